What follows belongs to an exercise in optimizing a design on an open flow for a short achievable clock period and few clock cycles; a production flow would make more cautious choices.
RTL that was checked went through simulation tests only; none was proved equivalent to the original.
The runs stand in the order in which they began. Some may have run side by side, so a run need not build on the results above it, and the first need not be the original design.
Not every run is shown, and edits may drop behaviour that the tests do not exercise.
For runs 1 to 3, only the layout was checked, not whether the RTL still works.
Power is estimated from default activity; no workload was simulated.

==> flow/design.v <==
`timescale 1ns / 1ps
module ShiftReg #(
    parameter STEP  = 4,
    parameter WIDTH = 1,
    parameter RST   = 1'b0
) (
    input clk,
    input rst,
    input [WIDTH-1:0] in,
    output [WIDTH-1:0] out
);
  integer i;
  reg [WIDTH-1:0] Info[STEP-1:0];
  assign out = Info[0];
  always @(posedge clk) begin
    if (rst == 1'b1) begin
      for (i = 0; i < STEP; i = i + 1) begin
        Info[i] <= RST;
      end
    end else begin
      for (i = 0; i < STEP - 1; i = i + 1) begin
        Info[i] <= Info[i+1];
      end
      Info[STEP-1] <= in;
    end
  end
endmodule
`timescale 1ns / 1ps
module controller (
    input [31:0] inst,
    output reg [3:0] isB,
    output reg PCSel,
    output reg [2:0] ImmSel,
    output reg BrUn,
    output reg ASel,
    output reg BSel,
    output reg [3:0] ALUSel,
    output reg MemRW,
    output reg RegWen,
    output reg [1:0] WBSel,
    output reg RDValid
);
  wire [4:0] opcode = inst[6:2];
  wire [2:0] funct3 = inst[14:12];
  wire funct7 = inst[30];
  always @(*) begin
    if (inst[1:0] == 2'b11) begin
      isB[3] = 1'b1;
      case (opcode)
        5'b01100: begin
          isB[2:0] = 3'b010;
          PCSel = 1'b0;
          ImmSel = 3'b000;
          BrUn = 1'b0;
          ASel = 1'b0;
          BSel = 1'b0;
          case (funct3)
            3'b000: ALUSel = (funct7 == 1'b1) ? 4'h1 : 4'h0;
            3'b111: ALUSel = 4'h4;
            3'b110: ALUSel = 4'h3;
            3'b100: ALUSel = 4'h2;
            3'b001: ALUSel = 4'h5;
            3'b010: ALUSel = 4'h9;
            3'b011: ALUSel = 4'ha;
            3'b101: ALUSel = (funct7 == 1'b1) ? 4'h7 : 4'h6;
          endcase
          MemRW  = 1'b0;
          RegWen = 1;
          WBSel  = 2'b01;
          RDValid = 1;
        end
        5'b00100: begin
          isB[2:0] = 3'b010;
          PCSel = 1'b0;
          ImmSel = 3'b000;
          BrUn = 1'b0;
          ASel = 1'b0;
          BSel = 1'b1;
          case (funct3)
            3'b000: ALUSel = 4'h0;
            3'b111: ALUSel = 4'h4;
            3'b110: ALUSel = 4'h3;
            3'b100: ALUSel = 4'h2;
            3'b001: ALUSel = 4'h5;
            3'b010: ALUSel = 4'h9;
            3'b011: ALUSel = 4'ha;
            3'b101: ALUSel = (funct7 == 1'b1) ? 4'h7 : 4'h6;
          endcase
          MemRW  = 1'b0;
          RegWen = 1;
          WBSel  = 2'b01;
          RDValid = 1;
        end
        5'b11000: begin
          isB[2:0] = funct3;
          PCSel = 1'b0;
          ImmSel = 3'b010;
          case (funct3)
            3'b110, 3'b111: BrUn = 1'b1;
            default: BrUn = 1'b0;
          endcase
          ASel   = 1'b1;
          BSel   = 1'b1;
          ALUSel = 4'h0;
          MemRW  = 1'b0;
          RegWen = 0;
          WBSel  = 2'b01;
          RDValid = 0;
        end
        5'b00000: begin
          isB[2:0]    = 3'b010;
          PCSel  = 1'b0;
          ImmSel = 3'b000;
          BrUn   = 1'b0;
          ASel   = 1'b0;
          BSel   = 1'b1;
          ALUSel = 4'h0;
          MemRW  = 1'b0;
          case (funct3)
            3'b000, 3'b001, 3'b010, 3'b100, 3'b101: RegWen = 1;
            default: RegWen = 0;
          endcase
          WBSel = 2'b00;
          RDValid = 1;
        end
        5'b01000: begin
          isB[2:0]    = 3'b010;
          PCSel  = 1'b0;
          ImmSel = 3'b001;
          BrUn   = 1'b0;
          ASel   = 1'b0;
          BSel   = 1'b1;
          ALUSel = 4'h0;
          case (funct3)
            3'b000, 3'b001, 3'b010: MemRW = 1'b1;
            default: MemRW = 1'b0;
          endcase
          RegWen = 0;
          WBSel  = 2'b00;
          RDValid = 0;
        end
        5'b11001: begin
          isB[2:0]    = 3'b011;
          PCSel  = 1'b1;
          ImmSel = 3'b000;
          BrUn   = 1'b0;
          ASel   = 1'b0;
          BSel   = 1'b1;
          ALUSel = 4'h0;
          MemRW  = 1'b0;
          case (funct3)
            3'b000: RegWen = 1;
            default: RegWen = 0;
          endcase
          WBSel = 2'b10;
          RDValid = 1;
        end
        5'b11011: begin
          isB[2:0]    = 3'b011;
          PCSel  = 1'b1;
          ImmSel = 3'b011;
          BrUn   = 1'b0;
          ASel   = 1'b1;
          BSel   = 1'b1;
          ALUSel = 4'h0;
          MemRW  = 1'b0;
          RegWen = 1;
          WBSel  = 2'b10;
          RDValid = 1;
        end
        5'b01101: begin
          isB    = 3'b010;
          PCSel  = 1'b0;
          ImmSel = 3'b100;   
          BrUn   = 1'b0;
          ASel   = 1'b1;
          BSel   = 1'b1;
          ALUSel = 4'h8;
          MemRW  = 1'b0;
          RegWen = 1;
          WBSel  = 2'b01;
          RDValid = 1;
        end
        5'b00101: begin
          isB    = 3'b010;
          PCSel  = 1'b0;
          ImmSel = 3'b100;   
          BrUn   = 1'b0;
          ASel   = 1'b1;
          BSel   = 1'b1;
          ALUSel = 4'h0;
          MemRW  = 1'b0;
          RegWen = 1;
          WBSel  = 2'b01;
          RDValid = 1;
        end
        default: begin
          isB[2:0]    = 3'b010;
          PCSel  = 1'b0;
          ImmSel = 3'b000;
          BrUn   = 1'b0;
          ASel   = 1'b1;
          BSel   = 1'b1;
          ALUSel = 4'h0;
          MemRW  = 1'b0;
          RegWen = 0;
          WBSel  = 2'b01;
          RDValid = 0;
        end
      endcase
    end else begin
      isB[3]    = 1'b0;
      isB[2:0] = 3'b010;
      PCSel  = 1'b0;
      ImmSel = 3'b000;
      BrUn   = 1'b0;
      ASel   = 1'b1;
      BSel   = 1'b1;
      ALUSel = 4'h0;
      MemRW  = 1'b0;
      RegWen = 0;
      WBSel  = 2'b01;
      RDValid = 1'b0;
    end
  end
endmodule
`timescale 1ns / 1ps
module regs (
    input clk,
    input rst,
    input [4:0] AddrA,
    input [4:0] AddrB,
    input [4:0] AddrD,
    input RegWEn,
    input [31:0] DataD,
    output [31:0] DataA,
    output [31:0] DataB
);
  integer i;
  reg [31:0] registers[31:0];
  wire hitA = (RegWEn == 1'b1) && (AddrD == AddrA);
  wire hitB = (RegWEn == 1'b1) && (AddrD == AddrB);
  assign DataA = (AddrA == 5'b00000) ? 32'h00000000 : (hitA ? DataD : registers[AddrA]);
  assign DataB = (AddrB == 5'b00000) ? 32'h00000000 : (hitB ? DataD : registers[AddrB]);
  always @(posedge clk) begin
    if (rst == 1) begin
      for (i = 0; i < 32; i = i + 1) begin
        registers[i] <= 32'h00000000;
      end
      registers[1] <= 32'h00010ffc;
      registers[2] <= 32'h00010054;
      registers[8] <= 32'h00010054;
    end else begin
      if (RegWEn == 1) begin
        registers[AddrD] <= DataD;
      end
    end
  end
endmodule
`timescale 1ns / 1ps
module ImmGen (
    input [24:0] inst_imm,
    input [2:0] ImmSel,
    output reg [31:0] imm
);
  always @(*) begin
    case (ImmSel)
      3'b000: begin
          imm[11:0]  = inst_imm[24:13];
          imm[31:12] = {(32 - 12) {imm[11]}};
      end
      3'b001: begin
        imm[11:5]  = inst_imm[24:18];
        imm[4:0]   = inst_imm[4:0];
        imm[31:12] = {(32 - 12) {imm[11]}};
      end
      3'b010: begin
        imm[12] = inst_imm[24];
        imm[11] = inst_imm[0];
        imm[10:5] = inst_imm[23:18];
        imm[4:1] = inst_imm[4:1];
        imm[0] = 1'b0;
        imm[31:13] = {(32 - 13) {imm[12]}};
      end
      3'b011: begin
        imm[20] = inst_imm[24];
        imm[19:12] = inst_imm[12:5];
        imm[11] = inst_imm[13];
        imm[10:1] = inst_imm[23:14];
        imm[0] = 1'b0;
        imm[31:21] = {(32 - 21) {imm[20]}};
      end
      3'b100: begin
        imm[31:12] = inst_imm[24:5];
        imm[11:0]  = 12'h000;
      end
      3'b101: begin
        imm[31:12] = inst_imm[24:5];
        imm[11:0]  = 12'h000;
      end
      default: imm[31:0] = 32'h00000000;
    endcase
  end
endmodule
`timescale 1ns / 1ps
module BranchComp (
    input [31:0] DataA,
    input [31:0] DataB,
    input BrUn,
    output reg BrEQ,
    output reg BrLT
);
  always @(*) begin
    if (DataA == DataB) begin
      BrEQ = 1'b1;
      BrLT = 1'b0;
    end else begin
      BrEQ = 1'b0;
      case (BrUn)
        1'b1: begin
          if (DataA < DataB) begin
            BrLT = 1'b1;
          end else begin
            BrLT = 1'b0;
          end
        end
        1'b0: begin
          if ($signed(DataA) < $signed(DataB)) begin
            BrLT = 1'b1;
          end else begin
            BrLT = 1'b0;
          end
        end
      endcase
    end
  end
endmodule
`timescale 1ns / 1ps
module BranchController (
    input [3:0] isB,
    input BrEQ,
    input BrLT,
    input PCSel_In,
    output reg PCSel_Out,
    output reg Clear
);
  always @(*) begin
    if (isB[3] == 1'b0) begin
      PCSel_Out = 1'b0;
      Clear = 1'b1;
    end else begin
      case (isB[2:0])
        3'b011: begin
          PCSel_Out = 1'b1;
          Clear = 1'b0;
        end
        3'b010: begin
          PCSel_Out = PCSel_In;
          Clear = 1'b1;
        end
        3'b000: begin
          PCSel_Out = (BrEQ) ? 1'b1 : 1'b0;
          Clear = (BrEQ) ? 1'b0 : 1'b1;
        end
        3'b001: begin
          PCSel_Out = (BrEQ) ? 1'b0 : 1'b1;
          Clear = (BrEQ) ? 1'b1 : 1'b0;
        end
        3'b100: begin
          PCSel_Out = (BrLT) ? 1'b1 : 1'b0;
          Clear = (BrLT) ? 1'b0 : 1'b1;
        end
        3'b101: begin
          PCSel_Out = (BrLT) ? 1'b0 : 1'b1;
          Clear = (BrLT) ? 1'b1 : 1'b0;
        end
        3'b110: begin
          PCSel_Out = (BrLT) ? 1'b1 : 1'b0;
          Clear = (BrLT) ? 1'b0 : 1'b1;
        end
        3'b111: begin
          PCSel_Out = (BrLT) ? 1'b0 : 1'b1;
          Clear = (BrLT) ? 1'b1 : 1'b0;
        end
      endcase
    end
  end
endmodule
`timescale 1ns / 1ps
module alu (
    input [31:0] op1,
    input [31:0] op2,
    input [3:0] ALUSel,
    output reg [31:0] res
);
  wire [31:0] srlres;
  wire [31:0] srlmask;
  assign srlres = op1 >> op2[4:0];
  assign srlmask = 32'hffffffff >> op2[4:0];
  always @(*) begin
    case (ALUSel)
      4'h0: begin
        res = op1 + op2;
      end
      4'h1: begin
        res = op1 - op2;
      end
      4'h2: begin
        res = op1 ^ op2;
      end
      4'h3: begin
        res = op1 | op2;
      end
      4'h4: begin
        res = op1 & op2;
      end
      4'h5: begin
        res = op1 << op2[4:0];
      end
      4'h6: begin
        res = srlres;
      end
      4'h7: begin
        res = srlres | ({32{op1[31]}} & (~srlmask));
      end
      4'h8: begin
        res = op2;
      end
      4'h9: begin
        res = {32{(~($signed(op1) >= $signed(op2)))}} & 32'h1;
      end
      4'ha: begin
        res = {32{(~(op1 >= op2))}} & 32'h1;
      end
      default: res = 32'h11111111;
    endcase
  end
endmodule
`timescale 1ns / 1ps
module DataSel (
    input  [31:0] DataIn,
    input  [ 1:0] Offset,
    input  [ 2:0] DataSel,
    output reg [31:0] DataOut
);
  localparam [31:0] ByteSel = 32'h000000ff;
  localparam [31:0] HalfSel = 32'h0000ffff;
  wire [31:0] Shifted = DataIn >> {Offset, 3'b000};
  always @(*) begin
    case (DataSel)
      3'b000:  DataOut = ((Shifted & ByteSel) | ({32{Shifted[7]}}) & (~ByteSel));
      3'b001:  DataOut = ((Shifted & HalfSel) | ({32{Shifted[15]}}) & (~HalfSel));
      3'b010:  DataOut = DataIn;
      3'b100: DataOut = Shifted & ByteSel;
      3'b101: DataOut = Shifted & HalfSel;
      default: DataOut = 32'h00000000;
    endcase
  end
endmodule
`timescale 1ns / 1ps
module Forward (
    input [4:0] Addr,
    input [4:0] AddrD4,
    input RDValid4,
    input [4:0] AddrD5,
    input RDValid5,
    input WBSel4,
    input WBSel5,
    input [31:0] DataALU4,
    input [31:0] DataALU5,
    input [31:0] DataMem4,
    input [31:0] DataMem5,
    input [31:0] DataIn,
    output [31:0] DataOut
);
  wire [1:0] ForwardSel;
  assign ForwardSel[1] = (Addr == AddrD5) & (RDValid5 == 1'b1);   
  assign ForwardSel[0] = (Addr == AddrD4) & (RDValid4 == 1'b1);   
  wire [31:0] DataForward4 = (WBSel4 == 1'b1) ? DataALU4 : DataMem4;
  wire [31:0] DataForward5 = (WBSel5 == 1'b1) ? DataALU5 : DataMem5;
  wire [31:0] DataForward = (ForwardSel[0]) ? DataForward4 : DataForward5;
  assign DataOut = (Addr == 5'b00000) ? 5'b00000 : ((ForwardSel[0] | ForwardSel[1]) ? DataForward : DataIn);
endmodule
`timescale 1ns / 1ps
module writeback (
    input [31:0] rd,
    input [31:0] mem,
    input [31:0] pc,
    input [1:0] WBSel,
    output reg [31:0] wb
);
  always @(*) begin
    case (WBSel)
      2'b01: wb = rd;
      2'b00: wb = mem;
      2'b10: wb = pc + 32'h00000004;
      default: wb = rd;
    endcase
  end
endmodule
`timescale 1ns / 1ps
module datapath (
    input clk,
    input rst,
    input [31:0] inst,
    input [31:0] l_data,
    output [31:0] addr_inst,
    output reg [31:0] addr_data,
    output reg [31:0] s_data,
    output reg mem_rw,
    output reg [3:0] mem_be
);
  reg [31:0] pc;
  assign addr_inst = pc;
  reg [3:0] isB_buf[1:0];
  reg mem_rw_buf[2:0];
  reg reg_w_en_buf[3:0];
  wire [4:0] addr_a2;
  wire [4:0] addr_b2;
  reg [4:0] addr_a3;
  reg [4:0] addr_b3;
  wire [4:0] addr_d4;
  reg [4:0] addr_d5;
  wire rd_valid_ctrl;
  reg rd_valid[3:0];
  reg [31:0] alu_out_wb;
  reg [31:0] l_data_reg;
  reg [1:0] wb_sel;
  wire [31:0] pc_n;
  wire pc_sel;
  wire [31:0] alu_out;
  assign pc_n = (pc_sel == 1'b0) ? (pc + 32'h00000004) : {alu_out[31:1], 1'b0};
  wire [31:0] s_data_selected;
  wire [3:0] mem_be_selected;
  wire clr;
  wire [3:0] isB;
  wire [3:0] isB_ctrl;
  assign isB = isB_buf[1];
  wire mem_rw_ctrl;
  wire [31:0] l_data_selected;
  wire reg_w_en;
  wire reg_w_en_ctrl;
  assign reg_w_en = reg_w_en_buf[3];
  wire [1:0] wb_sel_forward;
  always @(posedge clk) begin
    if (rst == 0) begin
      pc <= pc_n;
      addr_data <= alu_out;
      s_data <= s_data_selected;
      mem_be <= mem_be_selected;
      alu_out_wb <= addr_data;
      l_data_reg <= l_data_selected;
      isB_buf[1] <= (clr == 1'b1) ? isB_buf[0] : 4'h0;
      isB_buf[0] <= (clr == 1'b1) ? isB_ctrl : 4'h0;
      mem_rw <= mem_rw_buf[1];
      mem_rw_buf[1] <= mem_rw_buf[0] & clr;
      mem_rw_buf[0] <= mem_rw_ctrl & clr;
      reg_w_en_buf[3] <= reg_w_en_buf[2];
      reg_w_en_buf[2] <= reg_w_en_buf[1];
      reg_w_en_buf[1] <= reg_w_en_buf[0] & clr;
      reg_w_en_buf[0] <= reg_w_en_ctrl & clr;
      wb_sel <= wb_sel_forward;
      addr_a3 <= addr_a2;
      addr_b3 <= addr_b2;
      addr_d5 <= addr_d4;
      rd_valid[3] <= rd_valid[2];
      rd_valid[2] <= rd_valid[1];
      rd_valid[1] <= rd_valid[0] & clr;
      rd_valid[0] <= rd_valid_ctrl & clr;
    end else begin
      pc <= 32'h00010054;
      addr_data <= 32'h00000000;
      s_data <= 32'h00000000;
      mem_be <= 4'h0;
      mem_rw <= 1'b0;
      isB_buf[0] <= 4'h0;
      isB_buf[1] <= 4'h0;
      mem_rw_buf[0] <= 1'b0;
      mem_rw_buf[1] <= 1'b0;
      reg_w_en_buf[0] <= 1'b0;
      reg_w_en_buf[1] <= 1'b0;
      reg_w_en_buf[2] <= 1'b0;
      reg_w_en_buf[3] <= 1'b0;
      addr_d5 <= 5'b11111;
      alu_out_wb <= 32'h00000000;
      l_data_reg <= 32'h00000000;
      wb_sel <= 2'b11;
      rd_valid[0] <= 1'b0;
      rd_valid[1] <= 1'b0;
      rd_valid[2] <= 1'b0;
      rd_valid[3] <= 1'b0;
      addr_a3 <= 5'b00000;
      addr_b3 <= 5'b00000;
    end
  end
  wire [31:0] pc_alu;
  ShiftReg #(
      .STEP (2),
      .WIDTH(32),
      .RST  (32'h00000000)
  ) pc_alu_sr (
      .clk(clk),
      .rst(rst),
      .in (pc),
      .out(pc_alu)
  );
  wire [31:0] pc_wb;
  ShiftReg #(
      .STEP (2),
      .WIDTH(32),
      .RST  (32'h00000000)
  ) pc_wb_sr (
      .clk(clk),
      .rst(rst),
      .in (pc_alu),
      .out(pc_wb)
  );
  wire [4:0] addr_a1;
  assign addr_a1 = inst[19:15];
  ShiftReg #(
      .STEP (1),
      .WIDTH(5),
      .RST  (5'b00000)
  ) addr_a_sr (
      .clk(clk),
      .rst(rst),
      .in (addr_a1),
      .out(addr_a2)
  );
  wire [4:0] addr_b1;
  assign addr_b1 = inst[24:20];
  ShiftReg #(
      .STEP (1),
      .WIDTH(5),
      .RST  (5'b00000)
  ) addr_b_sr (
      .clk(clk),
      .rst(rst),
      .in (addr_b1),
      .out(addr_b2)
  );
  wire [4:0] addr_d1;
  assign addr_d1 = inst[11:7];
  ShiftReg #(
      .STEP (3),
      .WIDTH(5),
      .RST  (5'b00000)
  ) addr_d_sr (
      .clk(clk),
      .rst(rst),
      .in (addr_d1),
      .out(addr_d4)
  );
  wire pc_sel_ctrl;
  wire [2:0] imm_sel_ctrl;
  wire br_un_ctrl;
  wire asel_ctrl;
  wire bsel_ctrl;
  wire [3:0] alu_sel_ctrl;
  wire [1:0] wb_sel_ctrl;
  controller my_controller (
      .inst(inst),
      .isB(isB_ctrl),
      .PCSel(pc_sel_ctrl),
      .ImmSel(imm_sel_ctrl),
      .BrUn(br_un_ctrl),
      .ASel(asel_ctrl),
      .BSel(bsel_ctrl),
      .ALUSel(alu_sel_ctrl),
      .MemRW(mem_rw_ctrl),
      .RegWen(reg_w_en_ctrl),
      .WBSel(wb_sel_ctrl),
      .RDValid(rd_valid_ctrl)
  );
  wire pc_sel_branch;
  ShiftReg #(
      .STEP (2),
      .WIDTH(1),
      .RST  (1'b0)
  ) pc_sel_sr (
      .clk(clk),
      .rst(rst),
      .in (pc_sel_ctrl),
      .out(pc_sel_branch)
  );
  wire [2:0] imm_sel;
  ShiftReg #(
      .STEP (2),
      .WIDTH(3),
      .RST  (3'b000)
  ) imm_sel_sr (
      .clk(clk),
      .rst(rst),
      .in (imm_sel_ctrl),
      .out(imm_sel)
  );
  wire br_un_branch;
  ShiftReg #(
      .STEP (2),
      .WIDTH(1),
      .RST  (1'b0)
  ) br_un_sr (
      .clk(clk),
      .rst(rst),
      .in (br_un_ctrl),
      .out(br_un_branch)
  );
  wire asel;
  ShiftReg #(
      .STEP (2),
      .WIDTH(1),
      .RST  (1'b0)
  ) asel_sr (
      .clk(clk),
      .rst(rst),
      .in (asel_ctrl),
      .out(asel)
  );
  wire bsel;
  ShiftReg #(
      .STEP (2),
      .WIDTH(1),
      .RST  (1'b0)
  ) bsel_sr (
      .clk(clk),
      .rst(rst),
      .in (bsel_ctrl),
      .out(bsel)
  );
  wire [3:0] alu_sel;
  ShiftReg #(
      .STEP (2),
      .WIDTH(4),
      .RST  (4'h0)
  ) alu_sel_sr (
      .clk(clk),
      .rst(rst),
      .in (alu_sel_ctrl),
      .out(alu_sel)
  );
  ShiftReg #(
      .STEP (3),
      .WIDTH(2),
      .RST  (2'b01)
  ) wb_sel_sr (
      .clk(clk),
      .rst(rst),
      .in (wb_sel_ctrl),
      .out(wb_sel_forward)
  );
  wire [2:0] data_sel_ctrl;
  assign data_sel_ctrl = inst[14:12];
  wire [2:0] data_sel_store;
  wire [2:0] data_sel_load;
  ShiftReg #(
      .STEP (2),
      .WIDTH(3),
      .RST  (3'b010)
  ) data_sel_store_sr (
      .clk(clk),
      .rst(rst),
      .in (data_sel_ctrl),
      .out(data_sel_store)
  );
  ShiftReg #(
      .STEP (1),
      .WIDTH(3),
      .RST  (3'b010)
  ) data_sel_load_sr (
      .clk(clk),
      .rst(rst),
      .in (data_sel_store),
      .out(data_sel_load)
  );
  wire [24:0] imm_src;
  ShiftReg #(
      .STEP (2),
      .WIDTH(25),
      .RST  (25'b0)
  ) imm_src_sr (
      .clk(clk),
      .rst(rst),
      .in (inst[31:7]),
      .out(imm_src)
  );
  wire [31:0] wb;
  wire [31:0] data_a2;
  wire [31:0] data_b2;
  regs my_regs (
      .clk(clk),
      .rst(rst),
      .AddrA(addr_a2),
      .AddrB(addr_b2),
      .AddrD(addr_d5),
      .RegWEn(reg_w_en),
      .DataD(wb),
      .DataA(data_a2),
      .DataB(data_b2)
  );
  wire [31:0] data_a3_forward;
  wire [31:0] data_a3;
  ShiftReg #(
      .STEP (1),
      .WIDTH(32),
      .RST  (32'h00000000)
  ) data_a_sr (
      .clk(clk),
      .rst(rst),
      .in (data_a2),
      .out(data_a3)
  );
  wire [31:0] data_b3_forward;
  wire [31:0] data_b3;
  ShiftReg #(
      .STEP (1),
      .WIDTH(32),
      .RST  (32'h00000000)
  ) data_b_sr (
      .clk(clk),
      .rst(rst),
      .in (data_b2),
      .out(data_b3)
  );
  wire br_eq;
  wire br_lt;
  BranchComp my_bc (
      .DataA(data_a3_forward),
      .DataB(data_b3_forward),
      .BrUn (br_un_branch),
      .BrEQ (br_eq),
      .BrLT (br_lt)
  );
  wire [31:0] imm;
  ImmGen my_ig (
      .inst_imm(imm_src),
      .ImmSel(imm_sel),
      .imm(imm)
  );
  wire [31:0] alu_in1;
  Forward af (
      .Addr(addr_a3),
      .AddrD4(addr_d4),
      .RDValid4(rd_valid[2]),
      .AddrD5(addr_d5),
      .RDValid5(rd_valid[3]),
      .WBSel4(wb_sel_forward[0]),
      .WBSel5(wb_sel[0]),
      .DataALU4(addr_data),
      .DataALU5(alu_out_wb),
      .DataMem4(l_data_selected),
      .DataMem5(l_data_reg),
      .DataIn(data_a3),
      .DataOut(data_a3_forward)
  );
  assign alu_in1 = (asel == 1'b1) ? pc_alu : data_a3_forward;
  wire [31:0] alu_in2;
  Forward bf (
      .Addr(addr_b3),
      .AddrD4(addr_d4),
      .RDValid4(rd_valid[2]),
      .AddrD5(addr_d5),
      .RDValid5(rd_valid[3]),
      .WBSel4(wb_sel_forward[0]),
      .WBSel5(wb_sel[0]),
      .DataALU4(addr_data),
      .DataALU5(alu_out_wb),
      .DataMem4(l_data_selected),
      .DataMem5(l_data_reg),
      .DataIn(data_b3),
      .DataOut(data_b3_forward)
  );
  assign alu_in2 = (bsel == 1'b0) ? data_b3_forward : imm;
  alu my_alu (
      .op1(alu_in1),
      .op2(alu_in2),
      .ALUSel(alu_sel),
      .res(alu_out)
  );
  assign s_data_selected = (data_sel_store == 3'b000) ? {4{data_b3_forward[7:0]}} :
                           ((data_sel_store == 3'b001) ? {2{data_b3_forward[15:0]}} : data_b3_forward);
  assign mem_be_selected = (data_sel_store == 3'b000) ? (4'b0001 << alu_out[1:0]) :
                           ((data_sel_store == 3'b001) ? (alu_out[1] ? 4'b1100 : 4'b0011) : 4'b1111);
  BranchController my_bctrl (
      .isB(isB),
      .BrEQ(br_eq),
      .BrLT(br_lt),
      .PCSel_In(pc_sel_branch),
      .PCSel_Out(pc_sel),
      .Clear(clr)
  );
  DataSel my_load_ds (
      .DataIn (l_data),
      .Offset (addr_data[1:0]),
      .DataSel(data_sel_load),
      .DataOut(l_data_selected)
  );
  writeback my_wb (
      .rd(alu_out_wb),
      .mem(l_data_reg),
      .pc(pc_wb),
      .WBSel(wb_sel),
      .wb(wb)
  );
endmodule
==> flow/run.sh <==
#!/bin/bash
# synth_recipe.tcl (not shown) runs the flow's synth.tcl, then flattens the netlist and writes it again
# the make line also repeats each setting of config.mk as NAME=value (left out here)
make -C /OpenROAD-flow-scripts/flow DESIGN_CONFIG=/design/flow/config.mk WORK_HOME=/design/flow/orfs CLKGATE_MAP_FILE= SYNTH_SCRIPT=/design/flow/synth_recipe.tcl finish
==> flow/config.mk <==
export PLATFORM = sky130hd
export DESIGN_NAME = datapath
export DESIGN_NICKNAME = datapath
export VERILOG_FILES = /design/flow/design.v
export SDC_FILE = /design/flow/constraint.sdc
export NUM_CORES = 8
export LEC_CHECK = 0
export CAP_MARGIN = 20
export CORE_MARGIN = 2
export CORE_UTILIZATION = 40
export PLACE_DENSITY = 0.6
export SLEW_MARGIN = 20
==> flow/constraint.sdc <==
create_clock -name core_clock -period 10.0 [get_ports {clk}]
set_input_delay 2.0000 -clock core_clock [delete_from_list [all_inputs] [get_ports {clk}]]
set_output_delay 2.0000 -clock core_clock [all_outputs]
set_load 0.01 [all_outputs]
==> results of run 1 <==
[cell type report]
cell class / instances / area (um^2) / area share, %
tap: 2688 / 3360 / 3.65
clock inverter: 68 / 648 / 0.703
antenna: 6 / 15.0 / 0.0163
multi-input combinational: 4913 / 39800 / 43.1
timing repair buffer: 416 / 3650 / 3.96
sequential: 1489 / 39800 / 43.1
inverter: 128 / 489 / 0.530
clock buffer: 229 / 4540 / 4.93
[per-stage QoR]
| step | utilization [%] | total power (uW) |
|---|---|---|
| finish | 45.1 | 15000 |
| global route | 45.1 | 15400 |
| CTS | 45.1 | 15000 |
| detailed placement | 42.5 | 9160 |
| global placement | 42.5 | 9150 |
| floorplan | - | 8250 |
[worst max path at each step]
stage	from	endpoint	slack, ns	cells past startpoint
after floorplan	l_data[26]	mem_be[1]	3.28	22
after global placement	l_data[25]	mem_be[3]	1.04	21
after detailed placement	l_data[25]	mem_be[1]	1.02	21
after CTS	l_data[25]	mem_be[1]	1.86	21
after global routing	l_data[25]	mem_be[1]	1.54	21
final	l_data[25]	mem_be[1]	1.74	21
[routing by layer]
layer	global-route usage, %	up-vias	part of all wire (%)
li1	-	26600	-
met1	41.4	32400	36
met2	52.4	3949	47
met3	6.86	919	9.6
met4	20.6	2	7.4
met5	0	-	0.0031
[where the power goes]
part	internal [uW]	total, uW	switching, uW	leakage (uW)
clock network	3340	5940	2600	0.00254
logic	795	2140	1340	0.0146
registers	6760	6950	194	0.0143
total	10900	15000	4140	0.0314
[worst register-to-register path: cells and delay by family, from the launching register on]
kind	cells	cell delay [ns]
flip-flops	1	0.78
AO/OA/AOI/OAI	11	4.05
adder cells (fa/ha/maj)	1	0.48
buffers and inverters	4	0.71
multiplexers	1	0.38
AND/OR/NAND/NOR	4	1.30
[logic make-up after synthesis]
group | share of synthesized area, %
AOI/OAI and AO/OA | 10.2
xor gates and xnor gates | 0.969
adders and majority gates | 2.04
buffers and inverters | 3.86
DFF | 48.3
muxes | 20.7
other | 0.00456
and+or+nand+nor | 13.9
[cells in the mapped netlist (95+ instances only)]
master / count / area (um^2)
inv_1: 114 / 428
mux4_2: 642 / 14500
dfxtp_1: 497 / 9950
a211oi_1: 135 / 1010
edfxtp_1: 992 / 29800
nor2_1: 1472 / 5530
mux2i_1: 197 / 1970
nor2b_1: 293 / 1830
nand2_1: 342 / 1280
clkbuf_1: 484 / 1820
nor3_1: 95 / 475
o21ai_0: 199 / 996
ha_1: 131 / 1640
a21oi_1: 323 / 1620
[cell usage in the layout, fill, tap and decap left out, types with 131 or more instances in the layout]
cell	n
mux4_2	642
dfxtp_1	487
a21oi_1	322
nand2_1	280
mux2i_1	196
nor2_1	1468
clkbuf_16	166
nor2b_1	292
edfxtp_1	992
clkdlybuf4s50_1	164
buf_4	243
ha_1	131
o21ai_0	197
==> results.tsv, run 1 <==
metric	value	unit
clock_skew	0.0680	ns
crit_buf_inv	4	
dpl_worst_slack	1.02	ns
crit_chain	clkdlybuf4s50_1 > mux2_2 > a221oi_1 > a21oi_1 > and2_1 > o21ai_0 > a2bb2oi_1 > buf_4 > inv_1 > ha_1 > inv_1 > a21oi_1 > a2111oi_0 > o41ai_1 > and3_1 > nor3_1 > or4b_2 > a21oi_1 > a211oi_2 > o221a_2 > a221oi_1	
synthFlopType	edfxtp_1	
cts_hold_buf	0	
placedCellCount	9634	
grt-ovfl-total	0	
synth-edff-count	992	
fmax	121	MHz
worstPathMaxFanout	10	
antenna_found_initial	22	
die_w	457	um
setup_violations	0	
postCtsSetupBuffers	0	
ios	167	
worst_setup_path_end_kind	flip-flop	
drv_slew	0	
report.final.hold_viol_count	0	
crit_arrival	8.96	ns
gp_congestion	1.05	
area_delta_synth_final	12.1	%
port_buffers	165	
finalCritPeriodShare	82.6	%
num_rows	166	
ys.warnings.count	39	
dpl_cell_area	87000	um^2
tightest_slew	1.21	ns
synth_cell_types	128	
min_path_cells	1	
fin_area	92200	um^2
cts_root_buffer	clkbuf_16	
fin_tns_setup	0	ns
grt_pass1_vias	62000	
status	timing/DRC/antenna clean	
drive_above_1_share	19.3	%
layout_min_cycle_time	8.26	ns
core	205000	um^2
min_to	wb_sel_sr.Info[1][0]	
p_per_area	163	nW/um^2
r2r_start	addr_data[1]	
post_cts_resized	0	
finalNonFillerCells	9937	
detail_route.wl_per_cell	35.4	um
dr.first_iter.drc_count	8307	
top_register	my_regs.registers	
max_cap_viol_count	0	
cp-start-kind	input port	
first_pass_iters	8	
h-tree-depth	4	
drc	0	
ff2ff_path_depth	21	
cts_buffers	161	
top_regs	my_regs.registers (1024), pc_alu_sr.Info (62), pc_wb_sr.Info (62)	
cp.required	10.70	ns
clock_latency	0.83	ns
synthCells	7179	
r2r-end	mem_be[1]	
hold_slack	0.395	ns
die_area	209000	um^2
vias	63800	
leakage	0.0314	uW
tritoncts	yes	
synth-seq-cells	1489	
finalNetCount	7308	
fin_ws	1.74	ns
ys_seq_area_share	48.3	%
ant_nets	0	
grt_max_degree	190	
clock_path_buffers	3	
hold_start	wb_sel_sr.Info[2][0]	
ir_drop	0.172	mV
syn_avg_cell_area	11.5	um^2
crit_path_max_incr_delay	0.81	ns
initial_utilization	40.2	%
largest_reg_flops	1024	
grt_usage	33.0	%
die_h	457	um
crit_type	input port to flip-flop	
cpMostUsedCell	a21oi_1	
rsz0062_at_grt	no	
syn_area	82300	um^2
crit_slowest_cell	o41ai_1	
async_reset_ff_share	0	%
hold_path_class	flip-flop to flip-flop	
rrSetupSlack	2.18	ns
routed_via_density	6.42	
clk_pin_slew	0.06	ns
grt_pass1_wl	488	mm
cp_top_family	compound AO/OA/AOI/OAI gates	
fill_cells	18700	
finalWirelength	352	mm
cts.sink_count	1489	
detailed_place_hpwl	243	mm
slew_headroom	19.0	%
==> run 2, diff against run 1 <==
==> flow/design.v (replaced) <==
`timescale 1ns / 1ps
module regs (
    input clk,
    input rst,
    input [4:0] AddrA,
    input [4:0] AddrB,
    input [4:0] AddrD,
    input RegWEn,
    input [31:0] DataD,
    output [31:0] DataA,
    output [31:0] DataB
);
  wire [31:0] rv[0:31];
  assign rv[0] = 32'h00000000;
  assign DataA = rv[AddrA];
  assign DataB = rv[AddrB];
  genvar i;
  generate
    for (i = 1; i < 32; i = i + 1) begin : g_reg
      reg [31:0] r;
      assign rv[i] = r;
      always @(posedge clk) begin
        if (rst) begin
          r <= (i == 1) ? 32'h00010ffc : ((i == 2 || i == 8) ? 32'h00010054 : 32'h00000000);
        end else if (RegWEn && AddrD == i) begin
          r <= DataD;
        end
      end
    end
  endgenerate
endmodule
`timescale 1ns / 1ps
module alu (
    input [31:0] a,
    input [31:0] b,
    input [31:0] c,
    input [31:0] link,
    input s_add,
    input s_sub,
    input s_xor,
    input s_or,
    input s_and,
    input s_sll,
    input s_srl,
    input s_sra,
    input s_slt,
    input s_link,
    input un,
    output [31:0] sum,
    output [31:0] res,
    output eq,
    output lt
);
  assign sum = a + b;
  wire [31:0] diff = a - b;
  wire [4:0] sh = b[4:0];
  wire [31:0] sll = a << sh;
  wire [31:0] srl = a >> sh;
  wire [31:0] sra = $signed(a) >>> sh;
  assign eq = (a == c);
  wire lt31 = a[30:0] < c[30:0];
  wire sdiff = a[31] ^ c[31];
  wire lt_u = sdiff ? c[31] : lt31;
  wire lt_s = sdiff ? a[31] : lt31;
  assign lt = un ? lt_u : lt_s;
  assign res = ({32{s_add}} & sum) | ({32{s_sub}} & diff) | ({32{s_xor}} & (a ^ b)) |
               ({32{s_or}} & (a | b)) | ({32{s_and}} & (a & b)) | ({32{s_sll}} & sll) |
               ({32{s_srl}} & srl) | ({32{s_sra}} & sra) | ({32{s_slt}} & {31'b0, lt}) |
               ({32{s_link}} & link);
endmodule
`timescale 1ns / 1ps
module datapath (
    input clk,
    input rst,
    input [31:0] inst,
    input [31:0] l_data,
    output [31:0] addr_inst,
    output reg [31:0] addr_data,
    output reg [31:0] s_data,
    output reg mem_rw,
    output reg [3:0] mem_be
);
  localparam [31:0] START = 32'h00010054;
  wire mis;               
  wire [31:2] redirect;   
  wire stall;             
  wire upd;               
  wire [3:0] upd_idx;
  wire [31:6] upd_tag;
  wire [31:2] upd_tgt;
  wire [1:0] upd_ctr;
  reg upd_q;
  reg [3:0] uidx_q;
  reg [31:6] utag_q;
  reg [31:2] utgt_q;
  reg [1:0] uctr_q;
  always @(posedge clk) begin
    if (rst) upd_q <= 1'b0;
    else upd_q <= upd;
    uidx_q <= upd_idx;
    utag_q <= upd_tag;
    utgt_q <= upd_tgt;
    uctr_q <= upd_ctr;
  end
  reg [31:2] pc_f;
  assign addr_inst = {pc_f, 2'b00};
  wire btb_v[0:15];
  wire [31:6] btb_tag[0:15];
  wire [31:2] btb_tgt[0:15];
  wire [1:0] btb_ctr[0:15];
  genvar gi;
  generate
    for (gi = 0; gi < 16; gi = gi + 1) begin : g_btb
      reg v;
      reg [31:6] tag;
      reg [31:2] tgt;
      reg [1:0] ctr;
      assign btb_v[gi] = v;
      assign btb_tag[gi] = tag;
      assign btb_tgt[gi] = tgt;
      assign btb_ctr[gi] = ctr;
      always @(posedge clk) begin
        if (rst) v <= 1'b0;
        else if (upd_q && uidx_q == gi) v <= 1'b1;
        if (upd_q && uidx_q == gi) begin
          tag <= utag_q;
          tgt <= utgt_q;
          ctr <= uctr_q;
        end
      end
    end
  endgenerate
  wire [3:0] f_idx = pc_f[5:2];
  wire f_hit = btb_v[f_idx] && (btb_tag[f_idx] == pc_f[31:6]);
  wire [1:0] f_ctr = f_hit ? btb_ctr[f_idx] : 2'b00;
  wire f_pt = f_hit & btb_ctr[f_idx][1];
  wire [31:2] f_tgt = btb_tgt[f_idx];
  wire [31:2] pc_f_inc = pc_f + 30'd1;
  reg [31:2] alt_e, alt1_e;
  reg altf_e;
  wire [3:0] a_idx = alt_e[5:2];
  wire a_hit = btb_v[a_idx] && (btb_tag[a_idx] == alt_e[31:6]);
  wire [1:0] a_ctr = a_hit ? btb_ctr[a_idx] : 2'b00;
  wire a_pt = a_hit & btb_ctr[a_idx][1];
  wire [31:2] a_tgt = btb_tgt[a_idx];
  always @(posedge clk) begin
    if (rst) pc_f <= START[31:2];
    else if (mis) pc_f <= altf_e ? (a_pt ? a_tgt : alt1_e) : redirect;
    else if (stall) pc_f <= pc_f;
    else if (f_pt) pc_f <= f_tgt;
    else pc_f <= pc_f_inc;
  end
  reg v_d;
  reg [31:0] inst_d;
  reg [31:2] pc_d;
  reg pt_d, hit_d;
  reg [1:0] ctr_d;
  reg [31:2] ptgt_d;
  always @(posedge clk) begin
    if (rst) v_d <= 1'b0;
    else if (mis) v_d <= altf_e;
    else if (!stall) v_d <= 1'b1;
    if (mis) begin
      inst_d <= l_data;
      pc_d <= alt_e;
      pt_d <= a_pt;
      hit_d <= a_hit;
      ctr_d <= a_ctr;
      ptgt_d <= a_tgt;
    end else if (!stall) begin
      inst_d <= inst;
      pc_d <= pc_f;
      pt_d <= f_pt;
      hit_d <= f_hit;
      ctr_d <= f_ctr;
      ptgt_d <= f_tgt;
    end
  end
  wire [4:0] d_opc = inst_d[6:2];
  wire d_legal = (inst_d[1:0] == 2'b11);
  wire [4:0] d_rd = inst_d[11:7];
  wire [2:0] d_f3 = inst_d[14:12];
  wire [4:0] d_rs1 = inst_d[19:15];
  wire [4:0] d_rs2 = inst_d[24:20];
  wire d_alt = inst_d[30];
  wire d_op = d_legal & (d_opc == 5'b01100);
  wire d_opi = d_legal & (d_opc == 5'b00100);
  wire d_ld = d_legal & (d_opc == 5'b00000);
  wire d_st = d_legal & (d_opc == 5'b01000);
  wire d_br = d_legal & (d_opc == 5'b11000);
  wire d_jal = d_legal & (d_opc == 5'b11011);
  wire d_jalr = d_legal & (d_opc == 5'b11001);
  wire d_lui = d_legal & (d_opc == 5'b01101);
  wire d_auipc = d_legal & (d_opc == 5'b00101);
  wire d_ld_ok = (d_f3 == 3'b000) | (d_f3 == 3'b001) | (d_f3 == 3'b010) |
                 (d_f3 == 3'b100) | (d_f3 == 3'b101);
  wire d_st_ok = (d_f3 == 3'b000) | (d_f3 == 3'b001) | (d_f3 == 3'b010);
  wire d_writes = d_op | d_opi | (d_ld & d_ld_ok) | d_lui | d_auipc | d_jal |
                  (d_jalr & (d_f3 == 3'b000));
  wire d_wen = d_writes & (d_rd != 5'd0);
  wire d_use1 = d_op | d_opi | d_ld | d_st | d_br | d_jalr;
  wire d_use2 = d_op | d_st | d_br;
  wire [31:0] imm_i = {{20{inst_d[31]}}, inst_d[31:20]};
  wire [31:0] imm_s = {{20{inst_d[31]}}, inst_d[31:25], inst_d[11:7]};
  wire [31:0] imm_b = {{19{inst_d[31]}}, inst_d[31], inst_d[7], inst_d[30:25], inst_d[11:8], 1'b0};
  wire [31:0] imm_u = {inst_d[31:12], 12'b0};
  wire [31:0] imm_j = {{11{inst_d[31]}}, inst_d[31], inst_d[19:12], inst_d[20], inst_d[30:21], 1'b0};
  wire m_wen;
  wire [4:0] m_rd_w;
  wire [31:0] m_wdata;
  wire [31:0] rf_a, rf_b;
  regs my_regs (
      .clk(clk),
      .rst(rst),
      .AddrA(d_rs1),
      .AddrB(d_rs2),
      .AddrD(m_rd_w),
      .RegWEn(m_wen),
      .DataD(m_wdata),
      .DataA(rf_a),
      .DataB(rf_b)
  );
  wire [31:0] d_v1 = (m_wen && m_rd_w == d_rs1) ? m_wdata : rf_a;
  wire [31:0] d_v2 = (m_wen && m_rd_w == d_rs2) ? m_wdata : rf_b;
  reg v_e;
  reg e_wen, e_ld;
  reg [4:0] e_rd;
  wire hz1 = v_e & e_wen & (e_rd == d_rs1) & d_use1;
  wire hz2 = v_e & e_wen & (e_rd == d_rs2) & d_use2;
  assign stall = v_d & e_ld & (hz1 | hz2);
  wire [31:2] d_pc1 = pc_d + 30'd1;
  wire [31:0] d_boff = d_jal ? imm_j : imm_b;
  wire [31:2] d_btgt = pc_d + d_boff[31:2];
  wire [31:0] d_jchk = {ptgt_d, 2'b00} - imm_i;
  reg [31:0] a_e, b_e, c_e, link_e;
  reg fa_e, fb_e, fc_e;
  reg s_add_e, s_sub_e, s_xor_e, s_or_e, s_and_e, s_sll_e, s_srl_e, s_sra_e, s_slt_e, s_link_e;
  reg un_e;
  reg e_st, e_br, e_jal_like, e_jalr, e_ctrl, e_misc_mis, pt_e, hit_e;
  reg [1:0] ctr_e;
  reg [2:0] f3_e;
  reg [31:2] pc_e, btgt_e;
  reg e_ldst;
  wire [31:2] d_altpc = pt_d ? d_pc1 : d_btgt;
  wire d_go = v_d & !stall & !mis;
  wire d_slt = (d_op | d_opi) & (d_f3 == 3'b010 || d_f3 == 3'b011);
  always @(posedge clk) begin
    if (rst) begin
      v_e <= 1'b0;
      e_wen <= 1'b0;
      e_ld <= 1'b0;
      e_ldst <= 1'b0;
      altf_e <= 1'b0;
    end else begin
      e_ldst <= d_go & (d_ld | d_st);
      altf_e <= d_go & (d_br | d_jal) & !e_ldst;
      v_e <= d_go;
      e_wen <= d_go & d_wen;
      e_ld <= d_go & d_ld;
    end
    e_rd <= d_rd;
    a_e <= d_lui ? 32'h00000000 : (d_auipc ? {pc_d, 2'b00} : d_v1);
    b_e <= d_op ? d_v2 : (d_st ? imm_s : ((d_lui | d_auipc) ? imm_u : imm_i));
    c_e <= d_jalr ? d_jchk : (d_opi ? imm_i : d_v2);
    link_e <= {d_pc1, 2'b00};
    fa_e <= hz1;
    fb_e <= hz2 & d_op;
    fc_e <= hz2;
    s_add_e <= ((d_op & !d_alt) | d_opi) & (d_f3 == 3'b000) | d_lui | d_auipc;
    s_sub_e <= d_op & d_alt & (d_f3 == 3'b000);
    s_xor_e <= (d_op | d_opi) & (d_f3 == 3'b100);
    s_or_e <= (d_op | d_opi) & (d_f3 == 3'b110);
    s_and_e <= (d_op | d_opi) & (d_f3 == 3'b111);
    s_sll_e <= (d_op | d_opi) & (d_f3 == 3'b001);
    s_srl_e <= (d_op | d_opi) & (d_f3 == 3'b101) & !d_alt;
    s_sra_e <= (d_op | d_opi) & (d_f3 == 3'b101) & d_alt;
    s_slt_e <= d_slt;
    s_link_e <= d_jal | d_jalr;
    un_e <= d_br ? d_f3[1] : d_f3[0];
    e_st <= d_st & d_st_ok;
    e_br <= d_br;
    e_jal_like <= d_jal;
    e_jalr <= d_jalr;
    e_ctrl <= d_br | d_jal | d_jalr;
    e_misc_mis <= (d_jal & !pt_d) | (!(d_br | d_jal | d_jalr) & pt_d);
    pt_e <= pt_d;
    hit_e <= hit_d;
    ctr_e <= ctr_d;
    f3_e <= d_f3;
    pc_e <= pc_d;
    alt_e <= d_altpc;
    alt1_e <= d_altpc + 30'd1;
    btgt_e <= d_btgt;
  end
  reg [31:0] res_m;
  wire [31:0] ea = fa_e ? res_m : a_e;
  wire [31:0] eb = fb_e ? res_m : b_e;
  wire [31:0] ec = fc_e ? res_m : c_e;
  wire [31:0] e_sum, e_res;
  wire e_eq, e_lt;
  alu my_alu (
      .a(ea),
      .b(eb),
      .c(ec),
      .link(link_e),
      .s_add(s_add_e),
      .s_sub(s_sub_e),
      .s_xor(s_xor_e),
      .s_or(s_or_e),
      .s_and(s_and_e),
      .s_sll(s_sll_e),
      .s_srl(s_srl_e),
      .s_sra(s_sra_e),
      .s_slt(s_slt_e),
      .s_link(s_link_e),
      .un(un_e),
      .sum(e_sum),
      .res(e_res),
      .eq(e_eq),
      .lt(e_lt)
  );
  wire br_taken = f3_e[2] ? (e_lt ^ f3_e[0]) : (e_eq ^ f3_e[0]);
  wire act_taken = e_br ? br_taken : (e_jal_like | e_jalr);
  assign mis = v_e & ((e_br & (br_taken ^ pt_e)) | (e_jalr & !(pt_e & e_eq)) | e_misc_mis);
  assign redirect = e_jalr ? e_sum[31:2] : alt_e;
  assign upd = v_e & e_ctrl & (act_taken | hit_e);
  assign upd_idx = pc_e[5:2];
  assign upd_tag = pc_e[31:6];
  assign upd_tgt = e_jalr ? e_sum[31:2] : btgt_e;
  assign upd_ctr = act_taken ? (hit_e ? ((ctr_e == 2'b11) ? 2'b11 : ctr_e + 2'b01) : 2'b10) :
                               ((ctr_e == 2'b00) ? 2'b00 : ctr_e - 2'b01);
  reg wen_m, ld_m;
  reg [4:0] rd_m;
  reg [2:0] f3_m;
  always @(posedge clk) begin
    if (rst) begin
      wen_m <= 1'b0;
      ld_m <= 1'b0;
      mem_rw <= 1'b0;
    end else begin
      wen_m <= e_wen;
      ld_m <= e_ld;
      mem_rw <= v_e & e_st;
    end
    rd_m <= e_rd;
    f3_m <= f3_e;
    res_m <= e_res;
    addr_data <= e_ldst ? e_sum : {d_altpc, 2'b00};
    s_data <= (f3_e[1:0] == 2'b00) ? {4{ec[7:0]}} : ((f3_e[1:0] == 2'b01) ? {2{ec[15:0]}} : ec);
    mem_be <= (f3_e[1:0] == 2'b00) ? (4'b0001 << e_sum[1:0]) :
              ((f3_e[1:0] == 2'b01) ? (e_sum[1] ? 4'b1100 : 4'b0011) : 4'b1111);
  end
  wire [31:0] l_sh = l_data >> {addr_data[1:0], 3'b000};
  reg [31:0] l_al;
  always @(*) begin
    case (f3_m)
      3'b000: l_al = {{24{l_sh[7]}}, l_sh[7:0]};
      3'b001: l_al = {{16{l_sh[15]}}, l_sh[15:0]};
      3'b100: l_al = {24'b0, l_sh[7:0]};
      3'b101: l_al = {16'b0, l_sh[15:0]};
      default: l_al = l_data;
    endcase
  end
  assign m_wen = wen_m;
  assign m_rd_w = rd_m;
  assign m_wdata = ld_m ? l_al : res_m;
endmodule
==> flow/flow/run.sh (new file) <==
#!/bin/bash
set -euo pipefail
MARGIN=${MARGIN:-7}
if [[ -f flow/margin.txt ]]; then MARGIN=$(cat flow/margin.txt); fi
bash standard.sh SETUP_SLACK_MARGIN=$MARGIN finish > standard.log 2>&1
==> flow/flow/margin.txt (new file) <==
7
==> flow/standard.sh (new file) <==
#!/bin/bash
# synth_recipe.tcl (not shown) runs the flow's synth.tcl, then flattens the netlist and writes it again
# the make line also repeats each setting of config.mk as NAME=value (left out here)
make -C /OpenROAD-flow-scripts/flow DESIGN_CONFIG=/design/flow/config.mk WORK_HOME=/design/flow/orfs CLKGATE_MAP_FILE= SYNTH_SCRIPT=/design/flow/synth_recipe.tcl "${@:-finish}"
--- a/flow/config.mk
+++ b/flow/config.mk
@@ -9,3 +9,3 @@
 export CORE_MARGIN = 2
-export CORE_UTILIZATION = 40
+export CORE_UTILIZATION = 35
 export PLACE_DENSITY = 0.6
removed: flow/run.sh
==> run 2 against run 1 <==
Net effect:
- the run now fails in 5_1_grt
- area after synthesis up 49%
- synthesized cell count up 83%
==> results.tsv, run 2 <==
metric	value	unit
status	aborted with a tool error	
cts.sink_count	2518	
initial_utilization	35.1	%
synth-edff-count	1023	
port_buffers	164	
ys_top_cells_by_count	nand2_1, dfxtp_1, a21oi_1	
post-synth-top-count-cell	nand2_1	
yosys-top-cells-area	edfxtp_1, dfxtp_1, nand2_1	
async_reset_ff_share	0	%
syn_area	123000	um^2
detailed_place_hpwl	426	mm
ys_seq_area_share	49.5	%
synth_cell_types	101	
grt-ovfl-total	1	
synthCells	13100	
stop_error	[ERROR GRT-0232] Routing congestion too high. Check the congestion heatmap in the GUI.	
die_h	596	um
ys.warnings.count	2	
grt_usage	45.4	%
synth_top_cell_by_area	edfxtp_1	
synth_top_cell_area_share	25.1	%
synth-seq-cells	2518	
lastStage	5_1_grt	
clock_path_buffers	4	
die_w	596	um
synthFlopType	dfxtp_1	
dpl_worst_slack	4.19	ns
ios	167	
cts_buffers	284	
num_rows	217	
cts_hold_buf	0	
gp_congestion	1.04	
grt_max_degree	109	
h-tree-depth	5	
syn_avg_cell_area	9.33	um^2
cts_root_buffer	clkbuf_16	
run 2: stage by stage:
step | area (um^2) | instances | power [uW] | hold slack (ns)
after CTS | 161000 | 18600 | 27600 | 0.320
after global placement | 131000 | 17100 | 15800 | 0.312
after floorplan | 125000 | 13100 | 13600 | 0.310
after detailed placement | 131000 | 17100 | 15700 | 0.312
run 2: kinds of logic after synthesis:
kind of cell	after synthesis	share of synthesized area, %
fa+ha+maj	199	2.05
flops	2518	49.5
simple gates	4169	14.7
other cells	1	0.00306
xor+xnor	196	1.40
buf+inv	1375	4.36
mux	411	3.58
compound gates	4268	24.4
run 2: worst min-delay path by stage:
stage	start	end	slack (ns)	depth (start not counted)
floorplan	pc_e[2]	uidx_q[0]	0.31	0
global placement	pc_e[27]	utag_q[27]	0.31	0
detailed placement	pc_e[14]	utag_q[14]	0.31	0
CTS	pc_e[27]	utag_q[27]	0.32	0
run 2: routing by layer:
metal	GRT overflow	GRT usage (%)
met5	0	15.4
met4	0	38.5
met3	1	32.5
met2	0	56.2
met1	0	49.8
run 2: what timing repair did:
action	4_1_cts
gates resized for setup	2700
hold endpoints to repair	0
pin swaps	598
buffers inserted	816
gates cloned	151
setup endpoints to repair	1795
run 2: power groups by stage:
| stage | Combinational, uW | Sequential (uW) | Clock, uW |
|---|---|---|---|
| 2_1_floorplan | 2350 | 11200 | 0 |
| 3_3_place_gp | 4330 | 11400 | 0 |
| 3_5_place_dp | 4320 | 11400 | 0 |
| 4_1_cts | 5530 | 11200 | 10900 |
==> run 3, diff against run 2 <==
==> flow/design.v (replaced) <==
`timescale 1ns / 1ps
module regs (
    input clk,
    input rst,
    input [4:0] AddrA,
    input [4:0] AddrB,
    input [4:0] AddrC,
    input [4:0] AddrE,
    input [4:0] AddrD,
    input RegWEn,
    input [31:0] DataD,
    output [31:0] DataA,
    output [31:0] DataB,
    output [31:0] DataC,
    output [31:0] DataE
);
  wire [31:0] rv[0:31];
  assign rv[0] = 32'h00000000;
  assign DataA = rv[AddrA];
  assign DataB = rv[AddrB];
  assign DataC = rv[AddrC];
  assign DataE = rv[AddrE];
  genvar i;
  generate
    for (i = 1; i < 32; i = i + 1) begin : g_reg
      reg [31:0] r;
      assign rv[i] = r;
      always @(posedge clk) begin
        if (rst) begin
          r <= (i == 1) ? 32'h00010ffc : ((i == 2 || i == 8) ? 32'h00010054 : 32'h00000000);
        end else if (RegWEn && AddrD == i) begin
          r <= DataD;
        end
      end
    end
  endgenerate
endmodule
`timescale 1ns / 1ps
module alu (
    input [31:0] a_r,
    input [31:0] b_r,
    input [31:0] m,
    input fa,
    input fb,
    input [31:0] link,
    input s_add,
    input s_sub,
    input s_xor,
    input s_or,
    input s_and,
    input s_sll,
    input s_srl,
    input s_sra,
    input s_slt,
    input s_link,
    input lt,
    output [31:0] sum,
    output [31:0] res
);
  wire [31:0] a = fa ? m : a_r;
  wire [31:0] b = fb ? m : b_r;
  wire k_ab = !fa & !fb;
  wire k_mb = fa & !fb;
  wire k_am = !fa & fb;
  wire k_mm = fa & fb;
  wire [31:0] sum_ab = a_r + b_r;
  wire [31:0] sum_mb = m + b_r;
  wire [31:0] sum_am = a_r + m;
  wire [31:0] sum_mm = {m[30:0], 1'b0};
  wire [31:0] dif_ab = a_r - b_r;
  wire [31:0] dif_mb = m - b_r;
  wire [31:0] dif_am = a_r - m;
  assign sum = ({32{k_ab}} & sum_ab) | ({32{k_mb}} & sum_mb) | ({32{k_am}} & sum_am) |
               ({32{k_mm}} & sum_mm);
  wire [31:0] diff = ({32{k_ab}} & dif_ab) | ({32{k_mb}} & dif_mb) | ({32{k_am}} & dif_am);
  wire [4:0] sh = b[4:0];
  wire [31:0] sll = a << sh;
  wire [31:0] srl = a >> sh;
  wire [31:0] sra = $signed(a) >>> sh;
  assign res = ({32{s_add}} & sum) | ({32{s_sub}} & diff) | ({32{s_xor}} & (a ^ b)) |
               ({32{s_or}} & (a | b)) | ({32{s_and}} & (a & b)) | ({32{s_sll}} & sll) |
               ({32{s_srl}} & srl) | ({32{s_sra}} & sra) | ({32{s_slt}} & {31'b0, lt}) |
               ({32{s_link}} & link);
endmodule
`timescale 1ns / 1ps
module datapath (
    input clk,
    input rst,
    input [31:0] inst,
    input [31:0] l_data,
    output [31:0] addr_inst,
    output reg [31:0] addr_data,
    output reg [31:0] s_data,
    output reg mem_rw,
    output reg [3:0] mem_be
);
  localparam [31:0] START = 32'h00010054;
  localparam IB = 3;
  localparam NB = 1 << IB;
  localparam TW = 6;
  localparam TL = IB + 2;
  localparam TH = TL + TW - 1;
  localparam ALT_ALL = 1;
  wire mis;               
  wire mis_d;             
  wire [31:2] redirect;   
  wire [31:2] redirect1;  
  wire stall;             
  wire split;             
  wire e_ldst_w;          
  wire use_alt;           
  reg [31:2] alt_e;       
  reg altf_e;             
  wire upd;               
  wire [IB-1:0] upd_idx;
  wire [TW-1:0] upd_tag;
  wire [31:2] upd_tgt;
  wire [1:0] upd_ctr;
  reg upd_q;
  reg [IB-1:0] uidx_q;
  reg [TW-1:0] utag_q;
  reg [31:2] utgt_q;
  reg [1:0] uctr_q;
  always @(posedge clk) begin
    if (rst) upd_q <= 1'b0;
    else upd_q <= upd;
    uidx_q <= upd_idx;
    utag_q <= upd_tag;
    utgt_q <= upd_tgt;
    uctr_q <= upd_ctr;
  end
  wire [31:2] utgt1_q = utgt_q + 30'd1;
  reg [31:2] pc_f;    
  reg [31:2] pcf1;    
  reg s1v;
  assign addr_inst = {pc_f, 2'b00};
  wire btb_v[0:NB-1];
  wire [TW-1:0] btb_tag[0:NB-1];
  wire [31:2] btb_tgt[0:NB-1];
  wire [31:2] btb_tgt1[0:NB-1];
  wire [1:0] btb_ctr[0:NB-1];
  genvar gi;
  generate
    for (gi = 0; gi < NB; gi = gi + 1) begin : g_btb
      reg v;
      reg [TW-1:0] tag;
      reg [31:2] tgt;
      reg [31:2] tgt1;
      reg [1:0] ctr;
      assign btb_v[gi] = v;
      assign btb_tag[gi] = tag;
      assign btb_tgt[gi] = tgt;
      assign btb_tgt1[gi] = tgt1;
      assign btb_ctr[gi] = ctr;
      always @(posedge clk) begin
        if (rst) v <= 1'b0;
        else if (upd_q && uidx_q == gi) v <= 1'b1;
        if (upd_q && uidx_q == gi) begin
          tag <= utag_q;
          tgt <= utgt_q;
          tgt1 <= utgt1_q;
          ctr <= uctr_q;
        end
      end
    end
  endgenerate
  wire [IB-1:0] fa_idx = pc_f[TL-1:2];
  wire fa_hit = btb_v[fa_idx] && (btb_tag[fa_idx] == pc_f[TH:TL]);
  wire [1:0] fa_ctr = fa_hit ? btb_ctr[fa_idx] : 2'b00;
  wire fa_pt = fa_hit & btb_ctr[fa_idx][1];
  wire [31:2] fa_tgt = btb_tgt[fa_idx];
  wire [31:2] fa_tgt1 = btb_tgt1[fa_idx];
  wire [IB-1:0] fb_idx = pcf1[TL-1:2];
  wire fb_hit = btb_v[fb_idx] && (btb_tag[fb_idx] == pcf1[TH:TL]);
  wire [1:0] fb_ctr = fb_hit ? btb_ctr[fb_idx] : 2'b00;
  wire fb_pt = fb_hit & btb_ctr[fb_idx][1];
  wire [31:2] fb_tgt = btb_tgt[fb_idx];
  wire [31:2] fb_tgt1 = btb_tgt1[fb_idx];
  wire [IB-1:0] ac_idx = alt_e[TL-1:2];
  wire ac_hit = btb_v[ac_idx] && (btb_tag[ac_idx] == alt_e[TH:TL]);
  wire [1:0] ac_ctr = ac_hit ? btb_ctr[ac_idx] : 2'b00;
  wire ac_pt = ac_hit & btb_ctr[ac_idx][1];
  wire [31:2] ac_tgt = btb_tgt[ac_idx];
  wire [31:2] ac_tgt1 = btb_tgt1[ac_idx];
  wire [31:2] alt_1 = alt_e + 30'd1;
  wire [31:2] alt_2 = alt_e + 30'd2;
  wire [31:2] alt_n = ac_pt ? ac_tgt : alt_1;
  wire [31:2] alt_n1 = ac_pt ? ac_tgt1 : alt_2;
  wire f_pair = s1v & !fa_pt;
  wire f_two = f_pair & !split;
  wire [31:2] pc_f2 = pcf1 + 30'd1;
  wire [31:2] pc_f3 = pcf1 + 30'd2;
  wire [31:2] seq_n = f_two ? (fb_pt ? fb_tgt : pc_f2) : (fa_pt ? fa_tgt : pcf1);
  wire [31:2] seq_n1 = f_two ? (fb_pt ? fb_tgt1 : pc_f3) : (fa_pt ? fa_tgt1 : pc_f2);
  wire [31:2] pc_n = mis ? (use_alt ? alt_n : redirect) : (stall ? pc_f : seq_n);
  wire [31:2] pc_n1 = mis ? (use_alt ? alt_n1 : redirect1) : (stall ? pcf1 : seq_n1);
  always @(posedge clk) begin
    if (rst) begin
      pc_f <= START[31:2];
      pcf1 <= START[31:2] + 30'd1;
    end else begin
      pc_f <= pc_n;
      pcf1 <= pc_n1;
    end
  end
  reg v_d, f_d;
  reg [31:0] inst_d, inst1_d;
  reg [31:2] pc_d, pc1_d;
  reg pt_d, hit_d, pt1_d, hit1_d;
  reg [1:0] ctr_d, ctr1_d;
  reg [31:2] ptgt_d, ptgt1_d;
  always @(posedge clk) begin
    if (rst) begin
      v_d <= 1'b0;
      f_d <= 1'b0;
    end else if (mis) begin
      v_d <= use_alt;
      f_d <= 1'b0;
    end else if (!stall) begin
      v_d <= 1'b1;
      f_d <= split | f_pair;
    end
    if (mis_d) begin
      inst_d <= l_data;
      pc_d <= alt_e;
      pt_d <= ac_pt;
      hit_d <= ac_hit;
      ctr_d <= ac_ctr;
      ptgt_d <= ac_tgt;
    end else if (!stall) begin
      if (split) begin
        inst_d <= inst1_d;
        pc_d <= pc1_d;
        pt_d <= pt1_d;
        hit_d <= hit1_d;
        ctr_d <= ctr1_d;
        ptgt_d <= ptgt1_d;
      end else begin
        inst_d <= inst;
        pc_d <= pc_f;
        pt_d <= fa_pt;
        hit_d <= fa_hit;
        ctr_d <= fa_ctr;
        ptgt_d <= fa_tgt;
      end
    end
    if (!stall) begin
      if (split) begin
        inst1_d <= inst;
        pc1_d <= pc_f;
        pt1_d <= fa_pt;
        hit1_d <= fa_hit;
        ctr1_d <= fa_ctr;
        ptgt1_d <= fa_tgt;
      end else begin
        inst1_d <= l_data;
        pc1_d <= pcf1;
        pt1_d <= fb_pt;
        hit1_d <= fb_hit;
        ctr1_d <= fb_ctr;
        ptgt1_d <= fb_tgt;
      end
    end
  end
  wire [4:0] d_opc = inst_d[6:2];
  wire d_legal = (inst_d[1:0] == 2'b11);
  wire [4:0] d_rd = inst_d[11:7];
  wire [2:0] d_f3 = inst_d[14:12];
  wire [4:0] d_rs1 = inst_d[19:15];
  wire [4:0] d_rs2 = inst_d[24:20];
  wire d_alt = inst_d[30];
  wire d_op = d_legal & (d_opc == 5'b01100);
  wire d_opi = d_legal & (d_opc == 5'b00100);
  wire d_ld = d_legal & (d_opc == 5'b00000);
  wire d_st = d_legal & (d_opc == 5'b01000);
  wire d_br = d_legal & (d_opc == 5'b11000);
  wire d_jal = d_legal & (d_opc == 5'b11011);
  wire d_jalr = d_legal & (d_opc == 5'b11001);
  wire d_lui = d_legal & (d_opc == 5'b01101);
  wire d_auipc = d_legal & (d_opc == 5'b00101);
  wire d_ctrl = d_br | d_jal | d_jalr;
  wire d_ld_ok = (d_f3 == 3'b000) | (d_f3 == 3'b001) | (d_f3 == 3'b010) |
                 (d_f3 == 3'b100) | (d_f3 == 3'b101);
  wire d_st_ok = (d_f3 == 3'b000) | (d_f3 == 3'b001) | (d_f3 == 3'b010);
  wire d_writes = d_op | d_opi | (d_ld & d_ld_ok) | d_lui | d_auipc | d_jal |
                  (d_jalr & (d_f3 == 3'b000));
  wire d_wen = d_writes & (d_rd != 5'd0);
  wire d_use1 = d_op | d_opi | d_ld | d_st | d_br | d_jalr;
  wire d_use2 = d_op | d_st | d_br;
  wire [31:0] imm_i = {{20{inst_d[31]}}, inst_d[31:20]};
  wire [31:0] imm_s = {{20{inst_d[31]}}, inst_d[31:25], inst_d[11:7]};
  wire [31:0] imm_b = {{19{inst_d[31]}}, inst_d[31], inst_d[7], inst_d[30:25], inst_d[11:8], 1'b0};
  wire [31:0] imm_u = {inst_d[31:12], 12'b0};
  wire [31:0] imm_j = {{11{inst_d[31]}}, inst_d[31], inst_d[19:12], inst_d[20], inst_d[30:21], 1'b0};
  wire d1_br = (inst1_d[6:0] == 7'b1100011);
  wire [2:0] d1_f3 = inst1_d[14:12];
  wire [4:0] d1_rs1 = inst1_d[19:15];
  wire [4:0] d1_rs2 = inst1_d[24:20];
  wire [31:0] imm_b1 = {{19{inst1_d[31]}}, inst1_d[31], inst1_d[7], inst1_d[30:25], inst1_d[11:8], 1'b0};
  wire dep01 = d_wen & ((d_rd == d1_rs1) | (d_rd == d1_rs2));
  wire pair = f_d & !d_ctrl & !pt_d & d1_br & !dep01;
  assign split = v_d & f_d & !pair;
  wire m_wen;
  wire [4:0] m_rd_w;
  wire [31:0] m_wdata;
  wire [31:0] rf_a, rf_b, rf_c, rf_e;
  regs my_regs (
      .clk(clk),
      .rst(rst),
      .AddrA(d_rs1),
      .AddrB(d_rs2),
      .AddrC(d1_rs1),
      .AddrE(d1_rs2),
      .AddrD(m_rd_w),
      .RegWEn(m_wen),
      .DataD(m_wdata),
      .DataA(rf_a),
      .DataB(rf_b),
      .DataC(rf_c),
      .DataE(rf_e)
  );
  reg wen_m, ld_m;
  reg [4:0] rd_m;
  reg [31:0] res_m;
  wire m_alu = wen_m & !ld_m;
  function automatic [31:0] bypass(input [4:0] rs, input [31:0] rf);
    begin
      if (m_alu && rd_m == rs) bypass = res_m;
      else if (m_wen && m_rd_w == rs) bypass = m_wdata;
      else bypass = rf;
    end
  endfunction
  wire [31:0] d_v1 = bypass(d_rs1, rf_a);
  wire [31:0] d_v2 = bypass(d_rs2, rf_b);
  wire [31:0] d1_v1 = bypass(d1_rs1, rf_c);
  wire [31:0] d1_v2 = bypass(d1_rs2, rf_e);
  reg v_e;
  reg e_wen, e_ld;
  reg [4:0] e_rd;
  wire hz1 = v_e & e_wen & (e_rd == d_rs1) & d_use1;
  wire hz2 = v_e & e_wen & (e_rd == d_rs2) & d_use2;
  wire hzp = v_e & e_wen & (e_rd == d1_rs1);
  wire hzq = v_e & e_wen & (e_rd == d1_rs2);
  wire m_ldw = wen_m & ld_m;
  wire hm1 = m_ldw & (rd_m == d_rs1) & d_use1;
  wire hm2 = m_ldw & (rd_m == d_rs2) & d_use2;
  wire hmp = m_ldw & (rd_m == d1_rs1);
  wire hmq = m_ldw & (rd_m == d1_rs2);
  assign stall = v_d & ((e_ld & (hz1 | hz2 | (pair & (hzp | hzq)))) |
                        hm1 | hm2 | (pair & (hmp | hmq)));
  wire [31:2] d_pc1 = pc_d + 30'd1;
  wire [31:2] d_cpc = pair ? pc1_d : pc_d;
  wire [31:2] d_cnxt = d_cpc + 30'd1;
  wire [31:2] d_cnxt1 = d_cpc + 30'd2;
  wire d_cpt = pair ? pt1_d : pt_d;
  wire [1:0] d_cctr = pair ? ctr1_d : ctr_d;
  wire [31:2] d_tb = pc_d + imm_b[31:2];
  wire [31:2] d_tj = pc_d + imm_j[31:2];
  wire [31:2] d_t1 = pc1_d + imm_b1[31:2];
  wire [31:1] d_tb1 = {pc_d, 1'b1} + {imm_b[31:2], 1'b1};
  wire [31:1] d_tj1 = {pc_d, 1'b1} + {imm_j[31:2], 1'b1};
  wire [31:1] d_t11 = {pc1_d, 1'b1} + {imm_b1[31:2], 1'b1};
  wire d_st1 = pair;
  wire d_stj = !pair & d_jal;
  wire d_stb = !pair & !d_jal;
  wire [31:2] d_ctgt = ({30{d_stb}} & d_tb) | ({30{d_stj}} & d_tj) | ({30{d_st1}} & d_t1);
  wire [31:2] d_altpc = d_cpt ? d_cnxt : d_ctgt;
  wire [31:0] d_jchk = {ptgt_d, 2'b00} - imm_i;
  reg [31:0] a_e, b_e, b4_e, c_e, p_e, q_e, link_e;
  reg fa_e, fb_e, fc_e, fp_e, fq_e;
  reg s_add_e, s_sub_e, s_xor_e, s_or_e, s_and_e, s_sll_e, s_srl_e, s_sra_e, s_slt_e, s_link_e;
  reg un_e, unb_e;
  reg e_st, e_ldst;
  reg [2:0] f3_e;
  reg c_br, c_jal, c_jalr, c_ctrl, c_misc, c_pt, c_hit;
  reg [1:0] c_ctr;
  reg [2:0] c_f3;
  reg [31:2] c_pc, c_nxt, c_ptgt;
  reg [31:2] tb_e, tj_e, t1_e, tb1_e, tj1_e, t11_e, c_nxt1;
  reg k_pq, k_mq, k_pm, k_mm;
  reg jk_p, jk_m;
  reg c_jal_v, c_misc_v, c_x, c_ltsel, c_bj;
  reg sel_tb, sel_tj, sel_t1;
  wire d_go = v_d & !stall & !mis;
  wire d_altf = d_go & (pair | d_br | (d_jal & !pt_d)) & !e_ldst &
                (ALT_ALL ? 1'b1 : (d_cctr == 2'b01 || d_cctr == 2'b10));
  wire d_slt = (d_op | d_opi) & (d_f3 == 3'b010 || d_f3 == 3'b011);
  always @(posedge clk) begin
    if (rst) begin
      v_e <= 1'b0;
      e_wen <= 1'b0;
      e_ld <= 1'b0;
      e_ldst <= 1'b0;
      altf_e <= 1'b0;
      k_pq <= 1'b0;
      k_mq <= 1'b0;
      k_pm <= 1'b0;
      k_mm <= 1'b0;
      jk_p <= 1'b0;
      jk_m <= 1'b0;
      c_jal_v <= 1'b0;
      c_misc_v <= 1'b0;
    end else begin
      k_pq <= d_go & (pair | d_br) & !(pair ? hzp : hz1) & !(pair ? hzq : hz2);
      k_mq <= d_go & (pair | d_br) & (pair ? hzp : hz1) & !(pair ? hzq : hz2);
      k_pm <= d_go & (pair | d_br) & !(pair ? hzp : hz1) & (pair ? hzq : hz2);
      k_mm <= d_go & (pair | d_br) & (pair ? hzp : hz1) & (pair ? hzq : hz2);
      jk_p <= d_go & !pair & d_jalr & !hz1;
      jk_m <= d_go & !pair & d_jalr & hz1;
      c_jal_v <= d_go & !pair & d_jal;
      c_misc_v <= d_go & !pair & !d_ctrl & pt_d;
      altf_e <= d_altf;
      v_e <= d_go;
      e_wen <= d_go & d_wen;
      e_ld <= d_go & d_ld;
      e_ldst <= d_go & (d_ld | (d_st & d_st_ok));
    end
    e_rd <= d_rd;
    a_e <= d_lui ? 32'h00000000 : (d_auipc ? {pc_d, 2'b00} : d_v1);
    b_e <= d_op ? d_v2 : (d_st ? imm_s : ((d_lui | d_auipc) ? imm_u : imm_i));
    b4_e <= imm_i + 32'd4;
    c_e <= d_opi ? imm_i : d_v2;
    p_e <= pair ? d1_v1 : d_v1;
    q_e <= pair ? d1_v2 : (d_jalr ? d_jchk : d_v2);
    link_e <= {d_pc1, 2'b00};
    fa_e <= hz1;
    fb_e <= hz2 & d_op;
    fc_e <= hz2;
    fp_e <= pair ? hzp : hz1;
    fq_e <= pair ? hzq : hz2;
    s_add_e <= ((d_op & !d_alt) | d_opi) & (d_f3 == 3'b000) | d_lui | d_auipc;
    s_sub_e <= d_op & d_alt & (d_f3 == 3'b000);
    s_xor_e <= (d_op | d_opi) & (d_f3 == 3'b100);
    s_or_e <= (d_op | d_opi) & (d_f3 == 3'b110);
    s_and_e <= (d_op | d_opi) & (d_f3 == 3'b111);
    s_sll_e <= (d_op | d_opi) & (d_f3 == 3'b001);
    s_srl_e <= (d_op | d_opi) & (d_f3 == 3'b101) & !d_alt;
    s_sra_e <= (d_op | d_opi) & (d_f3 == 3'b101) & d_alt;
    s_slt_e <= d_slt;
    s_link_e <= d_jal | d_jalr;
    un_e <= d_f3[0];
    e_st <= d_st & d_st_ok;
    f3_e <= d_f3;
    c_br <= pair | d_br;
    c_x <= (pair ? d1_f3[0] : d_f3[0]) ^ d_cpt;
    c_ltsel <= pair ? d1_f3[2] : d_f3[2];
    c_bj <= pair | d_br | d_jal;
    c_jal <= !pair & d_jal;
    c_jalr <= !pair & d_jalr;
    c_ctrl <= pair | d_ctrl;
    c_misc <= !pair & !d_ctrl & pt_d;
    c_pt <= pair ? pt1_d : pt_d;
    c_hit <= pair ? hit1_d : hit_d;
    c_ctr <= pair ? ctr1_d : ctr_d;
    c_f3 <= pair ? d1_f3 : d_f3;
    unb_e <= pair ? d1_f3[1] : d_f3[1];
    c_pc <= d_cpc;
    c_nxt <= d_cnxt;
    tb_e <= d_tb;
    tb1_e <= d_tb1[31:2];
    tj1_e <= d_tj1[31:2];
    t11_e <= d_t11[31:2];
    c_nxt1 <= d_cnxt1;
    tj_e <= d_tj;
    t1_e <= d_t1;
    sel_t1 <= d_st1;
    sel_tj <= d_stj;
    sel_tb <= d_stb;
    alt_e <= d_altpc;
    c_ptgt <= pair ? ptgt1_d : ptgt_d;
  end
  wire [31:0] ec = fc_e ? res_m : c_e;
  wire [31:0] e_sum, e_res;
  wire [31:0] e_sum4 = ({32{!fa_e}} & (a_e + b4_e)) | ({32{fa_e}} & (res_m + b4_e));
  wire [31:2] c_tgt = ({30{sel_tb}} & tb_e) | ({30{sel_tj}} & tj_e) | ({30{sel_t1}} & t1_e);
  function automatic less(input [31:0] x, input [31:0] y, input un);
    reg lo;
    begin
      lo = x[30:0] < y[30:0];
      less = (x[31] ^ y[31]) ? (un ? y[31] : x[31]) : lo;
    end
  endfunction
  wire lt_ac = less(a_e, c_e, un_e);
  wire lt_mc = less(res_m, c_e, un_e);
  wire lt_am = less(a_e, res_m, un_e);
  wire e_lt = fa_e ? (!fc_e & lt_mc) : (fc_e ? lt_am : lt_ac);
  wire eq_pq = (p_e == q_e);
  wire eq_mq = (res_m == q_e);
  wire eq_pm = (p_e == res_m);
  wire bl_pq = less(p_e, q_e, unb_e);
  wire bl_mq = less(res_m, q_e, unb_e);
  wire bl_pm = less(p_e, res_m, unb_e);
  wire b_eq = fp_e ? (fq_e | eq_mq) : (fq_e ? eq_pm : eq_pq);
  wire b_lt = fp_e ? (!fq_e & bl_mq) : (fq_e ? bl_pm : bl_pq);
  alu my_alu (
      .a_r(a_e),
      .b_r(b_e),
      .m(res_m),
      .fa(fa_e),
      .fb(fb_e),
      .link(link_e),
      .s_add(s_add_e),
      .s_sub(s_sub_e),
      .s_xor(s_xor_e),
      .s_or(s_or_e),
      .s_and(s_and_e),
      .s_sll(s_sll_e),
      .s_srl(s_srl_e),
      .s_sra(s_sra_e),
      .s_slt(s_slt_e),
      .s_link(s_link_e),
      .lt(e_lt),
      .sum(e_sum),
      .res(e_res)
  );
  wire br_cond = c_f3[2] ? b_lt : b_eq;
  wire br_taken = br_cond ^ c_f3[0];
  wire act_taken = c_br ? br_taken : (c_jal | c_jalr);
  wire bad = c_ptgt != c_tgt;
  wire mtk = !c_pt | bad;
  assign use_alt = altf_e & !(c_pt & bad);
  wire mis_bad = v_e & c_pt & bad & c_bj;
  wire jmis = (jk_p & !(c_pt & eq_pq)) | (jk_m & !(c_pt & eq_mq));
  wire cond_pq = c_ltsel ? bl_pq : eq_pq;
  wire cond_mq = c_ltsel ? bl_mq : eq_mq;
  wire cond_pm = c_ltsel ? bl_pm : eq_pm;
  wire cond_mm = !c_ltsel;
  wire mis_br = (k_pq & (cond_pq ^ c_x)) | (k_mq & (cond_mq ^ c_x)) | (k_pm & (cond_pm ^ c_x)) |
                (k_mm & (cond_mm ^ c_x));
  assign mis_d = mis_br | (c_jal_v & !c_pt) | mis_bad;
  assign mis = mis_d | jmis | c_misc_v | jredir_q;
  wire [31:2] c_tgt1 = ({30{sel_tb}} & tb1_e) | ({30{sel_tj}} & tj1_e) | ({30{sel_t1}} & t11_e);
  reg jredir_q;
  reg [31:2] jr_q, jr1_q;
  always @(posedge clk) begin
    if (rst) jredir_q <= 1'b0;
    else jredir_q <= jmis;
    jr_q <= e_sum[31:2];
    jr1_q <= e_sum4[31:2];
  end
  wire bad_ctl = bad & c_bj;
  assign redirect = jredir_q ? jr_q : (c_pt ? (bad_ctl ? c_pc : c_nxt) : c_tgt);
  assign redirect1 = jredir_q ? jr1_q : (c_pt ? (bad_ctl ? c_nxt : c_nxt1) : c_tgt1);
  assign upd = v_e & c_ctrl & (act_taken | c_hit);
  assign upd_idx = c_pc[TL-1:2];
  assign upd_tag = c_pc[TH:TL];
  assign upd_tgt = c_jalr ? e_sum[31:2] : c_tgt;
  assign upd_ctr = act_taken ? (c_hit ? ((c_ctr == 2'b11) ? 2'b11 : c_ctr + 2'b01) : 2'b10) :
                               ((c_ctr == 2'b00) ? 2'b00 : c_ctr - 2'b01);
  assign e_ldst_w = e_ldst;
  reg [2:0] f3_m;
  always @(posedge clk) begin
    if (rst) begin
      wen_m <= 1'b0;
      ld_m <= 1'b0;
      mem_rw <= 1'b0;
      s1v <= 1'b0;
    end else begin
      wen_m <= e_wen;
      ld_m <= e_ld;
      mem_rw <= v_e & e_st;
      s1v <= !e_ldst & !d_altf;
    end
    rd_m <= e_rd;
    f3_m <= f3_e;
    res_m <= e_res;
    addr_data <= e_ldst ? e_sum : (d_altf ? {d_altpc, 2'b00} : {pc_n1, 2'b00});
    s_data <= (f3_e[1:0] == 2'b00) ? {4{ec[7:0]}} : ((f3_e[1:0] == 2'b01) ? {2{ec[15:0]}} : ec);
    mem_be <= (f3_e[1:0] == 2'b00) ? (4'b0001 << e_sum[1:0]) :
              ((f3_e[1:0] == 2'b01) ? (e_sum[1] ? 4'b1100 : 4'b0011) : 4'b1111);
  end
  reg wen_w, ld_w;
  reg [4:0] rd_w;
  reg [2:0] f3_w;
  reg [1:0] off_w;
  reg [31:0] ld_w_raw, res_w;
  always @(posedge clk) begin
    if (rst) begin
      wen_w <= 1'b0;
      ld_w <= 1'b0;
    end else begin
      wen_w <= wen_m;
      ld_w <= ld_m;
    end
    rd_w <= rd_m;
    f3_w <= f3_m;
    off_w <= addr_data[1:0];
    ld_w_raw <= l_data;
    res_w <= res_m;
  end
  wire [31:0] l_sh = ld_w_raw >> {off_w, 3'b000};
  reg [31:0] l_al;
  always @(*) begin
    case (f3_w)
      3'b000: l_al = {{24{l_sh[7]}}, l_sh[7:0]};
      3'b001: l_al = {{16{l_sh[15]}}, l_sh[15:0]};
      3'b100: l_al = {24'b0, l_sh[7:0]};
      3'b101: l_al = {16'b0, l_sh[15:0]};
      default: l_al = ld_w_raw;
    endcase
  end
  assign m_wen = wen_w;
  assign m_rd_w = rd_w;
  assign m_wdata = ld_w ? l_al : res_w;
endmodule
--- a/flow/config.mk
+++ b/flow/config.mk
@@ -8,5 +8,8 @@
 export CAP_MARGIN = 20
+export CELL_PAD_IN_SITES_DETAIL_PLACEMENT = 1
+export CELL_PAD_IN_SITES_GLOBAL_PLACEMENT = 2
 export CORE_MARGIN = 2
-export CORE_UTILIZATION = 35
-export PLACE_DENSITY = 0.6
+export CORE_UTILIZATION = 20
+export GPL_ROUTABILITY_DRIVEN = 1
+export PLACE_DENSITY = 0.4
 export SLEW_MARGIN = 20
==> run 3 against run 2 <==
Net effect:
- the run now finishes clean
- area after synthesis increased by 34%
- synthesized cell count increased by 52%
==> results.tsv, run 3 <==
metric	value	unit
status	timing/DRC/antenna clean	
ir_drop	0.169	mV
routed_via_density	6.21	
worstPathMaxFanout	10	
post-synth-top-count-cell	nand2_1	
clock_latency	1.12	ns
crit_path_max_incr_delay	0.98	ns
yosys-top-cells-area	dfxtp_1, edfxtp_1, nand2_1	
multi_input_area	116000	um^2
cp-start-kind	flip-flop	
finalNetCount	22500	
fmax	217	MHz
grt_max_degree	147	
slew_headroom	9.19	%
ios	167	
syn_avg_cell_area	8.26	um^2
crit_chain	buf_12 > buf_12 > buf_6 > ha_4 > buf_6 > and3_4 > buf_16 > a22o_1 > a221oi_2 > nand4_1 > o21a_1 > a211oi_2 > a21oi_2 > a221o_1	
async_reset_ff_share	0	%
grt_usage	39.5	%
clk_pin_slew	0.06	ns
port_buffers	164	
gp_congestion	0.945	
vias	206000	
fin_tns_setup	0	ns
detailed_place_hpwl	1120	mm
ys_top_cells_by_count	nand2_1, dfxtp_1, a21oi_1	
largest_reg_flops	992	
max_cap_viol_count	0	
syn_area	165000	um^2
tightest_slew	1.36	ns
ys_seq_area_share	36.9	%
cp_top_family	compound AO/OA/AOI/OAI gates	
die_area	831000	um^2
h-tree-depth	5	
setup_violations	0	
cts_buffers	369	
finalWirelength	1740	mm
grt_pass1_vias	191000	
detail_route.wl_per_cell	52.4	um
die_w	912	um
ant_nets	0	
p_per_area	170	nW/um^2
num_rows	333	
synth_top_cell_area_share	23.5	%
finalCritPeriodShare	46.0	%
crit_buf_inv	5	
drc	0	
hold_path_class	flip-flop to flip-flop	
dpl_cell_area	184000	um^2
ys.warnings.count	2	
top_register	my_regs.g.r	
top_regs	my_regs.g.r (992), g_btb.tgt1 (240), g_btb.tgt (240)	
grt-ovfl-total	0	
layout_min_cycle_time	4.60	ns
cp.required	10.94	ns
die_h	912	um
synthCells	19900	
seq_area	61300	um^2
final_util	29.9	%
cts_root_buffer	clkbuf_16	
fin_area	245000	um^2
report.final.hold_viol_count	0	
drv_slew	0	
tritoncts	yes	
cts.sink_count	2670	
antenna_found_initial	242	
first_pass_iters	14	
final_common_cell	nand2_1	
synth_top_cell_by_area	dfxtp_1	
rsz0062_at_grt	yes	
drive_above_1_share	32.4	%
layout_common_cells	nand2_1, dfxtp_1, buf_4	
synth-edff-count	734	
crit_slowest_cell	nand4_1	
grt_pass1_wl	2170	mm
clock_skew	0.103	ns
worst_setup_path_end_kind	flip-flop	
synth-seq-cells	2670	
dr.first_iter.drc_count	30800	
leakage	0.0903	uW
power	41700	uW
synthFlopType	dfxtp_1	
initial_utilization	20.1	%
clock_path_buffers	4	
area_delta_synth_final	48.9	%
synth_cell_types	106	
crit_arrival	5.54	ns
core	822000	um^2
fill_cells	92200	
crit_type	flip-flop to flip-flop	
-- run 3: layer usage --
layer	up-vias	wire length (um)	GRT usage, %
met5	-	1630	0.342
met4	106	144000	24.9
met3	4562	191000	14.0
met2	15000	692000	55.8
met1	108000	708000	50.8
li1	78400	-	-
-- run 3: stage by stage --
step | std cells | hold WS, ns | setup slack [ns]
2_1_floorplan | 19900 | 0.310 | 6.12
3_3_place_gp | 30200 | 0.310 | 3.44
3_5_place_dp | 30200 | 0.315 | 3.46
4_1_cts | 32600 | 0.324 | 5.54
5_1_grt | 33000 | 0.336 | 5.50
6_report | 33200 | 0.324 | 5.40
-- run 3: kinds of logic (layout without fill, tap and decap cells) --
kind of cell	count (synthesis)	in the layout	synth area share, %
AOI/OAI and AO/OA	6623	6626	27.8
xor gates and xnor gates	724	724	3.85
adders and majority gates	607	607	4.66
buffers and inverters	2199	4349	5.17
DFF	2670	2670	36.9
muxes	655	655	4.75
other	1	148	0.00228
and+or+nand+nor	6466	6487	16.8
-- run 3: cell type report --
type / count / area share (%)
clock inverter: 154 / 0.733
sequential: 2670 / 25.0
antenna: 146 / 0.149
timing repair inverter: 3 / 0.0184
multi-input combinational: 15100 / 47.4
inverter: 461 / 0.838
clock buffer: 519 / 4.33
timing repair buffer: 3212 / 16.0
tap: 10900 / 5.55
-- run 3: worst paths after layout --
check	slack [ns]	cells past startpoint	start	to
setup / recovery	5.40	14	inst_d[22]	b_e[19]
hold / removal	0.32	0	f3_m[1]	f3_w[1]
setup reg to reg	5.40	14	inst_d[22]	b_e[19]
hold reg to reg	0.32	0	f3_m[1]	f3_w[1]
-- run 3: what timing repair did --
action,in CTS,in global routing
endpoints found under the hold margin,0,0
resized for setup,5040,1340
pin swaps,959,776
setup buffers,1522,422
cloned,178,23
endpoints found under the setup margin,2409,1510
hold buffers,0,0
-- run 3: power by group --
group | total (uW) | internal (uW) | switching [uW]
Clock | 14400 | 8200 | 6160
Combinational | 14500 | 4560 | 9930
Sequential | 12900 | 11900 | 951
==> run 4, diff against run 3 <==
--- a/flow/design.v
+++ b/flow/design.v
@@ -4,6 +4,6 @@
     input rst,
-    input [4:0] AddrA,
-    input [4:0] AddrB,
-    input [4:0] AddrC,
-    input [4:0] AddrE,
+    input [31:0] SelA,
+    input [31:0] SelB,
+    input [31:0] SelC,
+    input [31:0] SelE,
     input [4:0] AddrD,
@@ -18,6 +18,10 @@
   assign rv[0] = 32'h00000000;
-  assign DataA = rv[AddrA];
-  assign DataB = rv[AddrB];
-  assign DataC = rv[AddrC];
-  assign DataE = rv[AddrE];
+  wire [31:0] ta[0:31];
+  wire [31:0] tb[0:31];
+  wire [31:0] tc[0:31];
+  wire [31:0] te[0:31];
+  assign ta[0] = 32'h00000000;
+  assign tb[0] = 32'h00000000;
+  assign tc[0] = 32'h00000000;
+  assign te[0] = 32'h00000000;
   genvar i;
@@ -27,2 +31,6 @@
       assign rv[i] = r;
+      assign ta[i] = ta[i-1] | ({32{SelA[i]}} & r);
+      assign tb[i] = tb[i-1] | ({32{SelB[i]}} & r);
+      assign tc[i] = tc[i-1] | ({32{SelC[i]}} & r);
+      assign te[i] = te[i-1] | ({32{SelE[i]}} & r);
       always @(posedge clk) begin
@@ -36,2 +44,6 @@
   endgenerate
+  assign DataA = ta[31];
+  assign DataB = tb[31];
+  assign DataC = tc[31];
+  assign DataE = te[31];
 endmodule
@@ -45,4 +57,9 @@
     input [31:0] link,
-    input s_add,
-    input s_sub,
+    input sa_ab,
+    input sa_mb,
+    input sa_am,
+    input sa_mm,
+    input ss_ab,
+    input ss_mb,
+    input ss_am,
     input s_xor,
@@ -74,3 +91,2 @@
                ({32{k_mm}} & sum_mm);
-  wire [31:0] diff = ({32{k_ab}} & dif_ab) | ({32{k_mb}} & dif_mb) | ({32{k_am}} & dif_am);
   wire [4:0] sh = b[4:0];
@@ -79,3 +95,5 @@
   wire [31:0] sra = $signed(a) >>> sh;
-  assign res = ({32{s_add}} & sum) | ({32{s_sub}} & diff) | ({32{s_xor}} & (a ^ b)) |
+  assign res = ({32{sa_ab}} & sum_ab) | ({32{sa_mb}} & sum_mb) | ({32{sa_am}} & sum_am) |
+               ({32{sa_mm}} & sum_mm) | ({32{ss_ab}} & dif_ab) | ({32{ss_mb}} & dif_mb) |
+               ({32{ss_am}} & dif_am) | ({32{s_xor}} & (a ^ b)) |
                ({32{s_or}} & (a | b)) | ({32{s_and}} & (a & b)) | ({32{s_sll}} & sll) |
@@ -104,2 +122,5 @@
   wire mis;               
+  reg jv_q, jpt_q;
+  reg [31:2] jr_q, jr1_q, jptgt_q;
+  wire jfail = jv_q & !(jpt_q & (jr_q == jptgt_q));
   wire mis_d;             
@@ -205,2 +226,10 @@
   end
+  function automatic [31:0] onehot(input [4:0] r);
+    onehot = 32'd1 << r;
+  endfunction
+  wire [31:0] oh_i1 = onehot(inst[19:15]);
+  wire [31:0] oh_i2 = onehot(inst[24:20]);
+  wire [31:0] oh_l1 = onehot(l_data[19:15]);
+  wire [31:0] oh_l2 = onehot(l_data[24:20]);
+  reg [31:0] s1_d, s2_d, s1b_d, s2b_d;
   reg v_d, f_d;
@@ -224,2 +253,4 @@
       inst_d <= l_data;
+      s1_d <= oh_l1;
+      s2_d <= oh_l2;
       pc_d <= alt_e;
@@ -232,2 +263,4 @@
         inst_d <= inst1_d;
+        s1_d <= s1b_d;
+        s2_d <= s2b_d;
         pc_d <= pc1_d;
@@ -239,2 +272,4 @@
         inst_d <= inst;
+        s1_d <= oh_i1;
+        s2_d <= oh_i2;
         pc_d <= pc_f;
@@ -249,2 +284,4 @@
         inst1_d <= inst;
+        s1b_d <= oh_i1;
+        s2b_d <= oh_i2;
         pc1_d <= pc_f;
@@ -256,2 +293,4 @@
         inst1_d <= l_data;
+        s1b_d <= oh_l1;
+        s2b_d <= oh_l2;
         pc1_d <= pcf1;
@@ -309,6 +348,6 @@
       .rst(rst),
-      .AddrA(d_rs1),
-      .AddrB(d_rs2),
-      .AddrC(d1_rs1),
-      .AddrE(d1_rs2),
+      .SelA(s1_d),
+      .SelB(s2_d),
+      .SelC(s1b_d),
+      .SelE(s2b_d),
       .AddrD(m_rd_w),
@@ -352,4 +391,7 @@
   wire [31:2] d_cpc = pair ? pc1_d : pc_d;
-  wire [31:2] d_cnxt = d_cpc + 30'd1;
-  wire [31:2] d_cnxt1 = d_cpc + 30'd2;
+  wire [31:2] d_pc2 = pc_d + 30'd2;
+  wire [31:2] d1_pc1 = pc1_d + 30'd1;
+  wire [31:2] d1_pc2 = pc1_d + 30'd2;
+  wire [31:2] d_cnxt = ({30{pair}} & d1_pc1) | ({30{!pair}} & d_pc1);
+  wire [31:2] d_cnxt1 = ({30{pair}} & d1_pc2) | ({30{!pair}} & d_pc2);
   wire d_cpt = pair ? pt1_d : pt_d;
@@ -367,6 +409,5 @@
   wire [31:2] d_altpc = d_cpt ? d_cnxt : d_ctgt;
-  wire [31:0] d_jchk = {ptgt_d, 2'b00} - imm_i;
   reg [31:0] a_e, b_e, b4_e, c_e, p_e, q_e, link_e;
   reg fa_e, fb_e, fc_e, fp_e, fq_e;
-  reg s_add_e, s_sub_e, s_xor_e, s_or_e, s_and_e, s_sll_e, s_srl_e, s_sra_e, s_slt_e, s_link_e;
+  reg sa_ab_e, sa_mb_e, sa_am_e, sa_mm_e, ss_ab_e, ss_mb_e, ss_am_e, s_xor_e, s_or_e, s_and_e, s_sll_e, s_srl_e, s_sra_e, s_slt_e, s_link_e;
   reg un_e, unb_e;
@@ -380,3 +421,3 @@
   reg k_pq, k_mq, k_pm, k_mm;
-  reg jk_p, jk_m;
+  reg jk_e;
   reg c_jal_v, c_misc_v, c_x, c_ltsel, c_bj;
@@ -387,2 +428,4 @@
   wire d_slt = (d_op | d_opi) & (d_f3 == 3'b010 || d_f3 == 3'b011);
+  wire d_sadd = ((d_op & !d_alt) | d_opi) & (d_f3 == 3'b000) | d_lui | d_auipc;
+  wire d_ssub = d_op & d_alt & (d_f3 == 3'b000);
   always @(posedge clk) begin
@@ -398,4 +441,3 @@
       k_mm <= 1'b0;
-      jk_p <= 1'b0;
-      jk_m <= 1'b0;
+      jk_e <= 1'b0;
       c_jal_v <= 1'b0;
@@ -407,4 +449,3 @@
       k_mm <= d_go & (pair | d_br) & (pair ? hzp : hz1) & (pair ? hzq : hz2);
-      jk_p <= d_go & !pair & d_jalr & !hz1;
-      jk_m <= d_go & !pair & d_jalr & hz1;
+      jk_e <= d_go & !pair & d_jalr;
       c_jal_v <= d_go & !pair & d_jal;
@@ -423,3 +464,3 @@
     p_e <= pair ? d1_v1 : d_v1;
-    q_e <= pair ? d1_v2 : (d_jalr ? d_jchk : d_v2);
+    q_e <= pair ? d1_v2 : d_v2;
     link_e <= {d_pc1, 2'b00};
@@ -430,4 +471,9 @@
     fq_e <= pair ? hzq : hz2;
-    s_add_e <= ((d_op & !d_alt) | d_opi) & (d_f3 == 3'b000) | d_lui | d_auipc;
-    s_sub_e <= d_op & d_alt & (d_f3 == 3'b000);
+    sa_ab_e <= d_sadd & !hz1 & !(hz2 & d_op);
+    sa_mb_e <= d_sadd & hz1 & !(hz2 & d_op);
+    sa_am_e <= d_sadd & !hz1 & (hz2 & d_op);
+    sa_mm_e <= d_sadd & hz1 & (hz2 & d_op);
+    ss_ab_e <= d_ssub & !hz1 & !hz2;
+    ss_mb_e <= d_ssub & hz1 & !hz2;
+    ss_am_e <= d_ssub & !hz1 & hz2;
     s_xor_e <= (d_op | d_opi) & (d_f3 == 3'b100);
@@ -501,4 +547,9 @@
       .link(link_e),
-      .s_add(s_add_e),
-      .s_sub(s_sub_e),
+      .sa_ab(sa_ab_e),
+      .sa_mb(sa_mb_e),
+      .sa_am(sa_am_e),
+      .sa_mm(sa_mm_e),
+      .ss_ab(ss_ab_e),
+      .ss_mb(ss_mb_e),
+      .ss_am(ss_am_e),
       .s_xor(s_xor_e),
@@ -520,5 +571,4 @@
   wire mtk = !c_pt | bad;
-  assign use_alt = altf_e & !(c_pt & bad);
+  assign use_alt = altf_e & !(c_pt & bad) & !jfail;
   wire mis_bad = v_e & c_pt & bad & c_bj;
-  wire jmis = (jk_p & !(c_pt & eq_pq)) | (jk_m & !(c_pt & eq_mq));
   wire cond_pq = c_ltsel ? bl_pq : eq_pq;
@@ -530,9 +580,13 @@
   assign mis_d = mis_br | (c_jal_v & !c_pt) | mis_bad;
-  assign mis = mis_d | jmis | c_misc_v | jredir_q;
+  assign mis = mis_d | c_misc_v | jfail;
   wire [31:2] c_tgt1 = ({30{sel_tb}} & tb1_e) | ({30{sel_tj}} & tj1_e) | ({30{sel_t1}} & t11_e);
-  reg jredir_q;
-  reg [31:2] jr_q, jr1_q;
+  wire bad_ctl = bad & c_bj;
+  assign redirect = jfail ? jr_q : (c_pt ? (bad_ctl ? c_pc : c_nxt) : c_tgt);
+  assign redirect1 = jfail ? jr1_q : (c_pt ? (bad_ctl ? c_nxt : c_nxt1) : c_tgt1);
+  assign upd = v_e & c_ctrl & (act_taken | c_hit) & !jfail;
   always @(posedge clk) begin
-    if (rst) jredir_q <= 1'b0;
-    else jredir_q <= jmis;
+    if (rst) jv_q <= 1'b0;
+    else jv_q <= jk_e & !jfail;
+    jpt_q <= c_pt;
+    jptgt_q <= c_ptgt;
     jr_q <= e_sum[31:2];
@@ -540,6 +594,2 @@
   end
-  wire bad_ctl = bad & c_bj;
-  assign redirect = jredir_q ? jr_q : (c_pt ? (bad_ctl ? c_pc : c_nxt) : c_tgt);
-  assign redirect1 = jredir_q ? jr1_q : (c_pt ? (bad_ctl ? c_nxt : c_nxt1) : c_tgt1);
-  assign upd = v_e & c_ctrl & (act_taken | c_hit);
   assign upd_idx = c_pc[TL-1:2];
@@ -558,5 +608,5 @@
     end else begin
-      wen_m <= e_wen;
-      ld_m <= e_ld;
-      mem_rw <= v_e & e_st;
+      wen_m <= e_wen & !jfail;
+      ld_m <= e_ld & !jfail;
+      mem_rw <= v_e & e_st & !jfail;
       s1v <= !e_ldst & !d_altf;
==> flow/flow/run.sh (replaced) <==
#!/bin/bash
set -euo pipefail
MARGIN=7
if [[ -f flow/margin.txt ]]; then MARGIN=$(cat flow/margin.txt); fi
EXTRA=()
if [[ -f flow/extra.txt ]]; then read -r -a EXTRA < flow/extra.txt; fi
bash standard.sh SETUP_SLACK_MARGIN=$MARGIN "${EXTRA[@]}" finish > standard.log 2>&1
==> run 4 against run 3 <==
Net effect:
- the layout now fails its checks (antenna rules)
- via count increased by 0.44%
- global-route usage is 1.4 points lower
- final cell count up 1.5%
- cell area up 2.3%
- count of clock-buffer cells in the layout rose by 35
- setup slack improved by 0.21 ns
- largest cell class unchanged
- utilization is 0.35 points lower
- power decreased by 2.8%
- sequential share of layout area grew 1.2 points
- critical endpoint is now s2_d[6]
- combinational power down 19%
==> results.tsv, run 4 <==
metric	value	unit
synth-seq-cells	2829	
worst_setup_path_end_kind	flip-flop	
die_w	927	um
grt_max_degree	144	
ant_nets	2	
ys.warnings.count	2	
layout_min_cycle_time	4.39	ns
cp-start-kind	flip-flop	
cts_buffers	388	
ys_top_cells_by_count	nand2_1, dfxtp_1, a21oi_1	
synth-edff-count	858	
area_delta_synth_final	47.3	%
clock_skew	0.0997	ns
report.final.hold_viol_count	0	
synth_cell_types	103	
p_per_area	162	nW/um^2
finalCritPeriodShare	43.9	%
ir_drop	0.153	mV
grt_usage	38.1	%
crit_type	flip-flop to flip-flop	
status	complete, but fails checks	
core	850000	um^2
cts.sink_count	2829	
routed_via_density	6.14	
slew_headroom	4.81	%
num_rows	339	
ios	167	
top_regs	my_regs.g.r (992), g_btb.tgt1 (240), g_btb.tgt (240)	
antenna_found_initial	182	
finalNetCount	22500	
die_area	859000	um^2
syn_area	170000	um^2
finalWirelength	1740	mm
clock_path_buffers	4	
tritoncts	yes	
drv_slew	0	
fin_tns_setup	0	ns
clk_pin_slew	0.06	ns
yosys-top-cells-area	dfxtp_1, edfxtp_1, nand2_1	
dr.first_iter.drc_count	28600	
grt_pass1_wl	2170	mm
synthFlopType	dfxtp_1	
drc	0	
h-tree-depth	5	
largest_reg_flops	992	
ys_seq_area_share	38.3	%
port_buffers	164	
first_pass_iters	12	
syn_avg_cell_area	8.47	um^2
cts_root_buffer	clkbuf_16	
die_h	927	um
cp.required	10.85	ns
synth_top_cell_by_area	dfxtp_1	
rsz0062_at_grt	yes	
hold_path_class	flip-flop to flip-flop	
top_register	my_regs.g.r	
tightest_slew	1.41	ns
synthCells	20100	
violations	antenna rules	
final_common_cell	nand2_1	
clock_latency	1.12	ns
initial_utilization	20.0	%
layout_common_cells	nand2_1, dfxtp_1, buf_4	
cts_hold_buf	0	
drive_above_1_share	31.7	%
fmax	228	MHz
leakage	0.0908	uW
crit_arrival	5.24	ns
grt-ovfl-total	0	
max_cap_viol_count	0	
vias	207000	
rrSetupSlack	5.61	ns
setup_violations	0	
final_util	29.5	%
grt_pass1_vias	194000	
detail_route.wl_per_cell	51.6	um
async_reset_ff_share	0	%
detailed_place_hpwl	1090	mm
gp_congestion	0.931	
synth_top_cell_area_share	23.2	%
worstPathMaxFanout	7	
post-synth-top-count-cell	nand2_1	
-- run 4: cell families after synthesis --
kind of cell / after synthesis / synth area share, %
AO/OA/AOI/OAI: 6511 / 26.8
multiplexers: 773 / 5.14
adder cells (fa/ha/maj): 569 / 4.23
buffers and inverters: 2259 / 5.10
flip-flops: 2829 / 38.3
AND/OR/NAND/NOR: 6417 / 16.5
XOR/XNOR: 766 / 3.94
other: 1 / 0.00220
-- run 4: power by group --
part	leakage [uW]	internal, uW	total (uW)	switching (uW)
Combinational	0.0596	3930	11700	7820
Sequential	0.0247	12600	13700	1020
Clock	0.00646	8670	15100	6470
Total	0.0908	25200	40600	15300
-- run 4: layout make-up --
class | count | area [um^2]
diodes | 187 | 468
clock buffers | 554 | 11400
clock inverters | 159 | 1800
fillers | 95200 | 600000
inverters | 442 | 1940
multi-input cells | 15100 | 116000
flip-flops and latches | 2829 | 65800
well taps | 11300 | 14100
repair buffers | 3152 | 38800
repair inverters | 7 | 133
-- run 4: what timing repair did --
action,in CTS,in global routing
setup buffers,1306,492
pin swaps,746,770
endpoints found under the setup margin,2542,1892
gates cloned,236,71
gates resized for setup,4461,1736
-- run 4: layer usage --
metal	vias to the layer above	share of wire, %	GRT usage [%]
li1	79300	-	-
met1	107000	38	44.6
met2	14300	44	59.4
met4	64	11	29.9
met5	-	0.049	0.431
met3	5650	8.0	9.57
-- run 4: through the flow --
step	setup slack (ns)	hold slack, ns	power (uW)	std cells	cell area (um^2)
final	5.61	0.325	40600	33600	251000
after global routing	5.71	0.335	41100	33500	250000
after CTS	5.72	0.326	39700	32900	237000
after detailed placement	3.55	0.315	22500	30600	189000
after global placement	3.47	0.314	22500	30600	189000
after floorplan	5.00	0.310	17200	20100	173000
-- run 4: worst max-delay path, stage by stage, from the launching register on --
cell and delay, ns:
dfxtp_4 0.41, a222oi_1 0.77, xnor2_1 0.25, nor4_4 0.31
nand4_1 0.32, o21ai_4 0.28, buf_12 0.15, o21ai_4 0.06
a21oi_4 0.19, buf_4 0.16, buf_6 0.08, and3_4 0.25
buf_12 0.14, nand2_8 0.13, buf_12 0.24, buf_12 0.16
buf_16 0.15
-- run 4: final timing paths --
kind | start | endpoint | depth (start not counted)
hold / removal | f3_m[1] | f3_w[1] | 0
setup reg to reg | sel_tb | s2_d[6] | 16
hold reg to reg | f3_m[1] | f3_w[1] | 0
setup / recovery | sel_tb | s2_d[6] | 16
Testbench counts for the RTL of run 4, summed over its fixed seeds: cycles 375,094.
==> run 5, diff against run 4 <==
==> flow/design.v (replaced) <==
`timescale 1ns / 1ps
module controller (
    input [31:0] inst,
    input [31:2] pc,
    input [31:0] v1,   
    input [31:0] v2,   
    output [4:0] rd,
    output [4:0] rs1,
    output [4:0] rs2,
    output [2:0] f3,
    output op,
    output opi,
    output ld,
    output st,
    output st_ok,
    output br,
    output jal,
    output jalr,
    output ctrl,
    output simple,   
    output wen,
    output use1,
    output use2,
    output [31:0] a,
    output [31:0] b,
    output [31:0] b4,
    output [31:0] c,
    output [31:0] link,
    output s_add,
    output s_sub,
    output s_xor,
    output s_or,
    output s_and,
    output s_sll,
    output s_srl,
    output s_sra,
    output s_slt,
    output s_link
);
  wire [4:0] opc = inst[6:2];
  wire legal = (inst[1:0] == 2'b11);
  wire alt = inst[30];
  assign rd = inst[11:7];
  assign f3 = inst[14:12];
  assign rs1 = inst[19:15];
  assign rs2 = inst[24:20];
  assign op = legal & (opc == 5'b01100);
  assign opi = legal & (opc == 5'b00100);
  assign ld = legal & (opc == 5'b00000);
  assign st = legal & (opc == 5'b01000);
  assign br = legal & (opc == 5'b11000);
  assign jal = legal & (opc == 5'b11011);
  assign jalr = legal & (opc == 5'b11001);
  wire lui = legal & (opc == 5'b01101);
  wire auipc = legal & (opc == 5'b00101);
  assign ctrl = br | jal | jalr;
  assign simple = op | opi | lui | auipc;
  wire ld_ok = (f3 == 3'b000) | (f3 == 3'b001) | (f3 == 3'b010) |
               (f3 == 3'b100) | (f3 == 3'b101);
  assign st_ok = (f3 == 3'b000) | (f3 == 3'b001) | (f3 == 3'b010);
  wire writes = op | opi | (ld & ld_ok) | lui | auipc | jal | (jalr & (f3 == 3'b000));
  assign wen = writes & (rd != 5'd0);
  assign use1 = op | opi | ld | st | br | jalr;
  assign use2 = op | st | br;
  wire [31:0] imm_i = {{20{inst[31]}}, inst[31:20]};
  wire [31:0] imm_s = {{20{inst[31]}}, inst[31:25], inst[11:7]};
  wire [31:0] imm_u = {inst[31:12], 12'b0};
  assign a = lui ? 32'h00000000 : (auipc ? {pc, 2'b00} : v1);
  assign b = op ? v2 : (st ? imm_s : ((lui | auipc) ? imm_u : imm_i));
  assign b4 = imm_i + 32'd4;
  assign c = opi ? imm_i : v2;
  assign link = {pc + 30'd1, 2'b00};
  wire opx = op | opi;
  assign s_add = ((op & !alt) | opi) & (f3 == 3'b000) | lui | auipc;
  assign s_sub = op & alt & (f3 == 3'b000);
  assign s_xor = opx & (f3 == 3'b100);
  assign s_or = opx & (f3 == 3'b110);
  assign s_and = opx & (f3 == 3'b111);
  assign s_sll = opx & (f3 == 3'b001);
  assign s_srl = opx & (f3 == 3'b101) & !alt;
  assign s_sra = opx & (f3 == 3'b101) & alt;
  assign s_slt = opx & (f3 == 3'b010 || f3 == 3'b011);
  assign s_link = jal | jalr;
endmodule
`timescale 1ns / 1ps
module regs (
    input clk,
    input rst,
    input [31:0] SelA,
    input [31:0] SelB,
    input [31:0] SelC,
    input [31:0] SelE,
    input [4:0] AddrD,
    input RegWEn,
    input [31:0] DataD,
    input [4:0] AddrD2,
    input RegWEn2,
    input [31:0] DataD2,
    output [31:0] DataA,
    output [31:0] DataB,
    output [31:0] DataC,
    output [31:0] DataE
);
  wire [31:0] rv[0:31];
  assign rv[0] = 32'h00000000;
  wire [31:0] ta[0:31];
  wire [31:0] tb[0:31];
  wire [31:0] tc[0:31];
  wire [31:0] te[0:31];
  assign ta[0] = 32'h00000000;
  assign tb[0] = 32'h00000000;
  assign tc[0] = 32'h00000000;
  assign te[0] = 32'h00000000;
  genvar i;
  generate
    for (i = 1; i < 32; i = i + 1) begin : g_reg
      reg [31:0] r;
      assign rv[i] = r;
      assign ta[i] = ta[i-1] | ({32{SelA[i]}} & r);
      assign tb[i] = tb[i-1] | ({32{SelB[i]}} & r);
      assign tc[i] = tc[i-1] | ({32{SelC[i]}} & r);
      assign te[i] = te[i-1] | ({32{SelE[i]}} & r);
      always @(posedge clk) begin
        if (rst) begin
          r <= (i == 1) ? 32'h00010ffc : ((i == 2 || i == 8) ? 32'h00010054 : 32'h00000000);
        end else if (RegWEn2 && AddrD2 == i) begin
          r <= DataD2;
        end else if (RegWEn && AddrD == i) begin
          r <= DataD;
        end
      end
    end
  endgenerate
  assign DataA = ta[31];
  assign DataB = tb[31];
  assign DataC = tc[31];
  assign DataE = te[31];
endmodule
`timescale 1ns / 1ps
module alu (
    input [31:0] a_r,
    input [31:0] b_r,
    input [31:0] m1,
    input [31:0] m2,
    input ar,
    input a1,
    input a2,
    input br,
    input b1,
    input b2,
    input [31:0] link,
    input s_add,
    input s_sub,
    input s_xor,
    input s_or,
    input s_and,
    input s_sll,
    input s_srl,
    input s_sra,
    input s_slt,
    input s_link,
    input un,
    output [31:0] sum,
    output [31:0] res
);
  wire [31:0] a = ({32{ar}} & a_r) | ({32{a1}} & m1) | ({32{a2}} & m2);
  wire [31:0] b = ({32{br}} & b_r) | ({32{b1}} & m1) | ({32{b2}} & m2);
  assign sum = a + b;
  wire [31:0] diff = a - b;
  wire lt = (a[31] ^ b[31]) ? (un ? b[31] : a[31]) : diff[31];
  wire [4:0] sh = b[4:0];
  wire [31:0] sll = a << sh;
  wire [31:0] srl = a >> sh;
  wire [31:0] sra = $signed(a) >>> sh;
  assign res = ({32{s_add}} & sum) | ({32{s_sub}} & diff) | ({32{s_xor}} & (a ^ b)) |
               ({32{s_or}} & (a | b)) | ({32{s_and}} & (a & b)) | ({32{s_sll}} & sll) |
               ({32{s_srl}} & srl) | ({32{s_sra}} & sra) | ({32{s_slt}} & {31'b0, lt}) |
               ({32{s_link}} & link);
endmodule
`timescale 1ns / 1ps
module datapath (
    input clk,
    input rst,
    input [31:0] inst,
    input [31:0] l_data,
    output [31:0] addr_inst,
    output reg [31:0] addr_data,
    output reg [31:0] s_data,
    output reg mem_rw,
    output reg [3:0] mem_be
);
  localparam [31:0] START = 32'h00010054;
  localparam IB = 3;
  localparam NB = 1 << IB;
  localparam TW = 6;
  localparam TL = IB + 2;
  localparam TH = TL + TW - 1;
  wire mis;               
  reg jv_q, jpt_q;
  reg [31:2] jr_q, jr1_q, jptgt_q;
  wire jfail = jv_q & !(jpt_q & (jr_q == jptgt_q));
  wire mis_d;             
  wire [31:2] redirect;   
  wire [31:2] redirect1;  
  wire stall;             
  wire split;             
  wire e_ldst_w;          
  wire use_alt;           
  reg [31:2] alt_e;       
  reg altf_e;             
  wire upd;               
  wire [IB-1:0] upd_idx;
  wire [TW-1:0] upd_tag;
  wire [31:2] upd_tgt;
  wire [1:0] upd_ctr;
  reg upd_q;
  reg [IB-1:0] uidx_q;
  reg [TW-1:0] utag_q;
  reg [31:2] utgt_q;
  reg [1:0] uctr_q;
  always @(posedge clk) begin
    if (rst) upd_q <= 1'b0;
    else upd_q <= upd;
    uidx_q <= upd_idx;
    utag_q <= upd_tag;
    utgt_q <= upd_tgt;
    uctr_q <= upd_ctr;
  end
  reg [31:2] pc_f;    
  reg [31:2] pcf1;    
  reg s1v;
  assign addr_inst = {pc_f, 2'b00};
  wire btb_v[0:NB-1];
  wire [TW-1:0] btb_tag[0:NB-1];
  wire [31:2] btb_tgt[0:NB-1];
  wire [1:0] btb_ctr[0:NB-1];
  wire btb_tiv[0:NB-1];
  wire [31:0] btb_tinst[0:NB-1];
  wire [31:2] btb_tiaddr[0:NB-1];
  reg fill_q;
  reg [IB-1:0] fidx_q;
  genvar gi;
  generate
    for (gi = 0; gi < NB; gi = gi + 1) begin : g_btb
      reg v;
      reg [TW-1:0] tag;
      reg [31:2] tgt;
      reg [1:0] ctr;
      reg tiv;
      reg [31:0] tinst;
      reg [31:2] tiaddr;
      assign btb_tiv[gi] = tiv;
      assign btb_tinst[gi] = tinst;
      assign btb_tiaddr[gi] = tiaddr;
      assign btb_v[gi] = v;
      assign btb_tag[gi] = tag;
      assign btb_tgt[gi] = tgt;
      assign btb_ctr[gi] = ctr;
      always @(posedge clk) begin
        if (rst) v <= 1'b0;
        else if (upd_q && uidx_q == gi) v <= 1'b1;
        if (upd_q && uidx_q == gi) begin
          tag <= utag_q;
          tgt <= utgt_q;
          ctr <= uctr_q;
        end
        if (rst) tiv <= 1'b0;
        else if (fill_q && fidx_q == gi) tiv <= (inst[6:4] != 3'b110);
        if (fill_q && fidx_q == gi) begin
          tinst <= inst;
          tiaddr <= pc_f;
        end
      end
    end
  endgenerate
  wire [IB-1:0] fa_idx = pc_f[TL-1:2];
  wire fa_hit = btb_v[fa_idx] && (btb_tag[fa_idx] == pc_f[TH:TL]);
  wire [1:0] fa_ctr = fa_hit ? btb_ctr[fa_idx] : 2'b00;
  wire fa_pt = fa_hit & btb_ctr[fa_idx][1];
  wire [31:2] fa_tgt = btb_tgt[fa_idx];
  wire [31:0] fa_tinst = btb_tinst[fa_idx];
  wire fa_ti = btb_tiv[fa_idx] && (btb_tiaddr[fa_idx] == fa_tgt);
  wire [IB-1:0] fb_idx = pcf1[TL-1:2];
  wire fb_hit = btb_v[fb_idx] && (btb_tag[fb_idx] == pcf1[TH:TL]);
  wire [1:0] fb_ctr = fb_hit ? btb_ctr[fb_idx] : 2'b00;
  wire fb_pt = fb_hit & btb_ctr[fb_idx][1];
  wire [31:2] fb_tgt = btb_tgt[fb_idx];
  wire [IB-1:0] ac_idx = alt_e[TL-1:2];
  wire ac_hit = btb_v[ac_idx] && (btb_tag[ac_idx] == alt_e[TH:TL]);
  wire [1:0] ac_ctr = ac_hit ? btb_ctr[ac_idx] : 2'b00;
  wire ac_pt = ac_hit & btb_ctr[ac_idx][1];
  wire [31:2] ac_tgt = btb_tgt[ac_idx];
  wire [31:2] fa_tgt1 = fa_tgt + 30'd1;
  wire [31:2] fb_tgt1 = fb_tgt + 30'd1;
  wire [31:2] ac_tgt1 = ac_tgt + 30'd1;
  wire [31:2] alt_1 = alt_e + 30'd1;
  wire [31:2] alt_2 = alt_e + 30'd2;
  wire [31:2] alt_n = ({30{ac_pt}} & ac_tgt) | ({30{!ac_pt}} & alt_1);
  wire [31:2] alt_n1 = ({30{ac_pt}} & ac_tgt1) | ({30{!ac_pt}} & alt_2);
  wire f_pair = s1v & !fa_pt;
  wire f_two = f_pair & !split;
  wire f_tj = fa_pt & fa_ti & !split;
  wire [31:2] fa_tgt2 = fa_tgt + 30'd2;
  wire [31:2] pc_f2 = pcf1 + 30'd1;
  wire [31:2] seq_n = f_tj ? fa_tgt1 : (f_two ? (fb_pt ? fb_tgt : pc_f2) : (fa_pt ? fa_tgt : pcf1));
  wire [31:2] pc_f3 = pcf1 + 30'd2;
  wire [31:2] seq_n1 = ({30{f_two & fb_pt}} & fb_tgt1) | ({30{f_two & !fb_pt}} & pc_f3) |
                       ({30{!f_two & fa_pt & !f_tj}} & fa_tgt1) | ({30{!f_two & !fa_pt}} & pc_f2) |
                       ({30{f_tj}} & fa_tgt2);
  wire [31:2] pc_m = use_alt ? alt_n : redirect;
  wire [31:2] pc_m1 = use_alt ? alt_n1 : redirect1;
  wire [31:2] pc_s = stall ? pc_f : seq_n;
  wire [31:2] pc_s1 = stall ? pcf1 : seq_n1;
  wire [31:2] pc_n = mis ? pc_m : pc_s;
  wire [31:2] pc_n1 = mis ? pc_m1 : pc_s1;
  always @(posedge clk) begin
    if (rst) begin
      pc_f <= START[31:2];
      pcf1 <= START[31:2] + 30'd1;
    end else begin
      pc_f <= pc_n;
      pcf1 <= pc_n1;
    end
  end
  function automatic [31:0] onehot(input [4:0] r);
    onehot = 32'd1 << r;
  endfunction
  wire [31:0] oh_i1 = onehot(inst[19:15]);
  wire [31:0] oh_i2 = onehot(inst[24:20]);
  wire [31:0] oh_l1 = onehot(l_data[19:15]);
  wire [31:0] oh_l2 = onehot(l_data[24:20]);
  wire [31:0] oh_t1 = onehot(fa_tinst[19:15]);
  wire [31:0] oh_t2 = onehot(fa_tinst[24:20]);
  always @(posedge clk) begin
    if (rst) fill_q <= 1'b0;
    else fill_q <= fa_pt & !f_tj & !stall & !mis;
    fidx_q <= fa_idx;
  end
  reg [31:0] s1_d, s2_d, s1b_d, s2b_d;
  reg v_d, f_d;
  reg [31:0] inst_d, inst1_d;
  reg [31:2] pc_d, pc1_d;
  reg pt_d, hit_d, pt1_d, hit1_d;
  reg [1:0] ctr_d, ctr1_d;
  reg [31:2] ptgt_d, ptgt1_d;
  always @(posedge clk) begin
    if (rst) begin
      v_d <= 1'b0;
      f_d <= 1'b0;
    end else if (mis) begin
      v_d <= use_alt;
      f_d <= 1'b0;
    end else if (!stall) begin
      v_d <= 1'b1;
      f_d <= split | f_pair | f_tj;
    end
    if (mis_d) begin
      inst_d <= l_data;
      s1_d <= oh_l1;
      s2_d <= oh_l2;
      pc_d <= alt_e;
      pt_d <= ac_pt;
      hit_d <= ac_hit;
      ctr_d <= ac_ctr;
      ptgt_d <= ac_tgt;
    end else if (!stall) begin
      if (split) begin
        inst_d <= inst1_d;
        s1_d <= s1b_d;
        s2_d <= s2b_d;
        pc_d <= pc1_d;
        pt_d <= pt1_d;
        hit_d <= hit1_d;
        ctr_d <= ctr1_d;
        ptgt_d <= ptgt1_d;
      end else begin
        inst_d <= inst;
        s1_d <= oh_i1;
        s2_d <= oh_i2;
        pc_d <= pc_f;
        pt_d <= fa_pt;
        hit_d <= fa_hit;
        ctr_d <= fa_ctr;
        ptgt_d <= fa_tgt;
      end
    end
    if (!stall) begin
      if (split) begin
        inst1_d <= inst;
        s1b_d <= oh_i1;
        s2b_d <= oh_i2;
        pc1_d <= pc_f;
        pt1_d <= fa_pt;
        hit1_d <= fa_hit;
        ctr1_d <= fa_ctr;
        ptgt1_d <= fa_tgt;
      end else if (f_tj) begin
        inst1_d <= fa_tinst;
        s1b_d <= oh_t1;
        s2b_d <= oh_t2;
        pc1_d <= fa_tgt;
        pt1_d <= 1'b0;
        hit1_d <= 1'b0;
        ctr1_d <= 2'b00;
        ptgt1_d <= fa_tgt;
      end else begin
        inst1_d <= l_data;
        s1b_d <= oh_l1;
        s2b_d <= oh_l2;
        pc1_d <= pcf1;
        pt1_d <= fb_pt;
        hit1_d <= fb_hit;
        ctr1_d <= fb_ctr;
        ptgt1_d <= fb_tgt;
      end
    end
  end
  wire [31:0] d_v1, d_v2, d1_v1, d1_v2;
  wire [4:0] d_rd, d_rs1, d_rs2, d1_rd, d1_rs1, d1_rs2;
  wire [2:0] d_f3, d1_f3;
  wire d_op, d_opi, d_ld, d_st, d_st_ok, d_br, d_jal, d_jalr, d_ctrl, d_simple, d_wen,
       d_use1, d_use2;
  wire d1_op, d1_opi, d1_ld, d1_st, d1_st_ok, d1_br, d1_jal, d1_jalr, d1_ctrl, d1_simple,
       d1_wen, d1_use1, d1_use2;
  wire [31:0] d_a, d_b, d_b4, d_c, d_link, d1_a, d1_b, d1_b4, d1_c, d1_link;
  wire d_sadd, d_ssub, d_sxor, d_sor, d_sand, d_ssll, d_ssrl, d_ssra, d_sslt, d_slink;
  wire d1_sadd, d1_ssub, d1_sxor, d1_sor, d1_sand, d1_ssll, d1_ssrl, d1_ssra, d1_sslt, d1_slink;
  controller dec0 (
      .inst(inst_d), .pc(pc_d), .v1(d_v1), .v2(d_v2),
      .rd(d_rd), .rs1(d_rs1), .rs2(d_rs2), .f3(d_f3),
      .op(d_op), .opi(d_opi), .ld(d_ld), .st(d_st), .st_ok(d_st_ok), .br(d_br), .jal(d_jal),
      .jalr(d_jalr), .ctrl(d_ctrl), .simple(d_simple), .wen(d_wen), .use1(d_use1),
      .use2(d_use2), .a(d_a), .b(d_b), .b4(d_b4), .c(d_c), .link(d_link),
      .s_add(d_sadd), .s_sub(d_ssub), .s_xor(d_sxor), .s_or(d_sor), .s_and(d_sand),
      .s_sll(d_ssll), .s_srl(d_ssrl), .s_sra(d_ssra), .s_slt(d_sslt), .s_link(d_slink)
  );
  controller dec1 (
      .inst(inst1_d), .pc(pc1_d), .v1(d1_v1), .v2(d1_v2),
      .rd(d1_rd), .rs1(d1_rs1), .rs2(d1_rs2), .f3(d1_f3),
      .op(d1_op), .opi(d1_opi), .ld(d1_ld), .st(d1_st), .st_ok(d1_st_ok), .br(d1_br),
      .jal(d1_jal), .jalr(d1_jalr), .ctrl(d1_ctrl), .simple(d1_simple), .wen(d1_wen),
      .use1(d1_use1), .use2(d1_use2), .a(d1_a), .b(d1_b), .b4(d1_b4), .c(d1_c),
      .link(d1_link),
      .s_add(d1_sadd), .s_sub(d1_ssub), .s_xor(d1_sxor), .s_or(d1_sor), .s_and(d1_sand),
      .s_sll(d1_ssll), .s_srl(d1_ssrl), .s_sra(d1_ssra), .s_slt(d1_sslt), .s_link(d1_slink)
  );
  wire [31:0] imm_b = {{19{inst_d[31]}}, inst_d[31], inst_d[7], inst_d[30:25], inst_d[11:8], 1'b0};
  wire [31:0] imm_j = {{11{inst_d[31]}}, inst_d[31], inst_d[19:12], inst_d[20], inst_d[30:21], 1'b0};
  wire [31:0] imm_b1 = {{19{inst1_d[31]}}, inst1_d[31], inst1_d[7], inst1_d[30:25], inst1_d[11:8], 1'b0};
  wire dep01 = d_wen & (((d_rd == d1_rs1) & d1_use1) | ((d_rd == d1_rs2) & d1_use2));
  wire x0 = !d_ctrl & !pt_d;
  wire pxb = f_d & x0 & d1_br & !dep01;
  wire pxy = f_d & x0 & d1_simple & !pt1_d & !dep01;
  wire pby = f_d & d_br & d1_simple & !pt1_d;
  wire d_skip1 = (inst_d[31:25] == 7'd0) & (inst_d[11:7] == 5'b01000);
  wire pred = pby & d_skip1 & !pt_d;
  wire two = pxb | pxy | pby;
  assign split = v_d & f_d & !two;
  wire ua = !pby;         
  wire ub = pxy | pby;    
  wire pair = pxb;        
  wire wen_w1;
  wire [4:0] rd_w1;
  wire [31:0] wdata_w1;
  reg wen2_w;
  reg [4:0] rd2_w;
  reg [31:0] res2_w;
  wire [31:0] rf_a, rf_b, rf_c, rf_e;
  regs my_regs (
      .clk(clk),
      .rst(rst),
      .SelA(s1_d),
      .SelB(s2_d),
      .SelC(s1b_d),
      .SelE(s2b_d),
      .AddrD(rd_w1),
      .RegWEn(wen_w1),
      .DataD(wdata_w1),
      .AddrD2(rd2_w),
      .RegWEn2(wen2_w),
      .DataD2(res2_w),
      .DataA(rf_a),
      .DataB(rf_b),
      .DataC(rf_c),
      .DataE(rf_e)
  );
  reg wen_m, ld_m, wen2_m;
  reg [4:0] rd_m, rd2_m;
  reg [31:0] res_m, res2_m;
  wire m_alu = wen_m & !ld_m;
  function automatic [31:0] bypass(input [4:0] rs, input [31:0] rf);
    begin
      if (wen2_m && rd2_m == rs) bypass = res2_m;
      else if (m_alu && rd_m == rs) bypass = res_m;
      else if (wen2_w && rd2_w == rs) bypass = res2_w;
      else if (wen_w1 && rd_w1 == rs) bypass = wdata_w1;
      else bypass = rf;
    end
  endfunction
  assign d_v1 = bypass(d_rs1, rf_a);
  assign d_v2 = bypass(d_rs2, rf_b);
  assign d1_v1 = bypass(d1_rs1, rf_c);
  assign d1_v2 = bypass(d1_rs2, rf_e);
  reg v_e;
  reg e_wen, e_ld, e2_wen;
  reg [4:0] e_rd, e2_rd;
  wire h2_01 = e2_wen & (e2_rd == d_rs1) & d_use1;
  wire h2_02 = e2_wen & (e2_rd == d_rs2) & d_use2;
  wire h2_11 = e2_wen & (e2_rd == d1_rs1) & d1_use1;
  wire h2_12 = e2_wen & (e2_rd == d1_rs2) & d1_use2;
  wire h1_01 = e_wen & (e_rd == d_rs1) & d_use1 & !h2_01;
  wire h1_02 = e_wen & (e_rd == d_rs2) & d_use2 & !h2_02;
  wire h1_11 = e_wen & (e_rd == d1_rs1) & d1_use1 & !h2_11;
  wire h1_12 = e_wen & (e_rd == d1_rs2) & d1_use2 & !h2_12;
  wire m_ldw = wen_m & ld_m;
  wire hm_01 = m_ldw & (rd_m == d_rs1) & d_use1 & !(wen2_m & (rd2_m == d_rs1));
  wire hm_02 = m_ldw & (rd_m == d_rs2) & d_use2 & !(wen2_m & (rd2_m == d_rs2));
  wire hm_11 = m_ldw & (rd_m == d1_rs1) & d1_use1 & !(wen2_m & (rd2_m == d1_rs1));
  wire hm_12 = m_ldw & (rd_m == d1_rs2) & d1_use2 & !(wen2_m & (rd2_m == d1_rs2));
  wire haz0 = (e_ld & (h1_01 | h1_02)) | hm_01 | hm_02;
  wire haz1 = (e_ld & (h1_11 | h1_12)) | hm_11 | hm_12;
  reg kp_rr, kp_1r, kp_2r, kp_r1, kp_r2, kp_11, kp_12, kp_21, kp_22, c_pred;
  wire hp0 = c_pred & (h2_01 | h2_02);
  wire hp1 = c_pred & (h2_11 | h2_12);
  assign stall = v_d & (haz0 | hp0 | (two & (haz1 | hp1)));
  wire [31:2] d_pc1 = pc_d + 30'd1;
  wire [31:2] d_cpc = pair ? pc1_d : pc_d;
  wire [31:2] d_pc2 = pc_d + 30'd2;
  wire [31:2] d1_pc1 = pc1_d + 30'd1;
  wire [31:2] d1_pc2 = pc1_d + 30'd2;
  wire [31:2] d_cnxt = ({30{pair}} & d1_pc1) | ({30{!pair}} & d_pc1);
  wire [31:2] d_cnxt1 = ({30{pair}} & d1_pc2) | ({30{!pair}} & d_pc2);
  wire d_cpt = pair ? pt1_d : pt_d;
  wire [31:2] d_tb = pc_d + imm_b[31:2];
  wire [31:2] d_tj = pc_d + imm_j[31:2];
  wire [31:2] d_t1 = pc1_d + imm_b1[31:2];
  wire d_st1 = pair;
  wire d_stj = !pair & d_jal;
  wire d_stb = !pair & !d_jal;
  wire [31:2] d_ctgt = ({30{d_stb}} & d_tb) | ({30{d_stj}} & d_tj) | ({30{d_st1}} & d_t1);
  wire [31:2] d_altpc = d_cpt ? d_cnxt : d_ctgt;
  reg [31:0] a_e, b_e, b4_e, c_e, link_e;
  reg far_e, fa1_e, fa2_e, fbr_e, fb1_e, fb2_e, fcr_e, fc1_e, fc2_e;
  reg s_add_e, s_sub_e, s_xor_e, s_or_e, s_and_e, s_sll_e, s_srl_e, s_sra_e, s_slt_e, s_link_e;
  reg un_e, e_st, e_ldst;
  reg [2:0] f3_e;
  reg [31:0] a2_e, b2_e;
  reg gar_e, ga1_e, ga2_e, gbr_e, gb1_e, gb2_e;
  reg t_add_e, t_sub_e, t_xor_e, t_or_e, t_and_e, t_sll_e, t_srl_e, t_sra_e, t_slt_e;
  reg un2_e, pby_e;
  reg [31:0] p_e, q_e;
  reg c_br, c_jal, c_jalr, c_ctrl, c_pt, c_hit;
  reg [1:0] c_ctr;
  reg [2:0] c_f3;
  reg unb_e;
  reg [31:2] c_pc, c_nxt, c_ptgt;
  reg [31:2] tb_e, tj_e, t1_e, c_nxt1;
  reg sel_tb, sel_tj, sel_t1;
  reg bad_b, bad_j, bad_1;
  reg k_rr, k_1r, k_2r, k_r1, k_r2, k_11, k_12, k_21, k_22;
  reg jk_e, c_jal_v, c_misc_v, c_x, c_ltsel, c_bj;
  wire d_go = v_d & !stall & !mis;
  wire [1:0] d_cctr = pair ? ctr1_d : ctr_d;
  wire d_weak = (d_cctr == 2'b01) | (d_cctr == 2'b10);
  wire d_altf = d_go & (pair | (d_br & !pred) | (d_jal & !pt_d)) & !e_ldst & d_weak;
  wire d_altp = v_d & !stall & (pair | (d_br & !pred) | (d_jal & !pt_d)) & !e_ldst & d_weak;
  wire p1 = pair ? h1_11 : h1_01;
  wire p2 = pair ? h2_11 : h2_01;
  wire q1 = pair ? h1_12 : h1_02;
  wire q2 = pair ? h2_12 : h2_02;
  wire pr = !p1 & !p2;
  wire qr = !q1 & !q2;
  wire cbr = pair | d_br;
  always @(posedge clk) begin
    if (rst) begin
      v_e <= 1'b0;
      e_wen <= 1'b0;
      e_ld <= 1'b0;
      e_ldst <= 1'b0;
      e2_wen <= 1'b0;
      pby_e <= 1'b0;
      altf_e <= 1'b0;
      kp_rr <= 1'b0;
      kp_1r <= 1'b0;
      kp_2r <= 1'b0;
      kp_r1 <= 1'b0;
      kp_r2 <= 1'b0;
      kp_11 <= 1'b0;
      kp_12 <= 1'b0;
      kp_21 <= 1'b0;
      kp_22 <= 1'b0;
      c_pred <= 1'b0;
      k_rr <= 1'b0;
      k_1r <= 1'b0;
      k_2r <= 1'b0;
      k_r1 <= 1'b0;
      k_r2 <= 1'b0;
      k_11 <= 1'b0;
      k_12 <= 1'b0;
      k_21 <= 1'b0;
      k_22 <= 1'b0;
      jk_e <= 1'b0;
      c_jal_v <= 1'b0;
      c_misc_v <= 1'b0;
    end else begin
      v_e <= d_go;
      e_wen <= d_go & ua & d_wen;
      e_ld <= d_go & ua & d_ld;
      e_ldst <= d_go & ua & (d_ld | (d_st & d_st_ok));
      e2_wen <= d_go & ub & d1_wen;
      pby_e <= d_go & pby;
      altf_e <= d_altf;
      k_rr <= d_go & cbr & !pred & pr & qr;
      k_1r <= d_go & cbr & !pred & p1 & qr;
      k_2r <= d_go & cbr & !pred & p2 & qr;
      k_r1 <= d_go & cbr & !pred & pr & q1;
      k_r2 <= d_go & cbr & !pred & pr & q2;
      k_11 <= d_go & cbr & !pred & p1 & q1;
      k_12 <= d_go & cbr & !pred & p1 & q2;
      k_21 <= d_go & cbr & !pred & p2 & q1;
      k_22 <= d_go & cbr & !pred & p2 & q2;
      kp_rr <= d_go & pred & pr & qr;
      kp_1r <= d_go & pred & p1 & qr;
      kp_2r <= d_go & pred & p2 & qr;
      kp_r1 <= d_go & pred & pr & q1;
      kp_r2 <= d_go & pred & pr & q2;
      kp_11 <= d_go & pred & p1 & q1;
      kp_12 <= d_go & pred & p1 & q2;
      kp_21 <= d_go & pred & p2 & q1;
      kp_22 <= d_go & pred & p2 & q2;
      c_pred <= d_go & pred;
      jk_e <= d_go & !pair & d_jalr;
      c_jal_v <= d_go & !pair & d_jal;
      c_misc_v <= d_go & !two & !d_ctrl & pt_d;
    end
    e_rd <= d_rd;
    a_e <= d_a;
    b_e <= d_b;
    b4_e <= d_b4;
    c_e <= d_v2;
    link_e <= d_link;
    far_e <= !h1_01 & !h2_01;
    fa1_e <= h1_01;
    fa2_e <= h2_01;
    fbr_e <= !(d_op & (h1_02 | h2_02));
    fb1_e <= d_op & h1_02;
    fb2_e <= d_op & h2_02;
    fcr_e <= !h1_02 & !h2_02;
    fc1_e <= h1_02;
    fc2_e <= h2_02;
    s_add_e <= d_sadd;
    s_sub_e <= d_ssub;
    s_xor_e <= d_sxor;
    s_or_e <= d_sor;
    s_and_e <= d_sand;
    s_sll_e <= d_ssll;
    s_srl_e <= d_ssrl;
    s_sra_e <= d_ssra;
    s_slt_e <= d_sslt;
    s_link_e <= d_slink;
    un_e <= d_f3[0];
    e_st <= ua & d_st & d_st_ok;
    f3_e <= d_f3;
    e2_rd <= d1_rd;
    a2_e <= d1_a;
    b2_e <= d1_b;
    gar_e <= !h1_11 & !h2_11;
    ga1_e <= h1_11;
    ga2_e <= h2_11;
    gbr_e <= !(d1_op & (h1_12 | h2_12));
    gb1_e <= d1_op & h1_12;
    gb2_e <= d1_op & h2_12;
    t_add_e <= d1_sadd;
    t_sub_e <= d1_ssub;
    t_xor_e <= d1_sxor;
    t_or_e <= d1_sor;
    t_and_e <= d1_sand;
    t_sll_e <= d1_ssll;
    t_srl_e <= d1_ssrl;
    t_sra_e <= d1_ssra;
    t_slt_e <= d1_sslt;
    un2_e <= d1_f3[0];
    p_e <= pair ? d1_v1 : d_v1;
    q_e <= pair ? d1_v2 : d_v2;
    c_br <= cbr;
    c_x <= (pair ? d1_f3[0] : d_f3[0]) ^ d_cpt;
    c_ltsel <= pair ? d1_f3[2] : d_f3[2];
    c_bj <= pair | d_br | d_jal;
    c_jal <= !pair & d_jal;
    c_jalr <= !pair & d_jalr;
    c_ctrl <= pair | d_ctrl;
    c_pt <= d_cpt;
    c_hit <= pair ? hit1_d : hit_d;
    c_ctr <= pair ? ctr1_d : ctr_d;
    c_f3 <= pair ? d1_f3 : d_f3;
    unb_e <= pair ? d1_f3[1] : d_f3[1];
    c_pc <= d_cpc;
    c_nxt <= d_cnxt;
    c_nxt1 <= d_cnxt1;
    tb_e <= d_tb;
    tj_e <= d_tj;
    t1_e <= d_t1;
    sel_t1 <= d_st1;
    sel_tj <= d_stj;
    sel_tb <= d_stb;
    alt_e <= d_altpc;
    c_ptgt <= pair ? ptgt1_d : ptgt_d;
    bad_b <= ptgt_d != d_tb;
    bad_j <= ptgt_d != d_tj;
    bad_1 <= ptgt1_d != d_t1;
  end
  wire [31:0] ec = ({32{fcr_e}} & c_e) | ({32{fc1_e}} & res_m) | ({32{fc2_e}} & res2_m);
  wire [31:0] ea = ({32{far_e}} & a_e) | ({32{fa1_e}} & res_m) | ({32{fa2_e}} & res2_m);
  wire [31:0] e_sum4 = ea + b4_e;
  wire [31:2] c_tgt = ({30{sel_tb}} & tb_e) | ({30{sel_tj}} & tj_e) | ({30{sel_t1}} & t1_e);
  wire [31:0] e_sum, e_res, e2_sum, e2_res;
  alu alu_a (
      .a_r(a_e), .b_r(b_e), .m1(res_m), .m2(res2_m),
      .ar(far_e), .a1(fa1_e), .a2(fa2_e), .br(fbr_e), .b1(fb1_e), .b2(fb2_e),
      .link(link_e),
      .s_add(s_add_e), .s_sub(s_sub_e), .s_xor(s_xor_e), .s_or(s_or_e), .s_and(s_and_e),
      .s_sll(s_sll_e), .s_srl(s_srl_e), .s_sra(s_sra_e), .s_slt(s_slt_e), .s_link(s_link_e),
      .un(un_e), .sum(e_sum), .res(e_res)
  );
  alu alu_b (
      .a_r(a2_e), .b_r(b2_e), .m1(res_m), .m2(res2_m),
      .ar(gar_e), .a1(ga1_e), .a2(ga2_e), .br(gbr_e), .b1(gb1_e), .b2(gb2_e),
      .link(32'h00000000),
      .s_add(t_add_e), .s_sub(t_sub_e), .s_xor(t_xor_e), .s_or(t_or_e), .s_and(t_and_e),
      .s_sll(t_sll_e), .s_srl(t_srl_e), .s_sra(t_sra_e), .s_slt(t_slt_e), .s_link(1'b0),
      .un(un2_e), .sum(e2_sum), .res(e2_res)
  );
  function automatic less(input [31:0] x, input [31:0] y, input un);
    reg lo;
    begin
      lo = x[30:0] < y[30:0];
      less = (x[31] ^ y[31]) ? (un ? y[31] : x[31]) : lo;
    end
  endfunction
  wire eq_rr = (p_e == q_e);
  wire eq_1r = (res_m == q_e);
  wire eq_2r = (res2_m == q_e);
  wire eq_r1 = (p_e == res_m);
  wire eq_r2 = (p_e == res2_m);
  wire eq_12 = (res_m == res2_m);
  wire lt_rr = less(p_e, q_e, unb_e);
  wire lt_1r = less(res_m, q_e, unb_e);
  wire lt_2r = less(res2_m, q_e, unb_e);
  wire lt_r1 = less(p_e, res_m, unb_e);
  wire lt_r2 = less(p_e, res2_m, unb_e);
  wire lt_12 = less(res_m, res2_m, unb_e);
  wire lt_21 = less(res2_m, res_m, unb_e);
  wire cd_rr = c_ltsel ? lt_rr : eq_rr;
  wire cd_1r = c_ltsel ? lt_1r : eq_1r;
  wire cd_2r = c_ltsel ? lt_2r : eq_2r;
  wire cd_r1 = c_ltsel ? lt_r1 : eq_r1;
  wire cd_r2 = c_ltsel ? lt_r2 : eq_r2;
  wire cd_12 = c_ltsel ? lt_12 : eq_12;
  wire cd_21 = c_ltsel ? lt_21 : eq_12;
  wire cd_same = !c_ltsel;
  wire br_cond = (k_rr & cd_rr) | (k_1r & cd_1r) | (k_2r & cd_2r) | (k_r1 & cd_r1) |
                 (k_r2 & cd_r2) | (k_12 & cd_12) | (k_21 & cd_21) | ((k_11 | k_22) & cd_same);
  wire pred_tk = (kp_rr & (cd_rr ^ c_x)) | (kp_1r & (cd_1r ^ c_x)) | (kp_2r & (cd_2r ^ c_x)) |
                 (kp_r1 & (cd_r1 ^ c_x)) | (kp_r2 & (cd_r2 ^ c_x)) | (kp_12 & (cd_12 ^ c_x)) |
                 (kp_21 & (cd_21 ^ c_x)) | ((kp_11 | kp_22) & (cd_same ^ c_x));
  wire br_taken = br_cond ^ c_f3[0];
  wire act_taken = c_br ? br_taken : (c_jal | c_jalr);
  wire bad = (sel_tb & bad_b) | (sel_tj & bad_j) | (sel_t1 & bad_1);
  assign use_alt = altf_e & !(c_pt & bad) & !jfail;
  wire mis_bad = v_e & c_pt & bad & c_bj;
  wire mis_br = (k_rr & (cd_rr ^ c_x)) | (k_1r & (cd_1r ^ c_x)) | (k_2r & (cd_2r ^ c_x)) |
                (k_r1 & (cd_r1 ^ c_x)) | (k_r2 & (cd_r2 ^ c_x)) | (k_12 & (cd_12 ^ c_x)) |
                (k_21 & (cd_21 ^ c_x)) | ((k_11 | k_22) & (cd_same ^ c_x));
  assign mis_d = mis_br | (c_jal_v & !c_pt) | mis_bad;
  assign mis = mis_d | c_misc_v | jfail;
  wire [31:2] c_tgt1 = c_tgt + 30'd1;
  wire bad_ctl = bad & c_bj;
  assign redirect = jfail ? jr_q : (c_pt ? (bad_ctl ? c_pc : c_nxt) : c_tgt);
  assign redirect1 = jfail ? jr1_q : (c_pt ? (bad_ctl ? c_nxt : c_nxt1) : c_tgt1);
  wire kill_a = jfail;
  wire kill_b = jfail | (pby_e & (mis_br | mis_bad)) | pred_tk;
  assign upd = v_e & c_ctrl & (act_taken | c_hit) & !jfail & !c_pred;
  always @(posedge clk) begin
    if (rst) jv_q <= 1'b0;
    else jv_q <= jk_e & !jfail;
    jpt_q <= c_pt;
    jptgt_q <= c_ptgt;
    jr_q <= e_sum[31:2];
    jr1_q <= e_sum4[31:2];
  end
  assign upd_idx = c_pc[TL-1:2];
  assign upd_tag = c_pc[TH:TL];
  assign upd_tgt = c_jalr ? e_sum[31:2] : c_tgt;
  assign upd_ctr = act_taken ? (c_hit ? ((c_ctr == 2'b11) ? 2'b11 : c_ctr + 2'b01) : 2'b10) :
                               ((c_ctr == 2'b00) ? 2'b00 : c_ctr - 2'b01);
  assign e_ldst_w = e_ldst;
  reg [2:0] f3_m;
  always @(posedge clk) begin
    if (rst) begin
      wen_m <= 1'b0;
      ld_m <= 1'b0;
      wen2_m <= 1'b0;
      mem_rw <= 1'b0;
      s1v <= 1'b0;
    end else begin
      wen_m <= e_wen & !kill_a;
      ld_m <= e_ld & !kill_a;
      wen2_m <= e2_wen & !kill_b;
      mem_rw <= v_e & e_st & !kill_a;
      s1v <= !e_ldst & (mis | !d_altp);
    end
    rd_m <= e_rd;
    rd2_m <= e2_rd;
    f3_m <= f3_e;
    res_m <= e_res;
    res2_m <= e2_res;
    addr_data <= mis ? (e_ldst ? e_sum : {pc_m1, 2'b00}) :
                       (e_ldst ? e_sum : (d_altp ? {d_altpc, 2'b00} : {pc_s1, 2'b00}));
    s_data <= (f3_e[1:0] == 2'b00) ? {4{ec[7:0]}} : ((f3_e[1:0] == 2'b01) ? {2{ec[15:0]}} : ec);
    mem_be <= (f3_e[1:0] == 2'b00) ? (4'b0001 << e_sum[1:0]) :
              ((f3_e[1:0] == 2'b01) ? (e_sum[1] ? 4'b1100 : 4'b0011) : 4'b1111);
  end
  reg wen_w, ld_w;
  reg [4:0] rd_w;
  reg [2:0] f3_w;
  reg [1:0] off_w;
  reg [31:0] ld_w_raw, res_w;
  always @(posedge clk) begin
    if (rst) begin
      wen_w <= 1'b0;
      ld_w <= 1'b0;
      wen2_w <= 1'b0;
    end else begin
      wen_w <= wen_m;
      ld_w <= ld_m;
      wen2_w <= wen2_m;
    end
    rd_w <= rd_m;
    rd2_w <= rd2_m;
    f3_w <= f3_m;
    off_w <= addr_data[1:0];
    ld_w_raw <= l_data;
    res_w <= res_m;
    res2_w <= res2_m;
  end
  wire [31:0] l_sh = ld_w_raw >> {off_w, 3'b000};
  reg [31:0] l_al;
  always @(*) begin
    case (f3_w)
      3'b000: l_al = {{24{l_sh[7]}}, l_sh[7:0]};
      3'b001: l_al = {{16{l_sh[15]}}, l_sh[15:0]};
      3'b100: l_al = {24'b0, l_sh[7:0]};
      3'b101: l_al = {16'b0, l_sh[15:0]};
      default: l_al = ld_w_raw;
    endcase
  end
  assign wen_w1 = wen_w;
  assign rd_w1 = rd_w;
  assign wdata_w1 = ld_w ? l_al : res_w;
endmodule
==> run 5 against run 4 <==
Net effect:
- still fails the layout checks on antenna rules
- global-route usage is 1.3 points higher
- setup slack worse by 0.55 ns
- area after synthesis is 15% higher
- combinational power is 38% higher
- critical path type unchanged
- largest power group unchanged
==> results.tsv, run 5 <==
metric	value	unit
core	976000	um^2
crit_type	flip-flop to flip-flop	
status	complete, but fails checks	
die_w	994	um
die_h	994	um
cts.sink_count	3188	
yosys-top-cells-area	dfxtp_1, edfxtp_1, nand2_1	
layout_common_cells	nand2_1, nor2_1, buf_4	
antenna_found_initial	320	
synth-seq-cells	3188	
routed_via_density	6.34	
leakage	0.109	uW
p_sw	19100	uW
h-tree-depth	5	
syn_area	196000	um^2
detailed_place_hpwl	1240	mm
first_pass_iters	12	
fmax	203	MHz
synth-edff-count	1114	
seq_area	75500	um^2
clk_pin_slew	0.06	ns
largest_reg_flops	992	
crit_arrival	5.90	ns
p_comb_share	32.9	%
top_register	my_regs.g.r	
area_delta_synth_final	52.7	%
ff2ff_path_depth	14	
gp_congestion	0.923	
rsz0062_at_grt	yes	
synthFlopType	dfxtp_1	
initial_utilization	20.1	%
clkPwrFrac	35.9	%
ys_top_cells_by_count	nand2_1, nor2_1, dfxtp_1	
dpl_worst_slack	2.67	ns
violations	antenna rules	
switching_share	38.9	%
grt_usage	39.4	%
syn_avg_cell_area	8.29	um^2
min_path_cells	0	
drv_slew	0	
synth_cell_types	118	
vias	251000	
worst_setup_path_end_kind	flip-flop	
max_cap_viol_count	0	
grt-ovfl-total	0	
ant_nets	12	
cp-start-kind	flip-flop	
grt_pass1_wl	2560	mm
dr.first_iter.drc_count	40500	
synth_top_cell_area_share	21.2	%
drive_above_1_share	33.0	%
crit_slowest_cell	nand4_1	
port_buffers	164	
cpMostUsedCell	nand4_1	
num_rows	363	
grt_pass1_vias	228000	
clock_skew	0.148	ns
finalNonFillerCells	39700	
crit_chain	ha_4 > fa_2 > a21o_1 > buf_4 > a211o_1 > a21oi_1 > xnor2_1 > xnor2_1 > nand4_1 > nor4_2 > nand4_1 > nor4_4 > and4_1 > nand4_1	
hold_path_class	flip-flop to flip-flop	
detail_route.wl_per_cell	51.9	um
synthCells	23600	
crit_path_max_incr_delay	0.62	ns
placedCellCount	35600	
tightest_slew	1.28	ns
worstPathMaxFanout	3	
top_regs	my_regs.g.r (992), g_btb.tinst (256)	
clock_path_buffers	5	
finalNetCount	26500	
fill_cells	109000	
final_common_cell	nand2_1	
cts_buffers	455	
setup_violations	0	
ys.warnings.count	2	
die_area	987000	um^2
finalWirelength	2060	mm
crit_buf_inv	1	
fin_tns_setup	0	ns
finalCritPeriodShare	49.3	%
clock_latency	1.16	ns
ys_seq_area_share	38.3	%
async_reset_ff_share	0	%
report.final.hold_viol_count	0	
layout_min_cycle_time	4.93	ns
power.internal	29900	uW
cp.required	10.96	ns
seqPwrFrac	31.2	%
synth_top_cell_by_area	dfxtp_1	
ios	167	
crit_cells	14	
slew_headroom	14.6	%
post-synth-top-count-cell	nand2_1	
fin_ws	5.07	ns
drc	0	
p_per_area	164	nW/um^2
ir_drop	0.180	mV
tritoncts	yes	
grt_max_degree	141	
cts_root_buffer	clkbuf_16	
cp_top_family	simple AND/OR/NAND/NOR gates	
multi_input_area	135000	um^2
run 5: cell types whose count changed in the layout (fill, tap and decap cells not counted), sizes merged, moves of 89 or more:
| cell | before | now |
|---|---|---|
| buf | 2983 | 3968 |
| o211ai | 157 | 947 |
| dfxtp | 1971 | 2074 |
| nand2 | 3362 | 2705 |
| diode | 187 | 389 |
| a211oi | 441 | 587 |
| nor3 | 260 | 457 |
| edfxtp | 858 | 1114 |
| and3 | 189 | 100 |
| nor2 | 1237 | 2477 |
| o21ai | 793 | 1794 |
| nor2b | 103 | 211 |
| a21oi | 1709 | 1429 |
| mux2 | 317 | 166 |
run 5: logic make-up after synthesis:
family	synth area share, %
AO/OA/AOI/OAI	29.8
AND/OR/NAND/NOR	16.6
flip-flops	38.3
buffers and inverters	5.50
XOR/XNOR	3.41
multiplexers	3.15
adder cells (fa/ha/maj)	3.28
other	0.00191
run 5: power groups by stage:
stage	combinational [uW]	sequential, uW	clock (uW)
after CTS	14800	15200	17700
after detailed placement	11100	15600	0
after global placement	11100	15600	0
final	16100	15300	17600
after global routing	16100	15200	18200
after floorplan	5580	14800	0
run 5: worst paths after layout:
path                               endpoint  slack (ns)        from
worst min-delay path            jptgt_q[20]        0.32  c_ptgt[20]
worst min register to register  jptgt_q[20]        0.32  c_ptgt[20]
worst max-delay path                  bad_1        5.07  inst1_d[9]
worst max register to register        bad_1        5.07  inst1_d[9]
run 5: metal layers:
metal	share of wire, %	vias up	global-route usage [%]
met5	0.093	-	1.02
met4	7.9	103	24.0
met2	40	19700	56.1
li1	-	94300	-
met3	11	6148	13.7
met1	41	131000	50.7
run 5: timing repair:
action | CTS | global route
pin swaps | 1331 | 1225
hold buffers | 0 | 0
setup buffers | 1945 | 580
gates cloned | 303 | 61
hold endpoints to repair | 0 | 0
resized for setup | 6268 | 1854
setup endpoints to repair | 2678 | 2067
run 5: worst reg2reg max path: stages, from the launching register on:
cell      delay, ns
edfxtp_1       0.55
ha_4           0.25
fa_2           0.36
a21o_1         0.24
buf_4          0.17
a211o_1        0.29
a21oi_1        0.19
xnor2_1        0.31
xnor2_1        0.19
nand4_1        0.24
nor4_2         0.54
nand4_1        0.62
nor4_4         0.47
and4_1         0.25
nand4_1        0.09
run 5: final cells by class:
class                      count  area share, %
timing repair buffer        4164           18.0
clock buffer                 619           4.31
tap                        13000           5.42
sequential                  3188           25.2
clock inverter               200          0.813
timing repair inverter         9         0.0397
inverter                     465          0.686
antenna                      389          0.325
multi-input combinational  17700           45.1
run 5: metrics by stage:
stage	total power (uW)	util, %	hold slack [ns]	instance area, um^2
after floorplan	20300	-	0.310	200000
after global placement	26700	22.4	0.312	219000
final	48900	30.6	0.323	299000
after CTS	47800	29.2	0.323	285000
after global routing	49500	30.6	0.333	298000
after detailed placement	26700	22.4	0.313	219000
Testbench counts for the RTL of run 5, summed over its fixed seeds: cycles 284,146.
==> run 6, diff against run 5 <==
--- a/flow/design.v
+++ b/flow/design.v
@@ -142,2 +142,6 @@
     input [31:0] b_r,
+    input [31:0] al_r,
+    input [31:0] bl_r,
+    input [31:0] as_r,
+    input [4:0] bs_r,
     input [31:0] m1,
@@ -167,2 +171,6 @@
   wire [31:0] b = ({32{br}} & b_r) | ({32{b1}} & m1) | ({32{b2}} & m2);
+  wire [31:0] al = ({32{ar}} & al_r) | ({32{a1}} & m1) | ({32{a2}} & m2);
+  wire [31:0] bl = ({32{br}} & bl_r) | ({32{b1}} & m1) | ({32{b2}} & m2);
+  wire [31:0] as = ({32{ar}} & as_r) | ({32{a1}} & m1) | ({32{a2}} & m2);
+  wire [4:0] bs = ({5{br}} & bs_r) | ({5{b1}} & m1[4:0]) | ({5{b2}} & m2[4:0]);
   assign sum = a + b;
@@ -170,8 +178,7 @@
   wire lt = (a[31] ^ b[31]) ? (un ? b[31] : a[31]) : diff[31];
-  wire [4:0] sh = b[4:0];
-  wire [31:0] sll = a << sh;
-  wire [31:0] srl = a >> sh;
-  wire [31:0] sra = $signed(a) >>> sh;
-  assign res = ({32{s_add}} & sum) | ({32{s_sub}} & diff) | ({32{s_xor}} & (a ^ b)) |
-               ({32{s_or}} & (a | b)) | ({32{s_and}} & (a & b)) | ({32{s_sll}} & sll) |
+  wire [31:0] sll = as << bs;
+  wire [31:0] srl = as >> bs;
+  wire [31:0] sra = $signed(as) >>> bs;
+  assign res = ({32{s_add}} & sum) | ({32{s_sub}} & diff) | ({32{s_xor}} & (al ^ bl)) |
+               ({32{s_or}} & (al | bl)) | ({32{s_and}} & (al & bl)) | ({32{s_sll}} & sll) |
                ({32{s_srl}} & srl) | ({32{s_sra}} & sra) | ({32{s_slt}} & {31'b0, lt}) |
@@ -199,5 +206,5 @@
   reg jv_q, jpt_q;
-  reg [31:2] jr_q, jr1_q, jptgt_q;
+  reg [31:2] jr_q, jptgt_q;
+  wire [31:2] jr1_q = jr_q + 30'd1;
   wire jfail = jv_q & !(jpt_q & (jr_q == jptgt_q));
-  wire mis_d;             
   wire [31:2] redirect;   
@@ -207,5 +214,2 @@
   wire e_ldst_w;          
-  wire use_alt;           
-  reg [31:2] alt_e;       
-  reg altf_e;             
   wire upd;               
@@ -218,4 +222,5 @@
   reg [TW-1:0] utag_q;
-  reg [31:2] utgt_q;
+  reg [31:2] utgt_e;
   reg [1:0] uctr_q;
+  reg ujalr_q;
   always @(posedge clk) begin
@@ -225,5 +230,6 @@
     utag_q <= upd_tag;
-    utgt_q <= upd_tgt;
+    utgt_e <= upd_tgt;
     uctr_q <= upd_ctr;
   end
+  wire [31:2] utgt_q = ujalr_q ? jr_q : utgt_e;
   reg [31:2] pc_f;    
@@ -238,3 +244,2 @@
   wire [31:0] btb_tinst[0:NB-1];
-  wire [31:2] btb_tiaddr[0:NB-1];
   reg fill_q;
@@ -250,6 +255,4 @@
       reg [31:0] tinst;
-      reg [31:2] tiaddr;
       assign btb_tiv[gi] = tiv;
       assign btb_tinst[gi] = tinst;
-      assign btb_tiaddr[gi] = tiaddr;
       assign btb_v[gi] = v;
@@ -266,7 +269,9 @@
         end
-        if (rst) tiv <= 1'b0;
-        else if (fill_q && fidx_q == gi) tiv <= (inst[6:4] != 3'b110);
-        if (fill_q && fidx_q == gi) begin
+        if (rst) begin
+          tiv <= 1'b0;
+        end else if (upd_q && uidx_q == gi) begin
+          tiv <= tiv & (utgt_q == tgt);
+        end else if (fill_q && fidx_q == gi) begin
+          tiv <= (pc_f == tgt) & (inst[6:4] != 3'b110);
           tinst <= inst;
-          tiaddr <= pc_f;
         end
@@ -276,25 +281,25 @@
   wire [IB-1:0] fa_idx = pc_f[TL-1:2];
-  wire fa_hit = btb_v[fa_idx] && (btb_tag[fa_idx] == pc_f[TH:TL]);
+  wire [NB-1:0] fa_ehit, fa_ept, fb_ehit, fb_ept;
+  genvar ge;
+  generate
+    for (ge = 0; ge < NB; ge = ge + 1) begin : g_cmp
+      assign fa_ehit[ge] = btb_v[ge] & (btb_tag[ge] == pc_f[TH:TL]);
+      assign fa_ept[ge] = fa_ehit[ge] & btb_ctr[ge][1];
+      assign fb_ehit[ge] = btb_v[ge] & (btb_tag[ge] == pcf1[TH:TL]);
+      assign fb_ept[ge] = fb_ehit[ge] & btb_ctr[ge][1];
+    end
+  endgenerate
+  wire fa_hit = fa_ehit[fa_idx];
   wire [1:0] fa_ctr = fa_hit ? btb_ctr[fa_idx] : 2'b00;
-  wire fa_pt = fa_hit & btb_ctr[fa_idx][1];
+  wire fa_pt = fa_ept[fa_idx];
   wire [31:2] fa_tgt = btb_tgt[fa_idx];
   wire [31:0] fa_tinst = btb_tinst[fa_idx];
-  wire fa_ti = btb_tiv[fa_idx] && (btb_tiaddr[fa_idx] == fa_tgt);
+  wire fa_ti = btb_tiv[fa_idx];
   wire [IB-1:0] fb_idx = pcf1[TL-1:2];
-  wire fb_hit = btb_v[fb_idx] && (btb_tag[fb_idx] == pcf1[TH:TL]);
+  wire fb_hit = fb_ehit[fb_idx];
   wire [1:0] fb_ctr = fb_hit ? btb_ctr[fb_idx] : 2'b00;
-  wire fb_pt = fb_hit & btb_ctr[fb_idx][1];
+  wire fb_pt = fb_ept[fb_idx];
   wire [31:2] fb_tgt = btb_tgt[fb_idx];
-  wire [IB-1:0] ac_idx = alt_e[TL-1:2];
-  wire ac_hit = btb_v[ac_idx] && (btb_tag[ac_idx] == alt_e[TH:TL]);
-  wire [1:0] ac_ctr = ac_hit ? btb_ctr[ac_idx] : 2'b00;
-  wire ac_pt = ac_hit & btb_ctr[ac_idx][1];
-  wire [31:2] ac_tgt = btb_tgt[ac_idx];
   wire [31:2] fa_tgt1 = fa_tgt + 30'd1;
   wire [31:2] fb_tgt1 = fb_tgt + 30'd1;
-  wire [31:2] ac_tgt1 = ac_tgt + 30'd1;
-  wire [31:2] alt_1 = alt_e + 30'd1;
-  wire [31:2] alt_2 = alt_e + 30'd2;
-  wire [31:2] alt_n = ({30{ac_pt}} & ac_tgt) | ({30{!ac_pt}} & alt_1);
-  wire [31:2] alt_n1 = ({30{ac_pt}} & ac_tgt1) | ({30{!ac_pt}} & alt_2);
   wire f_pair = s1v & !fa_pt;
@@ -309,4 +314,4 @@
                        ({30{f_tj}} & fa_tgt2);
-  wire [31:2] pc_m = use_alt ? alt_n : redirect;
-  wire [31:2] pc_m1 = use_alt ? alt_n1 : redirect1;
+  wire [31:2] pc_m = redirect;
+  wire [31:2] pc_m1 = redirect1;
   wire [31:2] pc_s = stall ? pc_f : seq_n;
@@ -339,2 +344,32 @@
   reg [31:0] s1_d, s2_d, s1b_d, s2b_d;
+  function automatic [7:0] pdec(input [31:0] w);
+    reg lg, op, opi, ld, st, br, jal, jalr, lui, auipc;
+    begin
+      lg = (w[1:0] == 2'b11);
+      op = lg & (w[6:2] == 5'b01100);
+      opi = lg & (w[6:2] == 5'b00100);
+      ld = lg & (w[6:2] == 5'b00000);
+      st = lg & (w[6:2] == 5'b01000);
+      br = lg & (w[6:2] == 5'b11000);
+      jal = lg & (w[6:2] == 5'b11011);
+      jalr = lg & (w[6:2] == 5'b11001);
+      lui = lg & (w[6:2] == 5'b01101);
+      auipc = lg & (w[6:2] == 5'b00101);
+      pdec = {jal, br | jal | jalr, br, op | opi | lui | auipc,
+              br & (w[31:25] == 7'd0) & (w[11:7] == 5'b01000),
+              (op | opi | ld | lui | auipc | jal | jalr) & (w[11:7] != 5'd0),
+              op | opi | ld | st | br | jalr, op | st | br};
+    end
+  endfunction
+  function automatic dep(input [31:0] w0, input [7:0] p0, input [31:0] w1, input [7:0] p1);
+    dep = p0[2] & (((w0[11:7] == w1[19:15]) & p1[1]) | ((w0[11:7] == w1[24:20]) & p1[0]));
+  endfunction
+  wire [7:0] pd_i = pdec(inst);
+  wire [7:0] pd_l = pdec(l_data);
+  wire [7:0] pd_t = pdec(fa_tinst);
+  reg [7:0] pd0_d, pd1_d;
+  reg dep01_d;
+  wire dep_s = dep(inst1_d, pd1_d, inst, pd_i);
+  wire dep_t = dep(inst, pd_i, fa_tinst, pd_t);
+  wire dep_l = dep(inst, pd_i, l_data, pd_l);
   reg v_d, f_d;
@@ -350,3 +385,3 @@
     end else if (mis) begin
-      v_d <= use_alt;
+      v_d <= 1'b0;
       f_d <= 1'b0;
@@ -356,12 +391,18 @@
     end
-    if (mis_d) begin
-      inst_d <= l_data;
-      s1_d <= oh_l1;
-      s2_d <= oh_l2;
-      pc_d <= alt_e;
-      pt_d <= ac_pt;
-      hit_d <= ac_hit;
-      ctr_d <= ac_ctr;
-      ptgt_d <= ac_tgt;
-    end else if (!stall) begin
+    if (!stall) begin
+      if (split) begin
+        pd0_d <= pd1_d;
+        pd1_d <= pd_i;
+        dep01_d <= dep_s;
+      end else if (f_tj) begin
+        pd0_d <= pd_i;
+        pd1_d <= pd_t;
+        dep01_d <= dep_t;
+      end else begin
+        pd0_d <= pd_i;
+        pd1_d <= pd_l;
+        dep01_d <= dep_l;
+      end
+    end
+    if (!stall) begin
       if (split) begin
@@ -449,14 +490,17 @@
   wire [31:0] imm_b1 = {{19{inst1_d[31]}}, inst1_d[31], inst1_d[7], inst1_d[30:25], inst1_d[11:8], 1'b0};
-  wire dep01 = d_wen & (((d_rd == d1_rs1) & d1_use1) | ((d_rd == d1_rs2) & d1_use2));
-  wire x0 = !d_ctrl & !pt_d;
-  wire pxb = f_d & x0 & d1_br & !dep01;
-  wire pxy = f_d & x0 & d1_simple & !pt1_d & !dep01;
-  wire pby = f_d & d_br & d1_simple & !pt1_d;
-  wire d_skip1 = (inst_d[31:25] == 7'd0) & (inst_d[11:7] == 5'b01000);
+  wire [31:0] imm_j1 = {{11{inst1_d[31]}}, inst1_d[31], inst1_d[19:12], inst1_d[20], inst1_d[30:21], 1'b0};
+  wire dep01 = dep01_d;
+  wire x0 = !pd0_d[6] & !pt_d;
+  wire pxb = f_d & x0 & pd1_d[5] & !dep01 & !(pd1_d[3] & !pt1_d);
+  wire pxy = f_d & x0 & pd1_d[4] & !pt1_d & !dep01;
+  wire pby = f_d & pd0_d[5] & pd1_d[4] & !pt1_d;
+  wire d_skip1 = pd0_d[3];
   wire pred = pby & d_skip1 & !pt_d;
-  wire two = pxb | pxy | pby;
+  wire pxj = f_d & x0 & pd1_d[7];
+  wire pjy = f_d & pd0_d[7] & pd1_d[4] & !pt1_d & !dep01;
+  wire two = pxb | pxy | pby | pxj | pjy;
   assign split = v_d & f_d & !two;
-  wire ua = !pby;         
-  wire ub = pxy | pby;    
-  wire pair = pxb;        
+  wire ua = !pby;                       
+  wire ub = pxy | pby | pxj | pjy;      
+  wire pair = pxb | pxj;                
   wire wen_w1;
@@ -489,3 +533,17 @@
   reg [31:0] res_m, res2_m;
-  wire m_alu = wen_m & !ld_m;
+  reg [2:0] f3_m;
+  function automatic [31:0] align(input [31:0] w, input [1:0] off, input [2:0] f3);
+    reg [31:0] sh;
+    begin
+      sh = w >> {off, 3'b000};
+      case (f3)
+        3'b000: align = {{24{sh[7]}}, sh[7:0]};
+        3'b001: align = {{16{sh[15]}}, sh[15:0]};
+        3'b100: align = {24'b0, sh[7:0]};
+        3'b101: align = {16'b0, sh[15:0]};
+        default: align = w;
+      endcase
+    end
+  endfunction
+  wire [31:0] l_al_m = align(l_data, addr_data[1:0], f3_m);
   function automatic [31:0] bypass(input [4:0] rs, input [31:0] rf);
@@ -493,3 +551,3 @@
       if (wen2_m && rd2_m == rs) bypass = res2_m;
-      else if (m_alu && rd_m == rs) bypass = res_m;
+      else if (wen_m && rd_m == rs) bypass = ld_m ? l_al_m : res_m;
       else if (wen2_w && rd2_w == rs) bypass = res2_w;
@@ -503,2 +561,3 @@
   assign d1_v2 = bypass(d1_rs2, rf_e);
+  reg sq_e;
   reg v_e;
@@ -506,21 +565,24 @@
   reg [4:0] e_rd, e2_rd;
-  wire h2_01 = e2_wen & (e2_rd == d_rs1) & d_use1;
-  wire h2_02 = e2_wen & (e2_rd == d_rs2) & d_use2;
-  wire h2_11 = e2_wen & (e2_rd == d1_rs1) & d1_use1;
-  wire h2_12 = e2_wen & (e2_rd == d1_rs2) & d1_use2;
-  wire h1_01 = e_wen & (e_rd == d_rs1) & d_use1 & !h2_01;
-  wire h1_02 = e_wen & (e_rd == d_rs2) & d_use2 & !h2_02;
-  wire h1_11 = e_wen & (e_rd == d1_rs1) & d1_use1 & !h2_11;
-  wire h1_12 = e_wen & (e_rd == d1_rs2) & d1_use2 & !h2_12;
-  wire m_ldw = wen_m & ld_m;
-  wire hm_01 = m_ldw & (rd_m == d_rs1) & d_use1 & !(wen2_m & (rd2_m == d_rs1));
-  wire hm_02 = m_ldw & (rd_m == d_rs2) & d_use2 & !(wen2_m & (rd2_m == d_rs2));
-  wire hm_11 = m_ldw & (rd_m == d1_rs1) & d1_use1 & !(wen2_m & (rd2_m == d1_rs1));
-  wire hm_12 = m_ldw & (rd_m == d1_rs2) & d1_use2 & !(wen2_m & (rd2_m == d1_rs2));
-  wire haz0 = (e_ld & (h1_01 | h1_02)) | hm_01 | hm_02;
-  wire haz1 = (e_ld & (h1_11 | h1_12)) | hm_11 | hm_12;
-  reg kp_rr, kp_1r, kp_2r, kp_r1, kp_r2, kp_11, kp_12, kp_21, kp_22, c_pred;
+  wire ew = e_wen & !sq_e;
+  wire el = e_ld & !sq_e;
+  wire ew2 = e2_wen & !sq_e;
+  wire h2_01 = ew2 & (e2_rd == d_rs1) & d_use1;
+  wire h2_02 = ew2 & (e2_rd == d_rs2) & d_use2;
+  wire h2_11 = ew2 & (e2_rd == d1_rs1) & d1_use1;
+  wire h2_12 = ew2 & (e2_rd == d1_rs2) & d1_use2;
+  wire h1_01 = ew & (e_rd == d_rs1) & d_use1 & !h2_01;
+  wire h1_02 = ew & (e_rd == d_rs2) & d_use2 & !h2_02;
+  wire h1_11 = ew & (e_rd == d1_rs1) & d1_use1 & !h2_11;
+  wire h1_12 = ew & (e_rd == d1_rs2) & d1_use2 & !h2_12;
+  wire haz0 = el & (h1_01 | h1_02);
+  wire haz1 = el & (h1_11 | h1_12);
+  reg pl1_rr, pl1_1r, pl1_2r, pl1_r1, pl1_r2, pl0_rr, pl0_1r, pl0_2r, pl0_r1, pl0_r2;
+  reg pe1_rr, pe1_1r, pe1_2r, pe1_r1, pe1_r2, pe0_rr, pe0_1r, pe0_2r, pe0_r1, pe0_r2;
+  reg c_pred;
   wire hp0 = c_pred & (h2_01 | h2_02);
   wire hp1 = c_pred & (h2_11 | h2_12);
-  assign stall = v_d & (haz0 | hp0 | (two & (haz1 | hp1)));
+  wire p_f = pair ? (h1_11 | h2_11) : (h1_01 | h2_01);
+  wire q_f = pair ? (h1_12 | h2_12) : (h1_02 | h2_02);
+  wire hpq = (pxb | d_br) & p_f & q_f;
+  assign stall = v_d & (haz0 | hp0 | hpq | (two & (haz1 | hp1)));
   wire [31:2] d_pc1 = pc_d + 30'd1;
@@ -536,8 +598,10 @@
   wire [31:2] d_t1 = pc1_d + imm_b1[31:2];
-  wire d_st1 = pair;
+  wire [31:2] d_t1j = pc1_d + imm_j1[31:2];
+  wire d_st1 = pxb;
+  wire d_st1j = pxj;
   wire d_stj = !pair & d_jal;
   wire d_stb = !pair & !d_jal;
-  wire [31:2] d_ctgt = ({30{d_stb}} & d_tb) | ({30{d_stj}} & d_tj) | ({30{d_st1}} & d_t1);
-  wire [31:2] d_altpc = d_cpt ? d_cnxt : d_ctgt;
-  reg [31:0] a_e, b_e, b4_e, c_e, link_e;
+  reg [31:0] a_e, b_e, c_e, link_e;
+  reg [31:0] al_e, bl_e, as_e;
+  reg [4:0] bs_e;
   reg far_e, fa1_e, fa2_e, fbr_e, fb1_e, fb2_e, fcr_e, fc1_e, fc2_e;
@@ -545,7 +609,11 @@
   reg un_e, e_st, e_ldst;
+  wire e_ls = e_ldst & !sq_e;
   reg [2:0] f3_e;
   reg [31:0] a2_e, b2_e;
+  reg [31:0] al2_e, bl2_e, as2_e;
+  reg [4:0] bs2_e;
   reg gar_e, ga1_e, ga2_e, gbr_e, gb1_e, gb2_e;
   reg t_add_e, t_sub_e, t_xor_e, t_or_e, t_and_e, t_sll_e, t_srl_e, t_sra_e, t_slt_e;
-  reg un2_e, pby_e;
+  reg un2_e, pby_e, t_link_e;
+  reg [31:0] link2_e;
   reg [31:0] p_e, q_e;
@@ -556,12 +624,9 @@
   reg [31:2] c_pc, c_nxt, c_ptgt;
-  reg [31:2] tb_e, tj_e, t1_e, c_nxt1;
-  reg sel_tb, sel_tj, sel_t1;
-  reg bad_b, bad_j, bad_1;
-  reg k_rr, k_1r, k_2r, k_r1, k_r2, k_11, k_12, k_21, k_22;
+  reg [31:2] tb_e, tj_e, t1_e, t1j_e, c_nxt1;
+  reg sel_tb, sel_tj, sel_t1, sel_t1j;
+  reg k_rr, k_1r, k_2r, k_r1, k_r2;
+  reg kl1_rr, kl1_1r, kl1_2r, kl1_r1, kl1_r2, kl0_rr, kl0_1r, kl0_2r, kl0_r1, kl0_r2;
+  reg ke1_rr, ke1_1r, ke1_2r, ke1_r1, ke1_r2, ke0_rr, ke0_1r, ke0_2r, ke0_r1, ke0_r2;
   reg jk_e, c_jal_v, c_misc_v, c_x, c_ltsel, c_bj;
-  wire d_go = v_d & !stall & !mis;
-  wire [1:0] d_cctr = pair ? ctr1_d : ctr_d;
-  wire d_weak = (d_cctr == 2'b01) | (d_cctr == 2'b10);
-  wire d_altf = d_go & (pair | (d_br & !pred) | (d_jal & !pt_d)) & !e_ldst & d_weak;
-  wire d_altp = v_d & !stall & (pair | (d_br & !pred) | (d_jal & !pt_d)) & !e_ldst & d_weak;
+  wire d_go = v_d & !stall;
   wire p1 = pair ? h1_11 : h1_01;
@@ -572,3 +637,5 @@
   wire qr = !q1 & !q2;
-  wire cbr = pair | d_br;
+  wire cbr = pxb | d_br;
+  wire c_lt = pair ? d1_f3[2] : d_f3[2];
+  wire c_xd = (pair ? d1_f3[0] : d_f3[0]) ^ d_cpt;
   always @(posedge clk) begin
@@ -581,22 +648,44 @@
       pby_e <= 1'b0;
-      altf_e <= 1'b0;
-      kp_rr <= 1'b0;
-      kp_1r <= 1'b0;
-      kp_2r <= 1'b0;
-      kp_r1 <= 1'b0;
-      kp_r2 <= 1'b0;
-      kp_11 <= 1'b0;
-      kp_12 <= 1'b0;
-      kp_21 <= 1'b0;
-      kp_22 <= 1'b0;
       c_pred <= 1'b0;
-      k_rr <= 1'b0;
-      k_1r <= 1'b0;
-      k_2r <= 1'b0;
-      k_r1 <= 1'b0;
-      k_r2 <= 1'b0;
-      k_11 <= 1'b0;
-      k_12 <= 1'b0;
-      k_21 <= 1'b0;
-      k_22 <= 1'b0;
+      sq_e <= 1'b0;
+      kl1_rr <= 1'b0;
+      kl0_rr <= 1'b0;
+      ke1_rr <= 1'b0;
+      ke0_rr <= 1'b0;
+      pl1_rr <= 1'b0;
+      pl0_rr <= 1'b0;
+      pe1_rr <= 1'b0;
+      pe0_rr <= 1'b0;
+      kl1_1r <= 1'b0;
+      kl0_1r <= 1'b0;
+      ke1_1r <= 1'b0;
+      ke0_1r <= 1'b0;
+      pl1_1r <= 1'b0;
+      pl0_1r <= 1'b0;
+      pe1_1r <= 1'b0;
+      pe0_1r <= 1'b0;
+      kl1_2r <= 1'b0;
+      kl0_2r <= 1'b0;
+      ke1_2r <= 1'b0;
+      ke0_2r <= 1'b0;
+      pl1_2r <= 1'b0;
+      pl0_2r <= 1'b0;
+      pe1_2r <= 1'b0;
+      pe0_2r <= 1'b0;
+      kl1_r1 <= 1'b0;
+      kl0_r1 <= 1'b0;
+      ke1_r1 <= 1'b0;
+      ke0_r1 <= 1'b0;
+      pl1_r1 <= 1'b0;
+      pl0_r1 <= 1'b0;
+      pe1_r1 <= 1'b0;
+      pe0_r1 <= 1'b0;
+      kl1_r2 <= 1'b0;
+      kl0_r2 <= 1'b0;
+      ke1_r2 <= 1'b0;
+      ke0_r2 <= 1'b0;
+      pl1_r2 <= 1'b0;
+      pl0_r2 <= 1'b0;
+      pe1_r2 <= 1'b0;
+      pe0_r2 <= 1'b0;
       jk_e <= 1'b0;
@@ -610,25 +699,52 @@
       e2_wen <= d_go & ub & d1_wen;
-      pby_e <= d_go & pby;
-      altf_e <= d_altf;
+      pby_e <= d_go & (pby | pjy);
+      sq_e <= mis;
+      c_pred <= d_go & pred;
       k_rr <= d_go & cbr & !pred & pr & qr;
+      kl1_rr <= d_go & cbr & !pred & pr & qr & c_lt & !c_xd;
+      kl0_rr <= d_go & cbr & !pred & pr & qr & c_lt & c_xd;
+      ke1_rr <= d_go & cbr & !pred & pr & qr & !c_lt & !c_xd;
+      ke0_rr <= d_go & cbr & !pred & pr & qr & !c_lt & c_xd;
+      pl1_rr <= d_go & pred & pr & qr & c_lt & !c_xd;
+      pl0_rr <= d_go & pred & pr & qr & c_lt & c_xd;
+      pe1_rr <= d_go & pred & pr & qr & !c_lt & !c_xd;
+      pe0_rr <= d_go & pred & pr & qr & !c_lt & c_xd;
       k_1r <= d_go & cbr & !pred & p1 & qr;
+      kl1_1r <= d_go & cbr & !pred & p1 & qr & c_lt & !c_xd;
+      kl0_1r <= d_go & cbr & !pred & p1 & qr & c_lt & c_xd;
+      ke1_1r <= d_go & cbr & !pred & p1 & qr & !c_lt & !c_xd;
+      ke0_1r <= d_go & cbr & !pred & p1 & qr & !c_lt & c_xd;
+      pl1_1r <= d_go & pred & p1 & qr & c_lt & !c_xd;
+      pl0_1r <= d_go & pred & p1 & qr & c_lt & c_xd;
+      pe1_1r <= d_go & pred & p1 & qr & !c_lt & !c_xd;
+      pe0_1r <= d_go & pred & p1 & qr & !c_lt & c_xd;
       k_2r <= d_go & cbr & !pred & p2 & qr;
+      kl1_2r <= d_go & cbr & !pred & p2 & qr & c_lt & !c_xd;
+      kl0_2r <= d_go & cbr & !pred & p2 & qr & c_lt & c_xd;
+      ke1_2r <= d_go & cbr & !pred & p2 & qr & !c_lt & !c_xd;
+      ke0_2r <= d_go & cbr & !pred & p2 & qr & !c_lt & c_xd;
+      pl1_2r <= d_go & pred & p2 & qr & c_lt & !c_xd;
+      pl0_2r <= d_go & pred & p2 & qr & c_lt & c_xd;
+      pe1_2r <= d_go & pred & p2 & qr & !c_lt & !c_xd;
+      pe0_2r <= d_go & pred & p2 & qr & !c_lt & c_xd;
       k_r1 <= d_go & cbr & !pred & pr & q1;
+      kl1_r1 <= d_go & cbr & !pred & pr & q1 & c_lt & !c_xd;
+      kl0_r1 <= d_go & cbr & !pred & pr & q1 & c_lt & c_xd;
+      ke1_r1 <= d_go & cbr & !pred & pr & q1 & !c_lt & !c_xd;
+      ke0_r1 <= d_go & cbr & !pred & pr & q1 & !c_lt & c_xd;
+      pl1_r1 <= d_go & pred & pr & q1 & c_lt & !c_xd;
+      pl0_r1 <= d_go & pred & pr & q1 & c_lt & c_xd;
+      pe1_r1 <= d_go & pred & pr & q1 & !c_lt & !c_xd;
+      pe0_r1 <= d_go & pred & pr & q1 & !c_lt & c_xd;
       k_r2 <= d_go & cbr & !pred & pr & q2;
-      k_11 <= d_go & cbr & !pred & p1 & q1;
-      k_12 <= d_go & cbr & !pred & p1 & q2;
-      k_21 <= d_go & cbr & !pred & p2 & q1;
-      k_22 <= d_go & cbr & !pred & p2 & q2;
-      kp_rr <= d_go & pred & pr & qr;
-      kp_1r <= d_go & pred & p1 & qr;
-      kp_2r <= d_go & pred & p2 & qr;
-      kp_r1 <= d_go & pred & pr & q1;
-      kp_r2 <= d_go & pred & pr & q2;
-      kp_11 <= d_go & pred & p1 & q1;
-      kp_12 <= d_go & pred & p1 & q2;
-      kp_21 <= d_go & pred & p2 & q1;
-      kp_22 <= d_go & pred & p2 & q2;
-      c_pred <= d_go & pred;
+      kl1_r2 <= d_go & cbr & !pred & pr & q2 & c_lt & !c_xd;
+      kl0_r2 <= d_go & cbr & !pred & pr & q2 & c_lt & c_xd;
+      ke1_r2 <= d_go & cbr & !pred & pr & q2 & !c_lt & !c_xd;
+      ke0_r2 <= d_go & cbr & !pred & pr & q2 & !c_lt & c_xd;
+      pl1_r2 <= d_go & pred & pr & q2 & c_lt & !c_xd;
+      pl0_r2 <= d_go & pred & pr & q2 & c_lt & c_xd;
+      pe1_r2 <= d_go & pred & pr & q2 & !c_lt & !c_xd;
+      pe0_r2 <= d_go & pred & pr & q2 & !c_lt & c_xd;
       jk_e <= d_go & !pair & d_jalr;
-      c_jal_v <= d_go & !pair & d_jal;
+      c_jal_v <= d_go & (pair ? d1_jal : d_jal);
       c_misc_v <= d_go & !two & !d_ctrl & pt_d;
@@ -638,3 +754,6 @@
     b_e <= d_b;
-    b4_e <= d_b4;
+    al_e <= (d_sxor | d_sor | d_sand) ? d_a : 32'h00000000;
+    bl_e <= (d_sxor | d_sor | d_sand) ? d_b : 32'h00000000;
+    as_e <= (d_ssll | d_ssrl | d_ssra) ? d_a : 32'h00000000;
+    bs_e <= (d_ssll | d_ssrl | d_ssra) ? d_b[4:0] : 5'd0;
     c_e <= d_v2;
@@ -666,2 +785,6 @@
     b2_e <= d1_b;
+    al2_e <= (d1_sxor | d1_sor | d1_sand) ? d1_a : 32'h00000000;
+    bl2_e <= (d1_sxor | d1_sor | d1_sand) ? d1_b : 32'h00000000;
+    as2_e <= (d1_ssll | d1_ssrl | d1_ssra) ? d1_a : 32'h00000000;
+    bs2_e <= (d1_ssll | d1_ssrl | d1_ssra) ? d1_b[4:0] : 5'd0;
     gar_e <= !h1_11 & !h2_11;
@@ -681,2 +804,4 @@
     t_slt_e <= d1_sslt;
+    t_link_e <= d1_slink;
+    link2_e <= d1_link;
     un2_e <= d1_f3[0];
@@ -688,3 +813,3 @@
     c_bj <= pair | d_br | d_jal;
-    c_jal <= !pair & d_jal;
+    c_jal <= pair ? d1_jal : d_jal;
     c_jalr <= !pair & d_jalr;
@@ -703,17 +828,15 @@
     sel_t1 <= d_st1;
+    sel_t1j <= d_st1j;
+    t1j_e <= d_t1j;
     sel_tj <= d_stj;
     sel_tb <= d_stb;
-    alt_e <= d_altpc;
     c_ptgt <= pair ? ptgt1_d : ptgt_d;
-    bad_b <= ptgt_d != d_tb;
-    bad_j <= ptgt_d != d_tj;
-    bad_1 <= ptgt1_d != d_t1;
   end
   wire [31:0] ec = ({32{fcr_e}} & c_e) | ({32{fc1_e}} & res_m) | ({32{fc2_e}} & res2_m);
-  wire [31:0] ea = ({32{far_e}} & a_e) | ({32{fa1_e}} & res_m) | ({32{fa2_e}} & res2_m);
-  wire [31:0] e_sum4 = ea + b4_e;
-  wire [31:2] c_tgt = ({30{sel_tb}} & tb_e) | ({30{sel_tj}} & tj_e) | ({30{sel_t1}} & t1_e);
+  wire [31:2] c_tgt = ({30{sel_tb}} & tb_e) | ({30{sel_tj}} & tj_e) | ({30{sel_t1}} & t1_e) |
+                     ({30{sel_t1j}} & t1j_e);
   wire [31:0] e_sum, e_res, e2_sum, e2_res;
   alu alu_a (
-      .a_r(a_e), .b_r(b_e), .m1(res_m), .m2(res2_m),
+      .a_r(a_e), .b_r(b_e), .al_r(al_e), .bl_r(bl_e), .as_r(as_e), .bs_r(bs_e),
+      .m1(res_m), .m2(res2_m),
       .ar(far_e), .a1(fa1_e), .a2(fa2_e), .br(fbr_e), .b1(fb1_e), .b2(fb2_e),
@@ -725,7 +848,8 @@
   alu alu_b (
-      .a_r(a2_e), .b_r(b2_e), .m1(res_m), .m2(res2_m),
+      .a_r(a2_e), .b_r(b2_e), .al_r(al2_e), .bl_r(bl2_e), .as_r(as2_e), .bs_r(bs2_e),
+      .m1(res_m), .m2(res2_m),
       .ar(gar_e), .a1(ga1_e), .a2(ga2_e), .br(gbr_e), .b1(gb1_e), .b2(gb2_e),
-      .link(32'h00000000),
+      .link(link2_e),
       .s_add(t_add_e), .s_sub(t_sub_e), .s_xor(t_xor_e), .s_or(t_or_e), .s_and(t_and_e),
-      .s_sll(t_sll_e), .s_srl(t_srl_e), .s_sra(t_sra_e), .s_slt(t_slt_e), .s_link(1'b0),
+      .s_sll(t_sll_e), .s_srl(t_srl_e), .s_sra(t_sra_e), .s_slt(t_slt_e), .s_link(t_link_e),
       .un(un2_e), .sum(e2_sum), .res(e2_res)
@@ -744,3 +868,2 @@
   wire eq_r2 = (p_e == res2_m);
-  wire eq_12 = (res_m == res2_m);
   wire lt_rr = less(p_e, q_e, unb_e);
@@ -750,27 +873,20 @@
   wire lt_r2 = less(p_e, res2_m, unb_e);
-  wire lt_12 = less(res_m, res2_m, unb_e);
-  wire lt_21 = less(res2_m, res_m, unb_e);
-  wire cd_rr = c_ltsel ? lt_rr : eq_rr;
-  wire cd_1r = c_ltsel ? lt_1r : eq_1r;
-  wire cd_2r = c_ltsel ? lt_2r : eq_2r;
-  wire cd_r1 = c_ltsel ? lt_r1 : eq_r1;
-  wire cd_r2 = c_ltsel ? lt_r2 : eq_r2;
-  wire cd_12 = c_ltsel ? lt_12 : eq_12;
-  wire cd_21 = c_ltsel ? lt_21 : eq_12;
-  wire cd_same = !c_ltsel;
-  wire br_cond = (k_rr & cd_rr) | (k_1r & cd_1r) | (k_2r & cd_2r) | (k_r1 & cd_r1) |
-                 (k_r2 & cd_r2) | (k_12 & cd_12) | (k_21 & cd_21) | ((k_11 | k_22) & cd_same);
-  wire pred_tk = (kp_rr & (cd_rr ^ c_x)) | (kp_1r & (cd_1r ^ c_x)) | (kp_2r & (cd_2r ^ c_x)) |
-                 (kp_r1 & (cd_r1 ^ c_x)) | (kp_r2 & (cd_r2 ^ c_x)) | (kp_12 & (cd_12 ^ c_x)) |
-                 (kp_21 & (cd_21 ^ c_x)) | ((kp_11 | kp_22) & (cd_same ^ c_x));
+  wire br_cond = (k_rr & (c_ltsel ? lt_rr : eq_rr)) | (k_1r & (c_ltsel ? lt_1r : eq_1r)) |
+                 (k_2r & (c_ltsel ? lt_2r : eq_2r)) | (k_r1 & (c_ltsel ? lt_r1 : eq_r1)) |
+                 (k_r2 & (c_ltsel ? lt_r2 : eq_r2));
   wire br_taken = br_cond ^ c_f3[0];
   wire act_taken = c_br ? br_taken : (c_jal | c_jalr);
-  wire bad = (sel_tb & bad_b) | (sel_tj & bad_j) | (sel_t1 & bad_1);
-  assign use_alt = altf_e & !(c_pt & bad) & !jfail;
+  wire pred_tk = (pl1_rr & lt_rr) | (pl0_rr & !lt_rr) | (pe1_rr & eq_rr) | (pe0_rr & !eq_rr) |
+                 (pl1_1r & lt_1r) | (pl0_1r & !lt_1r) | (pe1_1r & eq_1r) | (pe0_1r & !eq_1r) |
+                 (pl1_2r & lt_2r) | (pl0_2r & !lt_2r) | (pe1_2r & eq_2r) | (pe0_2r & !eq_2r) |
+                 (pl1_r1 & lt_r1) | (pl0_r1 & !lt_r1) | (pe1_r1 & eq_r1) | (pe0_r1 & !eq_r1) |
+                 (pl1_r2 & lt_r2) | (pl0_r2 & !lt_r2) | (pe1_r2 & eq_r2) | (pe0_r2 & !eq_r2);
+  wire bad = c_ptgt != c_tgt;
   wire mis_bad = v_e & c_pt & bad & c_bj;
-  wire mis_br = (k_rr & (cd_rr ^ c_x)) | (k_1r & (cd_1r ^ c_x)) | (k_2r & (cd_2r ^ c_x)) |
-                (k_r1 & (cd_r1 ^ c_x)) | (k_r2 & (cd_r2 ^ c_x)) | (k_12 & (cd_12 ^ c_x)) |
-                (k_21 & (cd_21 ^ c_x)) | ((k_11 | k_22) & (cd_same ^ c_x));
-  assign mis_d = mis_br | (c_jal_v & !c_pt) | mis_bad;
-  assign mis = mis_d | c_misc_v | jfail;
+  wire mis_br = (kl1_rr & lt_rr) | (kl0_rr & !lt_rr) | (ke1_rr & eq_rr) | (ke0_rr & !eq_rr) |
+                (kl1_1r & lt_1r) | (kl0_1r & !lt_1r) | (ke1_1r & eq_1r) | (ke0_1r & !eq_1r) |
+                (kl1_2r & lt_2r) | (kl0_2r & !lt_2r) | (ke1_2r & eq_2r) | (ke0_2r & !eq_2r) |
+                (kl1_r1 & lt_r1) | (kl0_r1 & !lt_r1) | (ke1_r1 & eq_r1) | (ke0_r1 & !eq_r1) |
+                (kl1_r2 & lt_r2) | (kl0_r2 & !lt_r2) | (ke1_r2 & eq_r2) | (ke0_r2 & !eq_r2);
+  assign mis = (!sq_e & (mis_br | (c_jal_v & !c_pt) | mis_bad | c_misc_v)) | jfail;
   wire [31:2] c_tgt1 = c_tgt + 30'd1;
@@ -779,8 +895,8 @@
   assign redirect1 = jfail ? jr1_q : (c_pt ? (bad_ctl ? c_nxt : c_nxt1) : c_tgt1);
-  wire kill_a = jfail;
-  wire kill_b = jfail | (pby_e & (mis_br | mis_bad)) | pred_tk;
-  assign upd = v_e & c_ctrl & (act_taken | c_hit) & !jfail & !c_pred;
+  wire kill_a = jfail | sq_e;
+  wire kill_b = jfail | sq_e | (pby_e & (mis_br | (c_jal_v & !c_pt) | mis_bad)) | pred_tk;
+  assign upd = v_e & !sq_e & c_ctrl & (act_taken | c_hit) & !jfail & !c_pred;
   always @(posedge clk) begin
     if (rst) jv_q <= 1'b0;
-    else jv_q <= jk_e & !jfail;
+    else jv_q <= jk_e & !sq_e & !jfail;
     jpt_q <= c_pt;
@@ -788,3 +904,3 @@
     jr_q <= e_sum[31:2];
-    jr1_q <= e_sum4[31:2];
+    ujalr_q <= c_jalr;
   end
@@ -792,3 +908,3 @@
   assign upd_tag = c_pc[TH:TL];
-  assign upd_tgt = c_jalr ? e_sum[31:2] : c_tgt;
+  assign upd_tgt = c_tgt;
   assign upd_ctr = act_taken ? (c_hit ? ((c_ctr == 2'b11) ? 2'b11 : c_ctr + 2'b01) : 2'b10) :
@@ -796,3 +912,2 @@
   assign e_ldst_w = e_ldst;
-  reg [2:0] f3_m;
   always @(posedge clk) begin
@@ -809,3 +924,3 @@
       mem_rw <= v_e & e_st & !kill_a;
-      s1v <= !e_ldst & (mis | !d_altp);
+      s1v <= !e_ls;
     end
@@ -816,4 +931,3 @@
     res2_m <= e2_res;
-    addr_data <= mis ? (e_ldst ? e_sum : {pc_m1, 2'b00}) :
-                       (e_ldst ? e_sum : (d_altp ? {d_altpc, 2'b00} : {pc_s1, 2'b00}));
+    addr_data <= e_ls ? e_sum : (mis ? {pc_m1, 2'b00} : {pc_s1, 2'b00});
     s_data <= (f3_e[1:0] == 2'b00) ? {4{ec[7:0]}} : ((f3_e[1:0] == 2'b01) ? {2{ec[15:0]}} : ec);
==> flow/flow/run.sh (replaced) <==
#!/bin/bash
set -euo pipefail
MARGIN=7
if [[ -f flow/margin.txt ]]; then MARGIN=$(cat flow/margin.txt); fi
EXTRA=()
if [[ -f flow/extra.txt ]]; then mapfile -t EXTRA < flow/extra.txt; fi
if [[ -f flow/post_resize.tcl ]]; then EXTRA+=("POST_RESIZE_TCL=$PWD/flow/post_resize.tcl"); fi
if [[ -f flow/post_grt.tcl ]]; then EXTRA+=("POST_GLOBAL_ROUTE_TCL=$PWD/flow/post_grt.tcl"); fi
if [[ -f flow/post_drt.tcl ]]; then EXTRA+=("POST_DETAIL_ROUTE_TCL=$PWD/flow/post_drt.tcl"); fi
bash standard.sh SETUP_SLACK_MARGIN=$MARGIN "${EXTRA[@]}" finish > standard.log 2>&1
==> flow/flow/extra.txt (new file) <==
BUFFER_PORTS_ARGS=-buffer_cell sky130_fd_sc_hd__buf_4
SKIP_ANTENNA_REPAIR_POST_DRT=1
==> flow/flow/post_drt.tcl (new file) <==
# Antenna repair after detailed routing with a ratio margin, repeated until check_antennas
# is clean (ORFS's own post-route repair, without margin, is skipped). Each repair is
# followed by detailed routing with ORFS's arguments.
upvar #0 all_args drt_args
set n 0
while {[check_antennas] && $n < 10} {
  repair_antennas -ratio_margin 20
  detailed_route {*}$drt_args
  incr n
}
==> flow/flow/post_grt.tcl (new file) <==
# Extra antenna repair with margin after global routing, so that detailed routing leaves
# fewer antenna violations to repair (each repair there means another detailed route).
repair_antennas -iterations 3 -ratio_margin 30 -allow_congestion
check_placement -verbose
check_antennas
==> flow/flow/post_resize.tcl (new file) <==
# Buffer long wires (over 250 um), which also keeps the antenna ratio of their segments low.
repair_design -max_wire_length 250 -slew_margin 20 -cap_margin 20 -match_cell_footprint
--- a/flow/config.mk
+++ b/flow/config.mk
@@ -11,5 +11,5 @@
 export CORE_MARGIN = 2
-export CORE_UTILIZATION = 20
+export CORE_UTILIZATION = 25
 export GPL_ROUTABILITY_DRIVEN = 1
-export PLACE_DENSITY = 0.4
+export PLACE_DENSITY = 0.5
 export SLEW_MARGIN = 20
==> run 6 against run 5 <==
Net effect:
- now clean on timing, DRC and antenna
- hold slack better by 0.028 ns
- setup slack better by 0.21 ns
- first-iteration DRC count decreased by 0.56%
- combinational power is 67% higher
- die area is 20% lower
- fmax is 4.4% higher
- largest power group is now combinational cells
- critical endpoint is now pcf1[16]
- final cell count shrank 2.0%
- global-route usage grew 4.3 points
- highest routed layer unchanged
==> results.tsv, run 6 <==
metric	value	unit
status	timing/DRC/antenna clean	
gp_congestion	0.988	
cts_root_buffer	clkbuf_16	
die_w	888	um
top_register	my_regs.g.r	
first_pass_iters	17	
r2r_start	pcf1[4]	
finalCritPeriodShare	47.2	%
postCtsSetupBuffers	1473	
min_to	f3_m[2]	
layout_common_cells	nand2_1, buf_4, buf_6	
synth_top_cell_area_share	23.4	%
hold_path_class	flip-flop to flip-flop	
async_reset_ff_share	0	%
synth_top_cell_by_area	dfxtp_1	
port_buffers	164	
num_rows	324	
area_delta_synth_final	61.7	%
clock_path_buffers	4	
worstPathMaxFanout	5	
wl_met2	715	mm
syn_avg_cell_area	8.31	um^2
die_area	788000	um^2
synth_cell_types	124	
ys_seq_area_share	37.1	%
tritoncts	yes	
ff2ff_path_depth	22	
seq_area	73000	um^2
ys.warnings.count	2	
final_common_cell	nand2_1	
detailed_place_hpwl	1420	mm
r2r-end	pcf1[16]	
crit_type	flip-flop to flip-flop	
tightest_slew	1.19	ns
grt_max_degree	90	
setup_violations	0	
post_cts_resized	5093	
synth-seq-cells	3177	
fmax	212	MHz
routed_via_density	6.46	
finalNetCount	28600	
wl_met3	212	mm
wl_met1	733	mm
crit_arrival	5.78	ns
drc	0	
max_cap_viol_count	0	
grt_pass1_wl	2340	mm
grt_pass1_vias	234000	
post-synth-top-count-cell	nand2_1	
fill_cells	85700	
vias	251000	
antenna_found_initial	143	
cts.sink_count	3177	
drive_above_1_share	38.4	%
synthCells	23500	
min_path_cells	0	
fin_tns_setup	0	ns
hold_slack	0.351	ns
cp.required	11.05	ns
clk_pin_slew	0.06	ns
leakage	0.123	uW
die_h	888	um
crit_path_start	pcf1[4]	
initial_utilization	25.1	%
report.final.hold_viol_count	0	
ant_nets	0	
grt_usage	43.7	%
ys_top_cells_by_count	nand2_1, nor2_1, dfxtp_1	
finalWirelength	1820	mm
top_layer	met5	
drv_slew	0	
hold_start	f3_e[2]	
syn_area	195000	um^2
detail_route.wl_per_cell	46.9	um
cts_hold_buf	0	
worst_setup_path_end_kind	flip-flop	
largest_reg_flops	992	
p_per_area	190	nW/um^2
ir_drop	0.178	mV
yosys-top-cells-area	dfxtp_1, edfxtp_1, nand2_1	
grt-ovfl-total	0	
rrSetupSlack	5.28	ns
multi_input_area	137000	um^2
top_regs	my_regs.g.r (992), g_btb.tinst (256), g_btb.tgt (240)	
h-tree-depth	5	
layout_min_cycle_time	4.72	ns
cts_buffers	421	
ios	167	
core	778000	um^2
cp-start-kind	flip-flop	
clock_latency	1.20	ns
clock_skew	0.143	ns
synth-edff-count	892	
dr.first_iter.drc_count	40300	
synthFlopType	dfxtp_1	
slew_headroom	20.4	%
==> run 6: cell count changes after synthesis, sizes merged, moves of 222 or more <==
cell / change
o21ai: -368
xor2: +313
a21oi: -305
nand2: +244
a22o: +225
edfxtp: -222
==> run 6: cell families after synthesis <==
kind of cell,Yosys count,synth area share (%)
adder cells (fa/ha/maj),515,3.33
other,1,0.00192
AND/OR/NAND/NOR,7479,16.9
multiplexers,659,3.70
buffers and inverters,2830,5.68
XOR/XNOR,1238,5.55
flip-flops,3177,37.1
AO/OA/AOI/OAI,7608,27.7
==> run 6: per-layer routing <==
metal,GRT usage (%),up-vias
met5,1.54,-
met4,27.8,138
met3,15.2,6676
met2,61.2,19700
met1,56.7,128000
li1,-,96700
==> run 6: through the flow <==
step / worst slack [ns] / cells / power (uW) / area [um^2] / utilization, %
finish: 5.28 / 38900 / 60000 / 316000 / 40.6
CTS: 5.45 / 38000 / 57300 / 301000 / 38.7
detailed placement: 3.94 / 35600 / 36700 / 248000 / 31.9
global placement: 3.04 / 32700 / 34400 / 213000 / 27.3
floorplan: 5.86 / 23500 / 24900 / 198000 / -
==> run 6: worst max-delay path, stage by stage, from the launching register on <==
cell and delay [ns]:
dfxtp_4 0.44, buf_16 0.14, buf_16 0.11, clkinv_8 0.05, buf_12 0.12, ha_4 0.14
or3_4 0.38, buf_12 0.14, or2_4 0.30, buf_6 0.16, buf_16 0.13, buf_4 0.14
a31oi_4 0.39, nand4_4 0.22, nor4_4 0.32, buf_6 0.18, buf_6 0.12, xor2_1 0.15
nand2_1 0.12, o311a_1 0.16, o211ai_1 0.29, o211ai_1 0.18, a32oi_1 0.23
==> run 6: power breakdown <==
part | total [uW] | internal [uW] | switching, uW
sequential | 16700 | 15000 | 1690
clock | 16400 | 9340 | 7080
combinational | 26900 | 10600 | 16300
total | 60000 | 34900 | 25100
==> run 6: how the worst max path moves through the flow <==
| stage | slack [ns] | endpoint | cells past startpoint |
|---|---|---|---|
| 2_1_floorplan | 5.86 | addr_data[28] | 22 |
| 6_report | 5.28 | pcf1[16] | 22 |
| 4_1_cts | 5.45 | addr_data[22] | 23 |
| 3_3_place_gp | 3.04 | pcf1[29] | 13 |
| 3_5_place_dp | 3.94 | pc_f[3] | 14 |
==> run 6: final cells by class <==
| class | count | share of cell area [%] |
|---|---|---|
| Multi-Input combinational cell | 17500 | 43.3 |
| Antenna cell | 233 | 0.185 |
| Timing Repair Buffer | 6318 | 24.1 |
| Inverter | 578 | 0.731 |
| Sequential cell | 3177 | 23.1 |
| Tap cell | 10300 | 4.07 |
| Clock inverter | 197 | 0.790 |
| Clock buffer | 583 | 3.74 |
Testbench counts for the RTL of run 6, summed over its fixed seeds: cycles 270,573.
==> run 7, diff against run 6 <==
--- a/flow/design.v
+++ b/flow/design.v
@@ -211,2 +211,4 @@
   wire [31:2] redirect1;  
+  wire [31:2] redirect2;  
+  wire [31:2] redirect3;  
   wire stall;             
@@ -236,2 +238,4 @@
   reg [31:2] pcf1;    
+  reg [31:2] pcf2;    
+  reg [31:2] pcf3;    
   reg s1v;
@@ -308,8 +312,21 @@
   wire [31:2] fa_tgt2 = fa_tgt + 30'd2;
-  wire [31:2] pc_f2 = pcf1 + 30'd1;
-  wire [31:2] seq_n = f_tj ? fa_tgt1 : (f_two ? (fb_pt ? fb_tgt : pc_f2) : (fa_pt ? fa_tgt : pcf1));
-  wire [31:2] pc_f3 = pcf1 + 30'd2;
-  wire [31:2] seq_n1 = ({30{f_two & fb_pt}} & fb_tgt1) | ({30{f_two & !fb_pt}} & pc_f3) |
-                       ({30{!f_two & fa_pt & !f_tj}} & fa_tgt1) | ({30{!f_two & !fa_pt}} & pc_f2) |
-                       ({30{f_tj}} & fa_tgt2);
+  wire [31:2] fa_tgt3 = fa_tgt + 30'd3;
+  wire [31:2] fa_tgt4 = fa_tgt + 30'd4;
+  wire [31:2] fb_tgt2 = fb_tgt + 30'd2;
+  wire [31:2] fb_tgt3 = fb_tgt + 30'd3;
+  wire [31:2] pc_f4 = pcf3 + 30'd1;
+  wire [31:2] pc_f5 = pcf3 + 30'd2;
+  wire s_tj = f_tj;
+  wire s_tb = !f_tj & f_two & fb_pt;
+  wire s_2 = !f_tj & f_two & !fb_pt;
+  wire s_ta = !f_tj & !f_two & fa_pt;
+  wire s_1 = !f_tj & !f_two & !fa_pt;
+  wire [31:2] seq_n = ({30{s_tj}} & fa_tgt1) | ({30{s_tb}} & fb_tgt) | ({30{s_2}} & pcf2) |
+                      ({30{s_ta}} & fa_tgt) | ({30{s_1}} & pcf1);
+  wire [31:2] seq_n1 = ({30{s_tj}} & fa_tgt2) | ({30{s_tb}} & fb_tgt1) | ({30{s_2}} & pcf3) |
+                       ({30{s_ta}} & fa_tgt1) | ({30{s_1}} & pcf2);
+  wire [31:2] seq_n2 = ({30{s_tj}} & fa_tgt3) | ({30{s_tb}} & fb_tgt2) | ({30{s_2}} & pc_f4) |
+                       ({30{s_ta}} & fa_tgt2) | ({30{s_1}} & pcf3);
+  wire [31:2] seq_n3 = ({30{s_tj}} & fa_tgt4) | ({30{s_tb}} & fb_tgt3) | ({30{s_2}} & pc_f5) |
+                       ({30{s_ta}} & fa_tgt3) | ({30{s_1}} & pc_f4);
   wire [31:2] pc_m = redirect;
@@ -318,2 +335,4 @@
   wire [31:2] pc_s1 = stall ? pcf1 : seq_n1;
+  wire [31:2] pc_s2 = stall ? pcf2 : seq_n2;
+  wire [31:2] pc_s3 = stall ? pcf3 : seq_n3;
   wire [31:2] pc_n = mis ? pc_m : pc_s;
@@ -324,2 +343,4 @@
       pcf1 <= START[31:2] + 30'd1;
+      pcf2 <= START[31:2] + 30'd2;
+      pcf3 <= START[31:2] + 30'd3;
     end else begin
@@ -327,2 +348,4 @@
       pcf1 <= pc_n1;
+      pcf2 <= mis ? redirect2 : pc_s2;
+      pcf3 <= mis ? redirect3 : pc_s3;
     end
@@ -594,2 +617,8 @@
   wire [31:2] d_cnxt1 = ({30{pair}} & d1_pc2) | ({30{!pair}} & d_pc2);
+  wire [31:2] d_pc3 = pc_d + 30'd3;
+  wire [31:2] d_pc4 = pc_d + 30'd4;
+  wire [31:2] d1_pc3 = pc1_d + 30'd3;
+  wire [31:2] d1_pc4 = pc1_d + 30'd4;
+  wire [31:2] d_cnxt2 = ({30{pair}} & d1_pc3) | ({30{!pair}} & d_pc3);
+  wire [31:2] d_cnxt3 = ({30{pair}} & d1_pc4) | ({30{!pair}} & d_pc4);
   wire d_cpt = pair ? pt1_d : pt_d;
@@ -624,3 +653,3 @@
   reg [31:2] c_pc, c_nxt, c_ptgt;
-  reg [31:2] tb_e, tj_e, t1_e, t1j_e, c_nxt1;
+  reg [31:2] tb_e, tj_e, t1_e, t1j_e, c_nxt1, c_nxt2, c_nxt3;
   reg sel_tb, sel_tj, sel_t1, sel_t1j;
@@ -824,2 +853,4 @@
     c_nxt1 <= d_cnxt1;
+    c_nxt2 <= d_cnxt2;
+    c_nxt3 <= d_cnxt3;
     tb_e <= d_tb;
@@ -895,2 +926,8 @@
   assign redirect1 = jfail ? jr1_q : (c_pt ? (bad_ctl ? c_nxt : c_nxt1) : c_tgt1);
+  wire [31:2] c_tgt2 = c_tgt + 30'd2;
+  wire [31:2] c_tgt3 = c_tgt + 30'd3;
+  wire [31:2] jr2_q = jr_q + 30'd2;
+  wire [31:2] jr3_q = jr_q + 30'd3;
+  assign redirect2 = jfail ? jr2_q : (c_pt ? (bad_ctl ? c_nxt1 : c_nxt2) : c_tgt2);
+  assign redirect3 = jfail ? jr3_q : (c_pt ? (bad_ctl ? c_nxt2 : c_nxt3) : c_tgt3);
   wire kill_a = jfail | sq_e;
==> run 7 against run 6 <==
Net effect:
- critical endpoint is now pcf1[30]
- largest cell class unchanged
- critical path type unchanged
- first-iteration DRC count is 15% higher
- power is 28% higher
- global-route usage is 2.1 points higher
- sequential power is 5% higher
- register-to-register slack better by 0.07 ns
- sequential share of layout area is 1.7 points lower
- count of clock-buffer cells in the layout is 8 higher
- utilization is 1.6 points higher
==> results.tsv, run 7 <==
metric	value	unit
clkPwrFrac	22.4	%
dpl_worst_slack	3.45	ns
power	76500	uW
crit_arrival	5.63	ns
port_buffers	164	
drc	0	
leakage	0.134	uW
ios	167	
ir_drop	0.204	mV
syn_area	209000	um^2
finalWirelength	2060	mm
hold_path_class	flip-flop to flip-flop	
vias	278000	
fin_ws	5.35	ns
detailed_place_hpwl	1610	mm
first_pass_iters	17	
synthCells	25500	
final_common_cell	buf_4	
r2r_start	pcf1[2]	
die_w	918	um
grt_usage	45.8	%
clock_latency	1.25	ns
top_register	my_regs.g.r	
area_delta_synth_final	68.2	%
grt_pass1_wl	2620	mm
ys.warnings.count	2	
drv_slew	0	
cp-start-kind	flip-flop	
crit_type	flip-flop to flip-flop	
initial_utilization	25.1	%
switching_share	45.8	%
die_area	844000	um^2
clock_skew	0.153	ns
cts.sink_count	3294	
synth_top_cell_by_area	dfxtp_1	
synth-edff-count	892	
top_regs	my_regs.g.r (992), g_btb.tinst (256), g_btb.tgt (240)	
crit_path_start	pcf1[2]	
ys_seq_area_share	35.8	%
yosys-top-cells-area	dfxtp_1, edfxtp_1, nand2_1	
grt_pass1_vias	256000	
seqPwrFrac	23.0	%
finalCritPeriodShare	46.5	%
postCtsSetupBuffers	1592	
p_per_area	218	nW/um^2
max_cap_viol_count	0	
p_comb_share	54.5	%
synth-seq-cells	3294	
placedCellCount	38900	
cts_hold_buf	0	
fmax	215	MHz
core	833000	um^2
power.internal	41500	uW
gp_congestion	1.03	
num_rows	335	
drive_above_1_share	41.5	%
finalNonFillerCells	42600	
cts_root_buffer	clkbuf_16	
synth_top_cell_area_share	23.0	%
report.final.hold_viol_count	0	
cts_buffers	430	
ys_top_cells_by_count	nand2_1, nor2_1, dfxtp_1	
final_util	42.2	%
h-tree-depth	5	
die_h	918	um
post-synth-top-count-cell	nand2_1	
grt-ovfl-total	0	
finalNetCount	31500	
status	timing/DRC/antenna clean	
dr.first_iter.drc_count	46200	
worstPathMaxFanout	16	
clk_pin_slew	0.07	ns
ant_nets	0	
setup_violations	0	
largest_reg_flops	992	
post_cts_resized	6460	
layout_common_cells	buf_4, nand2_1, buf_6	
detail_route.wl_per_cell	48.3	um
cp.required	10.98	ns
routed_via_density	6.52	
grt_max_degree	71	
async_reset_ff_share	0	%
synth_cell_types	119	
p_sw	35000	uW
synthFlopType	dfxtp_1	
worst_setup_path_end_kind	flip-flop	
clock_path_buffers	4	
syn_avg_cell_area	8.19	um^2
layout_min_cycle_time	4.65	ns
fin_tns_setup	0	ns
antenna_found_initial	191	
tritoncts	yes	
slew_headroom	15.3	%
tightest_slew	1.26	ns
hold_start	f3_e[2]	
[run 7: layout make-up]
type / count / area [um^2]
clock buffer: 591 / 12100
timing repair buffer: 7367 / 89600
tap: 11100 / 13900
multi-input combinational: 19200 / 155000
fill: 91200 / 481000
antenna: 281 / 703
sequential: 3294 / 75300
clock inverter: 196 / 2670
timing repair inverter: 1 / 16.3
inverter: 600 / 2390
[run 7: final timing paths]
check,cells after the start,slack (ns),end
max,18,5.35,pcf1[30]
min,0,0.33,f3_m[2]
min reg2reg,0,0.33,f3_m[2]
max reg2reg,18,5.35,pcf1[30]
[run 7: cell families after synthesis]
logic type	count (synthesis)	share of synthesized area, %
muxes	746	3.77
buffers and inverters	3030	5.71
AOI/OAI and AO/OA	8079	27.5
other	1	0.00179
adders and majority gates	526	3.18
DFF	3294	35.8
xor gates and xnor gates	1530	6.41
and+or+nand+nor	8306	17.6
[run 7: power by group through the flow]
stage	Sequential [uW]	Clock [uW]	Combinational, uW
2_1_floorplan	16700	0	12400
3_3_place_gp	18200	0	25800
3_5_place_dp	17700	0	30200
4_1_cts	17500	17200	36800
6_report	17600	17200	41700
[run 7: per-stage QoR]
stage	cell area (um^2)	hold WS (ns)
finish	352000	0.330
CTS	331000	0.330
global placement	228000	0.312
detailed placement	268000	0.315
floorplan	210000	0.310
[run 7: critical path, stage by stage, from the launching register on]
cell and delay, ns:
dfxtp_4 0.39, buf_12 0.16, buf_16 0.15, buf_16 0.17, nor2_1 0.16, buf_4 0.17, buf_6 0.17, a32oi_1 0.12
a31oi_4 0.42, buf_6 0.25, nor3b_4 0.29, buf_6 0.18, nand3_2 0.15, nor4_4 0.39, xnor2_4 0.17, a21oi_1 0.17
nand4_1 0.45, a21oi_2 0.38, a21oi_1 0.10
[run 7: metal layers]
layer,GRT usage [%],wire [um],vias up
met5,1.26,2430,-
met4,28.5,179000,144
met3,16.7,252000,7071
met2,63.4,798000,22600
met1,59.9,830000,142000
li1,-,-,106000
Testbench counts for the RTL of run 7, summed over its fixed seeds: cycles 270,573.

[separate check: timing with driven ports]
Ports are ideal in the flow. The routed layouts listed here were re-timed in OpenROAD. Step 1, drivers: a clkbuf_16 drives clk and a buf_2 each remaining input, both assumed. Step 2, shift: input delay + t, output delay - t, t = (earliest + latest rising clock arrival at the registers) / 2. This alone moves slack from input paths to output paths. Three values: ideal ports, drivers, drivers and shift; two values: the first two.
| run | t (ns) | setup WS [ns] | latest minus earliest clock arrival (ns) | worst slew at a driven data input, ns | pins driven straight from the clock port |
|---|---|---|---|---|---|
| run 1 | 0.877 | 1.735 / 1.790 / 0.914 | 0.069 / 0.069 | 0.07 | 1 |
| run 3 | 1.217 | 5.400 / 5.400 / 5.400 | 0.118 / 0.118 | 0.11 | 1 |
| run 4 | 1.217 | 5.614 / 5.614 / 5.262 | 0.107 / 0.108 | 0.10 | 1 |
| run 5 | 1.254 | 5.066 / 5.066 / 4.231 | 0.149 / 0.150 | 0.36 | 1 |
| run 6 | 1.272 | 5.276 / 5.276 / 4.812 | 0.143 / 0.143 | 0.12 | 1 |
| run 7 | 1.323 | 5.348 / 5.348 / 4.447 | 0.184 / 0.184 | 0.24 | 1 |
For run 7, which loses most, drivers alone change the setup slack by 0.000 ns; drivers and shift together by -0.901 ns.
